Background: an optimization exercise with open tools, aiming at small area, a short achievable clock period and few clock cycles per item. Do not read the settings as production practice. At most, simulation tests tie the RTL to the original design; equivalence was not proved. Order is by start time. A run may have started before the one above it ended, and the first run may already hold edits. Not every run is shown, and edits may drop behaviour that the tests do not exercise. The RTL of runs 1 to 9 and 16 was laid out without a check of its function. The clock cells of runs 23 to 28 come from the design's own scripts or RTL, not from TritonCTS. The clock port is modelled as an ideal driver, which makes a skipped or thinned clock tree look cheaper than it is; a real chip needs a root buffer or a tree. Power and IR drop assume default switching activity.

## design/flow/design.v

```verilog
module s_box (
    input [3:0] i_sb, output [3:0] o_sb
);
    assign o_sb[0] = (!i_sb[3]&!i_sb[2]&i_sb[1]) | (!i_sb[2]&i_sb[1]&i_sb[0]) 
    | (!i_sb[3]&i_sb[2]&!i_sb[1]) | (i_sb[2]&!i_sb[1]&i_sb[0]) | 
    (i_sb[3]&!i_sb[2]&!i_sb[1]&!i_sb[0]) | (i_sb[3]&i_sb[2]&i_sb[1]&!i_sb[0]);
    assign o_sb[1] = (!i_sb[3]&!i_sb[2]&!i_sb[0]) | (!i_sb[3]&!i_sb[1]&!i_sb[0]) | (i_sb[2]&i_sb[1]&i_sb[0]) 
| (i_sb[3]&!i_sb[2]&i_sb[0]) | (i_sb[3]&i_sb[2]&i_sb[1]);
    assign o_sb[2] = (!i_sb[3]&!i_sb[2]&!i_sb[1]) | (!i_sb[2]&!i_sb[1]&!i_sb[0]) | (!i_sb[3]&i_sb[2]&!i_sb[0]) 
| (i_sb[3]&i_sb[1]&i_sb[0]) | (i_sb[3]&i_sb[2]&i_sb[0]);
    assign o_sb[3] = (!i_sb[3]&!i_sb[2]&!i_sb[0]) | (!i_sb[3]&i_sb[1]&!i_sb[0]) | (!i_sb[3]&i_sb[2]&i_sb[0]) 
| (i_sb[3]&!i_sb[1]&!i_sb[0]) | (i_sb[3]&!i_sb[2]&i_sb[1]&i_sb[0]);
endmodule
module block_shuffle (
    input [15:0] i_bs, output [15:0] o_bs
);
    assign o_bs = {i_bs[7:4], i_bs[3:0], i_bs[15:12], i_bs[11:8]};
endmodule
module round_permutation #(
    parameter [5:0] shift = 5'b0000,
    parameter [7:0] data_length = 8'd16
)(
    input [data_length - 1:0] i_rp,  output [data_length - 1:0] o_rp
); 
assign o_rp = (i_rp << shift) | (i_rp >> (data_length - shift));
endmodule
module key_scheduler (
    input clk, rst, input [4:0] round_counter, input [79:0] i_ks_oldkey, output [79:0] o_ks_newkey 
);
    wire [79:0] level_shift;
    wire [79:0] level_sbox;
    wire [4:0] xor_rc;
    round_permutation #(.shift(13), .data_length(80)) rp (.i_rp(i_ks_oldkey), .o_rp(level_shift));
    s_box sb(.i_sb(level_shift[3:0]), .o_sb(level_sbox[3:0]));
    assign level_sbox[79:4] = level_shift[79:4];
    assign xor_rc = level_sbox[63:59]^(round_counter -1);
    assign o_ks_newkey = {level_sbox[79:64], xor_rc, level_sbox[58:0]};
endmodule
module dec_s_box (
    input [3:0] i_sb, output reg [3:0] o_sb 
);
    always @(*) begin
        case(i_sb)
        4'h0: o_sb = 4'hA;
        4'h1: o_sb = 4'h3;
        4'h2: o_sb = 4'h9;
        4'h3: o_sb = 4'hE;
        4'h4: o_sb = 4'h1;
        4'h5: o_sb = 4'hD;
        4'h6: o_sb = 4'hF;
        4'h7: o_sb = 4'h4;
        4'h8: o_sb = 4'hC;
        4'h9: o_sb = 4'h5;
        4'hA: o_sb = 4'h7;
        4'hB: o_sb = 4'h2;
        4'hC: o_sb = 4'h6;
        4'hD: o_sb = 4'h8;
        4'hE: o_sb = 4'h0;
        4'hF: o_sb = 4'hB;
        endcase
    end
endmodule
module dec_block_shuffle (
    input [15:0] i_bs, output [15:0] o_bs
);
    block_shuffle bs (i_bs, o_bs);
endmodule
module dec_round_permutation #(
    parameter [5:0] shift = 5'b0000,
    parameter [7:0] data_length = 8'd16
)(
    input [data_length - 1:0] i_rp,  output [data_length - 1:0] o_rp
); 
    assign o_rp = (i_rp >> shift) | (i_rp << (data_length - shift));
endmodule
module dec_XOR_layer (
    input [63:0] i_xor, output [63:0] o_xor
);
    assign o_xor = {(i_xor[63:48]^i_xor[47:32]), (i_xor[47:32]^i_xor[31:16]^i_xor[15:0]),(i_xor[63:48]^i_xor[47:32]^i_xor[31:16]), (i_xor[31:16]^i_xor[15:0])};
endmodule
module dec_permutation_layer (
    input [63:0] i_pl, output [63:0] o_pl
);
    wire [63:0] rp2bs;
    wire [63:0] xor2rp;
    dec_XOR_layer xl(.i_xor(i_pl), .o_xor(xor2rp));
            dec_round_permutation #(.shift(1), .data_length(16)) rp0(.i_rp(xor2rp[(16*0 + 15):16*0]), .o_rp(rp2bs[15:0]));
            dec_round_permutation #(.shift(4), .data_length(16)) rp1(.i_rp(xor2rp[(16*1 + 15):16*1]), .o_rp(rp2bs[(16 + 15):16*1]));
            dec_round_permutation #(.shift(7), .data_length(16)) rp2(.i_rp(xor2rp[(16*2 + 15):16*2]), .o_rp(rp2bs[(16*2 + 15):16*2]));
            dec_round_permutation #(.shift(9), .data_length(16)) rp3(.i_rp(xor2rp[(16*3 + 15):16*3]), .o_rp(rp2bs[(16*3 + 15):16*3]));
    genvar i;
    generate
        for (i = 0; i < 4; i = i +1 ) begin
            dec_block_shuffle bs(.i_bs(rp2bs[(16*i + 15):16*i]), .o_bs(o_pl[(16*i + 15):16*i]));
        end
    endgenerate
endmodule
module dec_add_round_key (
    input [63:0] i_ark_cipher, input [63:0] i_ark_key,
    output [63:0] o_ark_msg
);
    wire [63:0] sb2xor;
    wire [63:0] pl2sb;
    dec_permutation_layer pl(.i_pl(i_ark_cipher), .o_pl(pl2sb));
    genvar j;
    generate    
    for(j=0; j < 16; j = j + 1) begin
            dec_s_box sb(.i_sb(pl2sb[(4*j + 3):4*j]), .o_sb(sb2xor[(4*j + 3):4*j]));
        end
    endgenerate
    assign o_ark_msg = i_ark_key ^ sb2xor;
endmodule
module dec_key_scheduler (
    input clk, rst, input [4:0] round_counter, input [79:0] i_ks_oldkey, output [79:0] o_ks_newkey 
);
    wire [79:0] level_shift;
    wire [79:0] level_sbox;
    wire [4:0] xor_rc;
    assign {level_sbox[79:64], xor_rc, level_sbox[58:0]} = i_ks_oldkey;
    assign level_sbox[63:59] = xor_rc ^(round_counter -1);
    assign level_shift[79:4] = level_sbox[79:4];
    dec_s_box sb(.i_sb(level_sbox[3:0]), .o_sb(level_shift[3:0]));
    dec_round_permutation #(.shift(13), .data_length(80)) rp (.i_rp(level_shift), .o_rp(o_ks_newkey));
endmodule
module boron_dec (
    input  clk, rst, start, input [63:0] plain_text, input [79:0] master_key,
    output reg done, output reg [63:0] cipher_text
);
    parameter IDLE = 3'b000, KEYGEN = 3'b011, ROUND = 3'b001;
    reg [2:0] reg_sm_main;
    reg [4:0] reg_round_counter;
    reg [63:0] reg_plaintext;
    wire [63:0] reg_nextplaintext;
    reg [79:0] reg_key;
    wire [79:0] reg_nextkey, dec_reg_nextkey;
    key_scheduler ks(.clk(clk), .rst(rst), .round_counter(reg_round_counter), .i_ks_oldkey(reg_key), .o_ks_newkey(reg_nextkey));
    dec_key_scheduler dks(.clk(clk), .rst(rst), .round_counter(reg_round_counter), .i_ks_oldkey(reg_key), .o_ks_newkey(dec_reg_nextkey));
    dec_add_round_key ark(.i_ark_cipher(reg_plaintext), .i_ark_key(dec_reg_nextkey[63:0]), .o_ark_msg(reg_nextplaintext));
    always @(posedge clk ) begin
        if(!rst) begin
            reg_sm_main <= IDLE;
            done <= 1'b0;
        end
        else begin
            done <= 1'b0;
            case (reg_sm_main)
                IDLE:  
                    if(start) begin
                        reg_plaintext <= plain_text;
                        reg_key <= master_key;
                        reg_sm_main <= KEYGEN;
                        reg_round_counter <= 5'd1;
                    end
                    else
                        reg_sm_main <= IDLE;
                KEYGEN:
                    if(reg_round_counter < 25) begin
                        reg_key <= reg_nextkey;
                        reg_round_counter <= reg_round_counter + 1;
                        reg_sm_main <= KEYGEN;
                    end else begin
                        reg_sm_main <= ROUND;
                        reg_plaintext <= (reg_nextkey[63:0] ^ reg_plaintext);
                        reg_key <= reg_nextkey;
                    end
                ROUND:
                    if(reg_round_counter > 1) begin
                        reg_plaintext <= reg_nextplaintext;
                        reg_key <= dec_reg_nextkey;
                        reg_round_counter <= reg_round_counter - 1;
                        reg_sm_main <= ROUND;
                    end
                    else begin
                        cipher_text <= reg_nextplaintext;
                        done <= 1'b1;
                        reg_sm_main <= IDLE;
                    end
                default:
                    reg_sm_main <= IDLE;
            endcase
        end
    end
endmodule
```

## design/flow/run.sh

```bash
#!/bin/bash
# synth_recipe.tcl (not shown) runs the flow's synth.tcl, then flattens the netlist and writes it again
# the make line also repeats each setting of config.mk as NAME=value (left out here)
make -C /OpenROAD-flow-scripts/flow DESIGN_CONFIG=/design/flow/config.mk WORK_HOME=/design/flow/orfs CLKGATE_MAP_FILE= SYNTH_SCRIPT=/design/flow/synth_recipe.tcl finish
```

## design/flow/config.mk

```make
export PLATFORM = sky130hd
export DESIGN_NAME = boron_dec
export DESIGN_NICKNAME = boron_dec
export VERILOG_FILES = /design/flow/design.v
export SDC_FILE = /design/flow/constraint.sdc
export NUM_CORES = 4
export LEC_CHECK = 0
export CAP_MARGIN = 20
export CORE_MARGIN = 2
export CORE_UTILIZATION = 40
export SLEW_MARGIN = 20
```

## design/flow/constraint.sdc

```tcl
create_clock -name core_clock -period 5.0 [get_ports {clk}]
set_input_delay 1.0000 -clock core_clock [delete_from_list [all_inputs] [get_ports {clk}]]
set_output_delay 1.0000 -clock core_clock [all_outputs]
set_load 0.01 [all_outputs]
```

==> results of run 1 <==
## worst max path at each step
| stage | start | endpoint | slack [ns] | cells after the start |
|---|---|---|---|---|
| 6_report | reg_plaintext[4] | reg_plaintext[39] | 1.71 | 8 |
| 2_1_floorplan | start | dks.sb.o_sb[1] | 0.12 | 8 |
| 3_3_place_gp | start | dks.sb.o_sb[1] | 1.35 | 8 |
| 4_1_cts | reg_plaintext[4] | reg_plaintext[39] | 1.71 | 8 |
| 3_5_place_dp | start | dks.sb.o_sb[1] | 1.27 | 8 |
| 5_1_grt | reg_plaintext[4] | reg_plaintext[39] | 1.46 | 8 |
## cell families after synthesis
| logic type | after synthesis | synth area share, % |
|---|---|---|
| AOI/OAI and AO/OA | 211 | 8.16 |
| xor gates and xnor gates | 214 | 13.4 |
| adders and majority gates | 122 | 9.95 |
| buffers and inverters | 210 | 5.27 |
| DFF | 220 | 42.6 |
| muxes | 171 | 15.4 |
| and+or+nand+nor | 198 | 5.30 |
## cell type report
| type | instances | area (sq um) | share of cell area [%] |
|---|---|---|---|
| Multi-Input combinational cell | 916 | 8020 | 42.6 |
| Clock buffer | 37 | 733 | 3.89 |
| Timing Repair Buffer | 223 | 2230 | 11.8 |
| Sequential cell | 220 | 6540 | 34.7 |
| Inverter | 143 | 537 | 2.85 |
| Tap cell | 511 | 639 | 3.39 |
| Clock inverter | 11 | 131 | 0.698 |
## synthesized netlist by cell type (2+ instances only)
library cell and n:
o22ai_1 14, o211ai_1 22, nand2_1 47, a31oi_1 11
xor2_1 83, mux2_2 5, xnor2_2 6, xor2_2 2
mux4_2 40, a211oi_1 4, o2bb2ai_1 16, a21oi_1 81
nor2_1 126, and2_1 6, o21ai_0 52, xor3_1 4
buf_2 8, o221ai_1 3, inv_1 143, mux4_1 8
edfxtp_1 213, xnor2_1 115, o21a_1 2, xnor3_1 3
dfxtp_1 7, ha_1 122, buf_1 14, or3_1 2
clkbuf_1 42, clkbuf_2 2, nor2b_1 4, mux2i_1 117
a221o_1 3, nor3b_1 2, and3_1 3
## metrics by stage
step	setup slack, ns	utilization, %
detailed placement	1.27	47.6
floorplan	0.119	-
CTS	1.71	49.9
finish	1.71	49.9
global placement	1.35	47.6
global route	1.46	49.9
## worst max-delay path: cells and delay by family (launching register included)
| family | cells | cell delay [ns] |
|---|---|---|
| adders and majority gates | 1 | 0.33 |
| muxes | 1 | 0.55 |
| AOI/OAI and AO/OA | 2 | 0.26 |
| DFF | 1 | 0.49 |
| xor gates and xnor gates | 3 | 1.18 |
| buffers and inverters | 1 | 0.18 |
## routing by layer
layer,GRT usage (%),vias up,wire (um)
li1,-,5078,-
met1,32.2,5321,20400
met2,36.0,324,20600
met3,2.81,46,2440
met4,4.36,0,752
met5,0,-,0
## power by group
| part | total (mW) | internal, mW | switching, mW | leakage [nW] |
|---|---|---|---|---|
| Clock | 1.97 | 1.17 | 0.800 | 0.419 |
| Sequential | 2.56 | 2.34 | 0.228 | 2.04 |
| Combinational | 2.64 | 1.23 | 1.40 | 4.76 |
## state kept, by name, summed over array words and instances, names as in the netlist
name / count
done: 1
reg_sm_main: 2
dks.sb.o_sb: 4
reg_round_counter: 5
cipher_text: 64
reg_plaintext: 64
reg_key: 80
==> flow_metrics.tcl, run 1 <==
set metrics [dict create \
    outcome "timing/DRC/antenna clean" \
    grt_first_pass_wirelength_um 66300 \
    path_class "flop to flop" \
    syn_nets 1615 \
    core_area_sq_um 37800 \
    fmax_mhz 304 \
    final.min_clock_period_ns 3.29 \
    synth_edf_count 213 \
    num_antenna_cells 0 \
    ctsHtreeMaxLevel 1 \
    setup_violations 0 \
    hold_class "flop to flop" \
    setup_tns_ns 0 \
    place_area_sq_um 18000 \
    area_delta_synth_final_pct 22.7 \
    netlist_instances 1346 \
    instances_no_fill 2061 \
    worst_pin_slew_ns 1.09 \
    fin_area_sq_um 18800 \
    crit_chain "xnor2_1 -> xor2_1 -> inv_1 -> ha_1 -> mux4_1 -> xor2_1 -> o211ai_1 -> o21ai_0" \
    via_per_inst 5.23 \
    std_cell_rows 71 \
    vdd_ir_drop_max_mv 0.251 \
    cts_tree "yes" \
    fin_skew_ns 0.0209 \
    cts-root-buf "clkbuf_16" \
    synth_ff_type "edfxtp_1" \
    gp_congestion 0.862 \
    clk_path_buf_depth 3 \
    cts.repair.resized 0 \
    dpl.hpwl_um 32900 \
    drt_wl_total_um 44200 \
    async_flop_share_pct 0 \
    final_common_cell "edfxtp_1" \
    cpMostUsedCell "xor2_1" \
    leakage_nw 7.22 \
    critPathRequiredTime_ns 5.24 \
    final_cell_mix "213 x edfxtp_1, 211 x clkdlybuf4s50_1, 143 x inv_1" \
    grt_max_degree 227 \
    nets 1799 \
    totalPowerFinal_mw 7.17 \
    routedWlPerCell_um 21.5 \
    synth_top_cell_by_area "edfxtp_1" \
    drv_cap 0 \
    antenna_found_initial 0 \
    hold_ws_ns 0.654 \
    p_per_area_nw_per_um2 381 \
    min_period_over_period_pct 65.9 \
    fillerInstances 3433 \
    hp-start "reg_key[53]" \
    end_kind "flop" \
    cp_slowest_stage_delay_ns 0.57 \
    portBuffers 211 \
    start_kind "flop" \
    postCtsSetupBuffers 0 \
    first_pass_iters 5 \
    synth_warnings 2 \
    cp_slowest_cell "xnor2_1" \
    placed_cells 2013 \
    drtIter0Drc 833 \
    clock-sinks 220 \
    rrSetupSlack_ns 1.71 \
    drive_above_1_share_pct 6.97 \
    synthTopCellsByArea "edfxtp_1 42%, ha_1 9.9%, mux2i_1 7.6%, xnor2_1 6.6%, mux4_2 5.9%" \
    vias 10800 \
    rsz0062_at_grt "no" \
    grt_remaining_overflow 0 \
    antenna_left 0 \
    ys_types 49 \
    synth_area_sq_um 15300 \
    ff2ff_path_depth 8 \
    die_y_um 200 \
    pin_count 212 \
    hold_violations 0 \
    drv_slew 0 \
    hold_end "cipher_text[40]" \
    path_max_fanout 5 \
    drc 0 \
    die_area_sq_um 40000 \
    min_path_cells 1 \
    yosysSeqAreaShare_pct 42.6 \
    track_usage_pct 22.2 \
    cts_buffers 26 \
    clock_latency_ns 0.55 \
    path_clk_slew_ns 0.06 \
    die_w_um 200 \
    holdBufCountCts 0 \
    synth_top_cell_area_share_pct 41.7 \
    grt_pass1_vias 10800 \
    worst_slew_margin_rel_pct 27.1 \
    ys_ff_latch 220 \
    avgSynthCellArea_sq_um 11.4 \
    r2r-end "reg_plaintext[39]" \
    regToRegStartpoint "reg_plaintext[4]" \
    cp.arrival_ns 3.54 \
    start_util_pct 40.7 \
]
==> inputs of run 2 (changes only) <==
--- a/design/flow/design.v
+++ b/design/flow/design.v
@@ -124,59 +124,111 @@
 endmodule
 module boron_dec (
     input  clk, rst, start, input [63:0] plain_text, input [79:0] master_key,
-    output reg done, output reg [63:0] cipher_text
-);
-    parameter IDLE = 3'b000, KEYGEN = 3'b011, ROUND = 3'b001;
-    reg [2:0] reg_sm_main;
-    reg [4:0] reg_round_counter;
-    reg [63:0] reg_plaintext;
-    wire [63:0] reg_nextplaintext;
-    reg [79:0] reg_key;
-    wire [79:0] reg_nextkey, dec_reg_nextkey;
-    key_scheduler ks(.clk(clk), .rst(rst), .round_counter(reg_round_counter), .i_ks_oldkey(reg_key), .o_ks_newkey(reg_nextkey));
-    dec_key_scheduler dks(.clk(clk), .rst(rst), .round_counter(reg_round_counter), .i_ks_oldkey(reg_key), .o_ks_newkey(dec_reg_nextkey));
-    dec_add_round_key ark(.i_ark_cipher(reg_plaintext), .i_ark_key(dec_reg_nextkey[63:0]), .o_ark_msg(reg_nextplaintext));
-    always @(posedge clk ) begin
-        if(!rst) begin
-            reg_sm_main <= IDLE;
+    output reg done, output [63:0] cipher_text
+);
+    function [3:0] sbox(input [3:0] a);
+        case (a)
+            4'h0: sbox = 4'hE; 4'h1: sbox = 4'h4; 4'h2: sbox = 4'hB; 4'h3: sbox = 4'h1;
+            4'h4: sbox = 4'h7; 4'h5: sbox = 4'h9; 4'h6: sbox = 4'hC; 4'h7: sbox = 4'hA;
+            4'h8: sbox = 4'hD; 4'h9: sbox = 4'h2; 4'hA: sbox = 4'h0; 4'hB: sbox = 4'hF;
+            4'hC: sbox = 4'h8; 4'hD: sbox = 4'h5; 4'hE: sbox = 4'h3; default: sbox = 4'h6;
+        endcase
+    endfunction
+    function [3:0] isbox(input [3:0] a);
+        case (a)
+            4'h0: isbox = 4'hA; 4'h1: isbox = 4'h3; 4'h2: isbox = 4'h9; 4'h3: isbox = 4'hE;
+            4'h4: isbox = 4'h1; 4'h5: isbox = 4'hD; 4'h6: isbox = 4'hF; 4'h7: isbox = 4'h4;
+            4'h8: isbox = 4'hC; 4'h9: isbox = 4'h5; 4'hA: isbox = 4'h7; 4'hB: isbox = 4'h2;
+            4'hC: isbox = 4'h6; 4'hD: isbox = 4'h8; 4'hE: isbox = 4'h0; default: isbox = 4'hB;
+        endcase
+    endfunction
+    function [79:0] kfwd(input [79:0] k, input [4:0] rc);
+        reg [79:0] t;
+        begin
+            t = {k[66:0], k[79:67]};
+            t[3:0] = sbox(t[3:0]);
+            t[63:59] = t[63:59] ^ rc;
+            kfwd = t;
+        end
+    endfunction
+    function [79:0] kinv(input [79:0] k, input [4:0] rc);
+        reg [79:0] t;
+        begin
+            t = k;
+            t[63:59] = t[63:59] ^ rc;
+            t[3:0] = isbox(t[3:0]);
+            kinv = {t[12:0], t[79:13]};
+        end
+    endfunction
+    function [79:0] kfwd5(input [79:0] k, input [2:0] j);
+        reg [79:0] t;
+        reg [4:0] b;
+        begin
+            b = {j, 2'b00} + {2'b00, j};
+            t = kfwd(k, b);
+            t = kfwd(t, b + 5'd1);
+            t = kfwd(t, b + 5'd2);
+            t = kfwd(t, b + 5'd3);
+            kfwd5 = kfwd(t, b + 5'd4);
+        end
+    endfunction
+    function [63:0] iround(input [63:0] o);
+        reg [15:0] w0, w1, w2, w3;
+        reg [63:0] y, z;
+        integer j;
+        begin
+            w3 = o[63:48] ^ o[47:32];
+            w2 = o[47:32] ^ o[31:16] ^ o[15:0];
+            w1 = o[63:48] ^ o[47:32] ^ o[31:16];
+            w0 = o[31:16] ^ o[15:0];
+            y = {{w3[8:0], w3[15:9]}, {w2[6:0], w2[15:7]}, {w1[3:0], w1[15:4]}, {w0[0], w0[15:1]}};
+            for (j = 0; j < 4; j = j + 1)
+                z[16*j +: 16] = {y[16*j+4 +: 4], y[16*j +: 4], y[16*j+12 +: 4], y[16*j+8 +: 4]};
+            for (j = 0; j < 16; j = j + 1)
+                iround[4*j +: 4] = isbox(z[4*j +: 4]);
+        end
+    endfunction
+    localparam IDLE = 2'd0, KEYGEN = 2'd1, ROUND = 2'd2;
+    reg [1:0] phase;
+    reg [4:0] cnt;
+    reg [63:0] x;
+    reg [79:0] k;
+    wire idle = (phase != KEYGEN) && (phase != ROUND);
+    wire [79:0] kf = kfwd5(idle ? master_key : k, idle ? 3'd0 : cnt[2:0]);
+    wire [79:0] kb = kinv(k, cnt - 5'd1);
+    wire [63:0] xr = iround(x ^ k[63:0]);
+    assign cipher_text = x ^ k[63:0];
+    always @(posedge clk) begin
+        if (!rst) begin
+            phase <= IDLE;
             done <= 1'b0;
-        end
-        else begin
+        end else begin
             done <= 1'b0;
-            case (reg_sm_main)
-                IDLE:  
-                    if(start) begin
-                        reg_plaintext <= plain_text;
-                        reg_key <= master_key;
-                        reg_sm_main <= KEYGEN;
-                        reg_round_counter <= 5'd1;
+            case (phase)
+                KEYGEN: begin
+                    k <= kf;
+                    if (cnt == 5'd4) begin
+                        phase <= ROUND;
+                        cnt <= 5'd25;
+                    end else
+                        cnt <= cnt + 5'd1;
+                end
+                ROUND: begin
+                    x <= xr;
+                    k <= kb;
+                    cnt <= cnt - 5'd1;
+                    if (cnt == 5'd1) begin
+                        phase <= IDLE;
+                        done <= 1'b1;
                     end
-                    else
-                        reg_sm_main <= IDLE;
-                KEYGEN:
-                    if(reg_round_counter < 25) begin
-                        reg_key <= reg_nextkey;
-                        reg_round_counter <= reg_round_counter + 1;
-                        reg_sm_main <= KEYGEN;
-                    end else begin
-                        reg_sm_main <= ROUND;
-                        reg_plaintext <= (reg_nextkey[63:0] ^ reg_plaintext);
-                        reg_key <= reg_nextkey;
+                end
+                default:
+                    if (start) begin
+                        x <= plain_text;
+                        k <= kf;
+                        cnt <= 5'd1;
+                        phase <= KEYGEN;
                     end
-                ROUND:
-                    if(reg_round_counter > 1) begin
-                        reg_plaintext <= reg_nextplaintext;
-                        reg_key <= dec_reg_nextkey;
-                        reg_round_counter <= reg_round_counter - 1;
-                        reg_sm_main <= ROUND;
-                    end
-                    else begin
-                        cipher_text <= reg_nextplaintext;
-                        done <= 1'b1;
-                        reg_sm_main <= IDLE;
-                    end
-                default:
-                    reg_sm_main <= IDLE;
             endcase
         end
     end
==> run 2 against run 1 <==
Net effect:
- total power down 2.8%
- clock skew shrank 0.0060 ns
- non-clock buffer count is 3 lower
- first-iteration DRC count shrank 7.9%
- sequential share of layout area shrank 6.9 points
- count of clock-buffer cells in the layout shrank 19
- cell count shrank 4.7%
- critical path depth is 4 higher
- area after synthesis down 13%
- die area decreased by 12%
- clock power is 27% lower
==> flow_metrics.tcl, run 2 <==
set metrics [dict create \
    r2r-end "kinv$func$/design/flow/design.v:198$5473.$result[68]" \
    top_register "k" \
    synth.most_common_cell "edfxtp_1" \
    postCtsSetupBuffers 0 \
    start_kind "flop" \
    pin_count 212 \
    nets 1794 \
    netlist_instances 1319 \
    start_util_pct 40.3 \
    clock_latency_ns 0.44 \
    vdd_ir_drop_max_mv 0.238 \
    avgSynthCellArea_sq_um 10.2 \
    cp.arrival_ns 4.16 \
    fin_skew_ns 0.0149 \
    largest_registers "k (80), x (64), cnt (5)" \
    synth_area_sq_um 13400 \
    yosysSeqAreaShare_pct 34.4 \
    regToRegStartpoint "phase[0]" \
    cp-endpoint "kinv$func$/design/flow/design.v:198$5473.$result[68]" \
    ys_top_cells_by_count "149 x edfxtp_1, 142 x ha_1, 134 x inv_1" \
    highest_layer "met4" \
    synthTopCellsByArea "edfxtp_1 33%, ha_1 13%, mux2i_1 7.2%, xnor2_1 6.2%, mux4_2 4.7%" \
    synth_ff_type "edfxtp_1" \
    fmax_mhz 263 \
    ctsHtreeMaxLevel 4 \
    synth_top_cell_by_area "edfxtp_1" \
    synth_warnings 1 \
    rsz0062_at_grt "no" \
    drc 0 \
    area_delta_synth_final_pct 23.7 \
    path_max_fanout 53 \
    first_pass_iters 4 \
    ff2ff_path_depth 12 \
    die_area_sq_um 35000 \
    grt_pass1_vias 10100 \
    num_antenna_cells 0 \
    worst_slew_margin_rel_pct 30.3 \
    hold_violations 0 \
    end_kind "flop" \
    cts-root-buf "clkbuf_16" \
    drv_slew 0 \
    outcome "timing/DRC/antenna clean" \
    via_per_inst 5.24 \
    gp_congestion 0.893 \
    ys_types 61 \
    dpl.hpwl_um 31600 \
    ys_ff_latch 156 \
    final_common_cell "clkdlybuf4s50_1" \
    grt_remaining_overflow 0 \
    worst_pin_slew_ns 1.04 \
    syn_nets 1608 \
    drive_above_1_share_pct 8.04 \
    clock-sinks 156 \
    drt_wl_total_um 41000 \
    grt_first_pass_wirelength_um 61400 \
    holdBufCountCts 0 \
    setup_violations 0 \
    track_usage_pct 23.4 \
    setup_tns_ns 0 \
    largest_reg_flops 80 \
    clk_path_buf_depth 2 \
    die_y_um 187 \
    leakage_nw 6.87 \
    synth_top_cell_area_share_pct 33.4 \
    cts_buffers 17 \
    core_area_sq_um 33300 \
    cts.repair.resized 0 \
    std_cell_rows 67 \
    final.min_clock_period_ns 3.80 \
    drtIter0Drc 767 \
    synth_edf_count 149 \
    critPathRequiredTime_ns 5.36 \
    drv_cap 0 \
    routedWlPerCell_um 20.9 \
    dr_wl_met2_um 18800 \
    hold_class "flop to flop" \
    die_w_um 187 \
    crit_path_start "phase[0]" \
    vias 10300 \
    antenna_left 0 \
    totalPowerFinal_mw 6.97 \
    antenna_found_initial 0 \
    rrSetupSlack_ns 1.20 \
    path_clk_slew_ns 0.06 \
    p_per_area_nw_per_um2 420 \
    async_flop_share_pct 0 \
    route.met3.wl_um 2380 \
    final_cell_mix "211 x clkdlybuf4s50_1, 149 x edfxtp_1, 141 x ha_1" \
    portBuffers 211 \
    cts_tree "yes" \
    min_period_over_period_pct 76.0 \
    wl_met1_um 18600 \
    grt_max_degree 181 \
    path_class "flop to flop" \
]
## run 2: cell count changes in the layout (fill, tap and decap cells not counted), moves of 16 or more
cell,before,now
a21oi_1,81,62
edfxtp_1,213,149
ha_1,122,141
mux2_2,5,29
mux2i_1,117,96
nand2_1,47,125
nand2b_1,0,16
nor2_1,126,78
o21ai_0,52,107
xnor2_1,115,95
## run 2: kinds of logic (layout without fill, tap and decap cells)
logic type / after synthesis / after routing / share of synthesized area [%]
AND/OR/NAND/NOR: 247 / 247 / 7.79
AO/OA/AOI/OAI: 246 / 246 / 10.9
buffers and inverters: 189 / 387 / 5.47
XOR/XNOR: 181 / 181 / 12.9
multiplexers: 158 / 158 / 15.2
flip-flops: 156 / 156 / 34.4
adder cells (fa/ha/maj): 142 / 142 / 13.3
## run 2: layout make-up
type	instances	area, sq um
clock buffer	18	429
clock inverter	13	199
timing repair buffer	220	2190
tap	448	561
inverter	136	512
fill	3048	16700
sequential	156	4610
multi-input combinational	974	8080
## run 2: layer usage
layer	vias to the layer above	track usage, %
met2	361	37.0
li1	4930	-
met1	4941	32.7
met3	58	3.55
met4	0	8.18
met5	-	0
## run 2: critical path, stage by stage, from the launching register on
cell and delay [ns]:
dfxtp_1 0.35, inv_1 0.08, ha_4 0.73, mux2i_1 0.22
ha_1 0.38, nand2b_1 0.12, a211oi_1 0.08, or4b_2 0.70
a21o_1 0.25, inv_1 0.14, ha_1 0.27, mux2_2 0.27
mux2i_1 0.12
## run 2: how the worst min path moves through the flow
| stage | start | end | cells after the start | slack, ns |
|---|---|---|---|---|
| floorplan | kinv$func$/design/flow/design.v:198$5473.$result[67] | k[67] | 2 | 0.48 |
| global placement | k[65] | k[52] | 2 | 0.53 |
| detailed placement | k[65] | k[52] | 2 | 0.54 |
| CTS | phase[0] | phase[0] | 2 | 0.56 |
| global route | k[76] | k[63] | 2 | 0.58 |
| finish | phase[0] | phase[0] | 2 | 0.55 |
## run 2: per-stage QoR
stage | instance area [sq um] | std cells | hold slack [ns] | util (%) | worst slack, ns
after floorplan | 13400 | 1319 | 0.484 | - | 0.486
after CTS | 16600 | 1965 | 0.556 | 49.8 | 1.21
after detailed placement | 16000 | 1934 | 0.543 | 47.9 | 0.971
after global routing | 16600 | 1965 | 0.580 | 49.8 | 0.939
final | 16600 | 1965 | 0.550 | 49.8 | 1.20
after global placement | 16000 | 1934 | 0.530 | 47.9 | 1.03
## run 2: power breakdown
part           leakage, nW  internal (mW)  switching (mW)
registers             1.46           1.67           0.192
logic                 5.10           1.68            2.01
clock network        0.309          0.879           0.548
==> inputs of run 3 (changes only) <==
--- a/design/flow/design.v
+++ b/design/flow/design.v
@@ -127,20 +127,20 @@
     output reg done, output [63:0] cipher_text
 );
     function [3:0] sbox(input [3:0] a);
-        case (a)
-            4'h0: sbox = 4'hE; 4'h1: sbox = 4'h4; 4'h2: sbox = 4'hB; 4'h3: sbox = 4'h1;
-            4'h4: sbox = 4'h7; 4'h5: sbox = 4'h9; 4'h6: sbox = 4'hC; 4'h7: sbox = 4'hA;
-            4'h8: sbox = 4'hD; 4'h9: sbox = 4'h2; 4'hA: sbox = 4'h0; 4'hB: sbox = 4'hF;
-            4'hC: sbox = 4'h8; 4'hD: sbox = 4'h5; 4'hE: sbox = 4'h3; default: sbox = 4'h6;
-        endcase
+        begin
+            sbox[0] = 16'h693c >> a;
+            sbox[1] = 16'hca95 >> a;
+            sbox[2] = 16'ha953 >> a;
+            sbox[3] = 16'h19e5 >> a;
+        end
     endfunction
     function [3:0] isbox(input [3:0] a);
-        case (a)
-            4'h0: isbox = 4'hA; 4'h1: isbox = 4'h3; 4'h2: isbox = 4'h9; 4'h3: isbox = 4'hE;
-            4'h4: isbox = 4'h1; 4'h5: isbox = 4'hD; 4'h6: isbox = 4'hF; 4'h7: isbox = 4'h4;
-            4'h8: isbox = 4'hC; 4'h9: isbox = 4'h5; 4'hA: isbox = 4'h7; 4'hB: isbox = 4'h2;
-            4'hC: isbox = 4'h6; 4'hD: isbox = 4'h8; 4'hE: isbox = 4'h0; default: isbox = 4'hB;
-        endcase
+        begin
+            isbox[0] = 16'h8676 >> a;
+            isbox[1] = 16'h9c4b >> a;
+            isbox[2] = 16'h17e8 >> a;
+            isbox[3] = 16'ha16d >> a;
+        end
     endfunction
     function [79:0] kfwd(input [79:0] k, input [4:0] rc);
         reg [79:0] t;
@@ -160,11 +160,9 @@
             kinv = {t[12:0], t[79:13]};
         end
     endfunction
-    function [79:0] kfwd5(input [79:0] k, input [2:0] j);
+    function [79:0] kfwd5(input [79:0] k, input [4:0] b);
         reg [79:0] t;
-        reg [4:0] b;
-        begin
-            b = {j, 2'b00} + {2'b00, j};
+        begin
             t = kfwd(k, b);
             t = kfwd(t, b + 5'd1);
             t = kfwd(t, b + 5'd2);
@@ -188,48 +186,47 @@
                 iround[4*j +: 4] = isbox(z[4*j +: 4]);
         end
     endfunction
-    localparam IDLE = 2'd0, KEYGEN = 2'd1, ROUND = 2'd2;
-    reg [1:0] phase;
+    reg id, kg, rd;
     reg [4:0] cnt;
     reg [63:0] x;
     reg [79:0] k;
-    wire idle = (phase != KEYGEN) && (phase != ROUND);
-    wire [79:0] kf = kfwd5(idle ? master_key : k, idle ? 3'd0 : cnt[2:0]);
-    wire [79:0] kb = kinv(k, cnt - 5'd1);
+    wire [79:0] kl = kfwd5(master_key, 5'd0);
+    wire [79:0] kf = kfwd5(k, cnt);
+    wire [79:0] kb = kinv(k, cnt);
     wire [63:0] xr = iround(x ^ k[63:0]);
     assign cipher_text = x ^ k[63:0];
     always @(posedge clk) begin
+        x <= ({64{id}} & plain_text) | ({64{rd}} & xr) | ({64{kg}} & x);
+        k <= ({80{id}} & kl) | ({80{kg}} & kf) | ({80{rd}} & kb);
+        if (id)
+            cnt <= 5'd5;
+        else if (kg)
+            cnt <= (cnt == 5'd20) ? 5'd24 : cnt + 5'd5;
+        else
+            cnt <= cnt - 5'd1;
+    end
+    always @(posedge clk) begin
         if (!rst) begin
-            phase <= IDLE;
+            id <= 1'b1;
+            kg <= 1'b0;
+            rd <= 1'b0;
             done <= 1'b0;
         end else begin
-            done <= 1'b0;
-            case (phase)
-                KEYGEN: begin
-                    k <= kf;
-                    if (cnt == 5'd4) begin
-                        phase <= ROUND;
-                        cnt <= 5'd25;
-                    end else
-                        cnt <= cnt + 5'd1;
+            done <= rd && cnt == 5'd0;
+            if (id) begin
+                id <= !start;
+                kg <= start;
+            end else if (kg) begin
+                if (cnt == 5'd20) begin
+                    kg <= 1'b0;
+                    rd <= 1'b1;
                 end
-                ROUND: begin
-                    x <= xr;
-                    k <= kb;
-                    cnt <= cnt - 5'd1;
-                    if (cnt == 5'd1) begin
-                        phase <= IDLE;
-                        done <= 1'b1;
-                    end
+            end else if (rd) begin
+                if (cnt == 5'd0) begin
+                    rd <= 1'b0;
+                    id <= 1'b1;
                 end
-                default:
-                    if (start) begin
-                        x <= plain_text;
-                        k <= kf;
-                        cnt <= 5'd1;
-                        phase <= KEYGEN;
-                    end
-            endcase
+            end
         end
     end
 endmodule
==> run 3 against run 2 <==
Net effect:
- utilization increased by 0.97 points
- cell count shrank 2.5%
- hold slack lost 0.074 ns
- sequential power shrank 13%
- sequential share of layout area shrank 6.7 points
- cell area decreased by 12%
- maximum frequency is 21% higher
- total power decreased by 5.5%
- critical endpoint is now cipher_text[35]
- largest power group unchanged
- highest routed layer is now met5
==> flow_metrics.tcl, run 3 <==
set metrics [dict create \
    postCtsSetupBuffers 0 \
    grt_pass1_vias 9921 \
    first_pass_iters 10 \
    std_cell_rows 62 \
    async_flop_share_pct 0 \
    cp_slowest_stage_delay_ns 0.67 \
    outcome "timing/DRC/antenna clean" \
    place_worst_setup_slack_ns 2.06 \
    die_y_um 175 \
    fmax_mhz 318 \
    track_usage_pct 25.2 \
    drt_wl_total_um 39500 \
    antenna_found_initial 1 \
    grt_remaining_overflow 0 \
    path_class "flop to primary output" \
    top_register "k" \
    avgSynthCellArea_sq_um 8.53 \
    netlist_instances 1368 \
    ff2ff_path_depth 6 \
    start_kind "flop" \
    synth_warnings 1 \
    largest_registers "k (80), x (64), cnt (5)" \
    pin_count 212 \
    area_delta_synth_final_pct 24.9 \
    final.min_clock_period_ns 3.14 \
    critPathRequiredTime_ns 4.00 \
    yosysSeqAreaShare_pct 26.2 \
    crit_path_start "x[35]" \
    cp.arrival_ns 2.14 \
    holdBufCountCts 0 \
    num_antenna_cells 0 \
    synth.most_common_cell "dfxtp_1" \
    portBuffers 211 \
    nets 1749 \
    crit_chain "xor2_1 -> clkdlybuf4s50_1" \
    cts-root-buf "clkbuf_16" \
    crit_family "buffers and inverters" \
    rsz0062_at_grt "no" \
    p_per_area_nw_per_um2 452 \
    largest_reg_flops 80 \
    totalPowerFinal_mw 6.59 \
    clock-sinks 153 \
    end_kind "primary output" \
    vias 10800 \
    synth_top_cell_by_area "dfxtp_1" \
    path_clk_slew_ns 0.07 \
    dpl.hpwl_um 30300 \
    syn_nets 1598 \
    start_util_pct 40.7 \
    hold_ws_ns 0.476 \
    routedWlPerCell_um 20.6 \
    die_area_sq_um 30600 \
    worst_pin_slew_ns 1.04 \
    drive_above_1_share_pct 5.16 \
    die_w_um 175 \
    setup_slack_ns 1.86 \
    synth_ff_type "dfxtp_1" \
    rrSetupSlack_ns 2.04 \
    synth_top_cell_area_share_pct 26.2 \
    via_per_inst 5.62 \
    cts_buffers 17 \
    hold_class "flop to flop" \
    synth_area_sq_um 11700 \
    synth_edf_count 0 \
    ys_ff_latch 153 \
    ys_top_cells_by_count "153 x dfxtp_1, 152 x inv_1, 100 x xnor2_1" \
    cp_num_buf_inv 1 \
    grt_max_degree 76 \
    clock_latency_ns 0.43 \
    ys_types 65 \
    cp_num_cells 2 \
    worst_slew_margin_rel_pct 29.9 \
    antenna_left 0 \
    grt_first_pass_wirelength_um 58600 \
    gp_congestion 0.910 \
    setup_tns_ns 0 \
    drtIter0Drc 1313 \
    final_common_cell "clkdlybuf4s50_1" \
    fillerInstances 2756 \
    cts.repair.resized 0 \
    vdd_ir_drop_max_mv 0.267 \
    cp-endpoint "cipher_text[35]" \
    fin_skew_ns 0.0136 \
    cts_tree "yes" \
    synthTopCellsByArea "dfxtp_1 26%, ha_1 8.9%, xnor2_1 7.5%, xor2_1 5.7%, a222oi_1 5.6%" \
    leakage_nw 6.27 \
    regToRegStartpoint "k[31]" \
    clk_path_buf_depth 2 \
    drv_cap 0 \
    path_max_fanout 4 \
    cp_slowest_cell "clkdlybuf4s50_1" \
    min_period_over_period_pct 62.8 \
    setup_violations 0 \
    final_cell_mix "211 x clkdlybuf4s50_1, 152 x inv_1, 150 x dfxtp_1" \
    drc 0 \
    r2r-end "x[35]" \
    core_area_sq_um 28700 \
    drv_slew 0 \
    hold_violations 0 \
    ctsHtreeMaxLevel 4 \
]
==> run 3: cell count changes in the layout (fill, tap and decap cells not counted), sizes merged, moves of 24 or more <==
cell | before | now
ha | 142 | 83
mux4 | 32 | 4
dfxtp | 7 | 153
nand2 | 125 | 88
edfxtp | 149 | 0
inv | 135 | 162
o221ai | 3 | 27
a22oi | 3 | 57
mux2i | 96 | 43
mux2 | 30 | 3
a222oi | 0 | 65
==> run 3: where the power goes <==
group | switching (mW) | total (mW) | leakage (nW) | internal, mW
Sequential | 0.267 | 1.62 | 1.29 | 1.36
Clock | 0.567 | 1.35 | 0.291 | 0.787
Combinational | 1.99 | 3.61 | 4.69 | 1.62
==> run 3: how the worst min path moves through the flow <==
| stage | startpoint | to | slack (ns) | cells past startpoint |
|---|---|---|---|---|
| after CTS | k[71] | k[58] | 0.48 | 2 |
| after global placement | k[71] | k[58] | 0.46 | 2 |
| after global routing | k[71] | k[58] | 0.49 | 2 |
| after detailed placement | k[71] | k[58] | 0.46 | 2 |
| after floorplan | k[64] | k[51] | 0.43 | 2 |
| final | k[71] | k[58] | 0.48 | 2 |
==> run 3: worst register-to-register path, cell delays in order, from the launching register on <==
cell and delay (ns):
dfxtp_1 0.43, xnor2_1 0.56, xor2_1 0.71, xor2_1 0.53
ha_1 0.36, mux2i_1 0.14, o221ai_1 0.12
==> run 3: cell families (layout without fill, tap and decap cells) <==
group | after synthesis | in the layout | synth area share (%)
xor+xnor | 213 | 213 | 19.1
buf+inv | 245 | 408 | 8.02
fa+ha+maj | 87 | 87 | 9.24
mux | 50 | 50 | 4.75
flops | 153 | 153 | 26.2
compound gates | 394 | 394 | 24.1
simple gates | 226 | 226 | 8.58
==> run 3: metal layers <==
metal  part of all wire (%)  global-route usage, %  vias to the layer above
met5                  0.033                      0                        -
met4                    2.7                   7.95                        2
met3                    7.3                   3.83                       60
met2                     45                   39.5                      435
met1                     45                   35.5                     5096
li1                       -                      -                     5166
==> run 3: metrics by stage <==
step                      instances  util, %  cell area [sq um]
after CTS                      1915     50.8              14600
after floorplan                1368        -              11700
after detailed placement       1884     48.7              14000
final                          1915     50.8              14600
after global routing           1915     50.8              14600
after global placement         1884     48.7              14000
==> run 3: area by class of cell <==
type                       instances  area [sq um]  area share, %
inverter                         161           604           4.14
clock inverter                    10           129          0.884
clock buffer                      21           472           3.23
sequential                       153          3070           21.1
multi-input combinational        970          7670           52.6
timing repair buffer             216          2150           14.7
tap                              384           480           3.30
==> inputs of run 4 (changes only) <==
--- a/design/flow/config.mk
+++ b/design/flow/config.mk
@@ -7,5 +7,6 @@
 export LEC_CHECK = 0
 export CAP_MARGIN = 20
 export CORE_MARGIN = 2
-export CORE_UTILIZATION = 40
+export CORE_UTILIZATION = 60
+export CTS_BUF_LIST = sky130_fd_sc_hd__clkbuf_4 sky130_fd_sc_hd__clkbuf_8
 export SLEW_MARGIN = 20
==> run 4 against run 3 <==
Net effect:
- non-clock buffer count shrank 1
- critical path depth is the same
- global-route usage grew 9.9 points
- worst setup slack gained 0.047 ns
- first-iteration DRC count shrank 15%
- sequential share of layout area grew 0.48 points
- via count grew 2.2%
- critical endpoint is now cipher_text[1]
- largest cell class unchanged
==> flow_metrics.tcl, run 4 <==
set metrics [dict create \
    outcome "timing/DRC/antenna clean" \
    cp_slowest_cell "clkdlybuf4s50_1" \
    top_register "k" \
    synth.most_common_cell "dfxtp_1" \
    fmax_mhz 323 \
    synth_area_sq_um 11700 \
    vias 11000 \
    cp.arrival_ns 2.09 \
    rsz0062_at_grt "no" \
    path_max_fanout 8 \
    core_area_sq_um 19300 \
    largest_reg_flops 80 \
    synth_top_cell_by_area "dfxtp_1" \
    routedWlPerCell_um 20.5 \
    cp_num_buf_inv 1 \
    via_per_inst 6.12 \
    start_util_pct 60.6 \
    synth_warnings 1 \
    avgSynthCellArea_sq_um 8.53 \
    drtIter0Drc 1122 \
    setup_tns_ns 0 \
    die_y_um 143 \
    min_period_over_period_pct 61.9 \
    syn_nets 1598 \
    critPathRequiredTime_ns 4.00 \
    netlist_instances 1368 \
    hold_class "flop to flop" \
    drv_cap 0 \
    synth_top_cell_area_share_pct 26.2 \
    worst_pin_slew_ns 0.970 \
    area_delta_synth_final_pct 22.2 \
    cts_buffers 17 \
    dpl.hpwl_um 27700 \
    num_antenna_cells 0 \
    yosysSeqAreaShare_pct 26.2 \
    pin_count 212 \
    end_kind "primary output" \
    r2r-end "x[18]" \
    ctsHtreeMaxLevel 4 \
    drt_wl_total_um 36800 \
    p_per_area_nw_per_um2 440 \
    grt_remaining_overflow 0 \
    largest_registers "k (80), x (64), cnt (5)" \
    nets 1748 \
    drive_above_1_share_pct 5.36 \
    antenna_found_initial 0 \
    grt_first_pass_wirelength_um 54800 \
    clk_path_buf_depth 2 \
    hp-start "k[64]" \
    drv_slew 0 \
    fin_skew_ns 0.0226 \
    portBuffers 211 \
    leakage_nw 6.20 \
    grt_pass1_vias 9954 \
    vdd_ir_drop_max_mv 0.187 \
    fillerInstances 1524 \
    track_usage_pct 35.1 \
    synthTopCellsByArea "dfxtp_1 26%, ha_1 8.9%, xnor2_1 7.5%, xor2_1 5.7%, a222oi_1 5.6%" \
    cts.repair.resized 0 \
    ys_types 65 \
    clock_latency_ns 0.46 \
    die_area_sq_um 20600 \
    first_pass_iters 12 \
    path_class "flop to primary output" \
    min_path_cells 2 \
    synth_ff_type "dfxtp_1" \
    die_w_um 143 \
    hold_end "k[51]" \
    ff2ff_path_depth 7 \
    cts_tree "yes" \
    crit_chain "xor2_1 -> clkdlybuf4s50_1" \
    worst_slew_margin_rel_pct 34.9 \
    cts-root-buf "clkbuf_8" \
    postCtsSetupBuffers 0 \
    std_cell_rows 51 \
    path_clk_slew_ns 0.10 \
    async_flop_share_pct 0 \
    totalPowerFinal_mw 6.28 \
    rrSetupSlack_ns 2.17 \
    regToRegStartpoint "k[62]" \
    final_cell_mix "211 x clkdlybuf4s50_1, 151 x inv_1, 150 x dfxtp_1" \
    setup_violations 0 \
    gp_congestion 0.923 \
    antenna_left 0 \
    cp_slowest_stage_delay_ns 0.62 \
    hold_violations 0 \
    ys_ff_latch 153 \
    ys_top_cells_by_count "153 x dfxtp_1, 152 x inv_1, 100 x xnor2_1" \
    grt_max_degree 75 \
    holdBufCountCts 0 \
    clock-sinks 153 \
    crit_family "buffers and inverters" \
    synth_edf_count 0 \
    final.min_clock_period_ns 3.09 \
    start_kind "flop" \
    final_common_cell "clkdlybuf4s50_1" \
    drc 0 \
]
-- run 4: cell counts after synthesis --
No cell type changed its count.
-- run 4: how the worst max path moves through the flow --
| stage | cells past startpoint | slack (ns) | to | from |
|---|---|---|---|---|
| 2_1_floorplan | 9 | 2.87 | x[16] | k[44] |
| 5_1_grt | 3 | 1.81 | cipher_text[17] | k[17] |
| 3_5_place_dp | 7 | 2.18 | x[18] | k[62] |
| 4_1_cts | 2 | 1.90 | cipher_text[1] | k[1] |
| 6_report | 2 | 1.91 | cipher_text[1] | k[1] |
| 3_3_place_gp | 7 | 2.22 | k[16] | master_key[28] |
-- run 4: report_power, final --
group | total (mW) | switching, mW | internal, mW
clock | 1.06 | 0.518 | 0.543
sequential | 1.62 | 0.258 | 1.36
combinational | 3.60 | 1.99 | 1.61
-- run 4: final cells by class --
type                            instances  area [sq um]  share of cell area (%)
Clock buffer                           21           277                    1.94
Clock inverter                         11           159                    1.11
Inverter                              161           604                    4.24
Multi-Input combinational cell        970          7670                    53.8
Sequential cell                       153          3070                    21.6
Tap cell                              265           332                    2.33
Timing Repair Buffer                  215          2140                    15.0
-- run 4: logic make-up (layout without fill, tap and decap cells) --
| logic type | after synthesis | after routing | share of synthesized area (%) |
|---|---|---|---|
| AOI/OAI and AO/OA | 394 | 394 | 24.1 |
| muxes | 50 | 50 | 4.75 |
| DFF | 153 | 153 | 26.2 |
| xor gates and xnor gates | 213 | 213 | 19.1 |
| buffers and inverters | 245 | 408 | 8.02 |
| and+or+nand+nor | 226 | 226 | 8.58 |
| adders and majority gates | 87 | 87 | 9.24 |
-- run 4: stage by stage --
stage                     worst slack, ns  cells  instance area (sq um)  utilization (%)  hold WS (ns)
final                                1.91   1796                  14300             74.0         0.493
after CTS                            1.90   1796                  14300             74.0         0.489
after floorplan                      2.87   1368                  11700                -         0.433
after detailed placement             2.18   1764                  13800             71.7         0.467
after global placement               2.22   1764                  13800             71.7         0.452
after global routing                 1.81   1796                  14300             74.0         0.527
-- run 4: worst min-delay path: stages (launching register included) --
cell      delay [ns]
dfxtp_1         0.35
a222oi_1        0.07
inv_1           0.06
-- run 4: metal layers --
layer | up-vias | wire [um] | track usage, %
met5 | - | 0 | 0
li1 | 5177 | - | -
met2 | 601 | 16700 | 55.1
met4 | 0 | 1350 | 14.1
met3 | 81 | 3790 | 7.16
met1 | 5136 | 15000 | 47.4
==> inputs of run 5 (changes only) <==
--- a/design/flow/design.v
+++ b/design/flow/design.v
@@ -160,14 +160,14 @@
             kinv = {t[12:0], t[79:13]};
         end
     endfunction
-    function [79:0] kfwd5(input [79:0] k, input [4:0] b);
+    function [79:0] kfwd12(input [79:0] k, input [4:0] b);
         reg [79:0] t;
-        begin
-            t = kfwd(k, b);
-            t = kfwd(t, b + 5'd1);
-            t = kfwd(t, b + 5'd2);
-            t = kfwd(t, b + 5'd3);
-            kfwd5 = kfwd(t, b + 5'd4);
+        integer i;
+        begin
+            t = k;
+            for (i = 0; i < 12; i = i + 1)
+                t = kfwd(t, b + i[4:0]);
+            kfwd12 = t;
         end
     endfunction
     function [63:0] iround(input [63:0] o);
@@ -186,47 +186,33 @@
                 iround[4*j +: 4] = isbox(z[4*j +: 4]);
         end
     endfunction
-    reg id, kg, rd;
+    reg id, kg1, kg2, rd;
     reg [4:0] cnt;
     reg [63:0] x;
     reg [79:0] k;
-    wire [79:0] kl = kfwd5(master_key, 5'd0);
-    wire [79:0] kf = kfwd5(k, cnt);
+    wire [79:0] kl = kfwd(master_key, 5'd0);
+    wire [79:0] kf = kfwd12(k, kg2 ? 5'd13 : 5'd1);
     wire [79:0] kb = kinv(k, cnt);
     wire [63:0] xr = iround(x ^ k[63:0]);
     assign cipher_text = x ^ k[63:0];
     always @(posedge clk) begin
-        x <= ({64{id}} & plain_text) | ({64{rd}} & xr) | ({64{kg}} & x);
-        k <= ({80{id}} & kl) | ({80{kg}} & kf) | ({80{rd}} & kb);
-        if (id)
-            cnt <= 5'd5;
-        else if (kg)
-            cnt <= (cnt == 5'd20) ? 5'd24 : cnt + 5'd5;
-        else
-            cnt <= cnt - 5'd1;
+        x <= ({64{id}} & plain_text) | ({64{rd}} & xr) | ({64{kg1 | kg2}} & x);
+        k <= ({80{id}} & kl) | ({80{kg1 | kg2}} & kf) | ({80{rd}} & kb);
+        cnt <= rd ? cnt - 5'd1 : 5'd24;
     end
     always @(posedge clk) begin
         if (!rst) begin
             id <= 1'b1;
-            kg <= 1'b0;
+            kg1 <= 1'b0;
+            kg2 <= 1'b0;
             rd <= 1'b0;
             done <= 1'b0;
         end else begin
             done <= rd && cnt == 5'd0;
-            if (id) begin
-                id <= !start;
-                kg <= start;
-            end else if (kg) begin
-                if (cnt == 5'd20) begin
-                    kg <= 1'b0;
-                    rd <= 1'b1;
-                end
-            end else if (rd) begin
-                if (cnt == 5'd0) begin
-                    rd <= 1'b0;
-                    id <= 1'b1;
-                end
-            end
+            id <= id ? !start : (rd && cnt == 5'd0);
+            kg1 <= id && start;
+            kg2 <= kg1;
+            rd <= kg2 || (rd && cnt != 5'd0);
         end
     end
 endmodule
--- a/design/flow/config.mk
+++ b/design/flow/config.mk
@@ -7,6 +7,6 @@
 export LEC_CHECK = 0
 export CAP_MARGIN = 20
 export CORE_MARGIN = 2
-export CORE_UTILIZATION = 60
-export CTS_BUF_LIST = sky130_fd_sc_hd__clkbuf_4 sky130_fd_sc_hd__clkbuf_8
+export CORE_UTILIZATION = 40
+export SETUP_SLACK_MARGIN = 2.5
 export SLEW_MARGIN = 20
==> run 5 against run 4 <==
Net effect:
- sequential power grew about 40%
- global-route usage shrank 6.5 points
- wire length up 22%
- still clean on timing, DRC and antenna
- worst setup slack improved by 0.59 ns
- critical path depth is 1 higher
- critical path type unchanged
- non-clock buffer count rose by 73
- via count up 7.3%
- sequential share of layout area down 1.2 points
- critical endpoint is now cipher_text[36]
- sequential cell count is 1 higher
- combinational power grew 150%
- highest routed layer unchanged
- total power increased by 100%
==> flow_metrics.tcl, run 5 <==
set metrics [dict create \
    gp_congestion 0.927 \
    final_common_cell "clkdlybuf4s50_1" \
    drive_above_1_share_pct 21.1 \
    cts_tree "yes" \
    avgSynthCellArea_sq_um 8.49 \
    ff2ff_path_depth 7 \
    cp-endpoint "cipher_text[36]" \
    synth.most_common_cell "dfxtp_1" \
    critPathRequiredTime_ns 4.00 \
    cts_buffers 17 \
    regToRegStartpoint "k[48]" \
    p_per_area_nw_per_um2 757 \
    synth_edf_count 0 \
    netlist_instances 1383 \
    synthTopCellsByArea "dfxtp_1 26%, xnor2_1 8.4%, o21ai_0 6.1%, a22oi_1 5.9%, ha_1 5.0%" \
    ys_types 67 \
    path_max_fanout 4 \
    fillerInstances 2524 \
    area_delta_synth_final_pct 41.3 \
    synth_ff_type "dfxtp_1" \
    ys_ff_latch 154 \
    async_flop_share_pct 0 \
    grt_first_pass_wirelength_um 66400 \
    crit_path_start "k[36]" \
    antenna_found_initial 0 \
    ys_top_cells_by_count "154 x dfxtp_1, 142 x o21ai_0, 132 x inv_1" \
    drv_slew 0 \
    setup_slack_ns 2.49 \
    path_class "flop to primary output" \
    via_per_inst 5.88 \
    p_switching_mw 6.07 \
    drtIter0Drc 1301 \
    switching_share_pct 48.3 \
    instances_no_fill 2006 \
    r2r-end "x[63]" \
    place_worst_setup_slack_ns 2.15 \
    synth_top_cell_by_area "dfxtp_1" \
    grt_pass1_vias 10800 \
    start_util_pct 40.8 \
    num_antenna_cells 0 \
    power_frac_seq_pct 18.1 \
    clk_path_buf_depth 2 \
    largest_reg_flops 80 \
    core_area_sq_um 28800 \
    placed_cells 1904 \
    outcome "timing/DRC/antenna clean" \
    ctsHtreeMaxLevel 4 \
    hold_class "flop to flop" \
    drc 0 \
    worst_pin_slew_ns 1.04 \
    hold_violations 0 \
    cp.arrival_ns 1.51 \
    die_w_um 175 \
    grt_remaining_overflow 0 \
    syn_nets 1577 \
    setup_violations 0 \
    antenna_left 0 \
    totalPowerFinal_mw 12.6 \
    p_comb_share_pct 71.0 \
    synth_warnings 1 \
    dpl.hpwl_um 32000 \
    worst_slew_margin_rel_pct 30.5 \
    path_clk_slew_ns 0.07 \
    p_int_mw 6.49 \
    leakage_nw 6.89 \
    largest_registers "k (80), x (64), cnt (5)" \
    portBuffers 211 \
    final.min_clock_period_ns 2.51 \
    drv_cap 0 \
    final_cell_mix "147 x clkdlybuf4s50_1, 141 x o21ai_0, 130 x inv_1" \
    fmax_mhz 399 \
    min_period_over_period_pct 50.2 \
    pin_count 212 \
    yosysSeqAreaShare_pct 26.3 \
    vdd_ir_drop_max_mv 0.509 \
    rrSetupSlack_ns 2.56 \
    synth_area_sq_um 11700 \
    nets 1803 \
    clock-sinks 154 \
    setup_tns_ns 0 \
    rsz0062_at_grt "yes" \
    die_area_sq_um 30700 \
    vias 11800 \
    grt_max_degree 80 \
    pwr-share-clk_pct 10.9 \
    first_pass_iters 7 \
    track_usage_pct 28.6 \
    cts-root-buf "clkbuf_16" \
    die_y_um 175 \
    std_cell_rows 62 \
    drt_wl_total_um 44900 \
    top_register "k" \
    fin_skew_ns 0.0170 \
    clock_latency_ns 0.44 \
    start_kind "flop" \
    routedWlPerCell_um 22.4 \
    end_kind "primary output" \
    synth_top_cell_area_share_pct 26.3 \
]
[run 5: changes by cell type in the layout (fill, tap and decap cells not counted), moves of 52 or more]
cell,change
dfxtp_2,+57
xor2_1,-52
buf_4,+70
dfxtp_4,+55
dfxtp_1,-111
o21ai_0,+60
dlygate4sd2_1,+61
clkdlybuf4s50_1,-64
[run 5: worst max-delay path: stages (launching register included)]
cell           delay, ns
dfxtp_4             0.40
xnor2_4             0.24
inv_1               0.14
dlygate4sd2_1       0.31
[run 5: kinds of logic after synthesis]
kind of cell / share of synthesized area, %
xor gates and xnor gates: 18.5
adders and majority gates: 5.98
buffers and inverters: 7.11
muxes: 4.26
DFF: 26.3
and+or+nand+nor: 10.3
AOI/OAI and AO/OA: 27.6
[run 5: cell type report]
cell class | count | area (sq um) | area share (%)
multi-input combinational | 1015 | 8980 | 54.1
sequential | 154 | 3370 | 20.3
timing repair buffer | 288 | 2650 | 16.0
inverter | 133 | 499 | 3.01
tap | 384 | 480 | 2.90
clock buffer | 17 | 425 | 2.56
clock inverter | 15 | 178 | 1.07
[run 5: how the worst min path moves through the flow]
stage	start	end	slack [ns]	depth (start not counted)
2_1_floorplan	cnt[0]	cnt[0]	0.42	1
3_3_place_gp	k[66]	k[62]	0.45	1
3_5_place_dp	k[66]	k[62]	0.45	1
4_1_cts	k[66]	k[62]	0.45	1
5_1_grt	k[66]	k[62]	0.49	1
6_report	k[66]	k[62]	0.45	1
[run 5: metrics by stage]
stage / hold slack (ns) / cell area (sq um) / util, %
3_3_place_gp: 0.447 / 14100 / 49.0
5_1_grt: 0.489 / 16600 / 57.6
3_5_place_dp: 0.448 / 14100 / 49.0
4_1_cts: 0.453 / 16400 / 56.9
2_1_floorplan: 0.422 / 11700 / -
6_report: 0.449 / 16600 / 57.6
[run 5: power by group through the flow]
| stage | logic [mW] | registers, mW | clock network [mW] |
|---|---|---|---|
| 3_3_place_gp | 7.80 | 2.04 | 0 |
| 2_1_floorplan | 6.10 | 1.74 | 0 |
| 3_5_place_dp | 7.92 | 2.04 | 0 |
| 5_1_grt | 9.72 | 2.30 | 1.43 |
| 6_report | 8.92 | 2.27 | 1.37 |
| 4_1_cts | 8.52 | 2.26 | 1.37 |
[run 5: what timing repair did]
action,in CTS,in global routing
hold buffers,0,0
setup endpoints to repair,95,28
gates resized for setup,339,29
pin swaps,55,4
setup buffers,60,10
gates cloned,0,0
[run 5: per-layer routing]
metal / global-route usage [%] / vias up / wire length, um
met5: 0 / - / 0
met4: 9.69 / 0 / 1320
met3: 4.70 / 55 / 3490
met2: 44.9 / 532 / 20400
met1: 40.1 / 5716 / 19700
li1: - / 5498 / -
==> inputs of run 6 (changes only) <==
==> design/flow/flow/run.sh (new file) <==
#!/bin/bash
set -euo pipefail
export BUFFER_PORTS_ARGS="-buffer_cell sky130_fd_sc_hd__buf_1"
bash standard.sh > standard.log 2>&1
==> design/flow/standard.sh (new file) <==
#!/bin/bash
# synth_recipe.tcl (not shown) runs the flow's synth.tcl, then flattens the netlist and writes it again
# the make line also repeats each setting of config.mk as NAME=value (left out here)
make -C /OpenROAD-flow-scripts/flow DESIGN_CONFIG=/design/flow/config.mk WORK_HOME=/design/flow/orfs CLKGATE_MAP_FILE= SYNTH_SCRIPT=/design/flow/synth_recipe.tcl "${@:-finish}"
removed: design/flow/run.sh
==> run 6 against run 5 <==
Net effect:
- cell area fell by 13%
- die area did not move
- wire length fell by 6.5%
- first-iteration DRC count rose by 9.5%
- sequential cell count did not move
- utilization fell by 7.6 points
- largest cell class unchanged
==> flow_metrics.tcl, run 6 <==
set metrics [dict create \
    leakage_nw 5.84 \
    final.min_clock_period_ns 2.50 \
    via_per_inst 5.84 \
    fmax_mhz 400 \
    core_area_sq_um 28800 \
    final_cell_mix "211 x buf_1, 141 x o21ai_0, 131 x inv_1" \
    wl_met1_um 18700 \
    hold_class "flop to flop" \
    yosysSeqAreaShare_pct 26.3 \
    ys_ff_latch 154 \
    clk_path_buf_depth 2 \
    first_pass_iters 8 \
    std_cell_rows 62 \
    grt_first_pass_wirelength_um 62100 \
    nets 1737 \
    start_util_pct 40.8 \
    place_worst_setup_slack_ns 2.15 \
    ctsHtreeMaxLevel 4 \
    path_clk_slew_ns 0.07 \
    synth_warnings 1 \
    synth_area_sq_um 11700 \
    holdBufCountCts 0 \
    path_max_fanout 4 \
    async_flop_share_pct 0 \
    vias 11300 \
    critPathRequiredTime_ns 4.00 \
    vdd_ir_drop_max_mv 0.379 \
    hold_violations 0 \
    area_delta_synth_final_pct 22.6 \
    largest_registers "k (80), x (64), cnt (5)" \
    dr_wl_met2_um 18700 \
    ys_types 67 \
    avgSynthCellArea_sq_um 8.49 \
    min_period_over_period_pct 50.0 \
    routedWlPerCell_um 21.7 \
    num_antenna_cells 0 \
    synth_top_cell_by_area "dfxtp_1" \
    instances_no_fill 1939 \
    cp.arrival_ns 1.50 \
    gp_congestion 0.925 \
    worst_pin_slew_ns 1.03 \
    start_kind "flop" \
    drv_slew 0 \
    largest_reg_flops 80 \
    drc 0 \
    cts_tree "yes" \
    die_area_sq_um 30700 \
    grt_max_degree 100 \
    synth_edf_count 0 \
    route.met3.wl_um 3160 \
    synth_ff_type "dfxtp_1" \
    synth_top_cell_area_share_pct 26.3 \
    netlist_instances 1383 \
    die_w_um 175 \
    track_usage_pct 26.7 \
    ys_top_cells_by_count "154 x dfxtp_1, 142 x o21ai_0, 132 x inv_1" \
    pin_count 212 \
    portBuffers 211 \
    setup_slack_ns 2.50 \
    synth.most_common_cell "dfxtp_1" \
    end_kind "primary output" \
    cts-root-buf "clkbuf_16" \
    grt_remaining_overflow 0 \
    setup_tns_ns 0 \
    synthTopCellsByArea "dfxtp_1 26%, xnor2_1 8.4%, o21ai_0 6.1%, a22oi_1 5.9%, ha_1 5.0%" \
    top_register "k" \
    path_class "flop to primary output" \
    antenna_found_initial 0 \
    clock-sinks 154 \
    setup_violations 0 \
    dpl.hpwl_um 31400 \
    fin_skew_ns 0.0151 \
    rsz0062_at_grt "yes" \
    cts_buffers 17 \
    drv_cap 0 \
    final_common_cell "buf_1" \
    die_y_um 175 \
    outcome "timing/DRC/antenna clean" \
    worst_slew_margin_rel_pct 30.1 \
    p_per_area_nw_per_um2 814 \
    drt_wl_total_um 42000 \
    syn_nets 1577 \
    placed_cells 1905 \
    antenna_left 0 \
    drtIter0Drc 1425 \
    clock_latency_ns 0.44 \
    highest_layer "met4" \
    drive_above_1_share_pct 13.1 \
    grt_pass1_vias 10300 \
]
[run 6: timing repair]
| action | in CTS | in global routing |
|---|---|---|
| buffers inserted | 0 | 3 |
| endpoints found under the setup margin | 81 | 71 |
| pin swaps | 2 | 6 |
| resized for setup | 101 | 58 |
[run 6: layer usage]
layer | vias up | GRT usage, %
met5 | - | 0
met4 | 0 | 10.8
met3 | 68 | 3.44
met2 | 546 | 41.2
met1 | 5354 | 37.8
li1 | 5352 | -
[run 6: final cells by class]
type,instances,area (sq um)
repair buffers,222,887
well taps,384,480
fillers,2715,14400
multi-input cells,1015,8740
clock inverters,9,136
inverters,133,507
clock buffers,22,485
flip-flops and latches,154,3150
[run 6: kinds of logic after synthesis]
logic type | after synthesis | share of synthesized area, %
XOR/XNOR | 191 | 18.5
AO/OA/AOI/OAI | 470 | 27.6
buffers and inverters | 214 | 7.11
flip-flops | 154 | 26.3
AND/OR/NAND/NOR | 259 | 10.3
multiplexers | 37 | 4.26
adder cells (fa/ha/maj) | 58 | 5.98
[run 6: where the power goes]
part           switching, mW  internal [mW]  total [mW]
logic                   4.56           3.57        8.13
clock network          0.548          0.842        1.39
registers              0.645           1.54        2.19
total                   5.76           5.95        11.7
[run 6: critical path, stage by stage, from the launching register on]
cell and delay, ns:
dfxtp_1 0.44, xnor2_4 0.40, inv_1 0.09, buf_1 0.14
[run 6: worst paths after layout]
| kind | startpoint | end | slack [ns] | depth (start not counted) |
|---|---|---|---|---|
| max | k[11] | cipher_text[11] | 2.50 | 3 |
| min | cnt[0] | cnt[0] | 0.46 | 1 |
| max reg2reg | k[45] | x[19] | 2.65 | 7 |
| min reg2reg | cnt[0] | cnt[0] | 0.46 | 1 |
[run 6: metrics by stage]
stage / total power [mW] / hold WS (ns) / instance area, sq um / util (%)
2_1_floorplan: 7.84 / 0.422 / 11700 / -
3_3_place_gp: 9.44 / 0.439 / 12800 / 44.3
3_5_place_dp: 9.54 / 0.448 / 12800 / 44.3
4_1_cts: 11.3 / 0.463 / 14000 / 48.7
5_1_grt: 12.6 / 0.510 / 14400 / 50.0
6_report: 11.7 / 0.460 / 14400 / 50.0
==> inputs of run 7 (changes only) <==
--- a/design/flow/config.mk
+++ b/design/flow/config.mk
@@ -7,6 +7,7 @@
 export LEC_CHECK = 0
 export CAP_MARGIN = 20
 export CORE_MARGIN = 2
-export CORE_UTILIZATION = 40
-export SETUP_SLACK_MARGIN = 2.5
+export CORE_UTILIZATION = 60
+export CTS_BUF_LIST = sky130_fd_sc_hd__clkbuf_4 sky130_fd_sc_hd__clkbuf_8
+export SETUP_SLACK_MARGIN = 3.0
 export SLEW_MARGIN = 20
==> run 7 against run 6 <==
Net effect:
- the flow now stops in global routing (5_1_grt)
- area after synthesis is the same
- synthesized cell count is the same
==> flow_metrics.tcl, run 7 <==
set metrics [dict create \
    synth_warnings 1 \
    async_flop_share_pct 0 \
    synth_ff_type "dfxtp_1" \
    synthTopCellsByArea "dfxtp_1 26%, xnor2_1 8.4%, o21ai_0 6.1%, a22oi_1 5.9%, ha_1 5.0%" \
    synth_top_cell_area_share_pct 26.3 \
    first-error "[ERROR GRT-0232] Routing congestion too high. Check the congestion heatmap in the GUI." \
    synth_edf_count 0 \
    yosysSeqAreaShare_pct 26.3 \
    outcome "aborted with a tool error" \
    clk_path_buf_depth 2 \
    synth_area_sq_um 11700 \
    netlist_instances 1383 \
    portBuffers 211 \
    gp_congestion 0.938 \
    die_y_um 144 \
    pin_count 212 \
    worstEndpointType "top-level output" \
    clock-sinks 154 \
    syn_nets 1577 \
    dpl.hpwl_um 29000 \
    start_util_pct 60.7 \
    place_area_sq_um 13000 \
    ys_top_cells_by_count "154 x dfxtp_1, 142 x o21ai_0, 132 x inv_1" \
    avgSynthCellArea_sq_um 8.49 \
    std_cell_rows 51 \
    ys_types 67 \
    place_worst_setup_slack_ns 2.35 \
    die_w_um 144 \
    cts_buffers 17 \
    track_usage_pct 86.6 \
    synth.most_common_cell "dfxtp_1" \
    cts-root-buf "clkbuf_8" \
    ys_ff_latch 154 \
    grt_max_degree 61 \
    grt_worst_setup_endpoint "cipher_text[7]" \
    grt_remaining_overflow 241 \
    synth_top_cell_by_area "dfxtp_1" \
    ctsHtreeMaxLevel 4 \
    stop_stage "global routing (5_1_grt)" \
]
[run 7: cell counts after synthesis]
Identical to the previous run, type by type.
[run 7: power by group through the flow]
stage	clock (mW)	combinational, mW	sequential, mW
after CTS	1.04	10.1	2.22
after global placement	0	7.49	2.07
after floorplan	0	6.29	1.78
after detailed placement	0	7.63	2.07
[run 7: logic make-up after synthesis]
family          count (synthesis)  synth area share, %
flops                         154                 26.3
xor+xnor                      191                 18.5
compound gates                470                 27.6
mux                            37                 4.26
fa+ha+maj                      58                 5.98
simple gates                  259                 10.3
buf+inv                       214                 7.11
[run 7: metal layers]
layer	overflow	global-route usage (%)
met2	141	100
met3	4	74.8
met1	7	83.7
met5	0	39.3
met4	89	93.8
[run 7: repair_timing]
action                     CTS
setup endpoints to repair  184
pin swaps                  106
resized for setup          486
setup buffers              177
hold buffers                 0
gates cloned                 0
[run 7: worst max-delay path by stage]
stage / start / endpoint / slack (ns) / cells past startpoint
floorplan: k[7] / x[43] / 2.93 / 8
global placement: k[20] / x[39] / 2.40 / 7
detailed placement: k[20] / x[39] / 2.35 / 7
CTS: k[7] / cipher_text[7] / 2.64 / 3
[run 7: metrics by stage]
| step | utilization [%] | power [mW] | std cells |
|---|---|---|---|
| CTS | 86.5 | 13.3 | 1996 |
| detailed placement | 67.0 | 9.69 | 1787 |
| global placement | 67.0 | 9.56 | 1787 |
| floorplan | - | 8.07 | 1383 |
==> inputs of run 8 (changes only) <==
--- a/design/flow/config.mk
+++ b/design/flow/config.mk
@@ -7,7 +7,6 @@
 export LEC_CHECK = 0
 export CAP_MARGIN = 20
 export CORE_MARGIN = 2
-export CORE_UTILIZATION = 60
-export CTS_BUF_LIST = sky130_fd_sc_hd__clkbuf_4 sky130_fd_sc_hd__clkbuf_8
+export CORE_UTILIZATION = 40
 export SETUP_SLACK_MARGIN = 3.0
 export SLEW_MARGIN = 20
==> run 8 against run 7 <==
Net effect:
- the run now finishes clean
- synthesized cell count is the same
- area after synthesis is the same
==> flow_metrics.tcl, run 8 <==
set metrics [dict create \
    first_pass_iters 8 \
    synth_top_cell_area_share_pct 26.3 \
    grt_pass1_vias 11500 \
    cp_slowest_stage_delay_ns 0.41 \
    pin_count 212 \
    final_cell_mix "214 x buf_4, 160 x buf_1, 95 x o21ai_0" \
    synth.most_common_cell "dfxtp_1" \
    setup_slack_ns 2.67 \
    clock_latency_ns 0.44 \
    grt_first_pass_wirelength_um 69300 \
    ys_ff_latch 154 \
    path_clk_slew_ns 0.07 \
    worst_slew_margin_rel_pct 42.4 \
    holdBufCountCts 0 \
    grt_max_degree 73 \
    cts_tree "yes" \
    routedWlPerCell_um 23.4 \
    synth_top_cell_by_area "dfxtp_1" \
    drive_above_1_share_pct 45.3 \
    rsz0062_at_grt "yes" \
    r2r-end "x[51]" \
    grt_remaining_overflow 0 \
    clock-sinks 154 \
    area_delta_synth_final_pct 62.9 \
    crit_chain "xor2_4 -> buf_6" \
    cts_buffers 17 \
    netlist_instances 1383 \
    hold_violations 0 \
    hold_class "flop to flop" \
    ys_top_cells_by_count "154 x dfxtp_1, 142 x o21ai_0, 132 x inv_1" \
    avgSynthCellArea_sq_um 8.49 \
    synth_ff_type "dfxtp_1" \
    syn_nets 1577 \
    antenna_found_initial 0 \
    std_cell_rows 62 \
    async_flop_share_pct 0 \
    track_usage_pct 29.8 \
    ctsHtreeMaxLevel 4 \
    path_max_fanout 3 \
    start_util_pct 40.8 \
    antenna_left 0 \
    largest_reg_flops 80 \
    drv_slew 0 \
    dpl.hpwl_um 31800 \
    drc 0 \
    p_per_area_nw_per_um2 894 \
    die_w_um 175 \
    cp_slowest_cell "dfxtp_4" \
    ff2ff_path_depth 9 \
    top_register "k" \
    num_antenna_cells 0 \
    hp-start "k[65]" \
    min_period_over_period_pct 46.6 \
    hold_end "k[61]" \
    synth_edf_count 0 \
    cts-root-buf "clkbuf_16" \
    fin_area_sq_um 19100 \
    vdd_ir_drop_max_mv 0.743 \
    final_common_cell "buf_4" \
    largest_registers "k (80), x (64), cnt (5)" \
    placed_cells 1905 \
    final.min_clock_period_ns 2.33 \
    ys_types 67 \
    drv_cap 0 \
    rrSetupSlack_ns 2.70 \
    leakage_nw 7.81 \
    drtIter0Drc 1913 \
    min_path_cells 1 \
    hold_ws_ns 0.453 \
    place_area_sq_um 13100 \
    portBuffers 211 \
    place_worst_setup_slack_ns 2.31 \
    yosysSeqAreaShare_pct 26.3 \
    crit_family "flip-flops" \
    synth_warnings 1 \
    die_y_um 175 \
    worst_pin_slew_ns 0.864 \
    instances_no_fill 2213 \
    regToRegStartpoint "k[34]" \
    synthTopCellsByArea "dfxtp_1 26%, xnor2_1 8.4%, o21ai_0 6.1%, a22oi_1 5.9%, ha_1 5.0%" \
    nets 2010 \
    vias 13200 \
    setup_violations 0 \
    core_area_sq_um 28800 \
    drt_wl_total_um 51700 \
    path_class "flop to primary output" \
    clk_path_buf_depth 2 \
    gp_congestion 0.964 \
    end_kind "primary output" \
    outcome "timing/DRC/antenna clean" \
    fmax_mhz 429 \
    fin_skew_ns 0.0132 \
    cp.arrival_ns 1.33 \
    synth_area_sq_um 11700 \
    cp_num_buf_inv 1 \
    critPathRequiredTime_ns 4.00 \
    via_per_inst 5.95 \
    die_area_sq_um 30700 \
    setup_tns_ns 0 \
    start_kind "flop" \
]
[run 8: logic make-up after synthesis]
| group | after synthesis | share of synthesized area (%) |
|---|---|---|
| buf+inv | 214 | 7.11 |
| fa+ha+maj | 58 | 5.98 |
| xor+xnor | 191 | 18.5 |
| flops | 154 | 26.3 |
| compound gates | 470 | 27.6 |
| simple gates | 259 | 10.3 |
| mux | 37 | 4.26 |
[run 8: layout make-up]
type,count,area (sq um)
Multi-Input combinational cell,1020,10600
Inverter,133,548
Clock buffer,21,472
Clock inverter,11,134
Fill cell,2084,9660
Tap cell,384,480
Sequential cell,154,3460
Timing Repair Buffer,490,3460
[run 8: what timing repair did]
action,CTS,global route
endpoints found under the setup margin,189,160
resized for setup,480,314
gates cloned,1,4
pin swaps,108,152
buffers inserted,174,97
[run 8: metal layers]
layer  part of all wire (%)  track usage [%]
met1                     40             40.4
met4                    5.0             11.5
met5                      0                0
met2                     45             47.2
met3                    9.4             5.45
[run 8: worst max-delay path by stage]
stage,start,end,slack (ns),depth (start not counted)
after global placement,k[20],x[36],2.35,8
after detailed placement,k[4],x[39],2.31,7
final,k[50],cipher_text[50],2.67,2
after global routing,k[34],x[51],2.61,9
after CTS,k[50],cipher_text[50],2.74,2
after floorplan,k[7],x[43],2.93,8
[run 8: per-stage QoR]
step | util (%) | power (mW)
5_1_grt | 66.4 | 17.9
3_5_place_dp | 45.5 | 9.79
4_1_cts | 59.0 | 13.6
6_report | 66.4 | 17.1
3_3_place_gp | 45.5 | 9.73
2_1_floorplan | - | 8.07
[run 8: report_power, final]
part	switching [mW]	internal [mW]	total (mW)
logic	6.67	6.77	13.4
registers	0.639	1.63	2.27
clock network	0.594	0.787	1.38
==> inputs of run 9 (changes only) <==
--- a/design/flow/design.v
+++ b/design/flow/design.v
@@ -193,10 +193,10 @@
     wire [79:0] kl = kfwd(master_key, 5'd0);
     wire [79:0] kf = kfwd12(k, kg2 ? 5'd13 : 5'd1);
     wire [79:0] kb = kinv(k, cnt);
-    wire [63:0] xr = iround(x ^ k[63:0]);
-    assign cipher_text = x ^ k[63:0];
+    wire [63:0] xr = iround(x) ^ kb[63:0];
+    assign cipher_text = x;
     always @(posedge clk) begin
-        x <= ({64{id}} & plain_text) | ({64{rd}} & xr) | ({64{kg1 | kg2}} & x);
+        x <= ({64{id}} & plain_text) | ({64{rd}} & xr) | ({64{kg1 | kg2}} & (x ^ ({64{kg2}} & kf[63:0])));
         k <= ({80{id}} & kl) | ({80{kg1 | kg2}} & kf) | ({80{rd}} & kb);
         cnt <= rd ? cnt - 5'd1 : 5'd24;
     end
--- a/design/flow/config.mk
+++ b/design/flow/config.mk
@@ -8,5 +8,6 @@
 export CAP_MARGIN = 20
 export CORE_MARGIN = 2
 export CORE_UTILIZATION = 40
-export SETUP_SLACK_MARGIN = 3.0
+export CTS_BUF_LIST = sky130_fd_sc_hd__clkbuf_4 sky130_fd_sc_hd__clkbuf_8
+export SETUP_SLACK_MARGIN = 2.5
 export SLEW_MARGIN = 20
==> run 9 against run 8 <==
Net effect:
- hold slack gained 0.011 ns
- cell area shrank 22%
- wire length fell by 7.2%
- synthesized cell count up 6.1%
- via count down 7.6%
- utilization down 19 points
- total power is 45% lower
- sequential share of layout area up 3.1 points
- sequential power hardly changed
- worst setup slack lost 0.14 ns
- sequential cell count did not move
- still clean
- cell count is 7.5% lower
==> flow_metrics.tcl, run 9 <==
set metrics [dict create \
    outcome "timing/DRC/antenna clean" \
    area_delta_synth_final_pct 15.4 \
    final.min_clock_period_ns 2.47 \
    die_w_um 183 \
    synth_edf_count 0 \
    synth_area_sq_um 12800 \
    clock_latency_ns 0.49 \
    drv_slew 0 \
    top_register "k" \
    die_area_sq_um 33600 \
    synth_top_cell_area_share_pct 24.0 \
    cts-root-buf "clkbuf_8" \
    drtIter0Drc 1547 \
    cts_tree "yes" \
    path_clk_slew_ns 0.11 \
    async_flop_share_pct 0 \
    cp.arrival_ns 2.82 \
    p_switching_mw 4.58 \
    pwr-share-clk_pct 10.6 \
    rsz0062_at_grt "yes" \
    final_cell_mix "211 x buf_1, 151 x o21ai_0, 122 x dfxtp_1" \
    hold_violations 0 \
    grt_pass1_vias 11200 \
    power_frac_seq_pct 24.2 \
    start_util_pct 40.7 \
    die_y_um 183 \
    cts_buffers 17 \
    end_kind "flop" \
    core_area_sq_um 31600 \
    drt_wl_total_um 48000 \
    r2r-end "x[27]" \
    drv_cap 0 \
    ff2ff_path_depth 8 \
    grt_remaining_overflow 0 \
    regToRegStartpoint "x[36]" \
    fin_skew_ns 0.0219 \
    netlist_instances 1467 \
    yosysSeqAreaShare_pct 24.0 \
    antenna_found_initial 0 \
    dpl.hpwl_um 36100 \
    synth_ff_type "dfxtp_1" \
    rrSetupSlack_ns 2.53 \
    holdBufCountCts 0 \
    final_common_cell "buf_1" \
    worst_pin_slew_ns 1.01 \
    worst_slew_margin_rel_pct 32.9 \
    vias 12200 \
    path_class "flop to flop" \
    routedWlPerCell_um 23.4 \
    post-route-util_pct 47.0 \
    path_max_fanout 8 \
    syn_nets 1732 \
    ys_ff_latch 154 \
    ys_top_cells_by_count "155 x o21ai_0, 154 x dfxtp_1, 118 x ha_1, 118 x inv_1, 117 x xnor2_1" \
    via_per_inst 5.95 \
    antenna_left 0 \
    portBuffers 211 \
    drive_above_1_share_pct 11.1 \
    pin_count 212 \
    fmax_mhz 405 \
    first_pass_iters 9 \
    min_period_over_period_pct 49.4 \
    vdd_ir_drop_max_mv 0.209 \
    totalPowerFinal_mw 9.32 \
    start_kind "flop" \
    critPathRequiredTime_ns 5.35 \
    synth_top_cell_by_area "dfxtp_1" \
    synth_warnings 1 \
    clock-sinks 154 \
    hold_ws_ns 0.464 \
    largest_registers "k (80), x (64), cnt (5)" \
    grt_first_pass_wirelength_um 69800 \
    avgSynthCellArea_sq_um 8.76 \
    hold_class "flop to flop" \
    setup_violations 0 \
    std_cell_rows 65 \
    drc 0 \
    leakage_nw 6.07 \
    track_usage_pct 27.8 \
    largest_reg_flops 80 \
    p_per_area_nw_per_um2 628 \
    synthTopCellsByArea "dfxtp_1 24%, ha_1 11%, xnor2_1 8.0%, o21ai_0 6.0%, xor2_1 5.5%" \
    hold_end "cnt[0]" \
    switching_share_pct 49.2 \
    nets 1896 \
    p_int_mw 4.74 \
    hp-start "cnt[0]" \
    min_path_cells 1 \
    gp_congestion 0.907 \
    setup_tns_ns 0 \
    p_comb_share_pct 65.2 \
    grt_max_degree 81 \
    ctsHtreeMaxLevel 4 \
    synth.most_common_cell "o21ai_0" \
    clk_path_buf_depth 2 \
    num_antenna_cells 0 \
    ys_types 64 \
]
[run 9: what timing repair did]
action                     4_1_cts  5_1_grt
pin swaps                        1        8
setup endpoints to repair       38       51
buffers inserted                 4        9
resized for setup               37       61
hold endpoints to repair         0        0
gates cloned                     0        0
[run 9: layout make-up]
type | count | area, sq um
Fill cell | 3103 | 16700
Timing Repair Buffer | 234 | 965
Clock inverter | 12 | 114
Tap cell | 402 | 503
Clock buffer | 20 | 269
Inverter | 118 | 443
Multi-Input combinational cell | 1106 | 9390
Sequential cell | 154 | 3140
[run 9: metal layers]
| metal | global-route usage [%] | up-vias | routed length [um] |
|---|---|---|---|
| met4 | 8.83 | 0 | 1330 |
| met2 | 44.7 | 614 | 21900 |
| met1 | 37.6 | 5838 | 20300 |
| met3 | 5.46 | 78 | 4450 |
| met5 | 0 | - | 0 |
| li1 | - | 5635 | - |
[run 9: critical path: stages, from the launching register on]
cell and delay, ns:
dfxtp_1 0.63, xnor2_2 0.25, xnor2_4 0.31, ha_1 0.29
mux2_2 0.26, mux2i_1 0.18, xnor2_1 0.09, a222oi_1 0.21
o21ai_1 0.10
[run 9: worst max-delay path by stage]
stage | slack, ns | cells after the start | from | to
5_1_grt | 2.38 | 9 | x[44] | x[16]
3_3_place_gp | 2.36 | 8 | x[25] | x[42]
4_1_cts | 2.50 | 9 | k[28] | x[29]
6_report | 2.53 | 8 | x[36] | x[27]
2_1_floorplan | 2.50 | 10 | x[37] | x[27]
3_5_place_dp | 2.25 | 8 | x[25] | x[42]
[run 9: cells by family after synthesis]
family | Yosys count | share of synthesized area, %
AO/OA/AOI/OAI | 460 | 23.8
AND/OR/NAND/NOR | 232 | 8.54
XOR/XNOR | 225 | 17.6
buffers and inverters | 207 | 6.43
flip-flops | 154 | 24.0
adder cells (fa/ha/maj) | 126 | 12.1
multiplexers | 63 | 7.55
[run 9: per-stage QoR]
stage               worst slack [ns]  cell area, sq um  std cells
floorplan                       2.50             12800       1467
global placement                2.36             13900       2001
detailed placement              2.25             13900       2001
CTS                             2.50             14500       2037
global route                    2.38             14800       2046
finish                          2.53             14800       2046
[run 9: power groups by stage]
stage	clock network, mW	registers (mW)	logic, mW
after floorplan	0	1.88	4.48
after global placement	0	2.18	5.58
after detailed placement	0	2.19	5.65
after CTS	1.00	2.19	5.79
after global routing	1.04	2.28	6.67
final	0.992	2.25	6.07
==> inputs of run 10 (changes only) <==
--- a/design/flow/design.v
+++ b/design/flow/design.v
@@ -170,15 +170,15 @@
             kfwd12 = t;
         end
     endfunction
-    function [63:0] iround(input [63:0] o);
+    function [63:0] iround(input [63:0] x, input [63:0] k);
         reg [15:0] w0, w1, w2, w3;
         reg [63:0] y, z;
         integer j;
         begin
-            w3 = o[63:48] ^ o[47:32];
-            w2 = o[47:32] ^ o[31:16] ^ o[15:0];
-            w1 = o[63:48] ^ o[47:32] ^ o[31:16];
-            w0 = o[31:16] ^ o[15:0];
+            w3 = (x[63:48] ^ x[47:32]) ^ (k[63:48] ^ k[47:32]);
+            w2 = (x[47:32] ^ x[31:16] ^ x[15:0]) ^ (k[47:32] ^ k[31:16] ^ k[15:0]);
+            w1 = (x[63:48] ^ x[47:32] ^ x[31:16]) ^ (k[63:48] ^ k[47:32] ^ k[31:16]);
+            w0 = (x[31:16] ^ x[15:0]) ^ (k[31:16] ^ k[15:0]);
             y = {{w3[8:0], w3[15:9]}, {w2[6:0], w2[15:7]}, {w1[3:0], w1[15:4]}, {w0[0], w0[15:1]}};
             for (j = 0; j < 4; j = j + 1)
                 z[16*j +: 16] = {y[16*j+4 +: 4], y[16*j +: 4], y[16*j+12 +: 4], y[16*j+8 +: 4]};
@@ -193,10 +193,10 @@
     wire [79:0] kl = kfwd(master_key, 5'd0);
     wire [79:0] kf = kfwd12(k, kg2 ? 5'd13 : 5'd1);
     wire [79:0] kb = kinv(k, cnt);
-    wire [63:0] xr = iround(x) ^ kb[63:0];
-    assign cipher_text = x;
+    wire [63:0] xr = iround(x, k[63:0]);
+    assign cipher_text = x ^ k[63:0];
     always @(posedge clk) begin
-        x <= ({64{id}} & plain_text) | ({64{rd}} & xr) | ({64{kg1 | kg2}} & (x ^ ({64{kg2}} & kf[63:0])));
+        x <= ({64{id}} & plain_text) | ({64{rd}} & xr) | ({64{kg1 | kg2}} & x);
         k <= ({80{id}} & kl) | ({80{kg1 | kg2}} & kf) | ({80{rd}} & kb);
         cnt <= rd ? cnt - 5'd1 : 5'd24;
     end
==> run 10 against run 9 <==
Net effect:
- combinational power increased by 41%
- cell area decreased by 3.4%
- global-route usage decreased by 1.3 points
- highest routed layer unchanged
- sequential cell count unchanged
- sequential share of layout area increased by 1.1 points
- wire length decreased by 12%
- critical path depth decreased by 5
- area after synthesis decreased by 6.7%
- largest cell class unchanged
- die area decreased by 6.6%
- still clean on timing, DRC and antenna
- clock skew decreased by 0.0015 ns
- non-clock buffer count decreased by 10
==> flow_metrics.tcl, run 10 <==
set metrics [dict create \
    outcome "timing/DRC/antenna clean" \
    instances_no_fill 1943 \
    synth_top_cell_area_share_pct 25.7 \
    synth_area_sq_um 12000 \
    fillerInstances 2857 \
    path_class "flop to primary output" \
    crit_family "flip-flops" \
    clock-sinks 154 \
    post-route-util_pct 48.5 \
    first_pass_iters 5 \
    end_kind "primary output" \
    ys_ff_latch 154 \
    fin_skew_ns 0.0204 \
    start_kind "flop" \
    clk_path_buf_depth 2 \
    grt_max_degree 79 \
    rsz0062_at_grt "yes" \
    yosysSeqAreaShare_pct 25.7 \
    grt_pass1_vias 10300 \
    drv_slew 0 \
    routedWlPerCell_um 21.6 \
    min_period_over_period_pct 50.2 \
    fmax_mhz 398 \
    hold_end "cnt[0]" \
    cp_num_buf_inv 2 \
    drtIter0Drc 1063 \
    nets 1733 \
    p_per_area_nw_per_um2 825 \
    min_path_cells 1 \
    synth.most_common_cell "dfxtp_1" \
    die_w_um 177 \
    antenna_found_initial 1 \
    start_util_pct 40.6 \
    regToRegStartpoint "k[53]" \
    antenna_left 0 \
    die_area_sq_um 31400 \
    critPathRequiredTime_ns 4.00 \
    portBuffers 211 \
    largest_reg_flops 80 \
    path_max_fanout 5 \
    worst_slew_margin_rel_pct 36.9 \
    vdd_ir_drop_max_mv 0.299 \
    clock_latency_ns 0.49 \
    final.min_clock_period_ns 2.51 \
    r2r-end "x[27]" \
    final_cell_mix "210 x buf_1, 115 x inv_1, 101 x dfxtp_1" \
    largest_registers "k (80), x (64), cnt (5)" \
    leakage_nw 5.76 \
    ys_types 75 \
    async_flop_share_pct 0 \
    track_usage_pct 26.5 \
    top_register "k" \
    via_per_inst 5.81 \
    dpl.hpwl_um 32000 \
    drv_cap 0 \
    switching_share_pct 51.2 \
    drive_above_1_share_pct 15.4 \
    synth_edf_count 0 \
    cts_buffers 17 \
    rrSetupSlack_ns 2.62 \
    setup_violations 0 \
    drc 0 \
    pin_count 212 \
    ys_top_cells_by_count "154 x dfxtp_1, 117 x inv_1, 110 x xnor2_1" \
    cp_slowest_stage_delay_ns 0.44 \
    hold_ws_ns 0.479 \
    core_area_sq_um 29600 \
    p_comb_share_pct 72.6 \
    path_clk_slew_ns 0.09 \
    area_delta_synth_final_pct 19.6 \
    grt_first_pass_wirelength_um 62200 \
    pwr-share-clk_pct 8.2 \
    worst_pin_slew_ns 0.947 \
    avgSynthCellArea_sq_um 8.70 \
    drt_wl_total_um 42000 \
    p_int_mw 5.77 \
    hp-start "cnt[0]" \
    grt_remaining_overflow 0 \
    vias 11300 \
    crit_chain "xnor2_4 -> inv_1 -> buf_1" \
    synth_ff_type "dfxtp_1" \
    place_worst_setup_slack_ns 2.20 \
    synth_warnings 1 \
    setup_tns_ns 0 \
    cts-root-buf "clkbuf_8" \
    syn_nets 1572 \
    setup_slack_ns 2.49 \
    final_common_cell "buf_1" \
    die_y_um 177 \
    placed_cells 1902 \
    ff2ff_path_depth 8 \
    gp_congestion 0.917 \
    cts_tree "yes" \
    std_cell_rows 63 \
    power_frac_seq_pct 19.2 \
    hold_violations 0 \
    synthTopCellsByArea "dfxtp_1 26%, xnor2_1 8.0%, a22oi_1 5.8%, ha_1 4.9%, inv_1 3.7%" \
    hold_class "flop to flop" \
    p_switching_mw 6.05 \
    ctsHtreeMaxLevel 4 \
    cp.arrival_ns 1.51 \
    synth_top_cell_by_area "dfxtp_1" \
    cp_slowest_cell "dfxtp_1" \
    netlist_instances 1378 \
]
## run 10: cell families after synthesis
family / Yosys count / share of synthesized area (%)
DFF: 154 / 25.7
AOI/OAI and AO/OA: 465 / 26.9
adders and majority gates: 59 / 5.96
muxes: 49 / 5.04
and+or+nand+nor: 240 / 9.09
xor gates and xnor gates: 196 / 20.2
buffers and inverters: 215 / 7.14
## run 10: final cells by class
type / instances / area (sq um) / share of cell area [%]
Inverter: 133 / 503 / 3.51
Antenna cell: 1 / 2.50 / 0.0175
Clock buffer: 19 / 249 / 1.74
Multi-Input combinational cell: 1009 / 8840 / 61.7
Sequential cell: 154 / 3200 / 22.3
Tap cell: 390 / 488 / 3.40
Clock inverter: 13 / 136 / 0.952
Timing Repair Buffer: 224 / 916 / 6.39
## run 10: how the worst max path moves through the flow
stage                                 end  slack, ns  depth (start not counted)   from
final                     cipher_text[26]       2.49                          3  k[26]
after global routing      cipher_text[26]       2.42                          3  k[26]
after CTS                 cipher_text[26]       2.32                          3  k[26]
after detailed placement            x[31]       2.20                          7  k[56]
after global placement              x[31]       2.25                          7  k[56]
after floorplan                     x[27]       2.83                          8  k[20]
## run 10: per-stage QoR
stage	power (mW)	cell area, sq um
floorplan	8.44	12000
global placement	10.1	13000
detailed placement	10.2	13000
CTS	11.5	14000
global route	12.8	14300
finish	11.8	14300
## run 10: what timing repair did
item | in CTS | in global routing
hold buffers | 0 | 0
pin swaps | 5 | 15
setup endpoints to repair | 82 | 64
setup buffers | 1 | 7
resized for setup | 115 | 46
## run 10: routing by layer
| layer | up-vias | global-route usage (%) | share of wire (%) |
|---|---|---|---|
| met4 | 0 | 9.26 | 3.3 |
| met1 | 5390 | 36.6 | 43 |
| met2 | 512 | 41.8 | 46 |
| met3 | 62 | 4.42 | 8.2 |
| met5 | - | 0 | 0 |
| li1 | 5328 | - | - |
## run 10: power by group through the flow
stage / combinational (mW) / clock (mW) / sequential (mW)
2_1_floorplan: 6.66 / 0 / 1.77
3_3_place_gp: 7.98 / 0 / 2.11
3_5_place_dp: 8.08 / 0 / 2.11
4_1_cts: 8.34 / 0.995 / 2.21
5_1_grt: 9.49 / 1.04 / 2.30
6_report: 8.58 / 0.975 / 2.27
Testbench counts for the RTL of run 10, summed over its fixed seeds: cycles 10,760, items 384.
==> inputs of run 11 (changes only) <==
--- a/design/flow/config.mk
+++ b/design/flow/config.mk
@@ -9,5 +9,5 @@
 export CORE_MARGIN = 2
 export CORE_UTILIZATION = 40
 export CTS_BUF_LIST = sky130_fd_sc_hd__clkbuf_4 sky130_fd_sc_hd__clkbuf_8
-export SETUP_SLACK_MARGIN = 2.5
+export SETUP_SLACK_MARGIN = 2.2
 export SLEW_MARGIN = 20
==> run 11 against run 10 <==
Net effect:
- sequential share of layout area grew 0.65 points
- hold slack lost 0.0041 ns
- area after synthesis is the same
- highest routed layer unchanged
- clock power is essentially flat
- sequential cell count is the same
- utilization shrank 2.8 points
==> flow_metrics.tcl, run 11 <==
set metrics [dict create \
    syn_nets 1572 \
    grt_remaining_overflow 0 \
    synth_ff_type "dfxtp_1" \
    worst_slew_margin_rel_pct 37.2 \
    synth.most_common_cell "dfxtp_1" \
    area_delta_synth_final_pct 12.6 \
    synth_warnings 1 \
    fmax_mhz 366 \
    cts_tree "yes" \
    final.min_clock_period_ns 2.73 \
    use_met1_pct 35.7 \
    busiest_layer "met2" \
    grtUsageMet2_pct 40.7 \
    portBuffers 211 \
    path_max_fanout 5 \
    ys_top_cells_by_count "154 x dfxtp_1, 117 x inv_1, 110 x xnor2_1" \
    synthTopCellsByArea "dfxtp_1 26%, xnor2_1 8.0%, a22oi_1 5.8%, ha_1 4.9%, inv_1 3.7%" \
    start_kind "flop" \
    antenna_left 0 \
    drv_cap 0 \
    drc 0 \
    largest_registers "k (80), x (64), cnt (5)" \
    die_y_um 177 \
    end_kind "primary output" \
    critPathRequiredTime_ns 4.00 \
    final_cell_mix "211 x buf_1, 144 x dfxtp_1, 116 x inv_1" \
    p_per_area_nw_per_um2 841 \
    cp.arrival_ns 1.73 \
    path_class "flop to primary output" \
    routedWlPerCell_um 21.5 \
    ys_types 75 \
    drv_slew 0 \
    fin_area_sq_um 13500 \
    final_common_cell "buf_1" \
    grt_first_pass_wirelength_um 61300 \
    gp_congestion 0.917 \
    die_w_um 177 \
    largest_reg_flops 80 \
    drt_wl_total_um 41500 \
    netlist_instances 1378 \
    first_pass_iters 5 \
    drive_above_1_share_pct 9.65 \
    top_register "k" \
    start_util_pct 40.6 \
    avgSynthCellArea_sq_um 8.70 \
    leakage_nw 5.51 \
    pin_count 212 \
    synth_area_sq_um 12000 \
    std_cell_rows 63 \
    clk_path_buf_depth 2 \
    ctsHtreeMaxLevel 4 \
    hold_class "flop to flop" \
    setup_tns_ns 0 \
    ys_ff_latch 154 \
    nets 1725 \
    clock-sinks 154 \
    min_period_over_period_pct 54.6 \
    grt_max_degree 79 \
    dpl.hpwl_um 32000 \
    fin_skew_ns 0.0204 \
    setup_violations 0 \
    worst_pin_slew_ns 0.942 \
    rsz0062_at_grt "no" \
    cts-root-buf "clkbuf_8" \
    track_usage_pct 26.3 \
    outcome "timing/DRC/antenna clean" \
    vias 11100 \
    synth_edf_count 0 \
    yosysSeqAreaShare_pct 25.7 \
    postCtsSetupBuffers 0 \
    grt_pass1_vias 10200 \
    drtIter0Drc 1054 \
    die_area_sq_um 31400 \
    vdd_ir_drop_max_mv 0.281 \
    synth_top_cell_area_share_pct 25.7 \
    antenna_found_initial 1 \
    path_clk_slew_ns 0.10 \
    async_flop_share_pct 0 \
    clock_latency_ns 0.48 \
    via_per_inst 5.72 \
    synth_top_cell_by_area "dfxtp_1" \
    globalRouteMet3Util_pct 5.22 \
    core_area_sq_um 29600 \
    hold_violations 0 \
    cts_buffers 17 \
    place_area_sq_um 13000 \
]
==> run 11: layer usage <==
layer | vias up | routed length (um)
met5 | - | 0
met4 | 0 | 1430
met3 | 63 | 3530
met2 | 439 | 18700
met1 | 5254 | 17900
li1 | 5308 | -
==> run 11: cell families (layout without fill, tap and decap cells) <==
kind of cell / after synthesis / after routing / synth area share (%)
other: 0 / 1 / 0
AOI/OAI and AO/OA: 465 / 465 / 26.9
buffers and inverters: 215 / 381 / 7.14
adders and majority gates: 59 / 59 / 5.96
muxes: 49 / 49 / 5.04
and+or+nand+nor: 240 / 240 / 9.09
xor gates and xnor gates: 196 / 196 / 20.2
DFF: 154 / 154 / 25.7
==> run 11: worst max-delay path, stage by stage (launching register included) <==
cell     delay [ns]
dfxtp_1        0.45
xnor2_1        0.58
inv_1          0.08
buf_1          0.14
==> run 11: path summary, 6_finish.rpt <==
kind / startpoint / to / slack [ns] / cells after the start
worst min register to register: cnt[0] / cnt[0] / 0.48 / 1
worst max-delay path: k[55] / cipher_text[55] / 2.27 / 3
worst min-delay path: cnt[0] / cnt[0] / 0.48 / 1
worst max register to register: k[29] / k[29] / 2.40 / 8
==> run 11: stage by stage <==
stage / worst slack, ns / hold slack (ns) / power (mW) / cells / utilization (%)
after floorplan: 2.83 / 0.422 / 8.44 / 1378 / -
after CTS: 2.20 / 0.473 / 11.2 / 1934 / 45.4
final: 2.27 / 0.475 / 11.3 / 1935 / 45.7
after detailed placement: 2.20 / 0.449 / 10.2 / 1902 / 43.9
after global routing: 2.19 / 0.527 / 12.3 / 1934 / 45.7
after global placement: 2.25 / 0.438 / 10.1 / 1902 / 43.9
==> run 11: final cells by class <==
class	count	area, sq um
clock inverter	13	136
timing repair buffer	216	855
clock buffer	19	249
antenna	1	2.50
sequential	154	3100
tap	390	488
fill	2967	16100
inverter	133	499
multi-input combinational	1009	8170
==> run 11: timing repair <==
item	4_1_cts	5_1_grt
resized for setup	8	16
hold buffers	0	0
setup endpoints to repair	8	22
endpoints found under the hold margin	0	0
==> run 11: power breakdown <==
part           leakage (nW)  internal, mW  switching, mW
Sequential             1.30          1.53          0.582
Combinational          4.02          3.52           4.74
Clock                 0.189         0.419          0.558
Total                  5.51          5.47           5.88
==> inputs of run 12 (changes only) <==
--- a/design/flow/config.mk
+++ b/design/flow/config.mk
@@ -9,5 +9,6 @@
 export CORE_MARGIN = 2
 export CORE_UTILIZATION = 40
 export CTS_BUF_LIST = sky130_fd_sc_hd__clkbuf_4 sky130_fd_sc_hd__clkbuf_8
-export SETUP_SLACK_MARGIN = 2.2
+export PLACE_DENSITY = 0.75
+export SETUP_SLACK_MARGIN = 2.5
 export SLEW_MARGIN = 20
==> run 12 against run 11 <==
Net effect:
- area after synthesis did not move
- critical path type unchanged
- utilization rose by 2.7 points
- highest routed layer unchanged
- still clean on timing, DRC and antenna
- critical endpoint is now cipher_text[39]
- critical path depth fell by 1
==> flow_metrics.tcl, run 12 <==
set metrics [dict create \
    fin_skew_ns 0.0174 \
    start_util_pct 40.6 \
    antenna_left 0 \
    netlist_instances 1378 \
    final_common_cell "buf_1" \
    path_class "flop to primary output" \
    leakage_nw 5.76 \
    nets 1734 \
    p_comb_share_pct 72.5 \
    synth.most_common_cell "dfxtp_1" \
    p_switching_mw 6.09 \
    dpl.hpwl_um 31800 \
    clk_path_buf_depth 2 \
    setup_tns_ns 0 \
    fmax_mhz 404 \
    synthTopCellsByArea "dfxtp_1 26%, xnor2_1 8.0%, a22oi_1 5.8%, ha_1 4.9%, inv_1 3.7%" \
    outcome "timing/DRC/antenna clean" \
    p_int_mw 5.76 \
    clock_latency_ns 0.47 \
    portBuffers 211 \
    clock-sinks 154 \
    ys_types 75 \
    drc 0 \
    num_antenna_cells 0 \
    cts_tree "yes" \
    grt_remaining_overflow 0 \
    hold_class "flop to flop" \
    min_period_over_period_pct 49.5 \
    wl_met1_um 16400 \
    routedWlPerCell_um 21.3 \
    synth_top_cell_area_share_pct 25.7 \
    drv_cap 0 \
    via_per_inst 5.97 \
    area_delta_synth_final_pct 19.2 \
    synth_ff_type "dfxtp_1" \
    die_y_um 177 \
    largest_registers "k (80), x (64), cnt (5)" \
    path_max_fanout 4 \
    grt_max_degree 74 \
    end_kind "primary output" \
    pin_count 212 \
    totalPowerFinal_mw 11.9 \
    drive_above_1_share_pct 15.2 \
    fin_area_sq_um 14300 \
    syn_nets 1572 \
    setup_violations 0 \
    async_flop_share_pct 0 \
    worst_pin_slew_ns 0.868 \
    drt_wl_total_um 41300 \
    synth_area_sq_um 12000 \
    critPathRequiredTime_ns 4.00 \
    grt_first_pass_wirelength_um 60900 \
    ctsHtreeMaxLevel 4 \
    grt_pass1_vias 10500 \
    drtIter0Drc 1490 \
    path_clk_slew_ns 0.10 \
    track_usage_pct 25.6 \
    core_area_sq_um 29600 \
    cts-root-buf "clkbuf_8" \
    gp_congestion 0.991 \
    holdBufCountCts 0 \
    top_register "k" \
    vdd_ir_drop_max_mv 0.286 \
    switching_share_pct 51.4 \
    rsz0062_at_grt "yes" \
    hold_violations 0 \
    synth_warnings 1 \
    route.met3.wl_um 4670 \
    worst_slew_margin_rel_pct 41.3 \
    ys_top_cells_by_count "154 x dfxtp_1, 117 x inv_1, 110 x xnor2_1" \
    pwr-share-clk_pct 8.4 \
    cp.arrival_ns 1.48 \
    synth_top_cell_by_area "dfxtp_1" \
    start_kind "flop" \
    synth_edf_count 0 \
    power_frac_seq_pct 19.1 \
    vias 11600 \
    drv_slew 0 \
    ys_ff_latch 154 \
    first_pass_iters 8 \
    final_cell_mix "210 x buf_1, 116 x inv_1, 101 x dfxtp_1" \
    place_area_sq_um 13000 \
    largest_reg_flops 80 \
    std_cell_rows 63 \
    die_w_um 177 \
    cts_buffers 17 \
    antenna_found_initial 0 \
    dr_wl_met2_um 18300 \
    yosysSeqAreaShare_pct 25.7 \
    p_per_area_nw_per_um2 830 \
    highest_layer "met4" \
    die_area_sq_um 31400 \
    final.min_clock_period_ns 2.48 \
    avgSynthCellArea_sq_um 8.70 \
]
## run 12: cells by family (layout without fill, tap and decap cells)
| group | Yosys count | in the layout | share of synthesized area, % |
|---|---|---|---|
| flip-flops | 154 | 154 | 25.7 |
| adder cells (fa/ha/maj) | 59 | 59 | 5.96 |
| XOR/XNOR | 196 | 196 | 20.2 |
| buffers and inverters | 215 | 390 | 7.14 |
| AO/OA/AOI/OAI | 465 | 465 | 26.9 |
| AND/OR/NAND/NOR | 240 | 240 | 9.09 |
| multiplexers | 49 | 49 | 5.04 |
## run 12: per-layer routing
layer  vias to the layer above  GRT usage (%)
met3                        90           3.76
met4                         0           12.6
li1                       5325              -
met1                      5471           35.4
met5                         -              0
met2                       707           39.0
## run 12: final cells by class
cell class	count	area (sq um)
Fill cell	2742	15300
Clock inverter	14	158
Inverter	133	499
Clock buffer	18	248
Tap cell	390	488
Multi-Input combinational cell	1009	8800
Timing Repair Buffer	225	898
Sequential cell	154	3190
## run 12: final timing paths
check | startpoint | to | slack, ns | depth (start not counted)
worst max-delay path | x[39] | cipher_text[39] | 2.52 | 2
worst min-delay path | k[77] | k[73] | 0.47 | 1
worst max register to register | k[40] | x[31] | 2.61 | 8
worst min register to register | k[77] | k[73] | 0.47 | 1
## run 12: timing repair
item	4_1_cts	5_1_grt
setup buffers	0	5
endpoints found under the setup margin	86	65
pin swaps	5	11
resized for setup	94	60
## run 12: stage by stage
step	hold slack [ns]	worst slack, ns	utilization [%]	std cells
floorplan	0.422	2.83	-	1378
global placement	0.442	2.25	43.9	1906
detailed placement	0.453	2.17	43.9	1906
CTS	0.475	2.34	47.1	1938
global route	0.505	2.49	48.3	1943
finish	0.472	2.52	48.3	1943
## run 12: critical path: stages, from the launching register on
cell and delay [ns]:
dfxtp_1 0.48, xor2_2 0.30, clkbuf_2 0.23
## run 12: power by group through the flow
stage          logic, mW  registers, mW  clock network (mW)
6_report            8.59           2.27               0.990
3_5_place_dp        8.08           2.10                   0
5_1_grt             9.40           2.30                1.05
3_3_place_gp        7.86           2.09                   0
2_1_floorplan       6.66           1.77                   0
4_1_cts             8.29           2.17               0.994
==> inputs of run 13 (changes only) <==
--- a/design/flow/config.mk
+++ b/design/flow/config.mk
@@ -9,6 +9,5 @@
 export CORE_MARGIN = 2
 export CORE_UTILIZATION = 40
 export CTS_BUF_LIST = sky130_fd_sc_hd__clkbuf_4 sky130_fd_sc_hd__clkbuf_8
-export PLACE_DENSITY = 0.75
-export SETUP_SLACK_MARGIN = 2.5
+export SETUP_SLACK_MARGIN = 2.8
 export SLEW_MARGIN = 20
==> run 13 against run 12 <==
Net effect:
- sequential power is essentially flat
- critical path depth up 1
- still clean on timing, DRC and antenna
- combinational power is 27% higher
- total power grew 19%
- wire length rose by 14%
- clock skew up 0.0011 ns
- largest cell class unchanged
==> flow_metrics.tcl, run 13 <==
set metrics [dict create \
    outcome "timing/DRC/antenna clean" \
    cts_buffers 17 \
    drv_slew 0 \
    async_flop_share_pct 0 \
    first_pass_iters 7 \
    rrSetupSlack_ns 2.76 \
    die_area_sq_um 31400 \
    grt_remaining_overflow 0 \
    drv_cap 0 \
    fin_skew_ns 0.0185 \
    top_register "k" \
    final_common_cell "buf_4" \
    regToRegStartpoint "k[17]" \
    routedWlPerCell_um 22.2 \
    antenna_left 0 \
    largest_registers "k (80), x (64), cnt (5)" \
    leakage_nw 6.97 \
    start_kind "flop" \
    gp_congestion 0.917 \
    synth_ff_type "dfxtp_1" \
    ys_types 75 \
    final.min_clock_period_ns 2.35 \
    clock_latency_ns 0.50 \
    hold_class "flop to flop" \
    ctsHtreeMaxLevel 4 \
    cts_tree "yes" \
    ff2ff_path_depth 9 \
    final_cell_mix "175 x buf_4, 157 x buf_1, 92 x a22oi_1" \
    r2r-end "x[11]" \
    track_usage_pct 28.5 \
    grt_max_degree 79 \
    globalRouteMet3Util_pct 5.95 \
    fmax_mhz 426 \
    p_per_area_nw_per_um2 831 \
    dpl.hpwl_um 32000 \
    grt_pass1_vias 11300 \
    path_max_fanout 2 \
    area_delta_synth_final_pct 42.0 \
    cp.arrival_ns 1.35 \
    netlist_instances 1378 \
    min_period_over_period_pct 46.9 \
    drive_above_1_share_pct 35.7 \
    via_per_inst 5.84 \
    crit_path_start "x[12]" \
    path_class "flop to primary output" \
    synth_top_cell_area_share_pct 25.7 \
    rsz0062_at_grt "yes" \
    use_met1_pct 36.2 \
    vdd_ir_drop_max_mv 0.311 \
    die_y_um 177 \
    synth_area_sq_um 12000 \
    core_area_sq_um 29600 \
    synthTopCellsByArea "dfxtp_1 26%, xnor2_1 8.0%, a22oi_1 5.8%, ha_1 4.9%, inv_1 3.7%" \
    cp-endpoint "cipher_text[12]" \
    antenna_found_initial 1 \
    worst_pin_slew_ns 0.937 \
    placed_cells 1902 \
    syn_nets 1572 \
    worst_slew_margin_rel_pct 37.5 \
    start_util_pct 40.6 \
    portBuffers 211 \
    ys_top_cells_by_count "154 x dfxtp_1, 117 x inv_1, 110 x xnor2_1" \
    std_cell_rows 63 \
    fillerInstances 2491 \
    yosysSeqAreaShare_pct 25.7 \
    vias 12400 \
    synth_edf_count 0 \
    busiest_layer "met2" \
    critPathRequiredTime_ns 4.00 \
    clock-sinks 154 \
    largest_reg_flops 80 \
    instances_no_fill 2117 \
    path_clk_slew_ns 0.10 \
    holdBufCountCts 0 \
    hold_violations 0 \
    setup_violations 0 \
    grt_first_pass_wirelength_um 66400 \
    synth_top_cell_by_area "dfxtp_1" \
    avgSynthCellArea_sq_um 8.70 \
    ys_ff_latch 154 \
    drc 0 \
    grtUsageMet2_pct 44.7 \
    nets 1907 \
    synth_warnings 1 \
    end_kind "primary output" \
    clk_path_buf_depth 2 \
    drtIter0Drc 1138 \
    cts-root-buf "clkbuf_8" \
    synth.most_common_cell "dfxtp_1" \
    drt_wl_total_um 47000 \
    setup_tns_ns 0 \
    die_w_um 177 \
    pin_count 212 \
]
==> run 13: cell types whose count changed in the layout (fill, tap and decap cells not counted), moves of 19 or more <==
cell	previous run	this run
dfxtp_1	101	23
inv_1	116	90
buf_1	210	157
xnor2_4	33	60
dfxtp_4	17	86
buf_6	0	36
inv_2	17	38
buf_4	14	175
xnor2_2	36	17
==> run 13: power breakdown <==
| part | internal (mW) | switching, mW |
|---|---|---|
| clock | 0.419 | 0.574 |
| combinational | 5.24 | 5.61 |
| sequential | 1.64 | 0.649 |
| total | 7.30 | 6.83 |
==> run 13: kinds of logic (layout without fill, tap and decap cells) <==
group                    after synthesis  in the layout  synth area share, %
AO/OA/AOI/OAI                        465            465                 26.9
AND/OR/NAND/NOR                      240            241                 9.09
buffers and inverters                215            561                 7.14
XOR/XNOR                             196            196                 20.2
flip-flops                           154            154                 25.7
adder cells (fa/ha/maj)               59             59                 5.96
multiplexers                          49             50                 5.04
other                                  0              1                    0
==> run 13: worst max-delay path, stage by stage, from the launching register on <==
cell and delay (ns):
dfxtp_2 0.36, xnor2_4 0.29, inv_1 0.07, buf_1 0.13
==> run 13: through the flow <==
step                      instance area [sq um]  hold WS (ns)  worst slack [ns]  power (mW)  util [%]
after detailed placement                  13000         0.449              2.20        10.2      43.9
after floorplan                           12000         0.422              2.83        8.44         -
after CTS                                 16100         0.473              2.63        12.9      54.4
after global routing                      17000         0.528              2.62        15.1      57.6
after global placement                    13000         0.438              2.25        10.1      43.9
final                                     17000         0.472              2.65        14.1      57.6
==> run 13: worst min-delay path by stage <==
stage            from      to  depth (start not counted)
2_1_floorplan  cnt[0]  cnt[0]                          1
3_3_place_gp   cnt[0]  cnt[0]                          1
3_5_place_dp   cnt[0]  cnt[0]                          1
4_1_cts        cnt[0]  cnt[0]                          1
5_1_grt         k[77]   k[73]                          1
6_report       cnt[0]  cnt[0]                          1
==> run 13: layout make-up <==
class / count / area, sq um / share of cell area [%]
multi-input cells: 1011 / 9610 / 56.5
flip-flops and latches: 154 / 3460 / 20.3
repair buffers: 396 / 2550 / 15.0
inverters: 133 / 513 / 3.01
well taps: 390 / 488 / 2.87
clock buffers: 19 / 249 / 1.46
clock inverters: 13 / 136 / 0.801
diodes: 1 / 2.50 / 0.0147
==> run 13: metal layers <==
layer,vias up,part of all wire [%]
li1,5687,-
met1,5881,40
met2,672,45
met3,131,9.1
met4,0,6.3
met5,-,0
==> run 13: what timing repair did <==
action                                  CTS  global route
gates cloned                              0             2
resized for setup                       403           120
pin swaps                                65            56
buffers inserted                        138            42
endpoints found under the setup margin  174           113
==> inputs of run 14 (changes only) <==
--- a/design/flow/config.mk
+++ b/design/flow/config.mk
@@ -9,5 +9,6 @@
 export CORE_MARGIN = 2
 export CORE_UTILIZATION = 40
 export CTS_BUF_LIST = sky130_fd_sc_hd__clkbuf_4 sky130_fd_sc_hd__clkbuf_8
-export SETUP_SLACK_MARGIN = 2.8
+export PLACE_DENSITY = 0.75
+export SETUP_SLACK_MARGIN = 2.4
 export SLEW_MARGIN = 20
==> run 14 against run 13 <==
Net effect:
- first-iteration DRC count is 37% higher
- via count shrank 6.7%
- cell count down 8.5%
- maximum frequency decreased by 8.1%
==> flow_metrics.tcl, run 14 <==
set metrics [dict create \
    totalPowerFinal_mw 11.6 \
    rsz0062_at_grt "yes" \
    outcome "timing/DRC/antenna clean" \
    p_per_area_nw_per_um2 836 \
    instances_no_fill 1938 \
    postCtsSetupBuffers 0 \
    worst_pin_slew_ns 0.870 \
    clock_latency_ns 0.47 \
    path_clk_slew_ns 0.10 \
    hold_violations 0 \
    clock-sinks 154 \
    yosysSeqAreaShare_pct 25.7 \
    std_cell_rows 63 \
    synth_top_cell_by_area "dfxtp_1" \
    start_kind "flop" \
    num_antenna_cells 0 \
    r2r-end "x[29]" \
    final_common_cell "buf_1" \
    drive_above_1_share_pct 12.7 \
    synth_top_cell_area_share_pct 25.7 \
    place_worst_setup_slack_ns 2.17 \
    fin_skew_ns 0.0202 \
    min_period_over_period_pct 51.1 \
    critPathRequiredTime_ns 4.00 \
    area_delta_synth_final_pct 15.7 \
    ys_ff_latch 154 \
    vias 11500 \
    track_usage_pct 25.4 \
    portBuffers 211 \
    ys_top_cells_by_count "154 x dfxtp_1, 117 x inv_1, 110 x xnor2_1" \
    pin_count 212 \
    grt_max_degree 74 \
    fmax_mhz 392 \
    synth.most_common_cell "dfxtp_1" \
    drv_cap 0 \
    ff2ff_path_depth 5 \
    antenna_left 0 \
    leakage_nw 5.66 \
    synth_area_sq_um 12000 \
    drtIter0Drc 1559 \
    drv_slew 0 \
    final.min_clock_period_ns 2.55 \
    antenna_found_initial 0 \
    die_y_um 177 \
    cp_slowest_cell "dfxtp_1" \
    first_pass_iters 9 \
    cp_num_buf_inv 2 \
    cts_buffers 17 \
    drc 0 \
    setup_slack_ns 2.45 \
    die_area_sq_um 31400 \
    nets 1729 \
    die_w_um 177 \
    grt_first_pass_wirelength_um 60300 \
    core_area_sq_um 29600 \
    synth_warnings 1 \
    cp_slowest_stage_delay_ns 0.44 \
    crit_chain "xnor2_1 -> inv_1 -> buf_1" \
    grt_pass1_vias 10500 \
    synth_edf_count 0 \
    top_register "k" \
    routedWlPerCell_um 21.0 \
    end_kind "primary output" \
    path_class "flop to primary output" \
    setup_violations 0 \
    via_per_inst 5.96 \
    hold_end "cnt[0]" \
    vdd_ir_drop_max_mv 0.287 \
    ys_types 75 \
    cts-root-buf "clkbuf_8" \
    min_path_cells 1 \
    syn_nets 1572 \
    start_util_pct 40.6 \
    largest_reg_flops 80 \
    setup_tns_ns 0 \
    clk_path_buf_depth 2 \
    ctsHtreeMaxLevel 4 \
    synth_ff_type "dfxtp_1" \
    rrSetupSlack_ns 2.55 \
    async_flop_share_pct 0 \
    worst_slew_margin_rel_pct 41.9 \
    dpl.hpwl_um 31800 \
    regToRegStartpoint "kg2" \
    final_cell_mix "211 x buf_1, 124 x dfxtp_1, 117 x inv_1" \
    path_max_fanout 3 \
    netlist_instances 1378 \
    hold_class "flop to flop" \
    hp-start "cnt[0]" \
    cts_tree "yes" \
    holdBufCountCts 0 \
    placed_cells 1906 \
    avgSynthCellArea_sq_um 8.70 \
    largest_registers "k (80), x (64), cnt (5)" \
    drt_wl_total_um 40800 \
    crit_family "flip-flops" \
    gp_congestion 0.991 \
    synthTopCellsByArea "dfxtp_1 26%, xnor2_1 8.0%, a22oi_1 5.8%, ha_1 4.9%, inv_1 3.7%" \
    cp.arrival_ns 1.55 \
    grt_remaining_overflow 0 \
]
[run 14: cell counts after synthesis]
No cell type changed its count.
[run 14: power breakdown]
part | internal [mW] | leakage, nW | switching (mW) | total (mW)
registers | 1.54 | 1.30 | 0.642 | 2.19
logic | 3.63 | 4.16 | 4.79 | 8.42
clock network | 0.429 | 0.203 | 0.560 | 0.989
[run 14: metal layers]
metal  routed length [um]  global-route usage, %  share of wire, %  up-vias
met4                 1780                   11.7               4.4        0
li1                     -                      -                 -     5306
met1                16700                   34.9                41     5510
met5                    0                      0                 0        -
met3                 4190                   4.08                10       74
met2                18100                   39.0                44      651
[run 14: cells by family (layout without fill, tap and decap cells)]
| kind of cell | count (synthesis) | in the layout | share of synthesized area (%) |
|---|---|---|---|
| DFF | 154 | 154 | 25.7 |
| adders and majority gates | 59 | 59 | 5.96 |
| and+or+nand+nor | 240 | 240 | 9.09 |
| muxes | 49 | 49 | 5.04 |
| AOI/OAI and AO/OA | 465 | 465 | 26.9 |
| buffers and inverters | 215 | 385 | 7.14 |
| xor gates and xnor gates | 196 | 196 | 20.2 |
[run 14: final cells by class]
class,instances,area [sq um]
Sequential cell,154,3130
Inverter,133,499
Tap cell,390,488
Fill cell,2828,15700
Multi-Input combinational cell,1009,8490
Timing Repair Buffer,220,860
Clock buffer,18,248
Clock inverter,14,158
[run 14: timing repair]
action | in CTS | in global routing
pin swaps | 0 | 2
endpoints found under the hold margin | 0 | 0
gates resized for setup | 52 | 31
setup endpoints to repair | 49 | 38
[run 14: worst max-delay path by stage]
stage          start         endpoint  slack [ns]  depth (start not counted)
4_1_cts        k[40]  cipher_text[40]        2.32                          3
6_report       k[62]  cipher_text[62]        2.45                          3
2_1_floorplan  k[20]            x[27]        2.83                          8
5_1_grt        k[30]  cipher_text[30]        2.40                          3
3_3_place_gp   k[56]            x[31]        2.25                          7
3_5_place_dp   k[56]            x[31]        2.17                          7
[run 14: per-stage QoR]
stage                     util [%]  area (sq um)  hold WS (ns)
after detailed placement      43.9         13000         0.453
after floorplan                  -         12000         0.422
final                         46.9         13900         0.468
after global placement        43.9         13000         0.442
after CTS                     46.3         13700         0.475
after global routing          46.9         13900         0.505
[run 14: worst reg2reg max path: cells and delay by family, from the launching register on]
kind | cells | cell delay [ns]
DFF | 1 | 0.90
and+or+nand+nor | 1 | 0.63
AOI/OAI and AO/OA | 3 | 0.45
buffers and inverters | 1 | 0.41
==> inputs of run 15 (changes only) <==
--- a/design/flow/config.mk
+++ b/design/flow/config.mk
@@ -10,5 +10,5 @@
 export CORE_UTILIZATION = 40
 export CTS_BUF_LIST = sky130_fd_sc_hd__clkbuf_4 sky130_fd_sc_hd__clkbuf_8
 export PLACE_DENSITY = 0.75
-export SETUP_SLACK_MARGIN = 2.4
+export SETUP_SLACK_MARGIN = 2.6
 export SLEW_MARGIN = 20
==> run 15 against run 14 <==
Net effect:
- critical path type unchanged
- critical endpoint is now cipher_text[27]
- critical path depth unchanged
- area after synthesis unchanged
- cell area up 9.1%
- utilization up 4.3 points
- non-clock buffer count up 74
- sequential cell count unchanged
- clock power up 0.9%
- worst setup slack better by 0.17 ns
==> flow_metrics.tcl, run 15 <==
set metrics [dict create \
    synth_top_cell_by_area "dfxtp_1" \
    grt_first_pass_wirelength_um 61900 \
    p_int_mw 6.16 \
    synth-compound-area-share_pct 26.9 \
    drtIter0Drc 1775 \
    final_cell_mix "204 x buf_1, 113 x inv_1, 92 x a22oi_1" \
    clk_path_buf_depth 2 \
    drv_slew 0 \
    clock-sinks 154 \
    min_period_over_period_pct 47.7 \
    largest_reg_flops 80 \
    synthSimpleGateAreaFrac_pct 9.09 \
    fin_skew_ns 0.0168 \
    fin_area_sq_um 15100 \
    drt_wl_total_um 42800 \
    std_cell_rows 63 \
    clock_latency_ns 0.47 \
    ctsHtreeMaxLevel 4 \
    pin_count 212 \
    antenna_left 0 \
    syn_nets 1572 \
    start_kind "flop" \
    cts_tree "yes" \
    path_class "flop to primary output" \
    rsz0062_at_grt "yes" \
    ys_top_cells_by_count "154 x dfxtp_1, 117 x inv_1, 110 x xnor2_1" \
    end_kind "primary output" \
    routedWlPerCell_um 21.3 \
    core_area_sq_um 29600 \
    start_util_pct 40.6 \
    cp.arrival_ns 1.38 \
    leakage_nw 6.15 \
    netlist_instances 1378 \
    p_switching_mw 6.28 \
    dpl.hpwl_um 31800 \
    grt_max_degree 74 \
    setup_violations 0 \
    num_antenna_cells 0 \
    synthTopCellsByArea "dfxtp_1 26%, xnor2_1 8.0%, a22oi_1 5.8%, ha_1 4.9%, inv_1 3.7%" \
    setup_tns_ns 0 \
    synth_area_sq_um 12000 \
    die_area_sq_um 31400 \
    switching_share_pct 50.5 \
    track_usage_pct 26.1 \
    grt_pass1_vias 10700 \
    outcome "timing/DRC/antenna clean" \
    first_pass_iters 8 \
    nets 1803 \
    synth_edf_count 0 \
    largest_registers "k (80), x (64), cnt (5)" \
    die_y_um 177 \
    pwr-share-clk_pct 8.0 \
    die_w_um 177 \
    critPathRequiredTime_ns 4.00 \
    synthMuxAreaShare_pct 5.04 \
    gp_congestion 0.991 \
    power_frac_seq_pct 18.5 \
    p_per_area_nw_per_um2 822 \
    drive_above_1_share_pct 21.8 \
    yosysSeqAreaShare_pct 25.7 \
    grt_remaining_overflow 0 \
    async_flop_share_pct 0 \
    ys_ff_latch 154 \
    path_clk_slew_ns 0.09 \
    cts_buffers 17 \
    synth.most_common_cell "dfxtp_1" \
    cts-root-buf "clkbuf_8" \
    synth_ff_type "dfxtp_1" \
    top_register "k" \
    fmax_mhz 419 \
    area_delta_synth_final_pct 26.2 \
    synth_xor_xnor_area_share_pct 20.2 \
    synth_warnings 1 \
    drv_cap 0 \
    drc 0 \
    synth_top_family_by_area "compound AO/OA/AOI/OAI gates" \
    worst_pin_slew_ns 0.856 \
    portBuffers 211 \
    hold_class "flop to flop" \
    synth_top_cell_area_share_pct 25.7 \
    worst_slew_margin_rel_pct 42.2 \
    hold_violations 0 \
    avgSynthCellArea_sq_um 8.70 \
    path_max_fanout 3 \
    antenna_found_initial 0 \
    synthAdderAreaFrac_pct 5.96 \
    p_comb_share_pct 73.5 \
    place_area_sq_um 13000 \
    final.min_clock_period_ns 2.38 \
    via_per_inst 5.92 \
    fillerInstances 2645 \
    vdd_ir_drop_max_mv 0.315 \
    ys_types 75 \
    vias 11900 \
    final_common_cell "buf_1" \
]
[run 15: changes by cell type in the layout (fill, tap and decap cells not counted), sizes merged]
cell / change
clkbuf: +5
buf: +69
[run 15: stage by stage]
step	setup slack (ns)	utilization, %	hold WS [ns]	power (mW)	std cells
floorplan	2.83	-	0.422	8.44	1378
finish	2.62	51.2	0.474	12.4	2012
CTS	2.45	48.9	0.473	11.8	1953
global route	2.51	51.2	0.505	13.3	2012
global placement	2.25	43.9	0.442	9.95	1906
detailed placement	2.17	43.9	0.453	10.2	1906
[run 15: cell type report]
class / instances / area, sq um / share of cell area (%)
clock inverter: 14 / 158 / 1.04
tap: 390 / 488 / 3.22
multi-input combinational: 1009 / 9010 / 59.6
clock buffer: 18 / 248 / 1.64
timing repair buffer: 294 / 1440 / 9.49
inverter: 133 / 499 / 3.30
sequential: 154 / 3290 / 21.7
[run 15: cell families (layout without fill, tap and decap cells)]
group,Yosys count,after routing
AO/OA/AOI/OAI,465,465
AND/OR/NAND/NOR,240,240
buffers and inverters,215,459
XOR/XNOR,196,196
flip-flops,154,154
adder cells (fa/ha/maj),59,59
multiplexers,49,49
[run 15: power groups by stage]
stage | logic, mW | registers, mW | clock network [mW]
floorplan | 6.66 | 1.77 | 0
global placement | 7.86 | 2.09 | 0
detailed placement | 8.08 | 2.10 | 0
CTS | 8.51 | 2.26 | 0.993
global route | 9.96 | 2.32 | 1.05
finish | 9.15 | 2.30 | 0.998
[run 15: final timing paths]
path	from	to	slack, ns	cells past startpoint
worst max-delay path	k[27]	cipher_text[27]	2.62	3
worst min-delay path	cnt[0]	cnt[0]	0.47	1
worst max register to register	k[37]	x[27]	2.66	8
worst min register to register	cnt[0]	cnt[0]	0.47	1
[run 15: critical path, cell delays in order (launching register included)]
cell and delay (ns):
dfxtp_1 0.50, xnor2_4 0.15, inv_1 0.12, buf_1 0.14
[run 15: routing by layer]
layer  vias to the layer above  track usage (%)  share of wire (%)
li1                       5454                -                  -
met1                      5660             34.7                 39
met2                       687             39.7                 45
met3                       103             5.15                 11
met4                         0             14.1                5.2
met5                         -                0                  0
[run 15: timing repair]
| item | CTS | global route |
|---|---|---|
| hold buffers | 0 | 0 |
| resized for setup | 181 | 60 |
| buffers inserted | 15 | 59 |
| pin swaps | 27 | 25 |
| setup endpoints to repair | 123 | 68 |
==> inputs of run 16 (changes only) <==
--- a/design/flow/design.v
+++ b/design/flow/design.v
@@ -170,15 +170,15 @@
             kfwd12 = t;
         end
     endfunction
-    function [63:0] iround(input [63:0] x, input [63:0] k);
+    function [63:0] iround(input [63:0] o);
         reg [15:0] w0, w1, w2, w3;
         reg [63:0] y, z;
         integer j;
         begin
-            w3 = (x[63:48] ^ x[47:32]) ^ (k[63:48] ^ k[47:32]);
-            w2 = (x[47:32] ^ x[31:16] ^ x[15:0]) ^ (k[47:32] ^ k[31:16] ^ k[15:0]);
-            w1 = (x[63:48] ^ x[47:32] ^ x[31:16]) ^ (k[63:48] ^ k[47:32] ^ k[31:16]);
-            w0 = (x[31:16] ^ x[15:0]) ^ (k[31:16] ^ k[15:0]);
+            w3 = o[63:48] ^ o[47:32];
+            w2 = o[47:32] ^ o[31:16] ^ o[15:0];
+            w1 = o[63:48] ^ o[47:32] ^ o[31:16];
+            w0 = o[31:16] ^ o[15:0];
             y = {{w3[8:0], w3[15:9]}, {w2[6:0], w2[15:7]}, {w1[3:0], w1[15:4]}, {w0[0], w0[15:1]}};
             for (j = 0; j < 4; j = j + 1)
                 z[16*j +: 16] = {y[16*j+4 +: 4], y[16*j +: 4], y[16*j+12 +: 4], y[16*j+8 +: 4]};
@@ -193,7 +193,7 @@
     wire [79:0] kl = kfwd(master_key, 5'd0);
     wire [79:0] kf = kfwd12(k, kg2 ? 5'd13 : 5'd1);
     wire [79:0] kb = kinv(k, cnt);
-    wire [63:0] xr = iround(x, k[63:0]);
+    wire [63:0] xr = iround(x ^ k[63:0]);
     assign cipher_text = x ^ k[63:0];
     always @(posedge clk) begin
         x <= ({64{id}} & plain_text) | ({64{rd}} & xr) | ({64{kg1 | kg2}} & x);
--- a/design/flow/config.mk
+++ b/design/flow/config.mk
@@ -10,5 +10,5 @@
 export CORE_UTILIZATION = 40
 export CTS_BUF_LIST = sky130_fd_sc_hd__clkbuf_4 sky130_fd_sc_hd__clkbuf_8
 export PLACE_DENSITY = 0.75
-export SETUP_SLACK_MARGIN = 2.6
+export SETUP_SLACK_MARGIN = 2.5
 export SLEW_MARGIN = 20
==> run 16 against run 15 <==
Net effect:
- still clean on timing, DRC and antenna
- maximum frequency down 5.8%
- count of clock-buffer cells in the layout up 1
- utilization down 1.7 points
- worst setup slack worse by 0.15 ns
- clock skew up 0.0034 ns
- sequential share of layout area up 0.60 points
- hold slack worse by 0.015 ns
- critical path depth unchanged
- cell area down 5.8%
- critical path type unchanged
==> flow_metrics.tcl, run 16 <==
set metrics [dict create \
    path_max_fanout 4 \
    drv_cap 0 \
    yosysSeqAreaShare_pct 26.3 \
    cts-root-buf "clkbuf_8" \
    antenna_found_initial 0 \
    syn_nets 1577 \
    hp-start "k[65]" \
    cts_buffers 17 \
    final_common_cell "buf_1" \
    setup_violations 0 \
    worst_slew_margin_rel_pct 34.4 \
    path_clk_slew_ns 0.10 \
    start_util_pct 40.8 \
    ys_top_cells_by_count "154 x dfxtp_1, 142 x o21ai_0, 132 x inv_1" \
    synth_edf_count 0 \
    synth_warnings 1 \
    wl_met1_um 17300 \
    std_cell_rows 62 \
    rsz0062_at_grt "yes" \
    dpl.hpwl_um 31500 \
    fmax_mhz 395 \
    totalPowerFinal_mw 11.4 \
    ys_types 67 \
    cts_tree "yes" \
    crit_path_start "x[29]" \
    core_area_sq_um 28800 \
    synth_top_cell_by_area "dfxtp_1" \
    grt_first_pass_wirelength_um 62300 \
    largest_reg_flops 80 \
    drv_slew 0 \
    nets 1744 \
    clk_path_buf_depth 2 \
    synth_ff_type "dfxtp_1" \
    clock_latency_ns 0.48 \
    hold_class "flop to flop" \
    area_delta_synth_final_pct 21.4 \
    vias 11700 \
    grt_remaining_overflow 0 \
    cp_slowest_cell "dfxtp_1" \
    setup_tns_ns 0 \
    cp.arrival_ns 1.53 \
    end_kind "primary output" \
    route.met3.wl_um 4230 \
    hold_ws_ns 0.459 \
    cp_slowest_stage_delay_ns 0.37 \
    min_period_over_period_pct 50.6 \
    pin_count 212 \
    netlist_instances 1383 \
    gp_congestion 0.968 \
    num_antenna_cells 0 \
    drc 0 \
    portBuffers 211 \
    leakage_nw 5.76 \
    async_flop_share_pct 0 \
    ys_ff_latch 154 \
    clock-sinks 154 \
    grt_max_degree 84 \
    routedWlPerCell_um 21.7 \
    worst_pin_slew_ns 0.984 \
    vdd_ir_drop_max_mv 0.312 \
    ctsHtreeMaxLevel 4 \
    p_per_area_nw_per_um2 800 \
    hold_violations 0 \
    largest_registers "k (80), x (64), cnt (5)" \
    drt_wl_total_um 42300 \
    synth_top_cell_area_share_pct 26.3 \
    critPathRequiredTime_ns 4.00 \
    die_y_um 175 \
    drtIter0Drc 1409 \
    via_per_inst 6.00 \
    grt_pass1_vias 10600 \
    die_w_um 175 \
    final_cell_mix "211 x buf_1, 141 x o21ai_0, 130 x inv_1" \
    synthTopCellsByArea "dfxtp_1 26%, xnor2_1 8.4%, o21ai_0 6.1%, a22oi_1 5.9%, ha_1 5.0%" \
    crit_chain "xnor2_2 -> inv_1 -> buf_1" \
    synth_area_sq_um 11700 \
    outcome "timing/DRC/antenna clean" \
    die_area_sq_um 30700 \
    first_pass_iters 9 \
    drive_above_1_share_pct 13.9 \
    top_register "k" \
    regToRegStartpoint "k[60]" \
    avgSynthCellArea_sq_um 8.49 \
    post-route-util_pct 49.5 \
    track_usage_pct 26.5 \
    start_kind "flop" \
    fin_skew_ns 0.0202 \
    path_class "flop to primary output" \
    antenna_left 0 \
    synth.most_common_cell "dfxtp_1" \
    dr_wl_met2_um 18200 \
    final.min_clock_period_ns 2.53 \
    highest_layer "met4" \
]
## run 16: critical path, delay by kind of cell (launching register included)
kind,cells,cell delay (ns)
xor gates and xnor gates,1,0.34
buffers and inverters,2,0.35
DFF,1,0.37
## run 16: cell families (layout without fill, tap and decap cells)
family	after synthesis	in the layout	synth area share, %
adders and majority gates	58	58	5.98
AOI/OAI and AO/OA	470	470	27.6
DFF	154	154	26.3
buffers and inverters	214	394	7.11
muxes	37	37	4.26
xor gates and xnor gates	191	191	18.5
and+or+nand+nor	259	259	10.3
## run 16: where the power goes
group	switching [mW]	internal, mW
Combinational	4.65	3.61
Clock	0.547	0.380
Sequential	0.668	1.55
Total	5.87	5.54
## run 16: final cells by class
cell class	instances	area, sq um
fillers	2627	14500
inverters	133	503
repair buffers	229	940
clock buffers	19	262
well taps	384	480
multi-input cells	1015	8780
clock inverters	13	105
flip-flops and latches	154	3180
## run 16: final timing paths
check	end	slack [ns]	cells after the start
hold / removal	k[61]	0.46	1
hold reg to reg	k[61]	0.46	1
setup / recovery	cipher_text[29]	2.47	3
setup reg to reg	x[19]	2.50	9
## run 16: metrics by stage
step	cell area [sq um]	worst slack, ns	cells
CTS	13900	2.39	1941
global placement	12800	2.29	1908
finish	14300	2.47	1947
floorplan	11700	2.66	1383
detailed placement	12800	2.21	1908
global route	14300	2.34	1947
## run 16: routing by layer
layer	vias up	GRT usage, %
met5	-	0
met4	0	13.4
met3	134	6.10
met2	698	40.4
met1	5483	35.1
li1	5369	-
## run 16: timing repair
| action | 4_1_cts | 5_1_grt |
|---|---|---|
| pin swaps | 6 | 8 |
| resized for setup | 121 | 56 |
| setup buffers | 1 | 6 |
| setup endpoints to repair | 85 | 66 |
| gates cloned | 0 | 0 |
| hold buffers | 0 | 0 |
==> inputs of run 17 (changes only) <==
--- a/design/flow/design.v
+++ b/design/flow/design.v
@@ -170,15 +170,15 @@
             kfwd12 = t;
         end
     endfunction
-    function [63:0] iround(input [63:0] o);
+    function [63:0] iround(input [63:0] x, input [63:0] k);
         reg [15:0] w0, w1, w2, w3;
         reg [63:0] y, z;
         integer j;
         begin
-            w3 = o[63:48] ^ o[47:32];
-            w2 = o[47:32] ^ o[31:16] ^ o[15:0];
-            w1 = o[63:48] ^ o[47:32] ^ o[31:16];
-            w0 = o[31:16] ^ o[15:0];
+            w3 = (x[63:48] ^ x[47:32]) ^ (k[63:48] ^ k[47:32]);
+            w2 = (x[47:32] ^ x[31:16] ^ x[15:0]) ^ (k[47:32] ^ k[31:16] ^ k[15:0]);
+            w1 = (x[63:48] ^ x[47:32] ^ x[31:16]) ^ (k[63:48] ^ k[47:32] ^ k[31:16]);
+            w0 = (x[31:16] ^ x[15:0]) ^ (k[31:16] ^ k[15:0]);
             y = {{w3[8:0], w3[15:9]}, {w2[6:0], w2[15:7]}, {w1[3:0], w1[15:4]}, {w0[0], w0[15:1]}};
             for (j = 0; j < 4; j = j + 1)
                 z[16*j +: 16] = {y[16*j+4 +: 4], y[16*j +: 4], y[16*j+12 +: 4], y[16*j+8 +: 4]};
@@ -193,7 +193,7 @@
     wire [79:0] kl = kfwd(master_key, 5'd0);
     wire [79:0] kf = kfwd12(k, kg2 ? 5'd13 : 5'd1);
     wire [79:0] kb = kinv(k, cnt);
-    wire [63:0] xr = iround(x ^ k[63:0]);
+    wire [63:0] xr = iround(x, k[63:0]);
     assign cipher_text = x ^ k[63:0];
     always @(posedge clk) begin
         x <= ({64{id}} & plain_text) | ({64{rd}} & xr) | ({64{kg1 | kg2}} & x);
==> design/flow/flow/run.sh (replaced) <==
#!/bin/bash
set -euo pipefail
export BUFFER_PORTS_ARGS="-buffer_cell sky130_fd_sc_hd__buf_1"
export CTS_ARGS="-sink_clustering_enable -repair_clock_nets -buf_list {sky130_fd_sc_hd__clkbuf_4 sky130_fd_sc_hd__clkbuf_8} -dont_use_dummy_load"
bash standard.sh > standard.log 2>&1
--- a/design/flow/config.mk
+++ b/design/flow/config.mk
@@ -8,7 +8,6 @@
 export CAP_MARGIN = 20
 export CORE_MARGIN = 2
 export CORE_UTILIZATION = 40
-export CTS_BUF_LIST = sky130_fd_sc_hd__clkbuf_4 sky130_fd_sc_hd__clkbuf_8
 export PLACE_DENSITY = 0.75
 export SETUP_SLACK_MARGIN = 2.5
 export SLEW_MARGIN = 20
==> run 17 against run 16 <==
Net effect:
- non-clock buffer count shrank 5
- sequential power grew 2%
- clock power shrank 21%
- cell count shrank 1.0%
- cell area shrank 1.2%
- utilization shrank 1.9 points
- worst setup slack gained 0.047 ns
- register-to-register slack gained 0.07 ns
- highest routed layer unchanged
==> flow_metrics.tcl, run 17 <==
set metrics [dict create \
    worst_slew_margin_rel_pct 41.1 \
    synth_area_sq_um 12000 \
    rsz0062_at_grt "yes" \
    cp_num_buf_inv 2 \
    gp_congestion 0.991 \
    die_area_sq_um 31400 \
    ys_top_cells_by_count "154 x dfxtp_1, 117 x inv_1, 110 x xnor2_1" \
    cp_num_cells 3 \
    placed_cells 1906 \
    ys_types 75 \
    crit_chain "xnor2_4 -> inv_1 -> buf_1" \
    cp_slowest_cell "dfxtp_1" \
    ctsHtreeMaxLevel 4 \
    synthTopCellsByArea "dfxtp_1 26%, xnor2_1 8.0%, a22oi_1 5.8%, ha_1 4.9%, inv_1 3.7%" \
    vias 11600 \
    cp_slowest_stage_delay_ns 0.63 \
    cp.arrival_ns 1.48 \
    clk_path_buf_depth 2 \
    setup_violations 0 \
    drt_wl_total_um 41100 \
    min_path_cells 1 \
    cts-root-buf "clkbuf_8" \
    p_per_area_nw_per_um2 824 \
    first_pass_iters 6 \
    cts_tree "yes" \
    path_max_fanout 4 \
    via_per_inst 6.01 \
    avgSynthCellArea_sq_um 8.70 \
    critPathRequiredTime_ns 4.00 \
    final.min_clock_period_ns 2.48 \
    antenna_found_initial 0 \
    largest_registers "k (80), x (64), cnt (5)" \
    drv_cap 0 \
    clock_latency_ns 0.47 \
    grt_remaining_overflow 0 \
    fillerInstances 2766 \
    drv_slew 0 \
    drive_above_1_share_pct 14.3 \
    clock-sinks 154 \
    leakage_nw 5.67 \
    holdBufCountCts 0 \
    std_cell_rows 63 \
    die_w_um 177 \
    final_common_cell "buf_1" \
    synth_ff_type "dfxtp_1" \
    top_register "k" \
    vdd_ir_drop_max_mv 0.270 \
    grt_pass1_vias 10400 \
    ys_ff_latch 154 \
    path_class "flop to primary output" \
    final_cell_mix "210 x buf_1, 116 x inv_1, 102 x dfxtp_1" \
    nets 1733 \
    netlist_instances 1378 \
    dpl.hpwl_um 31800 \
    num_antenna_cells 0 \
    synth_warnings 1 \
    pin_count 212 \
    async_flop_share_pct 0 \
    track_usage_pct 25.5 \
    antenna_left 0 \
    synth_edf_count 0 \
    largest_reg_flops 80 \
    hold_class "flop to flop" \
    syn_nets 1572 \
    grt_first_pass_wirelength_um 60600 \
    instances_no_fill 1927 \
    fin_skew_ns 0.0418 \
    min_period_over_period_pct 49.7 \
    synth.most_common_cell "dfxtp_1" \
    cts_buffers 17 \
    place_worst_setup_slack_ns 2.17 \
    yosysSeqAreaShare_pct 25.7 \
    core_area_sq_um 29600 \
    start_kind "flop" \
    area_delta_synth_final_pct 17.4 \
    die_y_um 177 \
    drtIter0Drc 1757 \
    path_clk_slew_ns 0.08 \
    synth_top_cell_by_area "dfxtp_1" \
    ff2ff_path_depth 8 \
    worst_pin_slew_ns 0.871 \
    setup_slack_ns 2.52 \
    routedWlPerCell_um 21.3 \
    setup_tns_ns 0 \
    start_util_pct 40.6 \
    end_kind "primary output" \
    drc 0 \
    grt_max_degree 74 \
    fmax_mhz 403 \
    portBuffers 211 \
    synth_top_cell_area_share_pct 25.7 \
    outcome "timing/DRC/antenna clean" \
    crit_family "flip-flops" \
    hold_violations 0 \
]
## run 17: changes by cell type in the layout (fill, tap and decap cells not counted), moves of 8 or more
cell,delta
o21ai_0,-64
nand2_1,+9
inv_1,-14
o21ai_1,+52
nor2_1,-8
mux2i_1,+11
xor2_1,-8
xnor2_1,+10
xnor2_2,+11
inv_2,+16
## run 17: kinds of logic after synthesis
family          count (synthesis)  share of synthesized area [%]
mux                            49                           5.04
compound gates                465                           26.9
buf+inv                       215                           7.14
xor+xnor                      196                           20.2
simple gates                  240                           9.09
flops                         154                           25.7
fa+ha+maj                      59                           5.96
## run 17: final cells by class
type | count | area (sq um) | area share (%)
Tap cell | 390 | 488 | 3.47
Sequential cell | 154 | 3180 | 22.6
Clock buffer | 17 | 234 | 1.66
Multi-Input combinational cell | 1009 | 8770 | 62.3
Timing Repair Buffer | 224 | 903 | 6.42
Inverter | 133 | 499 | 3.55
## run 17: path summary, 6_finish.rpt
check | from | slack (ns) | to
min | cnt[0] | 0.47 | cnt[0]
min reg2reg | cnt[0] | 0.47 | cnt[0]
max | k[52] | 2.52 | cipher_text[52]
max reg2reg | k[28] | 2.57 | k[27]
## run 17: repair_timing
action / 4_1_cts / 5_1_grt
gates resized for setup: 90 / 57
endpoints found under the setup margin: 87 / 61
buffers inserted: 0 / 4
pin swaps: 5 / 10
## run 17: power by group
part	leakage [nW]	switching [mW]	internal, mW	total, mW
sequential	1.30	0.698	1.56	2.26
clock	0.122	0.434	0.300	0.734
combinational	4.25	4.82	3.78	8.60
## run 17: metal layers
metal  wire length [um]  GRT usage, %
met4               2020          12.4
met3               4660          4.04
met2              18100          39.0
met5                  0             0
met1              16400          35.1
## run 17: worst register-to-register path, stage by stage, from the launching register on
cell	delay [ns]
dfxtp_1	0.55
inv_1	0.17
ha_1	0.25
or3_1	0.38
a32oi_2	0.36
a21oi_1	0.08
mux2i_1	0.15
a21oi_1	0.11
a221o_1	0.29
## run 17: per-stage QoR
stage	cell area (sq um)	total power [mW]	utilization [%]	hold WS, ns
after global routing	14100	12.5	47.6	0.504
after detailed placement	13000	10.2	43.9	0.453
after global placement	13000	9.95	43.9	0.442
after CTS	13700	11.2	46.5	0.471
after floorplan	12000	8.44	-	0.422
final	14100	11.6	47.6	0.474
Testbench counts for the RTL of run 17, summed over its fixed seeds: cycles 10,760, items 384.
==> inputs of run 18 (changes only) <==
--- a/design/flow/design.v
+++ b/design/flow/design.v
@@ -127,19 +127,57 @@
     output reg done, output [63:0] cipher_text
 );
     function [3:0] sbox(input [3:0] a);
-        begin
-            sbox[0] = 16'h693c >> a;
-            sbox[1] = 16'hca95 >> a;
-            sbox[2] = 16'ha953 >> a;
-            sbox[3] = 16'h19e5 >> a;
+        reg t00, t01, t02, t03, t04, t05, t06, t07, t08, t09, t10, t11, t12, t13, t14, t15, t16, t17, t18, t19;
+        begin
+            t19 = a[1] ^ a[0];
+            t00 = a[2] | t19;
+            t01 = ~(a[2] & a[0]);
+            t02 = a[3] & t01;
+            t03 = ~(t00 & t02);
+            t04 = a[2] ? a[0] : a[1];
+            t05 = a[3] | ~t04;
+            sbox[2] = t03 & t05;
+            t06 = ~(a[2] & t19);
+            t07 = a[0] & ~a[2];
+            t08 = ~(a[3] | t07);
+            t09 = ~(t06 & t08);
+            t10 = a[2] | a[0];
+            t11 = a[1] | ~a[2];
+            t12 = a[3] & t10;
+            t13 = ~(t11 & t12);
+            sbox[1] = ~(t09 & t13);
+            t14 = ~(a[1] ^ a[2]);
+            t15 = a[3] & ~a[0];
+            sbox[0] = ~(t14 ^ t15);
+            t16 = a[0] | t11;
+            t17 = ~(t08 & t16);
+            t18 = t19 | ~t02;
+            sbox[3] = ~(t17 & t18);
         end
     endfunction
     function [3:0] isbox(input [3:0] a);
-        begin
-            isbox[0] = 16'h8676 >> a;
-            isbox[1] = 16'h9c4b >> a;
-            isbox[2] = 16'h17e8 >> a;
-            isbox[3] = 16'ha16d >> a;
+        reg t15, t00, t01, t02, t03, t04, t05, t06, t07, t08, t09, t10, t11, t12, t13, t14;
+        begin
+            t15 = a[0] | a[1];
+            t00 = a[0] & a[1];
+            t01 = ~(a[0] & a[1]);
+            t02 = a[2] | t00;
+            t03 = ~(t15 & t02);
+            isbox[2] = ~(a[3] ^ t03);
+            t04 = a[3] | ~a[0];
+            t05 = a[1] & t04;
+            t06 = a[2] | a[3];
+            t07 = ~(a[2] & a[3]);
+            t08 = a[0] | t07;
+            t09 = t06 & t08;
+            isbox[1] = ~(t05 ^ t09);
+            t10 = a[2] | t15;
+            t11 = t01 & t10;
+            isbox[0] = t07 ? t11 : t00;
+            t12 = a[0] & a[2];
+            t13 = a[1] & ~a[3];
+            t14 = ~(t12 ^ t13);
+            isbox[3] = ~(t10 & t14);
         end
     endfunction
     function [79:0] kfwd(input [79:0] k, input [4:0] rc);
==> run 18 against run 17 <==
Net effect:
- combinational power shrank 22%
- count of clock-buffer cells in the layout stayed put
- first-iteration DRC count down 13%
- worst setup slack worse by 0.0058 ns
- clock skew is 0.016 ns lower
- global-route usage increased by 1.1 points
- critical path depth is the same
- non-clock buffer count down 3
- cell count fell by 6.6%
- wire length is 5.2% lower
- critical path type unchanged
- largest cell class unchanged
- largest power group unchanged
- highest routed layer unchanged
==> flow_metrics.tcl, run 18 <==
set metrics [dict create \
    outcome "timing/DRC/antenna clean" \
    synthSimpleGateAreaFrac_pct 11.5 \
    min_period_over_period_pct 49.8 \
    p_per_area_nw_per_um2 733 \
    pin_count 212 \
    placed_cells 1779 \
    synth_top_family_by_area "compound AO/OA/AOI/OAI gates" \
    top_register "k" \
    critPathRequiredTime_ns 4.00 \
    start_kind "flop" \
    grt_first_pass_wirelength_um 57600 \
    vdd_ir_drop_max_mv 0.296 \
    drive_above_1_share_pct 11.9 \
    antenna_found_initial 0 \
    num_antenna_cells 0 \
    rrSetupSlack_ns 2.57 \
    totalPowerFinal_mw 9.51 \
    netlist_instances 1298 \
    setup_slack_ns 2.51 \
    drc 0 \
    grt_remaining_overflow 0 \
    dpl.hpwl_um 29700 \
    synth_edf_count 0 \
    synth_xor_xnor_area_share_pct 22.1 \
    synth-compound-area-share_pct 28.0 \
    core_area_sq_um 26900 \
    final_cell_mix "210 x buf_1, 147 x o21ai_0, 108 x dfxtp_1" \
    final.min_clock_period_ns 2.49 \
    vias 10700 \
    fin_area_sq_um 13000 \
    hold_ws_ns 0.447 \
    antenna_left 0 \
    start_util_pct 40.7 \
    via_per_inst 5.95 \
    setup_violations 0 \
    holdBufCountCts 0 \
    cp.arrival_ns 1.49 \
    cts_tree "yes" \
    leakage_nw 5.07 \
    drt_wl_total_um 39000 \
    synth.most_common_cell "dfxtp_1" \
    synth_top_cell_by_area "dfxtp_1" \
    synth_top_cell_area_share_pct 28.2 \
    synthTopCellsByArea "dfxtp_1 28%, xnor2_1 12%, o21ai_0 6.7%, a22oi_1 5.8%, xor2_1 3.9%" \
    ys_ff_latch 154 \
    hold_class "flop to flop" \
    ys_top_cells_by_count "154 x dfxtp_1, 147 x o21ai_0, 146 x xnor2_1" \
    fmax_mhz 402 \
    setup_tns_ns 0 \
    gp_congestion 0.950 \
    worst_pin_slew_ns 1.03 \
    die_w_um 169 \
    grt_max_degree 84 \
    nets 1625 \
    synthAdderAreaFrac_pct 2.97 \
    path_class "flop to primary output" \
    drv_cap 0 \
    place_worst_setup_slack_ns 2.17 \
    grt_pass1_vias 9762 \
    first_pass_iters 7 \
    yosysSeqAreaShare_pct 28.2 \
    async_flop_share_pct 0 \
    synthMuxAreaShare_pct 1.05 \
    portBuffers 211 \
    end_kind "primary output" \
    ys_types 60 \
    synth_area_sq_um 10900 \
    cp_slowest_cell "dfxtp_2" \
    rsz0062_at_grt "yes" \
    cts_buffers 17 \
    std_cell_rows 60 \
    place_area_sq_um 11900 \
    largest_reg_flops 80 \
    path_max_fanout 4 \
    synth_warnings 1 \
    avgSynthCellArea_sq_um 8.42 \
    routedWlPerCell_um 21.7 \
    syn_nets 1462 \
    clock-sinks 154 \
    drv_slew 0 \
    instances_no_fill 1800 \
    cp_slowest_stage_delay_ns 0.38 \
    largest_registers "k (80), x (64), cnt (5)" \
    post-route-util_pct 48.3 \
    drtIter0Drc 1527 \
    worst_slew_margin_rel_pct 31.3 \
    die_area_sq_um 28700 \
    final_common_cell "buf_1" \
    area_delta_synth_final_pct 18.8 \
    clk_path_buf_depth 2 \
    path_clk_slew_ns 0.09 \
    hold_violations 0 \
    crit_chain "xnor2_2 -> inv_1 -> buf_1" \
    clock_latency_ns 0.47 \
    die_y_um 169 \
    ctsHtreeMaxLevel 4 \
    synth_ff_type "dfxtp_1" \
    cts-root-buf "clkbuf_8" \
    fin_skew_ns 0.0261 \
    track_usage_pct 26.6 \
]
run 18: changes by cell type after synthesis, moves of 17 or more:
cell,delta
o21ai_1,-55
xnor2_1,+36
nor2b_1,+19
ha_1,-30
and2_1,+18
o21ai_0,+70
mux2i_1,-28
inv_1,-17
xor2_1,+27
a21oi_1,-25
run 18: per-layer routing:
metal	wire length (um)	up-vias	share of wire, %	global-route usage (%)
met4	2100	0	5.4	14.6
met1	16000	5034	41	35.3
li1	-	4993	-	-
met2	17100	573	44	40.7
met5	0	-	0	0
met3	3710	108	9.5	5.32
run 18: logic make-up (layout without fill, tap and decap cells):
| group | after synthesis | in the layout |
|---|---|---|
| flops | 154 | 154 |
| mux | 11 | 11 |
| simple gates | 260 | 260 |
| fa+ha+maj | 28 | 28 |
| compound gates | 438 | 438 |
| buf+inv | 177 | 338 |
| xor+xnor | 230 | 230 |
run 18: worst paths after layout:
| path | from | depth (start not counted) | endpoint |
|---|---|---|---|
| hold reg to reg | k[65] | 1 | k[61] |
| hold / removal | k[65] | 1 | k[61] |
| setup reg to reg | k[45] | 6 | x[18] |
| setup / recovery | k[24] | 3 | cipher_text[24] |
run 18: final cells by class:
class                           count  area (sq um)
Sequential cell                   154          3160
Timing Repair Buffer              221           868
Inverter                          100           375
Multi-Input combinational cell    967          7920
Clock buffer                       17           234
Fill cell                        2536         13900
Tap cell                          341           427
run 18: worst max-delay path: cells and delay by family, from the launching register on:
family                    cells  cell delay, ns
DFF                           1            0.38
buffers and inverters         2            0.31
xor gates and xnor gates      1            0.33
run 18: timing repair:
item	CTS	global route
pin swaps	3	6
buffers inserted	1	3
endpoints found under the hold margin	0	0
setup endpoints to repair	75	30
gates resized for setup	110	28
run 18: power by group:
| group | switching, mW | internal, mW |
|---|---|---|
| sequential | 0.590 | 1.52 |
| combinational | 3.69 | 2.99 |
| clock | 0.430 | 0.300 |
Testbench counts for the RTL of run 18, summed over its fixed seeds: cycles 10,760, items 384.
==> inputs of run 19 (changes only) <==
--- a/design/flow/config.mk
+++ b/design/flow/config.mk
@@ -9,5 +9,5 @@
 export CORE_MARGIN = 2
 export CORE_UTILIZATION = 40
 export PLACE_DENSITY = 0.75
-export SETUP_SLACK_MARGIN = 2.5
+export SETUP_SLACK_MARGIN = 2.7
 export SLEW_MARGIN = 20
==> run 19 against run 18 <==
Net effect:
- utilization is 6.2 points higher
- count of clock-buffer cells in the layout stayed put
- worst setup slack better by 0.15 ns
- area after synthesis stayed put
- sequential power is 3% higher
- combinational power is 16% higher
- hold slack worse by 0.0081 ns
- sequential cell count stayed put
- cell area is 13% higher
- still clean on timing, DRC and antenna
- clock power hardly changed
==> flow_metrics.tcl, run 19 <==
set metrics [dict create \
    outcome "timing/DRC/antenna clean" \
    grt_first_pass_wirelength_um 60500 \
    area_delta_synth_final_pct 34.0 \
    drc 0 \
    via_per_inst 6.00 \
    synth_edf_count 0 \
    std_cell_rows 60 \
    placed_cells 1779 \
    cts_buffers 17 \
    pin_count 212 \
    fin_skew_ns 0.0315 \
    die_y_um 169 \
    setup_violations 0 \
    regToRegStartpoint "k[45]" \
    start_kind "flop" \
    nets 1740 \
    ys_top_cells_by_count "154 x dfxtp_1, 147 x o21ai_0, 146 x xnor2_1" \
    antenna_found_initial 0 \
    ys_ff_latch 154 \
    worst_slew_margin_rel_pct 33.8 \
    routedWlPerCell_um 22.4 \
    drive_above_1_share_pct 25.0 \
    core_area_sq_um 26900 \
    ys_types 60 \
    gp_congestion 0.950 \
    min_period_over_period_pct 46.8 \
    die_w_um 169 \
    rrSetupSlack_ns 2.66 \
    grt_max_degree 84 \
    netlist_instances 1298 \
    final.min_clock_period_ns 2.34 \
    synth_area_sq_um 10900 \
    path_clk_slew_ns 0.08 \
    num_antenna_cells 0 \
    drt_wl_total_um 42800 \
    start_util_pct 40.7 \
    synth_warnings 1 \
    path_class "flop to flop" \
    clock_latency_ns 0.47 \
    dpl.hpwl_um 29700 \
    cp-endpoint "x[18]" \
    leakage_nw 5.84 \
    first_pass_iters 8 \
    synth.most_common_cell "dfxtp_1" \
    antenna_left 0 \
    cp.arrival_ns 2.66 \
    clock-sinks 154 \
    avgSynthCellArea_sq_um 8.42 \
    largest_registers "k (80), x (64), cnt (5)" \
    portBuffers 211 \
    fillerInstances 2298 \
    worst_pin_slew_ns 0.979 \
    cts_tree "yes" \
    hold_ws_ns 0.439 \
    synth_top_cell_by_area "dfxtp_1" \
    synthTopCellsByArea "dfxtp_1 28%, xnor2_1 12%, o21ai_0 6.7%, a22oi_1 5.8%, xor2_1 3.9%" \
    totalPowerFinal_mw 10.7 \
    clk_path_buf_depth 2 \
    grt_pass1_vias 10300 \
    drv_slew 0 \
    die_area_sq_um 28700 \
    path_max_fanout 7 \
    r2r-end "x[18]" \
    cts-root-buf "clkbuf_8" \
    fmax_mhz 427 \
    end_kind "flop" \
    setup_tns_ns 0 \
    min_path_cells 1 \
    rsz0062_at_grt "yes" \
    synth_ff_type "dfxtp_1" \
    synth_top_cell_area_share_pct 28.2 \
    final_common_cell "buf_1" \
    hold_class "flop to flop" \
    holdBufCountCts 0 \
    critPathRequiredTime_ns 5.32 \
    hold_violations 0 \
    ctsHtreeMaxLevel 4 \
    drv_cap 0 \
    vdd_ir_drop_max_mv 0.356 \
    p_per_area_nw_per_um2 730 \
    top_register "k" \
    async_flop_share_pct 0 \
    instances_no_fill 1915 \
    vias 11500 \
    crit_path_start "k[45]" \
    grt_remaining_overflow 0 \
    drtIter0Drc 1545 \
    syn_nets 1462 \
    ff2ff_path_depth 6 \
    final_cell_mix "183 x buf_1, 147 x o21ai_0, 125 x buf_4" \
    track_usage_pct 27.9 \
    largest_reg_flops 80 \
    yosysSeqAreaShare_pct 28.2 \
]
run 19: cell counts after synthesis:
No cell type changed its count.
run 19: power by group:
| group | switching [mW] | leakage (nW) | internal [mW] |
|---|---|---|---|
| Clock | 0.433 | 0.122 | 0.300 |
| Sequential | 0.608 | 1.32 | 1.57 |
| Combinational | 4.14 | 4.39 | 3.63 |
run 19: cells by family after synthesis:
kind of cell             count (synthesis)  synth area share (%)
flip-flops                             154                  28.2
AO/OA/AOI/OAI                          438                  28.0
multiplexers                            11                  1.05
XOR/XNOR                               230                  22.1
buffers and inverters                  177                  6.21
adder cells (fa/ha/maj)                 28                  2.97
AND/OR/NAND/NOR                        260                  11.5
run 19: cell type report:
type / instances / area (sq um) / share of cell area [%]
Tap cell: 341 / 427 / 2.91
Timing Repair Buffer: 336 / 1810 / 12.4
Sequential cell: 154 / 3360 / 23.0
Multi-Input combinational cell: 967 / 8420 / 57.5
Clock buffer: 17 / 234 / 1.60
Inverter: 100 / 378 / 2.58
run 19: through the flow:
stage	worst slack (ns)	utilization, %	cell area [sq um]
after floorplan	2.80	-	10900
after global routing	2.57	54.5	14600
after detailed placement	2.17	44.3	11900
after CTS	2.56	51.6	13900
after global placement	2.13	44.3	11900
final	2.66	54.5	14600
run 19: worst min-delay path by stage:
| stage | start | to |
|---|---|---|
| floorplan | k[65] | k[61] |
| global placement | k[77] | k[73] |
| detailed placement | k[65] | k[61] |
| CTS | k[65] | k[61] |
| global route | k[65] | k[61] |
| finish | k[65] | k[61] |
run 19: layer usage:
metal  vias to the layer above  global-route usage, %  wire length [um]
li1                       5225                      -                 -
met1                      5403                   35.9             16400
met2                       725                   43.0             19000
met3                       136                   6.81              4730
met4                         0                   15.5              2700
met5                         -                      0                 0
run 19: worst max-delay path, stage by stage, from the launching register on:
cell	delay [ns]
dfxtp_4	0.37
xor2_4	0.22
xor2_1	0.46
xnor2_1	0.31
maj3_1	0.43
xor2_1	0.29
o21ai_0	0.12
run 19: what timing repair did:
| item | in CTS | in global routing |
|---|---|---|
| pin swaps | 55 | 33 |
| hold endpoints to repair | 0 | 0 |
| resized for setup | 265 | 85 |
| endpoints found under the setup margin | 107 | 139 |
| buffers inserted | 54 | 65 |
==> inputs of run 20 (changes only) <==
--- a/design/flow/config.mk
+++ b/design/flow/config.mk
@@ -8,6 +8,6 @@
 export CAP_MARGIN = 20
 export CORE_MARGIN = 2
 export CORE_UTILIZATION = 40
-export PLACE_DENSITY = 0.75
-export SETUP_SLACK_MARGIN = 2.7
+export PLACE_DENSITY = 0.85
+export SETUP_SLACK_MARGIN = 2.5
 export SLEW_MARGIN = 20
==> run 20 against run 19 <==
Net effect:
- count of clock-buffer cells in the layout unchanged
- total power decreased by 8.5%
- worst setup slack got worse by 0.17 ns
- register-to-register slack got worse by 0.098 ns
- hold slack improved by 0.024 ns
- cell area decreased by 11%
- global-route usage decreased by 0.79 points
- die area unchanged
- combinational power decreased by 11%
- wire length decreased by 6.7%
==> flow_metrics.tcl, run 20 <==
set metrics [dict create \
    async_flop_share_pct 0 \
    critPathRequiredTime_ns 4.00 \
    syn_nets 1462 \
    clock_latency_ns 0.47 \
    fin_area_sq_um 13100 \
    antenna_found_initial 0 \
    multi_input_area_sq_um 8030 \
    ys_types 60 \
    worst_pin_slew_ns 1.01 \
    drv_slew 0 \
    pwr-share-clk_pct 7.5 \
    die_area_sq_um 28700 \
    nets 1625 \
    drc 0 \
    final_cell_mix "211 x buf_1, 147 x o21ai_0, 108 x dfxtp_1" \
    final_common_cell "buf_1" \
    hp-start "k[65]" \
    p_comb_share_pct 70.8 \
    gp_congestion 0.990 \
    leakage_nw 5.09 \
    drt_wl_total_um 39900 \
    track_usage_pct 27.1 \
    die_y_um 169 \
    drv_cap 0 \
    end_kind "primary output" \
    fin_skew_ns 0.0301 \
    drive_above_1_share_pct 11.8 \
    worst_slew_margin_rel_pct 32.2 \
    netlist_instances 1298 \
    path_class "flop to primary output" \
    synth_area_sq_um 10900 \
    dpl.hpwl_um 29900 \
    portBuffers 211 \
    synth_ff_type "dfxtp_1" \
    hold_class "flop to flop" \
    placed_cells 1779 \
    vdd_ir_drop_max_mv 0.323 \
    first_pass_iters 8 \
    grt_pass1_vias 10300 \
    vias 11000 \
    antenna_left 0 \
    p_per_area_nw_per_um2 747 \
    ys_top_cells_by_count "154 x dfxtp_1, 147 x o21ai_0, 146 x xnor2_1" \
    rsz0062_at_grt "yes" \
    area_delta_synth_final_pct 19.8 \
    setup_tns_ns 0 \
    path_clk_slew_ns 0.09 \
    largest_reg_flops 80 \
    holdBufCountCts 0 \
    avgSynthCellArea_sq_um 8.42 \
    cp.arrival_ns 1.51 \
    final.min_clock_period_ns 2.51 \
    synth_top_cell_area_share_pct 28.2 \
    cts_buffers 17 \
    instances_no_fill 1800 \
    cts-root-buf "clkbuf_8" \
    p_int_mw 4.86 \
    regToRegStartpoint "k[0]" \
    yosysSeqAreaShare_pct 28.2 \
    clk_path_buf_depth 2 \
    hold_violations 0 \
    fillerInstances 2438 \
    start_util_pct 40.7 \
    p_switching_mw 4.91 \
    grt_max_degree 77 \
    grt_first_pass_wirelength_um 59000 \
    synth_edf_count 0 \
    cts_tree "yes" \
    synth_top_cell_by_area "dfxtp_1" \
    via_per_inst 6.11 \
    clock-sinks 154 \
    synth.most_common_cell "dfxtp_1" \
    seqCellArea_sq_um 3160 \
    ys_ff_latch 154 \
    drtIter0Drc 1558 \
    pin_count 212 \
    routedWlPerCell_um 22.2 \
    min_period_over_period_pct 50.2 \
    start_kind "flop" \
    largest_registers "k (80), x (64), cnt (5)" \
    path_max_fanout 4 \
    setup_violations 0 \
    place_area_sq_um 11900 \
    die_w_um 169 \
    top_register "k" \
    synth_warnings 1 \
    crit_path_start "k[34]" \
    fmax_mhz 398 \
    power_frac_seq_pct 21.7 \
    core_area_sq_um 26900 \
    grt_remaining_overflow 0 \
    switching_share_pct 50.3 \
    num_antenna_cells 0 \
    ctsHtreeMaxLevel 4 \
    synthTopCellsByArea "dfxtp_1 28%, xnor2_1 12%, o21ai_0 6.7%, a22oi_1 5.8%, xor2_1 3.9%" \
    outcome "timing/DRC/antenna clean" \
    std_cell_rows 60 \
]
[run 20: cell counts after synthesis]
No cell type changed its count.
[run 20: cell families after synthesis]
family / after synthesis / share of synthesized area (%)
AND/OR/NAND/NOR: 260 / 11.5
multiplexers: 11 / 1.05
adder cells (fa/ha/maj): 28 / 2.97
flip-flops: 154 / 28.2
AO/OA/AOI/OAI: 438 / 28.0
XOR/XNOR: 230 / 22.1
buffers and inverters: 177 / 6.21
[run 20: final timing paths]
kind / to / slack (ns) / depth (start not counted)
worst max-delay path: cipher_text[34] / 2.49 / 3
worst min-delay path: k[61] / 0.46 / 1
worst max register to register: x[35] / 2.56 / 6
worst min register to register: k[61] / 0.46 / 1
[run 20: area by class of cell]
cell class / count / area share [%]
Clock buffer: 17 / 1.79
Tap cell: 341 / 3.26
Multi-Input combinational cell: 967 / 61.3
Inverter: 100 / 2.87
Timing Repair Buffer: 221 / 6.62
Sequential cell: 154 / 24.1
[run 20: through the flow]
step	setup WS [ns]	hold slack, ns	power, mW	util [%]
after floorplan	2.80	0.426	6.82	-
after CTS	2.35	0.454	9.37	47.7
final	2.49	0.463	9.77	48.7
after detailed placement	2.37	0.444	8.30	44.3
after global placement	2.42	0.438	8.07	44.3
after global routing	2.42	0.476	10.4	48.7
[run 20: power by group through the flow]
| stage | clock network, mW | logic (mW) | registers, mW |
|---|---|---|---|
| 2_1_floorplan | 0 | 5.11 | 1.71 |
| 3_3_place_gp | 0 | 6.12 | 1.95 |
| 3_5_place_dp | 0 | 6.34 | 1.96 |
| 4_1_cts | 0.728 | 6.58 | 2.06 |
| 5_1_grt | 0.776 | 7.48 | 2.14 |
| 6_report | 0.730 | 6.92 | 2.12 |
[run 20: layer usage]
layer	part of all wire, %	wire [um]	GRT usage (%)	vias up
met5	0	0	0	-
met4	6.7	2680	17.5	0
met3	11	4310	6.48	138
met2	44	17500	41.9	717
met1	39	15500	33.9	5143
li1	-	-	-	5002
[run 20: critical path, cell delays in order (launching register included)]
cell and delay [ns]:
dfxtp_1 0.44, xnor2_2 0.37, inv_1 0.09, buf_1 0.14
[run 20: repair_timing]
item | 4_1_cts | 5_1_grt
pin swaps | 3 | 8
gates resized for setup | 109 | 39
endpoints found under the setup margin | 75 | 45
buffers inserted | 0 | 4
==> inputs of run 21 (changes only) <==
--- a/design/flow/config.mk
+++ b/design/flow/config.mk
@@ -8,6 +8,6 @@
 export CAP_MARGIN = 20
 export CORE_MARGIN = 2
 export CORE_UTILIZATION = 40
-export PLACE_DENSITY = 0.85
-export SETUP_SLACK_MARGIN = 2.5
+export PLACE_DENSITY = 0.75
+export SETUP_SLACK_MARGIN = 2.4
 export SLEW_MARGIN = 20
==> run 21 against run 20 <==
Net effect:
- global-route usage shrank 0.65 points
- maximum frequency fell by 3.9%
- area after synthesis did not move
- worst setup slack lost 0.10 ns
- clock skew shrank 0.0056 ns
- non-clock buffer count shrank 4
- highest routed layer unchanged
- cell count fell by 0.22%
- combinational power down 5.1%
- sequential power shrank 3%
- clock power is essentially flat
- largest cell class unchanged
- critical endpoint is now cipher_text[58]
- first-iteration DRC count down 4.9%
- largest power group unchanged
==> flow_metrics.tcl, run 21 <==
set metrics [dict create \
    outcome "timing/DRC/antenna clean" \
    fmax_mhz 383 \
    ys_ff_latch 154 \
    synth_top_cell_area_share_pct 28.2 \
    clock_latency_ns 0.48 \
    worst_slew_margin_rel_pct 31.9 \
    core_area_sq_um 26900 \
    grt_first_pass_wirelength_um 57400 \
    routedWlPerCell_um 21.6 \
    drt_wl_total_um 38800 \
    path_class "flop to primary output" \
    ff2ff_path_depth 6 \
    dpl.hpwl_um 29700 \
    fillerInstances 2581 \
    syn_nets 1462 \
    min_path_cells 1 \
    avgSynthCellArea_sq_um 8.42 \
    hp-start "k[65]" \
    synth_area_sq_um 10900 \
    die_y_um 169 \
    nets 1621 \
    ys_top_cells_by_count "154 x dfxtp_1, 147 x o21ai_0, 146 x xnor2_1" \
    r2r-end "x[18]" \
    grt_max_degree 84 \
    start_kind "flop" \
    netlist_instances 1298 \
    clk_path_buf_depth 2 \
    num_antenna_cells 0 \
    hold_end "k[61]" \
    critPathRequiredTime_ns 4.00 \
    grt_pass1_vias 9698 \
    worst_pin_slew_ns 1.02 \
    holdBufCountCts 0 \
    setup_violations 0 \
    vdd_ir_drop_max_mv 0.291 \
    vias 10800 \
    top_register "k" \
    final_cell_mix "210 x buf_1, 147 x o21ai_0, 124 x dfxtp_1" \
    start_util_pct 40.7 \
    ctsHtreeMaxLevel 4 \
    seqCellArea_sq_um 3130 \
    cp.arrival_ns 1.61 \
    p_per_area_nw_per_um2 736 \
    min_period_over_period_pct 52.3 \
    rsz0062_at_grt "yes" \
    antenna_left 0 \
    async_flop_share_pct 0 \
    synth_ff_type "dfxtp_1" \
    drtIter0Drc 1482 \
    path_clk_slew_ns 0.08 \
    via_per_inst 5.99 \
    end_kind "primary output" \
    rrSetupSlack_ns 2.53 \
    std_cell_rows 60 \
    setup_tns_ns 0 \
    drive_above_1_share_pct 9.83 \
    yosysSeqAreaShare_pct 28.2 \
    hold_class "flop to flop" \
    pin_count 212 \
    area_delta_synth_final_pct 16.4 \
    synthTopCellsByArea "dfxtp_1 28%, xnor2_1 12%, o21ai_0 6.7%, a22oi_1 5.8%, xor2_1 3.9%" \
    ys_types 60 \
    synth.most_common_cell "dfxtp_1" \
    synth_top_cell_by_area "dfxtp_1" \
    synth_edf_count 0 \
    antenna_found_initial 0 \
    track_usage_pct 26.5 \
    postCtsSetupBuffers 0 \
    final.min_clock_period_ns 2.61 \
    leakage_nw 4.99 \
    final_common_cell "buf_1" \
    fin_skew_ns 0.0244 \
    die_w_um 169 \
    largest_reg_flops 80 \
    first_pass_iters 9 \
    grt_remaining_overflow 0 \
    path_max_fanout 8 \
    gp_congestion 0.950 \
    drv_cap 0 \
    drc 0 \
    multi_input_area_sq_um 7710 \
    hold_ws_ns 0.448 \
    clock-sinks 154 \
    cts_tree "yes" \
    cts_buffers 17 \
    portBuffers 211 \
    hold_violations 0 \
    cts-root-buf "clkbuf_8" \
    synth_warnings 1 \
    largest_registers "k (80), x (64), cnt (5)" \
    die_area_sq_um 28700 \
    drv_slew 0 \
    regToRegStartpoint "k[61]" \
]
## run 21: kinds of logic after synthesis
group           after synthesis  share of synthesized area, %
buf+inv                     177                          6.21
compound gates              438                          28.0
xor+xnor                    230                          22.1
fa+ha+maj                    28                          2.97
simple gates                260                          11.5
flops                       154                          28.2
mux                          11                          1.05
## run 21: routing by layer
| layer | wire length [um] | global-route usage, % | vias up | part of all wire, % |
|---|---|---|---|---|
| met5 | 0 | 0 | - | 0 |
| met4 | 2080 | 14.0 | 0 | 5.4 |
| met3 | 3650 | 5.27 | 96 | 9.4 |
| met2 | 16900 | 40.6 | 571 | 44 |
| met1 | 16100 | 35.2 | 5099 | 41 |
| li1 | - | - | 4986 | - |
## run 21: worst max path at each step
stage / startpoint / end / slack [ns] / cells after the start
2_1_floorplan: k[35] / x[20] / 2.80 / 6
3_3_place_gp: k[31] / x[32] / 2.13 / 6
3_5_place_dp: k[31] / x[35] / 2.17 / 6
4_1_cts: k[17] / cipher_text[17] / 2.30 / 3
5_1_grt: k[58] / cipher_text[58] / 2.35 / 3
6_report: k[58] / cipher_text[58] / 2.39 / 3
## run 21: final cells by class
type / instances / area share [%]
clock buffer: 17 / 1.84
timing repair buffer: 217 / 6.59
sequential: 154 / 24.6
inverter: 100 / 2.95
tap: 341 / 3.36
multi-input combinational: 967 / 60.7
## run 21: report_power, final
group	switching [mW]	leakage, nW	internal, mW
Combinational	3.66	3.57	2.90
Sequential	0.549	1.30	1.51
Clock	0.428	0.122	0.300
## run 21: through the flow
stage / instance area, sq um / power (mW) / util (%) / std cells / worst slack [ns]
2_1_floorplan: 10900 / 6.82 / - / 1298 / 2.80
3_3_place_gp: 11900 / 8.04 / 44.3 / 1779 / 2.13
3_5_place_dp: 11900 / 8.23 / 44.3 / 1779 / 2.17
4_1_cts: 12500 / 9.12 / 46.4 / 1796 / 2.30
5_1_grt: 12700 / 10.0 / 47.3 / 1796 / 2.35
6_report: 12700 / 9.36 / 47.3 / 1796 / 2.39
## run 21: timing repair
item	4_1_cts	5_1_grt
pin swaps	0	0
cloned	0	0
endpoints found under the setup margin	47	42
resized for setup	53	43
## run 21: critical path: stages (launching register included)
cell and delay, ns:
dfxtp_1 0.44, xnor2_1 0.49, inv_1 0.07, buf_1 0.14
==> inputs of run 22 (changes only) <==
==> design/flow/flow/run.sh (replaced) <==
#!/bin/bash
set -euo pipefail
export BUFFER_PORTS_ARGS="-buffer_cell sky130_fd_sc_hd__buf_1"
export CTS_ARGS="-sink_clustering_enable -repair_clock_nets -sink_clustering_size 40 -sink_clustering_max_diameter 400 -root_buf sky130_fd_sc_hd__clkbuf_16 -buf_list {sky130_fd_sc_hd__clkbuf_16} -dont_use_dummy_load"
bash standard.sh > standard.log 2>&1
--- a/design/flow/config.mk
+++ b/design/flow/config.mk
@@ -9,5 +9,5 @@
 export CORE_MARGIN = 2
 export CORE_UTILIZATION = 40
 export PLACE_DENSITY = 0.75
-export SETUP_SLACK_MARGIN = 2.4
+export SETUP_SLACK_MARGIN = 2.5
 export SLEW_MARGIN = 20
==> run 22 against run 21 <==
Net effect:
- still clean
- non-clock buffer count rose by 2
- sequential power is essentially flat
- cell count increased by 0.11%
- combinational power up 2%
==> flow_metrics.tcl, run 22 <==
set metrics [dict create \
    outcome "timing/DRC/antenna clean" \
    setup_violations 0 \
    path_max_fanout 3 \
    async_flop_share_pct 0 \
    drtIter0Drc 1501 \
    p_per_area_nw_per_um2 752 \
    synth_top_cell_area_share_pct 28.2 \
    vias 10800 \
    final.min_clock_period_ns 2.56 \
    synth_area_sq_um 10900 \
    synthAdderAreaFrac_pct 2.97 \
    synth_xor_xnor_area_share_pct 22.1 \
    portBuffers 211 \
    holdBufCountCts 0 \
    fin_skew_ns 0.0183 \
    synth_warnings 1 \
    crit_path_start "k[60]" \
    synth_ff_type "dfxtp_1" \
    grt_pass1_vias 9841 \
    cp_slowest_stage_delay_ns 0.51 \
    setup_tns_ns 0 \
    drt_wl_total_um 39200 \
    ff2ff_path_depth 6 \
    core_area_sq_um 26900 \
    fillerInstances 2538 \
    std_cell_rows 60 \
    fmax_mhz 390 \
    die_w_um 169 \
    worst_pin_slew_ns 1.01 \
    nets 1623 \
    yosysSeqAreaShare_pct 28.2 \
    leakage_nw 5.13 \
    cts_buffers 17 \
    path_clk_slew_ns 0.06 \
    die_y_um 169 \
    via_per_inst 5.99 \
    ys_types 60 \
    first_pass_iters 8 \
    hold_class "flop to flop" \
    synthSimpleGateAreaFrac_pct 11.5 \
    num_antenna_cells 0 \
    largest_registers "k (80), x (64), cnt (5)" \
    cp-endpoint "cipher_text[60]" \
    syn_nets 1462 \
    synthTopCellsByArea "dfxtp_1 28%, xnor2_1 12%, o21ai_0 6.7%, a22oi_1 5.8%, xor2_1 3.9%" \
    cts-root-buf "clkbuf_16" \
    cts_tree "yes" \
    antenna_left 0 \
    synth-compound-area-share_pct 28.0 \
    synth_top_cell_by_area "dfxtp_1" \
    antenna_found_initial 0 \
    min_period_over_period_pct 51.3 \
    vdd_ir_drop_max_mv 0.291 \
    synth_edf_count 0 \
    grt_max_degree 84 \
    rrSetupSlack_ns 2.58 \
    start_kind "flop" \
    setup_slack_ns 2.44 \
    synth.most_common_cell "dfxtp_1" \
    largest_reg_flops 80 \
    gp_congestion 0.950 \
    routedWlPerCell_um 21.8 \
    ys_top_cells_by_count "154 x dfxtp_1, 147 x o21ai_0, 146 x xnor2_1" \
    end_kind "primary output" \
    rsz0062_at_grt "yes" \
    track_usage_pct 26.7 \
    synthMuxAreaShare_pct 1.05 \
    cp_slowest_cell "xnor2_1" \
    netlist_instances 1298 \
    worst_slew_margin_rel_pct 32.5 \
    regToRegStartpoint "k[61]" \
    path_class "flop to primary output" \
    area_delta_synth_final_pct 19.6 \
    crit_chain "xnor2_1 -> inv_1 -> buf_1" \
    final_common_cell "buf_1" \
    avgSynthCellArea_sq_um 8.42 \
    critPathRequiredTime_ns 4.00 \
    dpl.hpwl_um 29700 \
    place_worst_setup_slack_ns 2.17 \
    clock_latency_ns 0.43 \
    clock-sinks 154 \
    grt_remaining_overflow 0 \
    final_cell_mix "210 x buf_1, 147 x o21ai_0, 117 x dfxtp_1" \
    top_register "k" \
    drv_slew 0 \
    clk_path_buf_depth 2 \
    ys_ff_latch 154 \
    ctsHtreeMaxLevel 4 \
    die_area_sq_um 28700 \
    r2r-end "x[18]" \
    synth_top_family_by_area "compound AO/OA/AOI/OAI gates" \
    drive_above_1_share_pct 10.9 \
    drc 0 \
    hold_violations 0 \
    pin_count 212 \
    hp-start "k[65]" \
    drv_cap 0 \
    start_util_pct 40.7 \
    grt_first_pass_wirelength_um 57900 \
    cp.arrival_ns 1.56 \
]
## run 22: kinds of logic after synthesis
group / count (synthesis)
compound gates: 438
simple gates: 260
xor+xnor: 230
buf+inv: 177
flops: 154
fa+ha+maj: 28
mux: 11
## run 22: metrics by stage
stage | total power, mW | utilization [%] | hold slack (ns) | instance area (sq um) | cells
6_report | 9.82 | 48.6 | 0.446 | 13100 | 1798
4_1_cts | 9.55 | 47.8 | 0.448 | 12800 | 1796
5_1_grt | 10.5 | 48.6 | 0.466 | 13100 | 1798
3_5_place_dp | 8.23 | 44.3 | 0.440 | 11900 | 1779
2_1_floorplan | 6.82 | - | 0.426 | 10900 | 1298
3_3_place_gp | 8.04 | 44.3 | 0.440 | 11900 | 1779
## run 22: critical path, delay by kind of cell, from the launching register on
family                    cells  cell delay [ns]
buffers and inverters         2             0.24
DFF                           1             0.38
xor gates and xnor gates      1             0.51
## run 22: how the worst min path moves through the flow
stage | slack [ns] | cells after the start | endpoint
detailed placement | 0.44 | 1 | k[61]
global placement | 0.44 | 1 | k[73]
finish | 0.45 | 1 | k[61]
global route | 0.47 | 1 | k[61]
floorplan | 0.43 | 1 | k[61]
CTS | 0.45 | 1 | k[73]
## run 22: power by group
| part | internal (mW) | total (mW) | leakage (nW) | switching (mW) |
|---|---|---|---|---|
| clock | 0.589 | 1.06 | 0.209 | 0.470 |
| combinational | 2.96 | 6.67 | 3.62 | 3.71 |
| sequential | 1.52 | 2.09 | 1.30 | 0.573 |
## run 22: layout make-up
type	instances	area (sq um)	share of cell area (%)
multi-input combinational	967	7850	60.0
timing repair buffer	219	853	6.53
clock buffer	17	425	3.26
tap	341	427	3.27
sequential	154	3140	24.0
inverter	100	375	2.87
## run 22: timing repair
item / in CTS / in global routing
setup endpoints to repair: 69 / 43
resized for setup: 83 / 35
pin swaps: 0 / 2
buffers inserted: 0 / 2
hold endpoints to repair: 0 / 0
## run 22: routing by layer
layer  global-route usage, %  vias up  wire, um
met3                    5.41      102      3710
li1                        -     5007         -
met1                    35.3     5078     16200
met5                       0        -         0
met2                    40.7      586     17200
met4                    14.8        0      2090
==> inputs of run 23 (changes only) <==
==> design/flow/flow/run.sh (replaced) <==
#!/bin/bash
set -euo pipefail
export BUFFER_PORTS_ARGS="-buffer_cell sky130_fd_sc_hd__buf_1"
export CTS_ARGS="-sink_clustering_enable -repair_clock_nets -buf_list {sky130_fd_sc_hd__clkbuf_4 sky130_fd_sc_hd__clkbuf_8} -dont_use_dummy_load"
export POST_CTS_TCL="$PWD/flow/clock4.tcl"
bash standard.sh > standard.log 2>&1
==> design/flow/flow/clock4.tcl (new file) <==
# POST_CTS hook: replace the clock tree that CTS built with a two-level tree
# of four clkbuf_8 and eight clkbuf_16 over equal-count groups of registers,
# then repair timing again. Every register still gets the clock through a buffer.
set db [ord::get_db]
set block [[$db getChip] getBlock]
set clknet [$block findNet clk]

# registers' clock pins
set regs {}
foreach inst [$block getInsts] {
  set m [[$inst getMaster] getName]
  if { [string match "sky130_fd_sc_hd__df*" $m] || [string match "sky130_fd_sc_hd__edf*" $m] } {
    lappend regs [$inst findITerm CLK]
  }
}
puts "clock4: [llength $regs] registers"

# tear down the buffer tree below clk
proc tear { net } {
  foreach it [$net getITerms] {
    if { [$it isInputSignal] } {
      set inst [$it getInst]
      set m [[$inst getMaster] getName]
      if { [string match "*clkbuf*" $m] || [string match "*clkinv*" $m] || [string match "*__buf_*" $m] || [string match "*__inv_*" $m] } {
        set out [$inst findITerm X]
        if { $out == "NULL" || $out == "" } { set out [$inst findITerm Y] }
        set onet [$out getNet]
        odb::dbInst_destroy $inst
        if { $onet != "NULL" && $onet != "" } {
          tear $onet
          odb::dbNet_destroy $onet
        }
      }
    }
  }
}
tear $clknet
foreach it $regs { if { [$it getNet] != "NULL" && [$it getNet] != "" } { $it disconnect } }

# eight groups of equal count by recursive bisection (x, y, x); four
# clkbuf_8 on the clock port each drive two clkbuf_16, each of which drives
# one group
proc loc { it } { set b [[$it getInst] getBBox]; return [list [expr {([$b xMin]+[$b xMax])/2}] [expr {([$b yMin]+[$b yMax])/2}]] }
proc bisect { l axis } {
  set s [lsort -command [list apply {{axis a b} { expr {[lindex [loc $a] $axis] - [lindex [loc $b] $axis]} }} $axis] $l]
  set h [expr {[llength $s] / 2}]
  return [list [lrange $s 0 [expr {$h-1}]] [lrange $s $h end]]
}
proc centroid { l } {
  set sx 0; set sy 0
  foreach it $l { lassign [loc $it] x y; incr sx $x; incr sy $y }
  return [list [expr {$sx / [llength $l]}] [expr {$sy / [llength $l]}]]
}
proc addbuf { block master name innet outnet x y } {
  set b [odb::dbInst_create $block $master $name]
  $b setLocation $x $y
  $b setPlacementStatus PLACED
  [$b findITerm A] connect $innet
  [$b findITerm X] connect $outnet
}
set m8 [$db findMaster sky130_fd_sc_hd__clkbuf_8]
set m16 [$db findMaster sky130_fd_sc_hd__clkbuf_16]
set i 0
foreach half [bisect $regs 0] {
  foreach quad [bisect $half 1] {
    set qnet [odb::dbNet_create $block "clknet_q$i"]
    $qnet setSigType CLOCK
    lassign [centroid $quad] qx qy
    addbuf $block $m8 "clkbuf_q$i" $clknet $qnet $qx $qy
    set j 0
    foreach grp [bisect $quad 0] {
      set gnet [odb::dbNet_create $block "clknet_q${i}_$j"]
      $gnet setSigType CLOCK
      lassign [centroid $grp] gx gy
      addbuf $block $m16 "clkbuf_q${i}_$j" $qnet $gnet $gx $gy
      foreach it $grp { $it connect $gnet }
      puts "clock4: clkbuf_q${i}_$j drives [llength $grp] registers at $gx $gy"
      incr j
    }
    incr i
  }
}
catch { global_connect } msg
puts "clock4: global_connect: $msg"
detailed_placement
estimate_parasitics -placement
report_clock_skew
repair_timing_helper
detailed_placement
check_placement -verbose
estimate_parasitics -placement
report_worst_slack -max
report_worst_slack -min
==> run 23 against run 22 <==
Net effect:
- maximum frequency up 7.2%
- synthesized cell count did not move
- highest routed layer unchanged
- cell area decreased by 1.8%
- clock skew increased by 0.0029 ns
- largest cell class unchanged
- first-iteration DRC count fell by 8.9%
- combinational power down 0.7%
- die area did not move
- sequential share of layout area increased by 0.52 points
- critical path depth unchanged
- clock power is 28% lower
- cell count is 0.33% lower
- hold slack improved by 0.0037 ns
==> flow_metrics.tcl, run 23 <==
set metrics [dict create \
    top_register "k" \
    fin_skew_ns 0.0212 \
    hold_ws_ns 0.450 \
    worst_pin_slew_ns 1.02 \
    grt_first_pass_wirelength_um 58000 \
    dpl.hpwl_um 29700 \
    grt_pass1_vias 9771 \
    yosysSeqAreaShare_pct 28.2 \
    clock_latency_ns 0.30 \
    final_common_cell "buf_1" \
    synth_edf_count 0 \
    fin_area_sq_um 12800 \
    hold_end "k[61]" \
    gp_congestion 0.950 \
    synth_ff_type "dfxtp_1" \
    num_antenna_cells 0 \
    via_per_inst 5.97 \
    setup_tns_ns 0 \
    critPathRequiredTime_ns 4.00 \
    synth_top_family_by_area "compound AO/OA/AOI/OAI gates" \
    antenna_found_initial 0 \
    area_delta_synth_final_pct 17.4 \
    die_y_um 169 \
    totalPowerFinal_mw 9.46 \
    setup_violations 0 \
    hp-start "k[65]" \
    path_max_fanout 13 \
    end_kind "primary output" \
    instances_no_fill 1792 \
    min_path_cells 1 \
    vdd_ir_drop_max_mv 0.302 \
    ys_types 60 \
    synthAdderAreaFrac_pct 2.97 \
    std_cell_rows 60 \
    setup_slack_ns 2.61 \
    portBuffers 211 \
    vias 10700 \
    async_flop_share_pct 0 \
    place_area_sq_um 11900 \
    synth-compound-area-share_pct 28.0 \
    antenna_left 0 \
    outcome "timing/DRC/antenna clean" \
    synth.most_common_cell "dfxtp_1" \
    ff2ff_path_depth 6 \
    min_period_over_period_pct 47.8 \
    clock-sinks 154 \
    die_w_um 169 \
    hold_violations 0 \
    synthMuxAreaShare_pct 1.05 \
    cp.arrival_ns 1.39 \
    die_area_sq_um 28700 \
    synthSimpleGateAreaFrac_pct 11.5 \
    rrSetupSlack_ns 2.62 \
    drv_slew 0 \
    p_per_area_nw_per_um2 738 \
    core_area_sq_um 26900 \
    ys_ff_latch 154 \
    largest_reg_flops 80 \
    syn_nets 1462 \
    grt_remaining_overflow 0 \
    largest_registers "k (80), x (64), cnt (5)" \
    r2r-end "x[18]" \
    drv_cap 0 \
    placed_cells 1779 \
    start_util_pct 40.7 \
    synth_area_sq_um 10900 \
    routedWlPerCell_um 21.8 \
    avgSynthCellArea_sq_um 8.42 \
    ys_top_cells_by_count "154 x dfxtp_1, 147 x o21ai_0, 146 x xnor2_1" \
    synth_top_cell_area_share_pct 28.2 \
    drc 0 \
    final.min_clock_period_ns 2.39 \
    drive_above_1_share_pct 10.8 \
    drtIter0Drc 1368 \
    path_class "flop to primary output" \
    start_kind "flop" \
    synth_warnings 1 \
    first_pass_iters 7 \
    worst_slew_margin_rel_pct 31.9 \
    leakage_nw 5.02 \
    grt_max_degree 84 \
    fmax_mhz 418 \
    netlist_instances 1298 \
    nets 1617 \
    synth_xor_xnor_area_share_pct 22.1 \
    hold_class "flop to flop" \
    pin_count 212 \
    regToRegStartpoint "k[44]" \
    synth_top_cell_by_area "dfxtp_1" \
    post-route-util_pct 47.7 \
    synthTopCellsByArea "dfxtp_1 28%, xnor2_1 12%, o21ai_0 6.7%, a22oi_1 5.8%, xor2_1 3.9%" \
    track_usage_pct 26.5 \
    place_worst_setup_slack_ns 2.17 \
    rsz0062_at_grt "no" \
    drt_wl_total_um 39100 \
    final_cell_mix "210 x buf_1, 147 x o21ai_0, 112 x dfxtp_1" \
    path_clk_slew_ns 0.08 \
]
-- run 23: cell counts after synthesis --
Identical to the previous run, type by type.
-- run 23: final cells by class --
cell class | instances | area, sq um
Sequential cell | 154 | 3150
Multi-Input combinational cell | 967 | 7770
Tap cell | 341 | 427
Fill cell | 2564 | 14100
Inverter | 100 | 375
Timing Repair Buffer | 218 | 846
Buffer | 12 | 255
-- run 23: worst max-delay path: stages (launching register included) --
cell and delay (ns):
dfxtp_4 0.42, xnor2_2 0.29, inv_1 0.21, buf_1 0.17
-- run 23: per-layer routing --
layer	up-vias	share of wire (%)	global-route usage [%]
met5	-	0	0
met4	0	4.8	12.7
met3	83	9.8	4.69
met2	584	44	41.3
met1	5044	41	35.5
li1	4985	-	-
-- run 23: worst max path at each step --
stage | to | depth (start not counted) | startpoint
global placement | x[32] | 6 | k[31]
floorplan | x[20] | 6 | k[35]
finish | cipher_text[28] | 3 | k[28]
detailed placement | x[35] | 6 | k[31]
global route | x[45] | 4 | kg2
-- run 23: where the power goes --
group	switching (mW)	internal (mW)	total (mW)
logic	3.69	2.93	6.62
clock network	0.407	0.361	0.768
registers	0.558	1.52	2.08
-- run 23: cell families after synthesis --
family,after synthesis
AOI/OAI and AO/OA,438
and+or+nand+nor,260
xor gates and xnor gates,230
buffers and inverters,177
DFF,154
adders and majority gates,28
muxes,11
==> inputs of run 24 (changes only) <==
--- a/design/flow/config.mk
+++ b/design/flow/config.mk
@@ -9,5 +9,5 @@
 export CORE_MARGIN = 2
 export CORE_UTILIZATION = 40
 export PLACE_DENSITY = 0.75
-export SETUP_SLACK_MARGIN = 2.5
+export SETUP_SLACK_MARGIN = 2.7
 export SLEW_MARGIN = 20
==> run 24 against run 23 <==
Net effect:
- still clean
- clock power about the same
- synthesized cell count stayed put
- sequential power rose by 5%
- area after synthesis stayed put
- cell area grew 9.8%
- combinational power increased by 11%
- via count up 4.0%
- critical path depth unchanged
- utilization grew 4.7 points
- clock skew shrank 0.0044 ns
- cell count grew 3.3%
- largest power group unchanged
- highest routed layer unchanged
==> flow_metrics.tcl, run 24 <==
set metrics [dict create \
    fin_skew_ns 0.0168 \
    num_antenna_cells 0 \
    path_max_fanout 5 \
    syn_nets 1462 \
    crit_chain "xnor2_4 -> inv_1 -> buf_1" \
    setup_violations 0 \
    cp.arrival_ns 1.26 \
    std_cell_rows 60 \
    start_kind "flop" \
    grt_max_degree 84 \
    worst_slew_margin_rel_pct 42.5 \
    regToRegStartpoint "k[4]" \
    fin_area_sq_um 14100 \
    synthTopCellsByArea "dfxtp_1 28%, xnor2_1 12%, o21ai_0 6.7%, a22oi_1 5.8%, xor2_1 3.9%" \
    synth_top_cell_area_share_pct 28.2 \
    ys_ff_latch 154 \
    grt_pass1_vias 10400 \
    synth_ff_type "dfxtp_1" \
    synth_top_family_by_area "compound AO/OA/AOI/OAI gates" \
    outcome "timing/DRC/antenna clean" \
    top_register "k" \
    place_area_sq_um 11900 \
    final_cell_mix "200 x buf_1, 147 x o21ai_0, 98 x inv_1" \
    post-route-util_pct 52.4 \
    grt_remaining_overflow 0 \
    drtIter0Drc 1430 \
    die_area_sq_um 28700 \
    totalPowerFinal_mw 10.3 \
    path_class "flop to primary output" \
    hold_end "k[61]" \
    drv_cap 0 \
    drc 0 \
    routedWlPerCell_um 22.1 \
    worst_pin_slew_ns 0.862 \
    hold_ws_ns 0.441 \
    grt_first_pass_wirelength_um 60800 \
    synth_edf_count 0 \
    die_w_um 169 \
    clock-sinks 154 \
    synth.most_common_cell "dfxtp_1" \
    hold_class "flop to flop" \
    drt_wl_total_um 41000 \
    cp_slowest_stage_delay_ns 0.39 \
    dpl.hpwl_um 29700 \
    setup_tns_ns 0 \
    avgSynthCellArea_sq_um 8.42 \
    async_flop_share_pct 0 \
    core_area_sq_um 26900 \
    hold_violations 0 \
    clock_latency_ns 0.30 \
    vdd_ir_drop_max_mv 0.296 \
    leakage_nw 5.50 \
    synth_xor_xnor_area_share_pct 22.1 \
    synth_warnings 1 \
    portBuffers 211 \
    drv_slew 0 \
    antenna_left 0 \
    p_per_area_nw_per_um2 731 \
    min_period_over_period_pct 45.2 \
    synth_top_cell_by_area "dfxtp_1" \
    area_delta_synth_final_pct 28.9 \
    final_common_cell "buf_1" \
    first_pass_iters 8 \
    ys_types 60 \
    rrSetupSlack_ns 2.78 \
    critPathRequiredTime_ns 4.00 \
    synthMuxAreaShare_pct 1.05 \
    largest_registers "k (80), x (64), cnt (5)" \
    synthSimpleGateAreaFrac_pct 11.5 \
    die_y_um 169 \
    cp_slowest_cell "dfxtp_1" \
    min_path_cells 1 \
    r2r-end "k[1]" \
    pin_count 212 \
    vias 11100 \
    path_clk_slew_ns 0.10 \
    ff2ff_path_depth 9 \
    via_per_inst 6.01 \
    gp_congestion 0.950 \
    final.min_clock_period_ns 2.26 \
    end_kind "primary output" \
    antenna_found_initial 0 \
    netlist_instances 1298 \
    yosysSeqAreaShare_pct 28.2 \
    largest_reg_flops 80 \
    track_usage_pct 27.7 \
    nets 1676 \
    synth-compound-area-share_pct 28.0 \
    drive_above_1_share_pct 19.3 \
    rsz0062_at_grt "no" \
    synthAdderAreaFrac_pct 2.97 \
    start_util_pct 40.7 \
    hp-start "k[65]" \
    synth_area_sq_um 10900 \
    fmax_mhz 442 \
    ys_top_cells_by_count "154 x dfxtp_1, 147 x o21ai_0, 146 x xnor2_1" \
]
[run 24: cell counts after synthesis]
Identical to the previous run, type by type.
[run 24: worst max-delay path, delay by kind of cell, from the launching register on]
kind / cells / cell delay [ns]
xor gates and xnor gates: 1 / 0.32
DFF: 1 / 0.39
buffers and inverters: 2 / 0.25
[run 24: metal layers]
layer  global-route usage, %  up-vias  routed length [um]
met5                       0        -                   0
met4                    14.8        0                2450
met3                    5.25      111                3960
met2                    43.4      592               18100
met1                    36.4     5315               16500
li1                        -     5107                   -
[run 24: worst max-delay path by stage]
stage	from	to	slack [ns]
3_5_place_dp	k[31]	x[35]	2.17
6_report	x[17]	cipher_text[17]	2.74
2_1_floorplan	k[35]	x[20]	2.80
3_3_place_gp	k[31]	x[32]	2.13
5_1_grt	k[4]	k[1]	2.69
[run 24: where the power goes]
group / total, mW / leakage, nW / internal (mW) / switching (mW)
logic: 7.35 / 4.05 / 3.42 / 3.94
registers: 2.18 / 1.32 / 1.56 / 0.621
clock network: 0.767 / 0.127 / 0.361 / 0.406
[run 24: layout make-up]
type,instances,area (sq um)
tap,341,427
fill,2360,12800
timing repair buffer,277,1310
sequential,154,3320
buffer,12,255
multi-input combinational,967,8400
inverter,100,375
[run 24: through the flow]
step / worst slack (ns) / cells
2_1_floorplan: 2.80 / 1298
3_3_place_gp: 2.13 / 1779
3_5_place_dp: 2.17 / 1779
5_1_grt: 2.69 / 1851
6_report: 2.74 / 1851
[run 24: cells by family (layout without fill, tap and decap cells)]
group | Yosys count | count (layout)
adder cells (fa/ha/maj) | 28 | 28
flip-flops | 154 | 154
buffers and inverters | 177 | 389
multiplexers | 11 | 11
AO/OA/AOI/OAI | 438 | 438
XOR/XNOR | 230 | 230
AND/OR/NAND/NOR | 260 | 260
==> inputs of run 25 (changes only) <==
--- a/design/flow/config.mk
+++ b/design/flow/config.mk
@@ -9,5 +9,5 @@
 export CORE_MARGIN = 2
 export CORE_UTILIZATION = 40
 export PLACE_DENSITY = 0.75
-export SETUP_SLACK_MARGIN = 2.7
+export SETUP_SLACK_MARGIN = 2.6
 export SLEW_MARGIN = 20
==> run 25 against run 24 <==
Net effect:
- sequential cell count stayed put
- register-to-register slack worse by 0.06 ns
- wire length is 3.4% lower
- maximum frequency is 2.9% lower
- clock skew is 0.0059 ns higher
- cell area is 5.5% lower
- largest cell class unchanged
- sequential power hardly changed
- clock power hardly changed
==> flow_metrics.tcl, run 25 <==
set metrics [dict create \
    leakage_nw 5.17 \
    synth_ff_type "dfxtp_1" \
    rsz0062_at_grt "no" \
    multi_input_area_sq_um 8100 \
    via_per_inst 6.00 \
    pin_count 212 \
    drive_above_1_share_pct 13.2 \
    fillerInstances 2496 \
    synth_top_cell_by_area "dfxtp_1" \
    portBuffers 211 \
    largest_registers "k (80), x (64), cnt (5)" \
    seqCellArea_sq_um 3210 \
    synthTopCellsByArea "dfxtp_1 28%, xnor2_1 12%, o21ai_0 6.7%, a22oi_1 5.8%, xor2_1 3.9%" \
    cp.arrival_ns 1.33 \
    drtIter0Drc 1466 \
    die_area_sq_um 28700 \
    avgSynthCellArea_sq_um 8.42 \
    top_register "k" \
    std_cell_rows 60 \
    cp_slowest_stage_delay_ns 0.44 \
    yosysSeqAreaShare_pct 28.2 \
    worst_pin_slew_ns 1.00 \
    setup_violations 0 \
    end_kind "primary output" \
    drv_cap 0 \
    p_switching_mw 4.78 \
    pwr-share-clk_pct 7.8 \
    hold_ws_ns 0.441 \
    synth_warnings 1 \
    place_worst_setup_slack_ns 2.17 \
    ys_top_cells_by_count "154 x dfxtp_1, 147 x o21ai_0, 146 x xnor2_1" \
    synth.most_common_cell "dfxtp_1" \
    track_usage_pct 26.9 \
    drt_wl_total_um 39600 \
    synth_edf_count 0 \
    ys_ff_latch 154 \
    die_w_um 169 \
    instances_no_fill 1806 \
    min_period_over_period_pct 46.6 \
    switching_share_pct 48.9 \
    grt_max_degree 84 \
    grt_pass1_vias 9933 \
    final_cell_mix "210 x buf_1, 147 x o21ai_0, 99 x inv_1" \
    outcome "timing/DRC/antenna clean" \
    first_pass_iters 6 \
    grt_first_pass_wirelength_um 59000 \
    setup_tns_ns 0 \
    worst_slew_margin_rel_pct 33.3 \
    dpl.hpwl_um 29700 \
    start_kind "flop" \
    vdd_ir_drop_max_mv 0.295 \
    cp_slowest_cell "dfxtp_2" \
    totalPowerFinal_mw 9.77 \
    fin_skew_ns 0.0228 \
    p_per_area_nw_per_um2 734 \
    start_util_pct 40.7 \
    nets 1631 \
    path_max_fanout 3 \
    grt_remaining_overflow 0 \
    synth_top_cell_area_share_pct 28.2 \
    placed_cells 1779 \
    clock_latency_ns 0.30 \
    path_class "flop to primary output" \
    hold_class "flop to flop" \
    async_flop_share_pct 0 \
    antenna_found_initial 0 \
    crit_chain "xor2_1 -> buf_1" \
    synth_area_sq_um 10900 \
    area_delta_synth_final_pct 21.9 \
    core_area_sq_um 26900 \
    num_antenna_cells 0 \
    hold_violations 0 \
    syn_nets 1462 \
    setup_slack_ns 2.67 \
    p_comb_share_pct 70.2 \
    p_int_mw 4.99 \
    path_clk_slew_ns 0.08 \
    fmax_mhz 429 \
    netlist_instances 1298 \
    antenna_left 0 \
    critPathRequiredTime_ns 4.00 \
    final.min_clock_period_ns 2.33 \
    routedWlPerCell_um 21.9 \
    power_frac_seq_pct 22.0 \
    largest_reg_flops 80 \
    clock-sinks 154 \
    vias 10800 \
    final_common_cell "buf_1" \
    die_y_um 169 \
    gp_congestion 0.950 \
    drc 0 \
    ys_types 60 \
    drv_slew 0 \
]
run 25: final timing paths:
kind,cells after the start,from,endpoint,slack (ns)
worst max-delay path,2,k[8],cipher_text[8],2.67
worst min-delay path,1,k[65],k[61],0.44
worst max register to register,7,k[32],x[20],2.72
worst min register to register,1,k[65],k[61],0.44
run 25: cell type report:
type,count,share of cell area (%)
timing repair buffer,232,7.14
multi-input combinational,967,60.8
buffer,12,1.92
tap,341,3.20
sequential,154,24.1
inverter,100,2.82
run 25: logic make-up after synthesis:
logic type	Yosys count	share of synthesized area (%)
AO/OA/AOI/OAI	438	28.0
XOR/XNOR	230	22.1
adder cells (fa/ha/maj)	28	2.97
buffers and inverters	177	6.21
flip-flops	154	28.2
multiplexers	11	1.05
AND/OR/NAND/NOR	260	11.5
run 25: critical path, delay by kind of cell (launching register included):
family | cells | cell delay (ns)
DFF | 1 | 0.44
xor gates and xnor gates | 1 | 0.40
buffers and inverters | 1 | 0.20
run 25: per-layer routing:
metal / part of all wire, % / global-route usage, % / vias to the layer above
li1: - / - / 5006
met1: 41 / 36.0 / 5144
met2: 44 / 42.1 / 580
met3: 9.0 / 4.59 / 102
met4: 5.5 / 13.3 / 0
met5: 0 / 0 / -
run 25: stage by stage:
step                area [sq um]  util, %
finish                     13300     49.5
global route               13300     49.5
detailed placement         11900     44.3
global placement           11900     44.3
floorplan                  10900        -
run 25: power by group through the flow:
stage          clock, mW  sequential [mW]  combinational (mW)
3_5_place_dp           0             1.98                6.25
2_1_floorplan          0             1.71                5.11
5_1_grt            0.814             2.18                7.44
6_report           0.765             2.15                6.85
3_3_place_gp           0             1.97                6.07
==> inputs of run 26 (changes only) <==
--- a/design/flow/config.mk
+++ b/design/flow/config.mk
@@ -8,6 +8,6 @@
 export CAP_MARGIN = 20
 export CORE_MARGIN = 2
 export CORE_UTILIZATION = 40
-export PLACE_DENSITY = 0.75
+export PLACE_DENSITY = 0.65
 export SETUP_SLACK_MARGIN = 2.6
 export SLEW_MARGIN = 20
==> run 26 against run 25 <==
Net effect:
- still clean on timing, DRC and antenna
- sequential power about the same
- cell count is 0.39% lower
- sequential cell count is the same
- hold slack improved by 0.035 ns
- utilization shrank 0.20 points
- critical endpoint is now cipher_text[44]
- largest power group unchanged
- highest routed layer unchanged
==> flow_metrics.tcl, run 26 <==
set metrics [dict create \
    worst_slew_margin_rel_pct 33.6 \
    ys_types 60 \
    fin_skew_ns 0.0209 \
    yosysSeqAreaShare_pct 28.2 \
    synth_area_sq_um 10900 \
    grt_max_degree 87 \
    setup_tns_ns 0 \
    seqCellArea_sq_um 3200 \
    die_w_um 169 \
    synth_top_cell_area_share_pct 28.2 \
    clock_latency_ns 0.30 \
    min_path_cells 1 \
    routedWlPerCell_um 21.8 \
    final.min_clock_period_ns 2.40 \
    top_register "k" \
    drv_slew 0 \
    dpl.hpwl_um 28900 \
    netlist_instances 1298 \
    final_cell_mix "210 x buf_1, 147 x o21ai_0, 99 x inv_1" \
    hold_class "flop to flop" \
    first_pass_iters 7 \
    drtIter0Drc 1272 \
    grt_first_pass_wirelength_um 58100 \
    antenna_left 0 \
    multi_input_area_sq_um 8090 \
    via_per_inst 5.89 \
    drive_above_1_share_pct 12.9 \
    hold_ws_ns 0.476 \
    synth_ff_type "dfxtp_1" \
    gp_congestion 0.928 \
    end_kind "primary output" \
    antenna_found_initial 0 \
    async_flop_share_pct 0 \
    min_period_over_period_pct 48.0 \
    std_cell_rows 60 \
    vias 10600 \
    ys_top_cells_by_count "154 x dfxtp_1, 147 x o21ai_0, 146 x xnor2_1" \
    grt_remaining_overflow 0 \
    place_area_sq_um 11900 \
    path_class "flop to primary output" \
    portBuffers 211 \
    ff2ff_path_depth 4 \
    worst_pin_slew_ns 0.996 \
    die_y_um 169 \
    synth_edf_count 0 \
    synth_warnings 1 \
    setup_violations 0 \
    synth.most_common_cell "dfxtp_1" \
    largest_reg_flops 80 \
    ys_ff_latch 154 \
    path_max_fanout 13 \
    die_area_sq_um 28700 \
    hold_violations 0 \
    clock-sinks 154 \
    outcome "timing/DRC/antenna clean" \
    rsz0062_at_grt "yes" \
    fin_area_sq_um 13300 \
    final_common_cell "buf_1" \
    core_area_sq_um 26900 \
    vdd_ir_drop_max_mv 0.378 \
    drt_wl_total_um 39200 \
    synthTopCellsByArea "dfxtp_1 28%, xnor2_1 12%, o21ai_0 6.7%, a22oi_1 5.8%, xor2_1 3.9%" \
    drc 0 \
    synth_top_cell_by_area "dfxtp_1" \
    pin_count 212 \
    grt_pass1_vias 9582 \
    fmax_mhz 417 \
    path_clk_slew_ns 0.08 \
    critPathRequiredTime_ns 4.00 \
    start_kind "flop" \
    area_delta_synth_final_pct 21.4 \
    nets 1624 \
    avgSynthCellArea_sq_um 8.42 \
    largest_registers "k (80), x (64), cnt (5)" \
    p_per_area_nw_per_um2 730 \
    track_usage_pct 26.7 \
    syn_nets 1462 \
    cp.arrival_ns 1.40 \
    drv_cap 0 \
    leakage_nw 5.13 \
    fillerInstances 2545 \
    start_util_pct 40.7 \
    num_antenna_cells 0 \
]
[run 26: cell types whose count changed in the layout (fill, tap and decap cells not counted), moves of 2 or more]
cell,previous run,this run
xor2_2,8,6
dfxtp_4,20,17
buf_4,21,12
dfxtp_1,95,93
dfxtp_2,39,44
[run 26: metrics by stage]
step	instances	setup slack (ns)	total power, mW	utilization, %
2_1_floorplan	1298	2.80	6.82	-
3_3_place_gp	1779	2.19	8.10	44.3
3_5_place_dp	1779	2.15	8.20	44.3
5_1_grt	1799	2.57	10.4	49.4
6_report	1799	2.60	9.69	49.4
[run 26: worst paths after layout]
| check | slack, ns | end | startpoint |
|---|---|---|---|
| worst max-delay path | 2.60 | cipher_text[44] | k[44] |
| worst min-delay path | 0.48 | k[61] | k[65] |
| worst max register to register | 2.70 | x[10] | kg2 |
| worst min register to register | 0.48 | k[61] | k[65] |
[run 26: report_power, final]
part	internal (mW)	switching (mW)
registers	1.53	0.627
clock network	0.361	0.414
logic	3.07	3.69
[run 26: cells by family after synthesis]
group	after synthesis	share of synthesized area, %
AO/OA/AOI/OAI	438	28.0
AND/OR/NAND/NOR	260	11.5
XOR/XNOR	230	22.1
buffers and inverters	177	6.21
flip-flops	154	28.2
adder cells (fa/ha/maj)	28	2.97
multiplexers	11	1.05
[run 26: layout make-up]
class | count | area share (%)
Multi-Input combinational cell | 967 | 61.0
Sequential cell | 154 | 24.1
Timing Repair Buffer | 225 | 6.90
Tap cell | 341 | 3.22
Inverter | 100 | 2.83
Buffer | 12 | 1.92
[run 26: layer usage]
metal	wire (um)	track usage [%]	share of wire, %
met5	0	0	0
met4	1670	11.0	4.2
met3	3050	4.45	7.8
met2	17700	41.9	45
met1	16900	36.4	43
[run 26: critical path: stages, from the launching register on]
cell,delay (ns)
dfxtp_2,0.57
xor2_4,0.34
buf_1,0.19
==> inputs of run 27 (changes only) <==
--- a/design/flow/config.mk
+++ b/design/flow/config.mk
@@ -8,6 +8,6 @@
 export CAP_MARGIN = 20
 export CORE_MARGIN = 2
 export CORE_UTILIZATION = 40
-export PLACE_DENSITY = 0.65
+export PLACE_DENSITY = 0.8
 export SETUP_SLACK_MARGIN = 2.6
 export SLEW_MARGIN = 20
==> run 27 against run 26 <==
Net effect:
- still clean on timing, DRC and antenna
- sequential share of layout area barely moved
- sequential cell count did not move
- combinational power rose by 2%
==> flow_metrics.tcl, run 27 <==
set metrics [dict create \
    outcome "timing/DRC/antenna clean" \
    avgSynthCellArea_sq_um 8.42 \
    std_cell_rows 60 \
    clock-sinks 154 \
    num_antenna_cells 0 \
    clock_latency_ns 0.30 \
    hold_class "flop to flop" \
    antenna_found_initial 0 \
    die_y_um 169 \
    path_class "flop to flop" \
    place_worst_setup_slack_ns 2.05 \
    syn_nets 1462 \
    pin_count 212 \
    yosysSeqAreaShare_pct 28.2 \
    drtIter0Drc 1307 \
    synth_warnings 1 \
    grt_max_degree 106 \
    setup_tns_ns 0 \
    end_kind "flop" \
    path_max_fanout 13 \
    instances_no_fill 1799 \
    core_area_sq_um 26900 \
    hold_violations 0 \
    final.min_clock_period_ns 2.31 \
    dpl.hpwl_um 29200 \
    cp_slowest_cell "dfxtp_4" \
    vias 10900 \
    cp.arrival_ns 2.53 \
    drc 0 \
    final_common_cell "buf_1" \
    leakage_nw 5.16 \
    drt_wl_total_um 39400 \
    cpMostUsedCell "xor2_1" \
    async_flop_share_pct 0 \
    largest_reg_flops 80 \
    synth.most_common_cell "dfxtp_1" \
    start_kind "flop" \
    setup_violations 0 \
    totalPowerFinal_mw 9.81 \
    nets 1624 \
    worst_pin_slew_ns 1.04 \
    post-route-util_pct 49.4 \
    critPathRequiredTime_ns 5.22 \
    fin_skew_ns 0.0221 \
    via_per_inst 6.07 \
    vdd_ir_drop_max_mv 0.294 \
    drive_above_1_share_pct 13.2 \
    netlist_instances 1298 \
    synth_edf_count 0 \
    synth_area_sq_um 10900 \
    ys_ff_latch 154 \
    placed_cells 1778 \
    hold_ws_ns 0.463 \
    synth_ff_type "dfxtp_1" \
    cp_num_buf_inv 0 \
    routedWlPerCell_um 21.9 \
    top_register "k" \
    largest_registers "k (80), x (64), cnt (5)" \
    p_per_area_nw_per_um2 739 \
    drv_slew 0 \
    fmax_mhz 432 \
    final_cell_mix "208 x buf_1, 147 x o21ai_0, 99 x inv_1" \
    die_area_sq_um 28700 \
    area_delta_synth_final_pct 21.5 \
    track_usage_pct 26.8 \
    setup_slack_ns 2.69 \
    ys_types 60 \
    rsz0062_at_grt "yes" \
    place_area_sq_um 11900 \
    synth_top_cell_by_area "dfxtp_1" \
    fin_area_sq_um 13300 \
    crit_chain "xor2_4 -> xor2_1 -> xnor2_1 -> maj3_1 -> xor2_1 -> o21ai_0" \
    synthTopCellsByArea "dfxtp_1 28%, xnor2_1 12%, o21ai_0 6.7%, a22oi_1 5.8%, xor2_1 3.9%" \
    grt_remaining_overflow 0 \
    first_pass_iters 8 \
    antenna_left 0 \
    crit_family "XOR/XNOR gates" \
    min_period_over_period_pct 46.3 \
    die_w_um 169 \
    path_clk_slew_ns 0.09 \
    grt_pass1_vias 10100 \
    grt_first_pass_wirelength_um 59200 \
    drv_cap 0 \
    portBuffers 211 \
    cp_slowest_stage_delay_ns 0.49 \
    synth_top_cell_area_share_pct 28.2 \
    gp_congestion 0.937 \
    worst_slew_margin_rel_pct 30.3 \
    start_util_pct 40.7 \
    ys_top_cells_by_count "154 x dfxtp_1, 147 x o21ai_0, 146 x xnor2_1" \
]
## run 27: path summary, 6_finish.rpt
kind | from | to | slack, ns | depth (start not counted)
worst max register to register | k[41] | x[30] | 2.69 | 6
worst max-delay path | k[41] | x[30] | 2.69 | 6
worst min register to register | k[66] | k[62] | 0.46 | 1
worst min-delay path | k[66] | k[62] | 0.46 | 1
## run 27: power by group
| group | internal [mW] | switching (mW) | total (mW) |
|---|---|---|---|
| Clock | 0.361 | 0.408 | 0.769 |
| Combinational | 3.07 | 3.84 | 6.91 |
| Sequential | 1.53 | 0.604 | 2.13 |
| Total | 4.96 | 4.85 | 9.81 |
## run 27: cells by family after synthesis
family,count (synthesis),synth area share [%]
xor+xnor,230,22.1
mux,11,1.05
fa+ha+maj,28,2.97
flops,154,28.2
simple gates,260,11.5
buf+inv,177,6.21
compound gates,438,28.0
## run 27: per-layer routing
layer  GRT usage, %  part of all wire, %
met5              0                    0
met4           11.6                  4.5
met3           4.43                   10
met2           42.8                   45
met1           35.8                   40
## run 27: area by class of cell
class	count	area, sq um
buffer	12	255
fill	2504	13600
inverter	100	375
multi-input combinational	967	8090
sequential	154	3200
tap	341	427
timing repair buffer	225	921
==> inputs of run 28 (changes only) <==
--- a/design/flow/config.mk
+++ b/design/flow/config.mk
@@ -7,7 +7,7 @@
 export LEC_CHECK = 0
 export CAP_MARGIN = 20
 export CORE_MARGIN = 2
-export CORE_UTILIZATION = 40
-export PLACE_DENSITY = 0.8
-export SETUP_SLACK_MARGIN = 2.6
+export CORE_UTILIZATION = 38
+export PLACE_DENSITY = 0.75
+export SETUP_SLACK_MARGIN = 2.65
 export SLEW_MARGIN = 20
==> run 28 against run 27 <==
Net effect:
- still clean on timing, DRC and antenna
- maximum frequency grew 0.81%
- wire length grew 3.7%
- global-route usage shrank 0.46 points
- cell count grew 4.1%
- clock skew grew 0.00052 ns
- area after synthesis is the same
- first-iteration DRC count grew 15%
- worst setup slack gained 0.019 ns
- total power grew 4.0%
- critical path depth grew 1
- hold slack gained 0.013 ns
- critical endpoint is now x[47]
- highest routed layer unchanged
==> flow_metrics.tcl, run 28 <==
set metrics [dict create \
    hold_class "flop to flop" \
    die_w_um 174 \
    hold_ws_ns 0.476 \
    power_frac_seq_pct 21.3 \
    path_clk_slew_ns 0.08 \
    std_cell_rows 62 \
    outcome "timing/DRC/antenna clean" \
    area_delta_synth_final_pct 26.7 \
    avgSynthCellArea_sq_um 8.42 \
    crit_chain "xnor2_4 -> buf_4 -> xnor2_4 -> xnor2_1 -> xnor2_1 -> a221oi_1 -> o21ai_0" \
    setup_violations 0 \
    vias 11100 \
    first_pass_iters 7 \
    end_kind "flop" \
    core_area_sq_um 28500 \
    p_per_area_nw_per_um2 737 \
    async_flop_share_pct 0 \
    cp.arrival_ns 2.46 \
    gp_congestion 0.964 \
    grt_remaining_overflow 0 \
    portBuffers 211 \
    synth_edf_count 0 \
    crit_family "XOR/XNOR gates" \
    path_max_fanout 9 \
    start_kind "flop" \
    cp_slowest_cell "xnor2_1" \
    p_int_mw 5.21 \
    vdd_ir_drop_max_mv 0.319 \
    final_common_cell "buf_1" \
    fin_skew_ns 0.0227 \
    worst_pin_slew_ns 1.06 \
    clock-sinks 154 \
    grt_max_degree 79 \
    antenna_left 0 \
    fmax_mhz 436 \
    cp_slowest_stage_delay_ns 0.58 \
    drive_above_1_share_pct 16.1 \
    via_per_inst 5.92 \
    largest_registers "k (80), x (64), cnt (5)" \
    grt_first_pass_wirelength_um 61300 \
    drv_cap 0 \
    ys_ff_latch 154 \
    top_register "k" \
    fillerInstances 2618 \
    synth.most_common_cell "dfxtp_1" \
    worst_slew_margin_rel_pct 29.2 \
    drv_slew 0 \
    p_comb_share_pct 71.1 \
    final_cell_mix "202 x buf_1, 147 x o21ai_0, 100 x inv_1" \
    synthTopCellsByArea "dfxtp_1 28%, xnor2_1 12%, o21ai_0 6.7%, a22oi_1 5.8%, xor2_1 3.9%" \
    synth_top_cell_by_area "dfxtp_1" \
    cp_num_buf_inv 1 \
    rsz0062_at_grt "yes" \
    synth_ff_type "dfxtp_1" \
    multi_input_area_sq_um 8340 \
    seqCellArea_sq_um 3260 \
    setup_tns_ns 0 \
    drt_wl_total_um 40900 \
    pin_count 212 \
    critPathRequiredTime_ns 5.16 \
    start_util_pct 38.4 \
    synth_warnings 1 \
    syn_nets 1462 \
    synth_top_cell_area_share_pct 28.2 \
    nets 1653 \
    track_usage_pct 26.3 \
    synth_area_sq_um 10900 \
    path_class "flop to flop" \
    pwr-share-clk_pct 7.6 \
    leakage_nw 5.36 \
    clock_latency_ns 0.30 \
    netlist_instances 1298 \
    rrSetupSlack_ns 2.71 \
    dpl.hpwl_um 30000 \
    ys_types 60 \
    yosysSeqAreaShare_pct 28.2 \
    die_y_um 174 \
    grt_pass1_vias 10500 \
    min_period_over_period_pct 45.9 \
    ys_top_cells_by_count "154 x dfxtp_1, 147 x o21ai_0, 146 x xnor2_1" \
    drtIter0Drc 1504 \
    routedWlPerCell_um 21.8 \
    die_area_sq_um 30100 \
    p_switching_mw 5.00 \
    largest_reg_flops 80 \
    drc 0 \
    switching_share_pct 49.0 \
    hold_violations 0 \
    antenna_found_initial 2 \
    final.min_clock_period_ns 2.29 \
]
## run 28: worst paths after layout
check                           endpoint    from  depth (start not counted)
worst min-delay path              cnt[0]  cnt[0]                          1
worst max-delay path               x[47]   x[27]                          7
worst max register to register     x[47]   x[27]                          7
worst min register to register    cnt[0]  cnt[0]                          1
## run 28: layout make-up
cell class / count / area share (%)
inverters: 100 / 2.71
well taps: 384 / 3.47
multi-input cells: 967 / 60.3
repair buffers: 254 / 8.18
flip-flops and latches: 154 / 23.5
plain buffers: 12 / 1.84
diodes: 1 / 0.0181
## run 28: cells by family after synthesis
group	after synthesis	synth area share, %
AO/OA/AOI/OAI	438	28.0
AND/OR/NAND/NOR	260	11.5
XOR/XNOR	230	22.1
buffers and inverters	177	6.21
flip-flops	154	28.2
adder cells (fa/ha/maj)	28	2.97
multiplexers	11	1.05
## run 28: power by group through the flow
stage	combinational, mW	sequential [mW]	clock [mW]
detailed placement	6.31	1.97	0
global placement	6.14	1.97	0
finish	7.26	2.17	0.777
global route	7.82	2.20	0.822
floorplan	5.11	1.71	0
## run 28: routing by layer
metal	global-route usage [%]	wire, um
met5	0	0
met4	14.7	2590
met3	6.27	4160
met2	40.9	18000
met1	33.6	16100
## run 28: worst reg2reg max path: cells and delay by family (launching register included)
| family | cells | cell delay, ns |
|---|---|---|
| xor gates and xnor gates | 4 | 1.06 |
| AOI/OAI and AO/OA | 2 | 0.48 |
| DFF | 1 | 0.45 |
| buffers and inverters | 1 | 0.17 |
## run 28: through the flow
| step | utilization (%) | power [mW] | worst slack, ns | instances | area, sq um |
|---|---|---|---|---|---|
| finish | 48.6 | 10.2 | 2.71 | 1872 | 13800 |
| global route | 48.6 | 10.8 | 2.59 | 1871 | 13800 |
| detailed placement | 41.9 | 8.28 | 2.29 | 1821 | 11900 |
| global placement | 41.9 | 8.11 | 2.28 | 1821 | 11900 |
| floorplan | - | 6.82 | 2.80 | 1298 | 10900 |

## port drivers added, routing unchanged
The results above use ideal ports. As a check the final layouts listed here were re-extracted and re-timed, cells and wires unchanged.
Step 1 assumes that a clkbuf_16 drives the clock port and a buf_2 every other input.
Step 2 moves the port delays by t, midway between the first and last clock arrival at a register: inputs arrive t later, outputs are due t later. That takes back most of the time a late clock gives input paths.
a / b / c = ideal / step 1 / step 2; a / b = the first two.
run | t (ns) | slack for setup (ns) | clock arrival spread, ns
run 1 | 0.593 | 1.706 / 1.706 / 1.304 | 0.021 / 0.021
run 2 | 0.477 | 1.200 / 1.200 / 0.920 | 0.015 / 0.015
run 3 | 0.475 | 1.860 / 1.810 / 2.035 | 0.014 / 0.014
run 4 | 0.494 | 1.907 / 1.863 / 2.158 | 0.023 / 0.022
run 5 | 0.485 | 2.492 / 2.440 / 2.448 | 0.018 / 0.018
run 6 | 0.478 | 2.499 / 2.450 / 2.649 | 0.016 / 0.015
run 8 | 0.483 | 2.670 / 2.622 / 2.696 | 0.013 / 0.014
run 9 | 0.524 | 2.532 / 2.532 / 2.532 | 0.023 / 0.022
run 10 | 0.524 | 2.488 / 2.439 / 2.620 | 0.021 / 0.021
run 11 | 0.522 | 2.271 / 2.223 / 2.396 | 0.020 / 0.021
run 12 | 0.510 | 2.524 / 2.478 / 2.612 | 0.018 / 0.019
run 13 | 0.540 | 2.654 / 2.604 / 2.764 | 0.019 / 0.019
run 14 | 0.506 | 2.447 / 2.400 / 2.549 | 0.021 / 0.021
run 15 | 0.512 | 2.616 / 2.570 / 2.661 | 0.018 / 0.018
run 16 | 0.514 | 2.469 / 2.423 / 2.500 | 0.021 / 0.021
run 17 | 0.497 | 2.516 / 2.472 / 2.575 | 0.042 / 0.042
run 18 | 0.502 | 2.510 / 2.464 / 2.565 | 0.027 / 0.027
run 19 | 0.498 | 2.658 / 2.645 / 2.658 | 0.031 / 0.032
run 20 | 0.495 | 2.488 / 2.450 / 2.561 | 0.031 / 0.030
run 21 | 0.508 | 2.386 / 2.341 / 2.529 | 0.025 / 0.025
run 22 | 0.471 | 2.437 / 2.390 / 2.580 | 0.018 / 0.019
run 23 | 0.371 | 2.609 / 2.526 / 2.621 | 0.023 / 0.022
run 24 | 0.372 | 2.739 / 2.657 / 2.777 | 0.018 / 0.017
run 25 | 0.371 | 2.671 / 2.589 / 2.717 | 0.024 / 0.023
run 26 | 0.376 | 2.599 / 2.516 / 2.696 | 0.021 / 0.021
run 27 | 0.371 | 2.687 / 2.622 / 2.687 | 0.024 / 0.024
run 28 | 0.375 | 2.706 / 2.658 / 2.706 | 0.025 / 0.024
After both steps every run listed still meets setup and hold. For run 1, which loses most, drivers alone change the setup slack by 0.000 ns; drivers and shift together by -0.402 ns.
